This design comes from an exercise in tuning for small area, a short achievable clock period and few clock cycles on the open sky130 flow, not from production work.
Only simulation tests tie the RTL to the original design; equivalence was not proved.
Order is by start time. A run may have started before the one above it ended, and the first run may already hold edits.
The series may have gaps, and a smaller design here may also do less where the tests do not look.
No activity file was given, so power comes from the tool's default toggle rates.

==> design/flow/design.v <==
module alu (a, b, ctrl, y, zero);
  input [31:0] a, b;
  input [2:0] ctrl;
  output [31:0] y;
  output zero;
  assign y =  (ctrl == 3'b000) ? (a & b) :
              (ctrl == 3'b001) ? (a | b) : 
              (ctrl == 3'b010) ? (a + b) :
              (ctrl == 3'b110) ? (a - b) : ((a < b) ? 32'd1: 32'd0);
  assign zero = (y == 32'd0) ? 1'b1 : 1'b0;
endmodule
module mux2to1_32b (i0, i1, sel, y);
  input [31:0] i0, i1;
  input sel;
  output [31:0] y;
  assign y = (sel==1'b1) ? i1 : i0;
endmodule
module mux4to1_32b (i0, i1, i2, i3, sel, y);
  input [31:0] i0, i1, i2, i3;
  input [1:0] sel;
  output [31:0] y;
  assign y = (sel==2'd0) ? i0 :
            (sel == 2'd1) ? i1 :
            (sel == 2'd2) ? i2 : i3;
endmodule
module mux4to1_5b (i0, i1, i2, i3, sel, y);
  input [4:0] i0, i1, i2, i3;
  input [1:0] sel;
  output [4:0] y;
  assign y = (sel==2'd0) ? i0 :
            (sel == 2'd1) ? i1 :
            (sel == 2'd2) ? i2 : i3;
endmodule
module reg_32b (d_in, sclr, ld, clk, d_out);
  input [31:0] d_in;
  input sclr, ld, clk;
  output [31:0] d_out;
  reg [31:0] d_out;
  always @(posedge clk)
  begin
    if (sclr==1'b1)
      d_out <= 32'd0;
    else if (ld)
      d_out <= d_in;
  end
endmodule
module reg_file (wr_data, rd_reg1, rd_reg2, wr_reg, reg_write, rst, clk, rd_data1, rd_data2);
  input [31:0] wr_data;
  input [4:0] rd_reg1, rd_reg2, wr_reg;
  input reg_write, rst, clk;
  output [31:0] rd_data1, rd_data2;
  reg [31:0] register_file [0:31];
  integer i;
  assign rd_data1 = (rd_reg1 == 5'b0) ? 32'd0 : register_file[rd_reg1];
  assign rd_data2 = (rd_reg2 == 5'b0) ? 32'd0 : register_file[rd_reg2];
  always @(posedge clk)
    if (rst == 1'b1)
      for (i=0; i<32 ; i=i+1 )
        register_file[i] <= 32'd0;
    else if (reg_write == 1'b1)
      if(wr_reg != 5'd0)
        register_file[wr_reg] <= wr_data;
endmodule
module shl2 (d_in, d_out);
  input [31:0] d_in;
  output [31:0] d_out;
  assign d_out = d_in << 2;
endmodule
module sign_ext (d_in, d_out);
  input [15:0] d_in;
  output [31:0] d_out;
  assign d_out = {{16{d_in[15]}}, d_in};
endmodule
module datapath( clk, rst, pc_write, pc_write_con, IorD, 
                mem_read_data, ir_write, reg_dst, reg_wr_dst, reg_write,
                alu_src_A, alu_src_B, alu_op, pc_src, zero, mem_adr, mem_write_data, instruction
                );
    input clk, rst, pc_write, pc_write_con, IorD, ir_write, reg_write, alu_src_A;
    input [1:0] pc_src;
    input [1:0] reg_dst;
    input [1:0] alu_src_B;
    input [1:0] reg_wr_dst;
    input [2:0] alu_op;
    input [31:0] mem_read_data;
    output [31:0] mem_adr;
    output [31:0] mem_write_data;
    output [31:0] instruction;
    output zero;
    wire pc_load;
    wire [31:0] pc_out;
    wire [31:0] IR_out;      
    wire [31:0] MDR_out;     
    wire [31:0] regAlu_out;
    wire [31:0] read_data1;
    wire [31:0] read_data2;
    wire[31:0] SE_out;
    wire [31:0] S1_out;
    wire [31:0] S2_out;
    wire [31:0] alu_out;
    wire[31:0] reg_d1_out;
    wire[31:0] reg_d2_out;
    wire [31:0] mux1_out;
    wire [31:0] mux3_out;
    wire [31:0] mux4_out;
    wire [31:0] mux5_out;
    wire [31:0] mux6_out;
    wire [4:0] mux2_out;
    reg_32b PC(mux6_out, rst, pc_load, clk, pc_out);  
    mux2to1_32b mux1(pc_out, regAlu_out, IorD, mux1_out);
    reg_32b IR(mem_read_data, rst, ir_write, clk, IR_out);
    reg_32b MDR(mem_read_data, rst, 1'b1, clk, MDR_out);
    mux4to1_5b mux2(IR_out[20:16], IR_out[15:11], 5'd31, 5'd0, reg_dst, mux2_out);
    mux4to1_32b mux3(regAlu_out, MDR_out, pc_out, 32'd0, reg_wr_dst, mux3_out);
    reg_file RF(mux3_out, IR_out[25:21], IR_out[20:16], mux2_out, reg_write, rst, clk, read_data1, read_data2);
    sign_ext SE(IR_out[15:0], SE_out);
    shl2 S1(SE_out, S1_out);
    reg_32b regD1(read_data1, rst, 1'b1, clk, reg_d1_out);
    reg_32b regD2(read_data2, rst, 1'b1, clk, reg_d2_out);
    mux2to1_32b mux4(pc_out, reg_d1_out, alu_src_A, mux4_out);
    mux4to1_32b mux5(reg_d2_out, 32'd4, SE_out, S1_out, alu_src_B, mux5_out);
    alu ALU(mux4_out, mux5_out, alu_op, alu_out, zero);      
    shl2 S2({6'd0, IR_out[25:0]}, S2_out);
    reg_32b regAlu(alu_out, rst, 1'b1, clk, regAlu_out);
    mux4to1_32b mux6(alu_out, {pc_out[31:28], S2_out[27:0]}, regAlu_out, read_data1, pc_src, mux6_out);
    assign pc_load = pc_write | (pc_write_con & zero);
    assign mem_adr = mux1_out;
    assign mem_write_data = reg_d2_out;
    assign instruction = IR_out;
endmodule
module mc_controller(clk,rst,opcode,func,alu_op,reg_dst,reg_wdst,reg_write,ir_write,l_or_d,alusrcA,alusrcB,pc_src,pc_write,pc_write_cond,mem_read,mem_write);
  input clk,rst;
  input[5:0] opcode,func;
  output reg[1:0] reg_dst,reg_wdst;
  output reg reg_write,ir_write,l_or_d,alusrcA;
  output reg [1:0] alusrcB;
  output reg [2:0] alu_op;
  output reg [1:0] pc_src;
  output reg pc_write,pc_write_cond;
  output reg mem_read,mem_write;
  reg [3:0] ps,ns;
  always @(posedge clk) begin
    if (rst)
      ps <= 4'd0;
    else
      ps <= ns;
  end
  always @(ps or func or opcode) begin
    ns = ps;
    case(ps)
      4'd0: ns = 4'd1;
      4'd1: case(opcode)
             6'b001010: ns = 4'd13;	 
             6'b001001: ns = 4'd12;	 
             6'b000010: ns = 4'd9;	 
             6'b000011: ns = 4'd10;	 
             6'b000110: ns = 4'd11; 	 
             6'b000000: ns = 4'd6;	 
             6'b100011: ns = 4'd2;	 
             6'b101011: ns = 4'd2;	 
             6'b000100: ns = 4'd8;	 
           endcase
      4'd2: case(opcode)
             6'b100011: ns = 4'd3;	 
             6'b101011: ns = 4'd5;	 
           endcase
      4'd3:  ns = 4'd4;
      4'd4:  ns = 4'd0;
      4'd5:  ns = 4'd0;
      4'd6:  ns = 4'd7;
      4'd7:  ns = 4'd0;
      4'd8:  ns = 4'd0;
      4'd9:  ns = 4'd0;
      4'd10: ns = 4'd0;
      4'd11: ns = 4'd0;
      4'd12: ns = 4'd14;
      4'd13: ns = 4'd14;
      4'd14: ns = 4'd0;
    endcase
  end
  always @(ps) begin
    {reg_dst,reg_wdst,reg_write,ir_write,l_or_d,alusrcA,alusrcB,pc_src,pc_write,pc_write_cond,mem_read,mem_write} = '0;
    case(ps)
      4'd0:  {mem_read,ir_write,alusrcB,pc_write,pc_src} = {1'b1,1'b1,2'b01,1'b1,2'b00};
      4'd1:  {alusrcB} = {2'b11};
      4'd2:  {alusrcA,alusrcB} = {1'b1,2'b10};
      4'd3:  {mem_read,l_or_d} = {1'b1,1'b1};
      4'd4:  {reg_dst,reg_write,reg_wdst} = {2'b00,1'b1,2'b01};
      4'd5:  {mem_write,l_or_d} = {1'b1,1'b1};
      4'd6:  {alusrcA,alusrcB} = {1'b1,2'b00};
      4'd7:  {reg_dst,reg_write,reg_wdst} = {2'b01,1'b1,2'b00};
      4'd8:  {alusrcA,alusrcB,pc_write_cond,pc_src} = {1'b1,2'b00,1'b1,2'b10};
      4'd9:  {pc_write,pc_src} = {1'b1,2'b01};
      4'd10: {reg_dst,reg_wdst,reg_write,pc_write,pc_src} = {2'b10,2'b10,1'b1,1'b1,2'b01};
      4'd11: {pc_write,pc_src} = {1'b1,2'b11};
      4'd12: {alusrcA,alusrcB} = {1'b1,2'b10};
      4'd13: {alusrcA,alusrcB} = {1'b1,2'b10};
      4'd14: {reg_dst,reg_write,reg_wdst} = {2'b00,1'b1,2'b00};
    endcase         
  end
  always @(ps or func) begin
    case(ps)
      4'd0: alu_op = 3'b010;
      4'd1: alu_op = 3'b010;
      4'd2: alu_op = 3'b010;
      4'd6: case(func)
             6'b100000: alu_op = 3'b010;
             6'b100011: alu_op = 3'b110;
             6'b100100: alu_op = 3'b000;
             6'b100101: alu_op = 3'b001;
             6'b101010: alu_op = 3'b111;
             default:   alu_op = 3'b000;
           endcase
      4'd8:  alu_op = 3'b110;
      4'd12: alu_op = 3'b010;
      4'd13: alu_op = 3'b111;
      default: alu_op = 3'b000;
    endcase
  end
endmodule
module mips_multicycle(clk, rst, mem_read_data, mem_adr, mem_write_data, mem_read, mem_write);
  input clk, rst;
  input [31:0] mem_read_data;
  output [31:0] mem_adr;
  output [31:0] mem_write_data;
  output mem_read, mem_write;
  wire pc_write, pc_write_con, IorD, ir_write, reg_write, alu_src_A, zero;
  wire [1:0] pc_src, alu_src_B, reg_wr_dst, reg_dst;
  wire [2:0] alu_op;
  wire [31:0] instruction;
  datapath dp(clk, rst, pc_write, pc_write_con, IorD,
              mem_read_data, ir_write, reg_dst, reg_wr_dst, reg_write,
              alu_src_A, alu_src_B, alu_op, pc_src,
              zero, mem_adr, mem_write_data, instruction);
  mc_controller controller(clk, rst, instruction[31:26], instruction[5:0],
                           alu_op, reg_dst, reg_wr_dst, reg_write, ir_write, IorD,
                           alu_src_A, alu_src_B, pc_src, pc_write, pc_write_con,
                           mem_read, mem_write);
endmodule
==> design/flow/run.sh <==
#!/bin/bash
# synth_recipe.tcl (not shown) runs the flow's synth.tcl, then flattens the netlist and writes it again
# the make line also repeats each setting of config.mk as NAME=value (left out here)
make -C /OpenROAD-flow-scripts/flow DESIGN_CONFIG=/design/flow/config.mk WORK_HOME=/design/flow/orfs CLKGATE_MAP_FILE= SYNTH_SCRIPT=/design/flow/synth_recipe.tcl finish
==> design/flow/config.mk <==
export PLATFORM = sky130hd
export DESIGN_NAME = mips_multicycle
export DESIGN_NICKNAME = mips_multicycle
export VERILOG_FILES = /design/flow/design.v
export SDC_FILE = /design/flow/constraint.sdc
export NUM_CORES = 4
export LEC_CHECK = 0
export CAP_MARGIN = 20
export CORE_MARGIN = 2
export CORE_UTILIZATION = 45
export PLACE_DENSITY = 0.6
export SLEW_MARGIN = 20
==> design/flow/constraint.sdc <==
create_clock -name core_clock -period 6.5 [get_ports {clk}]
set_input_delay 1.3000 -clock core_clock [delete_from_list [all_inputs] [get_ports {clk}]]
set_output_delay 1.3000 -clock core_clock [all_outputs]
set_load 0.01 [all_outputs]
==> out/results.ini, run 1 <==
[floorplanning]
core_sq_um=147000
floorplan.io_pins=100
initial_core_utilization_pct=45.2
core.rowCount=141
floorplan_die_area_sq_um=151000
dieHeight_microns=388
die-width_microns=388

[worst_hold_path]
holdCritStartpoint=dp.PC.d_out[23]$_SDFFE_PP0P_
hold_depth=2
path_class_of_the_lowest_slack_min_delay_path=flop to flop

[sta]
worst_slew_margin_rel_pct=19.5
timing_hold_violations_final=0
final.setup_skew_ps=27.7
achievable-frequency_mhz=165
report.final.setup_viol=0
fin_tns_setup_ps=0
post-route-period-util_pct=93.0
worstMarginPinSlew_ps=1200
unrepaired_setup_endpoints_after_global_routing=false
period_needed_ps=6040
timing_max_transition_violations_final=0

[grt]
global_route.usage.total_pct=33.2
first_global_vias=46718
grt-ovfl-total=0
grt_start_max_net_pins=115
first_pass_grt_wire_length_microns=353000
number_of_antenna_violations_at_the_first_check_in_global_routing=8

[clocking]
clkSlewWorstSetupHoldPaths_ps=60
root_buffer=clkbuf_16
clk_path_buf_depth=3
number_of_setup_buffers_added_after_cts=0
cts_resized=0
cts_tree=yes
clock-sinks=1240
hold_buffers=0
tritoncts.num_buffers=134
clock_insertion_delay_worst_skew_ps=800
ctsHtreeMaxLevel=4

[route]
drtAntennaViolNets=0
detail_route.first_pass.iterations=6
first_iter_violations=6393
avgViaCountPerCell=6.54
dr_total_vias=47768
drt-wirelength-per-cell_microns=34.4
drcViolationCount=0
wirelength_microns=251000

[worst_setup_path]
ordered_list_of_cells_on_the_worst_path=buf_4, mux2_2, a22o_1, ha_1, nor3_2, nand3_1, a211oi_2, nor3_1, o21a_1, xnor2_1, a21oi_1, nor4bb_1, nand4_1, or4_1, o21ai_4, a211oi_1
timing.reg2reg.worst_path_depth=16
crit_type=flop to flop
worst_path_max_delay_cell=or4_1
cp_num_buf_inv=1
timing.critical_path.fanout_max=13
worst_path_largest_cell_delay_ps=760
logic_depth_of_the_worst_path_buffers_included=16
timing.critical_path.from=dp.mux5.sel[0]$_SDFF_PP0_
critPathRequiredTime_ps=7120
cp_arrival_ps=6670
critical_register_to_register_path_startpoint=dp.mux5.sel[0]$_SDFF_PP0_
timing.critical_path.max_delay_family=simple AND/OR/NAND/NOR gates
worst_setup_path_end_kind=flop
critical_path_startpoint_category=flop

[synth]
synth.lib_cells_used.distinct=88
synth_seq_cells=1240
synth_top_cells_by_count=nor2_1 (1288), edfxtp_1 (1024), mux4_2 (570)
synth_warnings=3
synth_most_common_cell=nor2_1
post-synth-top-area-cell=edfxtp_1
postSynth.topFlopCell=edfxtp_1
netlist_instances=5314
synth_edf_count=1024
asyncSetResetFlopFracSynth_pct=0
post_synth_instance_area_sq_um=66500
share_of_the_synthesized_area_in_the_top_cell_type_pct=46.2
synth_seq_area_share_pct=52.7
avgSynthCellArea_sq_um=12.5
synth.area.top_cells=edfxtp_1 (46%), mux4_2 (19%), nor2_1 (7.3%), dfxtp_1 (6.5%), mux2i_1 (3.4%)

[power]
power.density_nw_per_um2=391
highest_ir_drop_seen_on_vdd_mv=0.318
p_leak_nw=25.2

[placement]
numPortBuffers=99
post-dp-hpwl_microns=163000
finalWeightedCongestion=1.01

[layout]
fin_nets=5397
finalCoreUtilization_pct=50.7
multiInputGateArea_sq_um=29700
syn2layout_area_growth_pct=12.2
final.fill_count=12573
final_layout_size_suffix_gt1_share_pct=21.4
seq_area_sq_um=35100

[flow_run]
max_cap_viol_count=0

[run_status]
outcome=timing/DRC/antenna clean

area by class of cell:
class | instances | share of cell area (%)
timing repair buffer | 275 | 3.59
clock buffer | 194 | 5.11
tap | 1930 | 3.24
sequential | 1240 | 47.1
clock inverter | 50 | 0.577
inverter | 122 | 0.619
multi-input combinational | 3487 | 39.8
antenna | 2 | 0.00671
final timing paths:
path / endpoint / slack, ps
worst min-delay path: dp.PC.d_out[23]$_SDFFE_PP0P_ / 500
worst max-delay path: dp.PC.d_out[21]$_SDFFE_PP0P_ / 460
worst min register to register: dp.PC.d_out[23]$_SDFFE_PP0P_ / 500
worst max register to register: dp.PC.d_out[21]$_SDFFE_PP0P_ / 460
routing by layer:
layer | wire length, microns | vias to the layer above | track usage, %
li1 | - | 19689 | -
met1 | 92700 | 24314 | 43.9
met2 | 113000 | 3126 | 50.2
met3 | 29100 | 637 | 7.74
met4 | 17100 | 2 | 19.4
met5 | 13 | - | 0
registers in the layout (all words and copies together) (netlist names), 2 cells and up, named ones only:
signal,count
controller.ps,4
dp.IR.d_out,32
dp.MDR.d_out,32
dp.PC.d_out,32
dp.RF.register_file,1024
dp.mux3.sel,2
dp.mux5.sel,2
dp.mux6.sel,2
dp.regAlu.d_out,32
dp.regD1.d_out,32
dp.regD2.d_out,32
through the flow:
stage,setup WS (ps),cells,power (W),hold WS [ps],cell area (sq um)
global route,232,7298,0.0300,535,74600
floorplan,1600,5345,0.0168,461,66600
CTS,668,7296,0.0289,498,74500
global placement,735,7045,0.0213,485,70100
detailed placement,713,7052,0.0214,490,70300
finish,456,7300,0.0292,499,74600
kinds of logic (layout without fill, tap and decap cells):
kind of cell | count (synthesis) | count (layout) | share of synthesized area, %
multiplexers | 864 | 864 | 23.8
AO/OA/AOI/OAI | 604 | 604 | 6.11
AND/OR/NAND/NOR | 1859 | 1859 | 11.5
XOR/XNOR | 25 | 25 | 0.329
buffers and inverters | 618 | 641 | 3.56
other | 1 | 34 | 0.00564
adder cells (fa/ha/maj) | 103 | 103 | 1.96
flip-flops | 1240 | 1240 | 52.7
worst reg2reg max path: stages (launching register included):
cell and delay, ps:
dfxtp_1 660, buf_4 280, mux2_2 340, a22o_1 200, ha_1 460, nor3_2 430
nand3_1 240, a211oi_2 380, nor3_1 230, o21a_1 230, xnor2_1 120, a21oi_1 250
nor4bb_1 490, nand4_1 320, or4_1 760, o21ai_4 350, a211oi_1 130
cell usage in the layout, fill, tap and decap left out, types with 61 or more instances in the layout:
cell and count:
nand2_2 61, ha_1 101, clkbuf_16 140, inv_1 119
buf_4 152, nand2_1 233, mux2_2 68, dfxtp_1 202
a21oi_1 136, edfxtp_1 1024, o21ai_0 88, nor2_1 1285
clkdlybuf4s50_1 98, mux2i_1 226, mux4_2 570
where the power goes:
part	internal [W]	switching [W]
registers	0.00917	0.000850
clock network	0.00426	0.00332
logic	0.00423	0.00734
total	0.0177	0.0115
Testbench counts, summed over its fixed seeds: cycles 95,322.
==> run 2: changes to the inputs <==
==> design/flow/design.v (replaced) <==
module mips_multicycle(clk, rst, mem_read_data, mem_adr, mem_write_data, mem_read, mem_write);
  input clk, rst;
  input [31:0] mem_read_data;
  output [31:0] mem_adr;
  output [31:0] mem_write_data;
  output mem_read, mem_write;
  reg  [31:0] pc;
  reg         e_valid;
  reg         e_alu;       
  reg         e_lw, e_sw, e_beq, e_jr;
  reg         e_use_imm;
  reg         e_sub;       
  reg         e_and, e_or, e_slt;
  reg  [4:0]  e_rd, e_rs, e_rt;    
  reg  [15:0] e_imm;
  reg  [31:0] a, b;
  reg         m_valid, m_lw;
  reg  [4:0]  m_rd;
  reg  [31:0] m_adr, m_wd;
  reg  [31:0] rf [1:31];
  reg  [31:1] rf_ok;       
  wire [31:0] ok = {rf_ok, 1'b0};
  wire [31:0] y = e_use_imm ? {{16{e_imm[15]}}, e_imm} : b;
  wire [31:0] yx = e_sub ? ~y : y;
  wire [32:0] sum = {1'b0, a} + {1'b0, yx} + {32'd0, e_sub};
  wire [31:0] alu_res = e_and ? (a & y) :
                        e_or  ? (a | y) :
                        e_slt ? {31'd0, ~sum[32]} : sum[31:0];
  wire        e_go    = e_valid & ~m_valid;
  wire        taken   = e_go & ((e_beq & (a == b)) | e_jr);
  wire [31:0] btarget = {pc[31:2] + {{14{e_imm[15]}}, e_imm}, 2'b00};
  wire [4:0]  e_wa    = (e_go & e_alu) ? e_rd : 5'd0;
  wire [31:0] ins   = mem_read_data;
  wire [5:0]  op    = ins[31:26];
  wire [4:0]  f_rs  = ins[25:21];
  wire [4:0]  f_rt  = ins[20:16];
  wire        f_r   = (op == 6'b000000);
  wire        f_addi= (op == 6'b001001);
  wire        f_slti= (op == 6'b001010);
  wire        f_lw  = (op == 6'b100011);
  wire        f_sw  = (op == 6'b101011);
  wire        f_beq = (op == 6'b000100);
  wire        f_j   = (op == 6'b000010);
  wire        f_jal = (op == 6'b000011);
  wire        f_jr  = (op == 6'b000110);
  wire [5:0]  fn    = ins[5:0];
  wire [31:0] pc4   = pc + 32'd4;
  wire [31:0] rs_rf = ok[f_rs] ? rf[f_rs] : 32'd0;
  wire [31:0] rt_rf = ok[f_rt] ? rf[f_rt] : 32'd0;
  wire [31:0] rs_v  = (e_wa != 5'd0 && e_wa == f_rs) ? alu_res : rs_rf;
  wire [31:0] rt_v  = (e_wa != 5'd0 && e_wa == f_rt) ? alu_res : rt_rf;
  wire [4:0]  w_a = m_valid ? (m_lw ? m_rd : 5'd0) : e_wa;
  wire [31:0] w_d = m_valid ? mem_read_data : alu_res;
  integer i;
  always @(posedge clk) begin
    for (i = 1; i < 32; i = i + 1)
      if (w_a == i) rf[i] <= w_d;
    if (rst) rf_ok <= 31'd0;
    else if (w_a != 5'd0) rf_ok[w_a] <= 1'b1;
  end
  always @(posedge clk) begin
    if (rst) begin
      pc      <= 32'd0;
      e_valid <= 1'b0;
      m_valid <= 1'b0;
    end else if (m_valid) begin
      m_valid <= 1'b0;
      if (m_lw && m_rd != 5'd0 && m_rd == e_rs) a <= mem_read_data;
      if (m_lw && m_rd != 5'd0 && m_rd == e_rt) b <= mem_read_data;
    end else begin
      m_valid <= e_valid & (e_lw | e_sw);
      m_lw    <= e_lw;
      m_rd    <= e_rd;
      m_adr   <= sum[31:0];
      m_wd    <= b;
      if (taken) pc <= e_jr ? a : btarget;
      else if (f_j | f_jal) pc <= {pc4[31:28], ins[25:0], 2'b00};
      else pc <= pc4;
      e_valid   <= ~taken;
      e_alu     <= f_r | f_addi | f_slti | f_jal;
      e_lw      <= f_lw;
      e_sw      <= f_sw;
      e_beq     <= f_beq;
      e_jr      <= f_jr;
      e_use_imm <= f_addi | f_slti | f_lw | f_sw;
      e_sub     <= (f_r & (fn == 6'b100011 || fn == 6'b101010)) | f_slti;
      e_and     <= f_r & ~(fn == 6'b100000 || fn == 6'b100011 || fn == 6'b100101 || fn == 6'b101010);
      e_or      <= f_r & (fn == 6'b100101);
      e_slt     <= (f_r & (fn == 6'b101010)) | f_slti;
      e_rd      <= f_r ? ins[15:11] : f_jal ? 5'd31 : (f_addi | f_slti | f_lw) ? f_rt : 5'd0;
      e_rs      <= (f_j | f_jal) ? 5'd0 : f_rs;
      e_rt      <= (f_r | f_beq | f_sw) ? f_rt : 5'd0;
      e_imm     <= ins[15:0];
      a         <= f_jal ? 32'd0 : rs_v;
      b         <= f_jal ? pc4 : rt_v;
    end
  end
  assign mem_adr        = m_valid ? m_adr : pc;
  assign mem_write_data = m_wd;
  assign mem_write      = m_valid & ~m_lw;
  assign mem_read       = ~mem_write;
endmodule
==> run 2 against run 1 <==
Effect of this change: sequential share of layout area is 5.5 points higher; via count up 12%; core utilization grew 2.0 points; still clean.
==> out/results.ini, run 2 <==
[grt]
global_route.usage.total_pct=43.3  ; +10 points
number_of_antenna_violations_at_the_first_check_in_global_routing=22  ; +14
first_global_vias=48574  ; +4.0%
first_pass_grt_wire_length_microns=404000  ; +15%
grt_start_max_net_pins=86  ; -25%
grt-ovfl-total=0  ; unchanged

[synth]
postSynth.topFlopCell=edfxtp_1
synth_seq_cells=1232  ; -0.65%
synth.lib_cells_used.distinct=101  ; +15%
synth_warnings=34  ; +31
share_of_the_synthesized_area_in_the_top_cell_type_pct=59.0  ; +13 points
post-synth-top-area-cell=edfxtp_1
netlist_instances=4898  ; -7.8%
synth.area.top_cells=edfxtp_1 (59%), a22oi_1 (11%), a21oi_1 (2.6%), nor2_1 (2.3%), nand2_1 (2.2%)
synth_edf_count=1167  ; +14%
synth_seq_area_share_pct=61.2  ; +8.5 points
synth_most_common_cell=edfxtp_1
synth_top_cells_by_count=edfxtp_1 (1167), a22oi_1 (834), nor2_1 (361)
asyncSetResetFlopFracSynth_pct=0  ; unchanged
avgSynthCellArea_sq_um=12.1  ; -3.1%
post_synth_instance_area_sq_um=59400  ; -11%

[power]
p_leak_nw=23.1  ; -8.5%
p_comb_share_pct=13.7  ; -26 points
internal-power_w=0.0144  ; -18%
highest_ir_drop_seen_on_vdd_mv=0.306  ; -3.8%
total_switching_power_w=0.00554  ; -52%
clock_power_share_pct=39.3  ; +13 points
power.share.switching_pct=27.7  ; -12 points
design_power_total_w=0.0200  ; -32%
p_seq_share_pct=47.0  ; +13 points
power.density_nw_per_um2=288  ; -26%

[clocking]
clock_insertion_delay_worst_skew_ps=830  ; +30 ps
cts_resized=0  ; unchanged
clkSlewWorstSetupHoldPaths_ps=60  ; about the same
cts_tree=yes
clk_path_buf_depth=3  ; unchanged
root_buffer=clkbuf_16
number_of_setup_buffers_added_after_cts=0  ; unchanged
tritoncts.num_buffers=134  ; unchanged
clock-sinks=1232  ; -0.65%
hold_buffers=0  ; unchanged
ctsHtreeMaxLevel=4  ; unchanged

[route]
drtAntennaViolNets=0  ; unchanged
first_iter_violations=13744  ; +110%
wirelength_microns=301000  ; +20%
dr_total_vias=53278  ; +12%
drt-wirelength-per-cell_microns=43.2  ; +25%
detail_route.first_pass.iterations=11  ; +5
avgViaCountPerCell=7.65  ; +17%
drcViolationCount=0  ; unchanged

[worst_setup_path]
timing.critical_path.max_delay_family=compound AO/OA/AOI/OAI gates
worst_r2r_setup_slack_ps=940  ; +490 ps
critical_register_to_register_path_startpoint=e_imm[15]$_DFFE_PP_
ordered_list_of_cells_on_the_worst_path=and2_1, a21oi_1, xnor2_1, ha_1, a21o_1, a21o_1, a21oi_1, nor3_1, a311oi_1, o211ai_1, nand4_1, nand2_1, o21ai_2, buf_4
worst_path_max_delay_cell=edfxtp_1
timing.critical_path.from=e_imm[15]$_DFFE_PP_
worst_setup_path_end_kind=flop
cp_num_buf_inv=1  ; unchanged
crit_type=flop to flop
critPathRequiredTime_ps=7090  ; -30 ps
critical_path_startpoint_category=flop
timing.critical_path.fanout_max=31  ; +18
cp_arrival_ps=6150  ; -520 ps
worst_path_largest_cell_delay_ps=860  ; +100 ps

[placement]
post-dp-hpwl_microns=196000  ; +20%
finalWeightedCongestion=1.06  ; +4.5%
numPortBuffers=99  ; unchanged

[floorplanning]
core_sq_um=131000  ; -11%
floorplan.io_pins=100  ; unchanged
dieHeight_microns=367  ; -5.5%
floorplan_die_area_sq_um=135000  ; -11%
die-width_microns=367  ; -5.5%
core.rowCount=133  ; -5.7%
initial_core_utilization_pct=45.2  ; +0.075 points

[layout]
layout.cells.most_common=edfxtp_1
final.fill_count=11172  ; -11%
multiInputGateArea_sq_um=22300  ; -25%
fin_nets=5200  ; -3.7%
largest_register_ffs=992  ; -3.1%
final_layout_size_suffix_gt1_share_pct=13.9  ; -7.5 points
layout_common_cells=edfxtp_1 (1167), a22oi_1 (834), nand2_1 (350)
seq_area_sq_um=36300  ; +3.5%
max_flop_register=rf
syn2layout_area_growth_pct=16.5

[worst_hold_path]
holdCritStartpoint=e_lw$_DFFE_PP_
path_class_of_the_lowest_slack_min_delay_path=flop to flop

[run_status]
outcome=timing/DRC/antenna clean

[sta]
report.final.setup_viol=0  ; unchanged
fin_tns_setup_ps=0  ; unchanged
post-route-period-util_pct=85.5  ; -7.5 points
timing_hold_violations_final=0  ; unchanged
final.setup_skew_ps=43.8  ; +16.1 ps
timing_max_transition_violations_final=0  ; unchanged
worst_slew_margin_rel_pct=12.4  ; -7.1 points
period_needed_ps=5560  ; -487 ps
worstMarginPinSlew_ps=1310  ; +107 ps
achievable-frequency_mhz=180  ; +8.8%
unrepaired_setup_endpoints_after_global_routing=false

[flow_run]
max_cap_viol_count=0  ; unchanged

[run 2: cell type report]
class                           instances  area share, %
Sequential cell                      1232           52.5
Multi-Input combinational cell       3278           32.3
Timing Repair Buffer                  390           5.23
Clock buffer                          160           5.20
Tap cell                             1755           3.17
Clock inverter                         82           1.23
Inverter                               58          0.318
Antenna cell                            9         0.0325
[run 2: final timing paths]
kind,endpoint,cells past startpoint
worst max register to register,rf[7][0]$_DFFE_PN_,14
worst min register to register,m_lw$_DFFE_PP_,0
worst max-delay path,rf[7][0]$_DFFE_PN_,14
worst min-delay path,m_lw$_DFFE_PP_,0
[run 2: worst register-to-register path: cells and delay by family, from the launching register on]
kind / cells / cell delay (ps)
xor gates and xnor gates: 1 / 190
AOI/OAI and AO/OA: 7 / 2030
buffers and inverters: 1 / 390
and+or+nand+nor: 4 / 1500
adders and majority gates: 1 / 360
DFF: 1 / 860
[run 2: cells by family (layout without fill, tap and decap cells)]
kind of cell	after synthesis	count (layout)	synth area share [%]
XOR/XNOR	161	161	2.39
buffers and inverters	388	690	2.85
AO/OA/AOI/OAI	1689	1689	20.0
adder cells (fa/ha/maj)	72	72	1.54
other	0	9	0
multiplexers	85	85	1.84
AND/OR/NAND/NOR	1271	1271	10.2
flip-flops	1232	1232	61.2
[run 2: power by group through the flow]
| stage | Clock (W) | Combinational [W] | Sequential, W |
|---|---|---|---|
| floorplan | 0 | 0.00141 | 0.00947 |
| global placement | 0 | 0.00253 | 0.00954 |
| detailed placement | 0 | 0.00255 | 0.00953 |
| CTS | 0.00783 | 0.00256 | 0.00937 |
| global route | 0.00814 | 0.00281 | 0.00938 |
| finish | 0.00785 | 0.00273 | 0.00937 |
[run 2: metrics by stage]
| stage | setup WS, ps | util (%) | cells | area [sq um] | hold WS, ps |
|---|---|---|---|---|---|
| CTS | 918 | 52.6 | 6949 | 69000 | 465 |
| floorplan | 887 | - | 4898 | 59400 | 421 |
| finish | 943 | 52.7 | 6964 | 69200 | 458 |
| global placement | 877 | 49.0 | 6700 | 64400 | 445 |
| global route | 892 | 52.7 | 6955 | 69200 | 471 |
| detailed placement | 856 | 49.2 | 6707 | 64600 | 459 |
[run 2: layer usage]
metal / GRT usage [%] / vias to the layer above / share of wire, %
li1: - / 20043 / -
met1: 53.6 / 25507 / 34
met2: 60.9 / 5957 / 40
met3: 19.4 / 1745 / 17
met4: 28.6 / 26 / 9.0
met5: 0.926 / - / 0.095
Testbench counts for the RTL of run 2, summed over its fixed seeds: cycles 34,184.
==> run 3: changes to the inputs <==
--- a/design/flow/config.mk
+++ b/design/flow/config.mk
@@ -5,8 +5,10 @@
 export SDC_FILE = /design/flow/constraint.sdc
 export NUM_CORES = 4
 export LEC_CHECK = 0
+export ABC_CLOCK_PERIOD_IN_PS = 3500
 export CAP_MARGIN = 20
 export CORE_MARGIN = 2
 export CORE_UTILIZATION = 45
 export PLACE_DENSITY = 0.6
+export SETUP_SLACK_MARGIN = 2.5
 export SLEW_MARGIN = 20
==> run 3 against run 2 <==
Effect of this change: power up 5.2%; via count up 3.9%; register-to-register slack better by 1300 ps; die area unchanged; worst hold slack better by 1.9 ps; highest routed layer unchanged.
==> out/results.ini, run 3 <==
[grt]
grt-ovfl-total=0  ; unchanged
first_pass_grt_wire_length_microns=427000  ; +5.5%
grt_start_max_net_pins=77  ; -10%
first_global_vias=49781  ; +2.5%
global_route.usage.total_pct=46.1  ; +2.8 points
number_of_antenna_violations_at_the_first_check_in_global_routing=23  ; +4.5%

[floorplanning]
floorplan_die_area_sq_um=135000  ; unchanged
die-width_microns=367  ; unchanged
dieHeight_microns=367  ; unchanged
initial_core_utilization_pct=45.2  ; unchanged
core.rowCount=133  ; unchanged
core_sq_um=131000  ; unchanged
floorplan.io_pins=100  ; unchanged

[layout]
largest_register_ffs=992  ; unchanged
max_flop_register=rf
final_layout_size_suffix_gt1_share_pct=20.1  ; +6.2 points
syn2layout_area_growth_pct=23.8
layout.cells.most_common=edfxtp_1
fin_nets=5448  ; +4.8%
layout_common_cells=edfxtp_1 (1167), a22oi_1 (833), buf_4 (388)
post_route_design_area_sq_um=73500  ; +6.3%
finalNonFillerCells=7223  ; +3.7%

[route]
drcViolationCount=0  ; unchanged
drtAntennaViolNets=0  ; unchanged
detail_route.first_pass.iterations=11  ; unchanged
dr_total_vias=55364  ; +3.9%
wirelength_microns=323000  ; +7.4%
drt-wirelength-per-cell_microns=44.8  ; +3.6%
first_iter_violations=12985  ; -5.5%
avgViaCountPerCell=7.66  ; +0.19%

[clocking]
clock_insertion_delay_worst_skew_ps=830  ; about the same
root_buffer=clkbuf_16
clkSlewWorstSetupHoldPaths_ps=60  ; about the same
clk_path_buf_depth=3  ; unchanged
ctsHtreeMaxLevel=4  ; unchanged
hold_buffers=0  ; unchanged
clock-sinks=1232  ; unchanged
cts_tree=yes
tritoncts.num_buffers=137  ; +2.2%

[sta]
achievable-frequency_mhz=235  ; +31%
timing_max_transition_violations_final=0  ; unchanged
final.setup_skew_ps=31.2  ; -12.6 ps
timing_hold_violations_final=0  ; unchanged
post-route-period-util_pct=65.4  ; -20 points
postLayoutSetupSlackWorst_ps=2250  ; +1310 ps
report.final.setup_viol=0  ; unchanged
period_needed_ps=4250  ; -1310 ps
worst_slew_margin_rel_pct=15.0  ; +2.6 points
fin_tns_setup_ps=0  ; unchanged
worstMarginPinSlew_ps=1270  ; -39.4 ps
unrepaired_setup_endpoints_after_global_routing=true

[power]
p_leak_nw=25.0  ; +8.2%
highest_ir_drop_seen_on_vdd_mv=0.299  ; -2.4%
power.density_nw_per_um2=286  ; -0.98%

[synth]
netlist_instances=4898  ; unchanged
avgSynthCellArea_sq_um=12.1  ; unchanged
synth_edf_count=1167  ; unchanged
synth_most_common_cell=edfxtp_1
synth_seq_area_share_pct=61.2  ; unchanged
share_of_the_synthesized_area_in_the_top_cell_type_pct=59.0  ; unchanged
asyncSetResetFlopFracSynth_pct=0  ; unchanged
synth.lib_cells_used.distinct=101  ; unchanged
post-synth-top-area-cell=edfxtp_1
postSynth.topFlopCell=edfxtp_1
synth_top_cells_by_count=edfxtp_1 (1167), a22oi_1 (834), nor2_1 (361)
synth_seq_cells=1232  ; unchanged
post_synth_instance_area_sq_um=59400  ; unchanged
synth_warnings=34  ; unchanged
synth.area.top_cells=edfxtp_1 (59%), a22oi_1 (11%), a21oi_1 (2.6%), nor2_1 (2.3%), nand2_1 (2.2%)

[placement]
dp_worst_setup_slack_ps=905  ; +49.3 ps
placed_cells_incl_taps=6683  ; -0.36%
finalWeightedCongestion=1.01  ; -4.5%
numPortBuffers=99  ; unchanged
placedInstanceArea_sq_um=64500  ; -0.22%
post-dp-hpwl_microns=193000  ; -1.6%

[worst_setup_path]
cp_arrival_ps=4950  ; -1200 ps
cpMostUsedCell=buf_4
critical_path_startpoint_category=flop
timing.critical_path.fanout_max=8  ; -74%
worst_setup_path_end_kind=flop
ordered_list_of_cells_on_the_worst_path=buf_12, buf_8, mux2i_4, xnor2_1, ha_1, o211ai_1, a32oi_2, buf_4, o2111ai_4, o22a_4, buf_4, buf_6, and2_4, xor2_4, nor2_1, o21ai_1, buf_4, o21ai_4, clkbuf_16
cp_num_buf_inv=7  ; +6
worst_path_largest_cell_delay_ps=420  ; -440 ps
critPathRequiredTime_ps=7200  ; +110 ps
worst_path_max_delay_cell=edfxtp_1
crit_type=flop to flop
timing.critical_path.max_delay_family=compound AO/OA/AOI/OAI gates

[flow_run]
max_cap_viol_count=0  ; unchanged

[run_status]
outcome=timing/DRC/antenna clean

[worst_hold_path]
path_class_of_the_lowest_slack_min_delay_path=flop to flop

## run 3: cell counts after synthesis
Identical to the previous run, type by type.
## run 3: per-layer routing
metal | global-route usage, % | wire length [microns]
met3 | 19.5 | 53900
met4 | 34.2 | 31900
met1 | 56.2 | 107000
met2 | 65.1 | 130000
met5 | 0.427 | 486
## run 3: final cells by class
| type | count | area [sq um] |
|---|---|---|
| fill | 10759 | 57800 |
| inverter | 58 | 234 |
| antenna | 17 | 42.5 |
| sequential | 1232 | 36400 |
| multi-input combinational | 3284 | 23500 |
| timing repair buffer | 629 | 6710 |
| clock buffer | 170 | 3660 |
| clock inverter | 78 | 865 |
| tap | 1755 | 2200 |
## run 3: final timing paths
kind	start	endpoint	depth (start not counted)	slack, ps
max	e_use_imm$_DFFE_PP_	rf[15][19]$_DFFE_PN_	19	2250
min reg2reg	e_lw$_DFFE_PP_	m_lw$_DFFE_PP_	0	460
min	e_lw$_DFFE_PP_	m_lw$_DFFE_PP_	0	460
max reg2reg	e_use_imm$_DFFE_PP_	rf[15][19]$_DFFE_PN_	19	2250
## run 3: through the flow
stage / power [W] / util, % / hold WS [ps]
finish: 0.0210 / 56.0 / 460
global route: 0.0213 / 56.0 / 471
CTS: 0.0204 / 54.6 / 463
detailed placement: 0.0121 / 49.1 / 449
global placement: 0.0121 / 49.0 / 432
floorplan: 0.0109 / - / 421
## run 3: report_power, final
part	leakage, nW	switching, W	internal (W)
Combinational	11.5	0.00227	0.00129
Sequential	11.3	0.000189	0.00919
Clock	2.21	0.00345	0.00461
## run 3: cells by family (layout without fill, tap and decap cells)
| group | Yosys count | in the layout | share of synthesized area [%] |
|---|---|---|---|
| other cells | 0 | 17 | 0 |
| xor+xnor | 161 | 161 | 2.39 |
| mux | 85 | 85 | 1.84 |
| fa+ha+maj | 72 | 72 | 1.54 |
| buf+inv | 388 | 935 | 2.85 |
| simple gates | 1271 | 1271 | 10.2 |
| compound gates | 1689 | 1695 | 20.0 |
| flops | 1232 | 1232 | 61.2 |
## run 3: worst reg2reg max path, cell delays in order (launching register included)
cell,delay [ps]
edfxtp_1,420
buf_12,170
buf_8,130
mux2i_4,180
xnor2_1,150
ha_1,410
o211ai_1,140
a32oi_2,230
buf_4,160
o2111ai_4,160
o22a_4,310
buf_4,150
buf_6,110
and2_4,160
xor2_4,180
nor2_1,110
o21ai_1,100
buf_4,190
o21ai_4,400
clkbuf_16,260
## run 3: what timing repair did
item | CTS | global route
endpoints found under the setup margin | 1112 | 854
pin swaps | 76 | 46
cloned | 9 | 26
resized for setup | 187 | 128
buffers inserted | 182 | 56
==> run 4: changes to the inputs <==
--- a/design/flow/design.v
+++ b/design/flow/design.v
@@ -14,20 +14,26 @@
   reg  [4:0]  e_rd, e_rs, e_rt;    
   reg  [15:0] e_imm;
   reg  [31:0] a, b;
+  reg         hit_a, hit_b;
+  reg  [31:0] r;
+  reg  [4:0]  w_rd;
   reg         m_valid, m_lw;
   reg  [4:0]  m_rd;
   reg  [31:0] m_adr, m_wd;
   reg  [31:0] rf [1:31];
   reg  [31:1] rf_ok;       
   wire [31:0] ok = {rf_ok, 1'b0};
-  wire [31:0] y = e_use_imm ? {{16{e_imm[15]}}, e_imm} : b;
-  wire [31:0] yx = e_sub ? ~y : y;
-  wire [32:0] sum = {1'b0, a} + {1'b0, yx} + {32'd0, e_sub};
-  wire [31:0] alu_res = e_and ? (a & y) :
-                        e_or  ? (a | y) :
+  wire [31:0] a_e = hit_a ? r : a;
+  wire [31:0] b_e = hit_b ? r : b;
+  wire [31:0] y   = e_use_imm ? {{16{e_imm[15]}}, e_imm} : b_e;
+  wire [31:0] yx  = e_sub ? ~y : y;
+  wire [33:0] sum_x = {1'b0, a_e, 1'b1} + {1'b0, yx, e_sub};
+  wire [32:0] sum = sum_x[33:1];
+  wire [31:0] alu_res = e_and ? (a_e & y) :
+                        e_or  ? (a_e | y) :
                         e_slt ? {31'd0, ~sum[32]} : sum[31:0];
   wire        e_go    = e_valid & ~m_valid;
-  wire        taken   = e_go & ((e_beq & (a == b)) | e_jr);
+  wire        taken   = e_go & ((e_beq & (a_e == b_e)) | e_jr);
   wire [31:0] btarget = {pc[31:2] + {{14{e_imm[15]}}, e_imm}, 2'b00};
   wire [4:0]  e_wa    = (e_go & e_alu) ? e_rd : 5'd0;
   wire [31:0] ins   = mem_read_data;
@@ -45,35 +51,39 @@
   wire        f_jr  = (op == 6'b000110);
   wire [5:0]  fn    = ins[5:0];
   wire [31:0] pc4   = pc + 32'd4;
-  wire [31:0] rs_rf = ok[f_rs] ? rf[f_rs] : 32'd0;
-  wire [31:0] rt_rf = ok[f_rt] ? rf[f_rt] : 32'd0;
-  wire [31:0] rs_v  = (e_wa != 5'd0 && e_wa == f_rs) ? alu_res : rs_rf;
-  wire [31:0] rt_v  = (e_wa != 5'd0 && e_wa == f_rt) ? alu_res : rt_rf;
-  wire [4:0]  w_a = m_valid ? (m_lw ? m_rd : 5'd0) : e_wa;
-  wire [31:0] w_d = m_valid ? mem_read_data : alu_res;
+  wire [31:0] rs_v = (w_rd != 5'd0 && w_rd == f_rs) ? r : ok[f_rs] ? rf[f_rs] : 32'd0;
+  wire [31:0] rt_v = (w_rd != 5'd0 && w_rd == f_rt) ? r : ok[f_rt] ? rf[f_rt] : 32'd0;
+  wire [4:0]  rf_wa = m_valid ? (m_lw ? m_rd : 5'd0) : w_rd;
+  wire [31:0] rf_wd = m_valid ? mem_read_data : r;
   integer i;
   always @(posedge clk) begin
     for (i = 1; i < 32; i = i + 1)
-      if (w_a == i) rf[i] <= w_d;
+      if (rf_wa == i) rf[i] <= rf_wd;
     if (rst) rf_ok <= 31'd0;
-    else if (w_a != 5'd0) rf_ok[w_a] <= 1'b1;
+    else if (rf_wa != 5'd0) rf_ok[rf_wa] <= 1'b1;
+  end
+  always @(posedge clk) begin
+    r     <= alu_res;
+    m_lw  <= e_lw;
+    m_rd  <= e_rd;
+    m_adr <= sum[31:0];
+    m_wd  <= b_e;
   end
   always @(posedge clk) begin
     if (rst) begin
       pc      <= 32'd0;
       e_valid <= 1'b0;
       m_valid <= 1'b0;
+      w_rd    <= 5'd0;
     end else if (m_valid) begin
       m_valid <= 1'b0;
+      w_rd    <= 5'd0;
       if (m_lw && m_rd != 5'd0 && m_rd == e_rs) a <= mem_read_data;
       if (m_lw && m_rd != 5'd0 && m_rd == e_rt) b <= mem_read_data;
     end else begin
       m_valid <= e_valid & (e_lw | e_sw);
-      m_lw    <= e_lw;
-      m_rd    <= e_rd;
-      m_adr   <= sum[31:0];
-      m_wd    <= b;
-      if (taken) pc <= e_jr ? a : btarget;
+      w_rd    <= e_wa;
+      if (taken) pc <= e_jr ? a_e : btarget;
       else if (f_j | f_jal) pc <= {pc4[31:28], ins[25:0], 2'b00};
       else pc <= pc4;
       e_valid   <= ~taken;
@@ -91,6 +101,8 @@
       e_rs      <= (f_j | f_jal) ? 5'd0 : f_rs;
       e_rt      <= (f_r | f_beq | f_sw) ? f_rt : 5'd0;
       e_imm     <= ins[15:0];
+      hit_a     <= ~(f_j | f_jal) && e_wa != 5'd0 && e_wa == f_rs;
+      hit_b     <= (f_r | f_beq | f_sw) && e_wa != 5'd0 && e_wa == f_rt;
       a         <= f_jal ? 32'd0 : rs_v;
       b         <= f_jal ? pc4 : rt_v;
     end
==> design/flow/config.mk (replaced) <==
export PLATFORM = sky130hd
export DESIGN_NAME = mips_multicycle
export DESIGN_NICKNAME = mips_multicycle
export VERILOG_FILES = /design/flow/design.v
export SDC_FILE = /design/flow/constraint.sdc
export NUM_CORES = 4
export LEC_CHECK = 0
export CAP_MARGIN = 20
export CORE_MARGIN = 2
export CORE_UTILIZATION = 40
export PLACE_DENSITY = 0.6
export SETUP_SLACK_MARGIN = 3.0
export SLEW_MARGIN = 20
==> run 4 against run 3 <==
Effect of this change: clock power decreased by 0.5%; sequential power rose by 6.2%; power grew 5.7%; first-iteration DRC count is 7.9% higher; register-to-register slack improved by 450 ps; flip-flop and latch count is 39 higher; synthesized cell count rose by 0.73%; die area up 14%; highest routed layer unchanged; non-clock buffer count rose by 179; still clean on timing, DRC and antenna; sequential share of layout area shrank 2.1 points; critical endpoint is now r[12]$_DFF_P_; critical path type unchanged.
==> out/results.ini, run 4 <==
[worst_setup_path]
cp_arrival_ps=4510  ; -440 ps
critPathRequiredTime_ps=7220  ; +20 ps
critical_register_to_register_path_startpoint=hit_b$_DFFE_PP_
timing.reg2reg.worst_path_depth=16  ; -3
critical_path.reg2reg.endpoint=r[12]$_DFF_P_
worst_setup_path_end_kind=flop
worst_r2r_setup_slack_ps=2700  ; +450 ps
timing.critical_path.fanout_max=5  ; -3
crit_type=flop to flop
critical_path_startpoint_category=flop

[floorplanning]
initial_core_utilization_pct=40.3  ; -5.0 points
dieHeight_microns=392  ; +6.8%
floorplan_die_area_sq_um=154000  ; +14%
floorplan.io_pins=100  ; unchanged
die-width_microns=392  ; +6.8%
core.rowCount=142  ; +6.8%
core_sq_um=150000  ; +14%

[sta]
fin_tns_setup_ps=0  ; unchanged
timing_hold_violations_final=0  ; unchanged
post-route-period-util_pct=58.4  ; -7.0 points
worstMarginPinSlew_ps=1200  ; -74.7 ps
report.final.setup_viol=0  ; unchanged
achievable-frequency_mhz=263  ; +12%
worst_slew_margin_rel_pct=20.0  ; +5.0 points
unrepaired_setup_endpoints_after_global_routing=true
final.setup_skew_ps=45.5  ; +14.3 ps
postLayoutSetupSlackWorst_ps=2700  ; +454 ps
period_needed_ps=3800  ; -454 ps
timing_max_transition_violations_final=0  ; unchanged

[route]
met3_wirelength_microns=55800  ; +3.5%
drtAntennaViolNets=0  ; unchanged
dr_total_vias=57453  ; +3.8%
avgViaCountPerCell=7.47  ; -2.6%
met1_length_microns=105000  ; -2.1%
wirelength_microns=322000  ; -0.46%
detail_route.first_pass.iterations=20  ; +9
top_layer_used=met5
drt-wirelength-per-cell_microns=41.8  ; -6.6%
routed_wl_met2_microns=126000  ; -2.8%
drcViolationCount=0  ; unchanged
first_iter_violations=14007  ; +7.9%

[worst_hold_path]
hold_path_end=m_rd[1]$_DFF_P_
holdCritStartpoint=e_rd[1]$_DFFE_PP_
path_class_of_the_lowest_slack_min_delay_path=flop to flop
hold_depth=0  ; unchanged

[clocking]
clock_insertion_delay_worst_skew_ps=840  ; about the same
cts_tree=yes
ctsHtreeMaxLevel=4  ; unchanged
root_buffer=clkbuf_16
clkSlewWorstSetupHoldPaths_ps=70  ; about the same
tritoncts.num_buffers=139  ; +1.5%
clock-sinks=1271  ; +3.2%
hold_buffers=0  ; unchanged
clk_path_buf_depth=3  ; unchanged

[placement]
dp_worst_setup_slack_ps=824  ; -80.8 ps
numPortBuffers=99  ; unchanged
placedInstanceArea_sq_um=66200  ; +2.8%
placed_cells_incl_taps=7002  ; +4.8%
post-dp-hpwl_microns=196000  ; +1.5%
finalWeightedCongestion=1.07  ; +5.9%

[synth]
synth_simple_gate_area_share_pct=9.58  ; -0.63 points
synth_adder_area_share_pct=1.51  ; -0.036 points
yosys.area_share.xor_xnor_pct=2.79  ; +0.40 points
synth.area.top_cells=edfxtp_1 (55%), a22oi_1 (7.1%), dfxtp_1 (5.7%), a221oi_1 (2.3%), a22o_1 (2.2%)
share_of_the_synthesized_area_in_the_top_cell_type_pct=54.7  ; -4.3 points
main_combinational_cell_family_by_area_after_synthesis=compound AO/OA/AOI/OAI gates
synth_most_common_cell=edfxtp_1
synth_seq_area_share_pct=60.4  ; -0.79 points
synth.lib_cells_used.distinct=85  ; -16%
avgSynthCellArea_sq_um=12.2  ; +0.84%
synth_seq_cells=1271  ; +3.2%
synth_top_cells_by_count=edfxtp_1 (1099), a22oi_1 (571), nor2_1 (322)
asyncSetResetFlopFracSynth_pct=0  ; unchanged
netlist_instances=4934  ; +0.73%
post_synth_instance_area_sq_um=60300  ; +1.6%
postSynth.topFlopCell=edfxtp_1
post-synth-top-area-cell=edfxtp_1
synth_compound_area_share_pct=19.8  ; -0.17 points
synth.area.mux_share_pct=3.02  ; +1.2 points
synth_warnings=34  ; unchanged
synth_edf_count=1099  ; -5.8%

[layout]
layout_common_cells=edfxtp_1 (1099), a22oi_1 (565), buf_4 (548)
syn2layout_area_growth_pct=27.7
max_flop_register=rf
fin_nets=5648  ; +3.7%
final.fill_count=12642  ; +18%
finalCoreUtilization_pct=51.4  ; -4.6 points
finalNonFillerCells=7695  ; +6.5%
layout.cells.most_common=edfxtp_1
final_layout_size_suffix_gt1_share_pct=25.8  ; +5.7 points
largest_register_ffs=992  ; unchanged
post_route_design_area_sq_um=77000  ; +4.8%

[power]
power.density_nw_per_um2=288  ; +0.94%
highest_ir_drop_seen_on_vdd_mv=0.307  ; +2.9%
p_leak_nw=26.7  ; +7.2%

[grt]
global_route.usage.total_pct=40.3  ; -5.8 points
first_global_vias=52164  ; +4.8%
number_of_antenna_violations_at_the_first_check_in_global_routing=27  ; +17%
grt_start_max_net_pins=65  ; -16%
grt-ovfl-total=0  ; unchanged
first_pass_grt_wire_length_microns=428000  ; +0.30%

[flow_run]
max_cap_viol_count=0  ; unchanged

[run_status]
outcome=timing/DRC/antenna clean

[run 4: cell count changes after synthesis, moves of 107 or more]
cell      before  now
a221oi_1      32  156
a22o_1        20  154
a22oi_1      834  571
clkbuf_1     156  266
dfxtp_1       65  172
nand2_1      350  234
[run 4: per-layer routing]
| layer | up-vias | track usage (%) |
|---|---|---|
| li1 | 21143 | - |
| met1 | 27456 | 47.3 |
| met2 | 6586 | 55.2 |
| met3 | 2228 | 20.8 |
| met4 | 40 | 30.8 |
| met5 | - | 2.74 |
[run 4: cell families after synthesis]
group | count (synthesis)
DFF | 1271
buffers and inverters | 445
adders and majority gates | 72
AOI/OAI and AO/OA | 1636
and+or+nand+nor | 1171
xor gates and xnor gates | 191
muxes | 148
[run 4: where the power goes]
group	leakage [nW]	switching, W	internal [W]	total (W)
Sequential	11.5	0.000330	0.00962	0.00995
Clock	2.18	0.00355	0.00448	0.00802
Combinational	13.1	0.00268	0.00154	0.00422
Total	26.7	0.00655	0.0156	0.0222
[run 4: how the worst max path moves through the flow]
stage / slack [ps] / startpoint / end / depth (start not counted)
2_1_floorplan: 2860 / hit_b$_DFFE_PP_ / r[26]$_DFF_P_ / 17
3_3_place_gp: 950 / mem_read_data[21] / a[21]$_DFFE_PP_ / 12
3_5_place_dp: 820 / mem_read_data[21] / a[5]$_DFFE_PP_ / 14
4_1_cts: 2740 / hit_b$_DFFE_PP_ / r[24]$_DFF_P_ / 16
5_1_grt: 2590 / hit_b$_DFFE_PP_ / r[26]$_DFF_P_ / 16
6_report: 2700 / hit_b$_DFFE_PP_ / r[12]$_DFF_P_ / 16
[run 4: cell type report]
cell class,instances,area (sq um),area share [%]
diodes,24,60.1,0.0780
clock buffers,183,3830,4.98
clock inverters,71,683,0.887
inverters,100,375,0.487
multi-input cells,3222,25000,32.5
flip-flops and latches,1271,36500,47.3
well taps,2016,2520,3.27
repair buffers,808,8060,10.5
[run 4: critical path, stage by stage (launching register included)]
cell and delay, ps:
edfxtp_1 390, buf_6 180, buf_8 140, mux2_4 340, mux2i_4 190, xnor2_1 140
ha_1 260, a21o_1 190, a31o_4 210, a221o_1 360, buf_4 160, o21a_4 220
o31ai_4 170, nand2_2 90, xor2_2 220, a21oi_2 90, a311oi_2 350
[run 4: per-stage QoR]
stage                     power [W]  hold WS (ps)
after floorplan              0.0119           343
after global placement       0.0133           425
after detailed placement     0.0134           412
after CTS                    0.0217           428
after global routing         0.0226           449
final                        0.0222           430
[run 4: timing repair]
action                     4_1_cts  5_1_grt
resized for setup              352      223
pin swaps                      136      113
setup endpoints to repair     1009      339
cloned                           9        8
setup buffers                  289      106
Testbench counts for the RTL of run 4, summed over its fixed seeds: cycles 34,184.
==> run 5: changes to the inputs <==
==> design/flow/design.v (replaced) <==
module mips_multicycle(clk, rst, mem_read_data, mem_adr, mem_write_data, mem_read, mem_write);
  input clk, rst;
  input [31:0] mem_read_data;
  output [31:0] mem_adr;
  output [31:0] mem_write_data;
  output mem_read, mem_write;
  reg  [31:0] pc;          
  reg  [31:0] adr;         
  reg         e_valid;
  reg         e_alu;       
  reg         e_lw, e_sw, e_beq, e_jr;
  reg         e_sub;       
  reg         e_and, e_or, e_slt;
  reg  [4:0]  e_rd, e_rs, e_rt;    
  reg  [15:0] e_imm;
  reg  [31:0] a, b, sd;    
  reg         hit_a, hit_b, hit_sd;
  reg  [31:0] r;
  reg  [4:0]  w_rd;
  reg         m_valid, m_lw, mw;
  reg  [4:0]  m_rd;
  reg  [31:0] m_wd;
  reg  [31:0] rf [1:31];
  reg  [31:1] rf_ok;       
  wire [31:0] ok = {rf_ok, 1'b0};
  wire [31:0] a_e = hit_a ? r : a;
  wire [31:0] y   = hit_b ? r : b;
  wire [31:0] yx  = e_sub ? ~y : y;
  wire [33:0] sum_x = {1'b0, a_e, 1'b1} + {1'b0, yx, e_sub};
  wire [32:0] sum = sum_x[33:1];
  wire [31:0] alu_res = e_and ? (a_e & y) :
                        e_or  ? (a_e | y) :
                        e_slt ? {31'd0, ~sum[32]} : sum[31:0];
  wire        e_go    = e_valid & ~m_valid;
  wire        e_mem   = e_go & (e_lw | e_sw);
  wire        taken   = e_go & ((e_beq & (a_e == y)) | e_jr);
  wire [31:0] btarget = {pc[31:2] + {{14{e_imm[15]}}, e_imm}, 2'b00};
  wire [4:0]  e_wa    = (e_go & e_alu) ? e_rd : 5'd0;
  wire [31:0] ins   = mem_read_data;
  wire [5:0]  op    = ins[31:26];
  wire [4:0]  f_rs  = ins[25:21];
  wire [4:0]  f_rt  = ins[20:16];
  wire        f_r   = (op == 6'b000000);
  wire        f_addi= (op == 6'b001001);
  wire        f_slti= (op == 6'b001010);
  wire        f_lw  = (op == 6'b100011);
  wire        f_sw  = (op == 6'b101011);
  wire        f_beq = (op == 6'b000100);
  wire        f_j   = (op == 6'b000010);
  wire        f_jal = (op == 6'b000011);
  wire        f_jr  = (op == 6'b000110);
  wire        f_imm = f_addi | f_slti | f_lw | f_sw;
  wire [5:0]  fn    = ins[5:0];
  wire [31:0] pc4   = pc + 32'd4;
  wire [31:0] pc_n  = taken ? (e_jr ? a_e : btarget) :
                      (f_j | f_jal) ? {pc4[31:28], ins[25:0], 2'b00} : pc4;
  wire [31:0] rs_v = (w_rd != 5'd0 && w_rd == f_rs) ? r : ok[f_rs] ? rf[f_rs] : 32'd0;
  wire [31:0] rt_v = (w_rd != 5'd0 && w_rd == f_rt) ? r : ok[f_rt] ? rf[f_rt] : 32'd0;
  wire [4:0]  rf_wa = m_valid ? (m_lw ? m_rd : 5'd0) : w_rd;
  wire [31:0] rf_wd = m_valid ? mem_read_data : r;
  integer i;
  always @(posedge clk) begin
    for (i = 1; i < 32; i = i + 1)
      if (rf_wa == i) rf[i] <= rf_wd;
    if (rst) rf_ok <= 31'd0;
    else if (rf_wa != 5'd0) rf_ok[rf_wa] <= 1'b1;
  end
  always @(posedge clk) begin
    r     <= alu_res;
    m_lw  <= e_lw;
    m_rd  <= e_rd;
    m_wd  <= hit_sd ? r : sd;
  end
  always @(posedge clk) begin
    if (rst) begin
      pc      <= 32'd0;
      adr     <= 32'd0;
      e_valid <= 1'b0;
      m_valid <= 1'b0;
      mw      <= 1'b0;
      w_rd    <= 5'd0;
    end else if (m_valid) begin
      m_valid <= 1'b0;
      mw      <= 1'b0;
      adr     <= pc;
      w_rd    <= 5'd0;
      if (m_lw && m_rd != 5'd0 && m_rd == e_rs) a <= mem_read_data;
      if (m_lw && m_rd != 5'd0 && m_rd == e_rt) begin
        if (e_sw) sd <= mem_read_data;
        else      b  <= mem_read_data;
      end
    end else begin
      m_valid <= e_mem;
      mw      <= e_go & e_sw;
      adr     <= e_mem ? sum[31:0] : pc_n;
      w_rd    <= e_wa;
      pc        <= pc_n;
      e_valid   <= ~taken;
      e_alu     <= f_r | f_addi | f_slti | f_jal;
      e_lw      <= f_lw;
      e_sw      <= f_sw;
      e_beq     <= f_beq;
      e_jr      <= f_jr;
      e_sub     <= (f_r & (fn == 6'b100011 || fn == 6'b101010)) | f_slti;
      e_and     <= f_r & ~(fn == 6'b100000 || fn == 6'b100011 || fn == 6'b100101 || fn == 6'b101010);
      e_or      <= f_r & (fn == 6'b100101);
      e_slt     <= (f_r & (fn == 6'b101010)) | f_slti;
      e_rd      <= f_r ? ins[15:11] : f_jal ? 5'd31 : (f_addi | f_slti | f_lw) ? f_rt : 5'd0;
      e_rs      <= (f_j | f_jal) ? 5'd0 : f_rs;
      e_rt      <= (f_r | f_beq | f_sw) ? f_rt : 5'd0;
      e_imm     <= ins[15:0];
      hit_a     <= ~(f_j | f_jal) && e_wa != 5'd0 && e_wa == f_rs;
      hit_b     <= (f_r | f_beq) && e_wa != 5'd0 && e_wa == f_rt;
      hit_sd    <= f_sw && e_wa != 5'd0 && e_wa == f_rt;
      a         <= f_jal ? 32'd0 : rs_v;
      b         <= f_jal ? pc4 : f_imm ? {{16{ins[15]}}, ins[15:0]} : rt_v;
      sd        <= rt_v;
    end
  end
  assign mem_adr        = adr;
  assign mem_write_data = m_wd;
  assign mem_write      = mw;
  assign mem_read       = ~mw;
endmodule
--- a/design/flow/config.mk
+++ b/design/flow/config.mk
@@ -9,5 +9,5 @@
 export CORE_MARGIN = 2
 export CORE_UTILIZATION = 40
 export PLACE_DENSITY = 0.6
-export SETUP_SLACK_MARGIN = 3.0
+export SETUP_SLACK_MARGIN = 3.5
 export SLEW_MARGIN = 20
==> run 5 against run 4 <==
Effect of this change: still clean on timing, DRC and antenna; non-clock buffer count grew 204; wire length grew 7.9%; critical path depth shrank 3; flip-flop and latch count grew 33; core utilization grew 3.5 points; fmax grew 3.0%; via count grew 4.6%; first-iteration DRC count shrank 1.6%; setup slack gained 110 ps; sequential share of layout area shrank 3.6 points; critical endpoint is now r[28]$_DFF_P_; largest cell class unchanged.
==> out/results.ini, run 5 <==
[run_status]
outcome=timing/DRC/antenna clean

[route]
dr_total_vias=60124  ; +4.6%
drt-wirelength-per-cell_microns=42.7  ; +2.0%
drcViolationCount=0  ; unchanged
first_iter_violations=13781  ; -1.6%
drtAntennaViolNets=0  ; unchanged
avgViaCountPerCell=7.39  ; -1.1%
detail_route.first_pass.iterations=14  ; -30%
wirelength_microns=347000  ; +7.9%

[placement]
placedInstanceArea_sq_um=68300  ; +3.1%
placed_cells_incl_taps=7192  ; +2.7%
dp_worst_setup_slack_ps=958  ; +133 ps
post-dp-hpwl_microns=195000  ; -0.75%
numPortBuffers=99  ; unchanged
finalWeightedCongestion=1.01  ; -5.0%

[sta]
post-route-period-util_pct=56.7  ; -1.7 points
timing_hold_violations_final=0  ; unchanged
fin_tns_setup_ps=0  ; unchanged
worstMarginPinSlew_ps=1190  ; -9.74 ps
unrepaired_setup_endpoints_after_global_routing=true
worst_slew_margin_rel_pct=20.8  ; +0.84 points
postLayoutSetupSlackWorst_ps=2810  ; +111 ps
timing_max_transition_violations_final=0  ; unchanged
period_needed_ps=3690  ; -111 ps
final.setup_skew_ps=50.3  ; +4.84 ps
achievable-frequency_mhz=271  ; +3.0%
report.final.setup_viol=0  ; unchanged

[synth]
post-synth-top-area-cell=edfxtp_1
postSynth.topFlopCell=edfxtp_1
avgSynthCellArea_sq_um=12.2  ; -0.17%
share_of_the_synthesized_area_in_the_top_cell_type_pct=54.3  ; -0.40 points
synth_warnings=34  ; unchanged
post_synth_instance_area_sq_um=62500  ; +3.7%
synth_seq_cells=1304  ; +2.6%
synth_seq_area_share_pct=59.8  ; -0.57 points
asyncSetResetFlopFracSynth_pct=0  ; unchanged
synth.area.top_cells=edfxtp_1 (54%), a22oi_1 (7.2%), dfxtp_1 (5.5%), ha_1 (2.7%), a22o_1 (2.1%)
synth_most_common_cell=edfxtp_1
synth.lib_cells_used.distinct=108  ; +27%
netlist_instances=5124  ; +3.9%
synth_edf_count=1131  ; +2.9%
synth_top_cells_by_count=edfxtp_1 (1131), a22oi_1 (596), nand2_1 (330)

[layout]
layout_common_cells=edfxtp_1 (1131), a22oi_1 (557), buf_4 (524)
final_layout_size_suffix_gt1_share_pct=33.5  ; +7.7 points
multiInputGateArea_sq_um=28800  ; +15%
syn2layout_area_growth_pct=36.7
largest_register_ffs=992  ; unchanged
seq_area_sq_um=37400  ; +2.7%
max_flop_register=rf
final.fill_count=12566  ; -0.60%
finalNonFillerCells=8141  ; +5.8%
fin_nets=6101  ; +8.0%
post_route_design_area_sq_um=85500  ; +11%
layout.cells.most_common=edfxtp_1

[worst_setup_path]
critical_path_startpoint_category=flop
critPathRequiredTime_ps=7200  ; -20 ps
timing.critical_path.fanout_max=7  ; +2
crit_type=flop to flop
cp_arrival_ps=4390  ; -120 ps
worst_setup_path_end_kind=flop

[grt]
global_route.usage.total_pct=41.0  ; +0.67 points
first_global_vias=54220  ; +3.9%
grt_start_max_net_pins=66  ; +1.5%
grt-ovfl-total=0  ; unchanged
first_pass_grt_wire_length_microns=449000  ; +5.0%
number_of_antenna_violations_at_the_first_check_in_global_routing=36  ; +33%

[floorplanning]
initial_core_utilization_pct=40.2  ; -0.10 points
die-width_microns=399  ; +1.8%
floorplan.io_pins=100  ; unchanged
core.rowCount=145  ; +2.1%
core_sq_um=156000  ; +3.9%
dieHeight_microns=399  ; +1.8%
floorplan_die_area_sq_um=160000  ; +3.6%

[power]
power.density_nw_per_um2=275  ; -4.7%
clock_power_share_pct=35.6  ; -0.5 points
p_seq_share_pct=43.1  ; -1.7 points
internal-power_w=0.0164  ; +4.7%
total_switching_power_w=0.00711  ; +8.6%
p_leak_nw=30.6  ; +14%
highest_ir_drop_seen_on_vdd_mv=0.286  ; -6.9%
power.share.switching_pct=30.3  ; +0.76 points
p_comb_share_pct=21.3  ; +2.3 points
design_power_total_w=0.0235  ; +5.8%

[flow_run]
max_cap_viol_count=0  ; unchanged

[clocking]
clk_path_buf_depth=3  ; unchanged
cts_tree=yes
clkSlewWorstSetupHoldPaths_ps=60  ; about the same
root_buffer=clkbuf_16
clock-sinks=1304  ; +2.6%
clock_insertion_delay_worst_skew_ps=860  ; +20 ps
tritoncts.num_buffers=144  ; +3.6%
ctsHtreeMaxLevel=4  ; unchanged

[worst_hold_path]
path_class_of_the_lowest_slack_min_delay_path=flop to flop

[run 5: worst paths after layout]
kind              slack (ps)               to  cells past startpoint            start
setup / recovery        2810    r[28]$_DFF_P_                     13  hit_a$_DFFE_PP_
hold / removal           460  m_wd[4]$_DFF_P_                      1  sd[4]$_DFFE_PP_
hold reg to reg          460  m_wd[4]$_DFF_P_                      1  sd[4]$_DFFE_PP_
setup reg to reg        2810    r[28]$_DFF_P_                     13  hit_a$_DFFE_PP_
[run 5: power by group through the flow]
stage	Sequential, W	Combinational, W	Clock (W)
2_1_floorplan	0.0102	0.00208	0
3_3_place_gp	0.0102	0.00349	0
3_5_place_dp	0.0102	0.00350	0
4_1_cts	0.0101	0.00434	0.00833
5_1_grt	0.0101	0.00516	0.00864
6_report	0.0101	0.00501	0.00837
[run 5: layout make-up]
cell class | count | share of cell area [%]
flip-flops and latches | 1304 | 43.8
multi-input cells | 3319 | 33.6
repair buffers | 1012 | 13.3
clock buffers | 187 | 4.56
well taps | 2058 | 3.01
clock inverters | 76 | 0.944
inverters | 150 | 0.683
diodes | 35 | 0.102
[run 5: kinds of logic after synthesis]
| group | Yosys count | synth area share [%] |
|---|---|---|
| AO/OA/AOI/OAI | 1671 | 19.7 |
| XOR/XNOR | 133 | 1.86 |
| adder cells (fa/ha/maj) | 136 | 2.73 |
| buffers and inverters | 508 | 3.58 |
| flip-flops | 1304 | 59.8 |
| multiplexers | 143 | 2.77 |
| AND/OR/NAND/NOR | 1229 | 9.56 |
[run 5: per-layer routing]
layer | wire (microns) | track usage, % | share of wire (%) | vias to the layer above
li1 | - | - | - | 22203
met3 | 58800 | 20.2 | 17 | 2427
met4 | 38100 | 31.2 | 11 | 42
met1 | 112000 | 47.3 | 32 | 28737
met5 | 1240 | 2.94 | 0.36 | -
met2 | 137000 | 57.8 | 40 | 6715
[run 5: per-stage QoR]
step | hold slack [ps] | utilization (%)
2_1_floorplan | 382 | -
3_3_place_gp | 458 | 43.8
3_5_place_dp | 463 | 43.9
4_1_cts | 473 | 52.0
5_1_grt | 493 | 54.9
6_report | 463 | 54.9
[run 5: timing repair]
item | 4_1_cts | 5_1_grt
hold buffers | 0 | 0
resized for setup | 780 | 512
pin swaps | 244 | 350
cloned | 23 | 12
setup endpoints to repair | 1241 | 348
endpoints found under the hold margin | 0 | 0
setup buffers | 423 | 192
[run 5: worst max-delay path, cell delays in order (launching register included)]
cell and delay, ps:
edfxtp_1 380, buf_4 250, mux2i_4 390, inv_1 160, ha_4 380, nand3_2 160, or4_4 580, nor2_2 160
o31ai_4 90, buf_6 150, a21oi_2 160, mux2i_2 300, a21oi_2 130, a211o_1 270
Testbench counts for the RTL of run 5, summed over its fixed seeds: cycles 34,184.
==> run 6: changes to the inputs <==
--- a/design/flow/design.v
+++ b/design/flow/design.v
@@ -14,7 +14,6 @@
   reg  [4:0]  e_rd, e_rs, e_rt;    
   reg  [15:0] e_imm;
   reg  [31:0] a, b, sd;    
-  reg         hit_a, hit_b, hit_sd;
   reg  [31:0] r;
   reg  [4:0]  w_rd;
   reg         m_valid, m_lw, mw;
@@ -22,12 +21,26 @@
   reg  [31:0] m_wd;
   reg  [31:0] rf [1:31];
   reg  [31:1] rf_ok;       
-  wire [31:0] ok = {rf_ok, 1'b0};
-  wire [31:0] a_e = hit_a ? r : a;
-  wire [31:0] y   = hit_b ? r : b;
+  wire [31:0] a_e = a;
+  wire [31:0] y   = b;
   wire [31:0] yx  = e_sub ? ~y : y;
-  wire [33:0] sum_x = {1'b0, a_e, 1'b1} + {1'b0, yx, e_sub};
-  wire [32:0] sum = sum_x[33:1];
+  wire [32:0] kg [0:6];
+  wire [32:0] kp [0:6];
+  assign kg[0] = {a_e & yx, e_sub};
+  assign kp[0] = {a_e ^ yx, 1'b0};
+  genvar ks, kb;
+  generate for (ks = 0; ks < 6; ks = ks + 1) begin : kst
+    for (kb = 0; kb < 33; kb = kb + 1) begin : kbt
+      if (kb >= (1 << ks)) begin : c
+        assign kg[ks+1][kb] = kg[ks][kb] | (kp[ks][kb] & kg[ks][kb - (1 << ks)]);
+        assign kp[ks+1][kb] = kp[ks][kb] & kp[ks][kb - (1 << ks)];
+      end else begin : p
+        assign kg[ks+1][kb] = kg[ks][kb];
+        assign kp[ks+1][kb] = kp[ks][kb];
+      end
+    end
+  end endgenerate
+  wire [32:0] sum = {kg[6][32], (a_e ^ yx) ^ kg[6][31:0]};    
   wire [31:0] alu_res = e_and ? (a_e & y) :
                         e_or  ? (a_e | y) :
                         e_slt ? {31'd0, ~sum[32]} : sum[31:0];
@@ -52,10 +65,24 @@
   wire        f_imm = f_addi | f_slti | f_lw | f_sw;
   wire [5:0]  fn    = ins[5:0];
   wire [31:0] pc4   = pc + 32'd4;
+  wire        hit_a = e_wa != 5'd0 && e_wa == f_rs;    
+  wire        hit_b = e_wa != 5'd0 && e_wa == f_rt;
+  reg  [31:0] rs_v, rt_v;
+  reg  [31:1] rd_ok;
+  integer k;
+  always @(*) begin
+    for (k = 1; k < 32; k = k + 1) rd_ok[k] = rf_ok[k] & (w_rd != k);
+    rs_v = r & {32{w_rd != 5'd0 && w_rd == f_rs}};
+    rt_v = r & {32{w_rd != 5'd0 && w_rd == f_rt}};
+    for (k = 1; k < 32; k = k + 1) begin
+      rs_v = rs_v | (rf[k] & {32{f_rs == k && rd_ok[k]}});
+      rt_v = rt_v | (rf[k] & {32{f_rt == k && rd_ok[k]}});
+    end
+  end
+  wire        f_jr_go = f_jr & ~hit_a;
   wire [31:0] pc_n  = taken ? (e_jr ? a_e : btarget) :
+                      f_jr_go ? rs_v :
                       (f_j | f_jal) ? {pc4[31:28], ins[25:0], 2'b00} : pc4;
-  wire [31:0] rs_v = (w_rd != 5'd0 && w_rd == f_rs) ? r : ok[f_rs] ? rf[f_rs] : 32'd0;
-  wire [31:0] rt_v = (w_rd != 5'd0 && w_rd == f_rt) ? r : ok[f_rt] ? rf[f_rt] : 32'd0;
   wire [4:0]  rf_wa = m_valid ? (m_lw ? m_rd : 5'd0) : w_rd;
   wire [31:0] rf_wd = m_valid ? mem_read_data : r;
   integer i;
@@ -69,7 +96,7 @@
     r     <= alu_res;
     m_lw  <= e_lw;
     m_rd  <= e_rd;
-    m_wd  <= hit_sd ? r : sd;
+    m_wd  <= sd;
   end
   always @(posedge clk) begin
     if (rst) begin
@@ -100,7 +127,7 @@
       e_lw      <= f_lw;
       e_sw      <= f_sw;
       e_beq     <= f_beq;
-      e_jr      <= f_jr;
+      e_jr      <= f_jr & hit_a;
       e_sub     <= (f_r & (fn == 6'b100011 || fn == 6'b101010)) | f_slti;
       e_and     <= f_r & ~(fn == 6'b100000 || fn == 6'b100011 || fn == 6'b100101 || fn == 6'b101010);
       e_or      <= f_r & (fn == 6'b100101);
@@ -109,12 +136,9 @@
       e_rs      <= (f_j | f_jal) ? 5'd0 : f_rs;
       e_rt      <= (f_r | f_beq | f_sw) ? f_rt : 5'd0;
       e_imm     <= ins[15:0];
-      hit_a     <= ~(f_j | f_jal) && e_wa != 5'd0 && e_wa == f_rs;
-      hit_b     <= (f_r | f_beq) && e_wa != 5'd0 && e_wa == f_rt;
-      hit_sd    <= f_sw && e_wa != 5'd0 && e_wa == f_rt;
-      a         <= f_jal ? 32'd0 : rs_v;
-      b         <= f_jal ? pc4 : f_imm ? {{16{ins[15]}}, ins[15:0]} : rt_v;
-      sd        <= rt_v;
+      a         <= f_jal ? 32'd0 : hit_a ? alu_res : rs_v;
+      b         <= f_jal ? pc4 : f_imm ? {{16{ins[15]}}, ins[15:0]} : hit_b ? alu_res : rt_v;
+      sd        <= hit_b ? alu_res : rt_v;
     end
   end
   assign mem_adr        = adr;
--- a/design/flow/config.mk
+++ b/design/flow/config.mk
@@ -9,5 +9,5 @@
 export CORE_MARGIN = 2
 export CORE_UTILIZATION = 40
 export PLACE_DENSITY = 0.6
-export SETUP_SLACK_MARGIN = 3.5
+export SETUP_SLACK_MARGIN = 2.6
 export SLEW_MARGIN = 20
==> run 6 against run 5 <==
Effect of this change: still clean on timing, DRC and antenna; synthesized area is 0.95% lower; non-clock buffer count is 559 lower; combinational power is 56% lower; synthesized cell count is 1.3% lower; first-iteration DRC count is 11% lower; fmax is 7.1% lower; flip-flop and latch count is 3 lower; worst hold slack worse by 120 ps; sequential share of layout area is 6.5 points higher; clock power is 1% lower; power is 14% lower; core utilization is 6.6 points lower.
==> out/results.ini, run 6 <==
[run_status]
outcome=timing/DRC/antenna clean

[power]
power.density_nw_per_um2=271  ; -1.2%
highest_ir_drop_seen_on_vdd_mv=0.258  ; -9.9%
p_leak_nw=24.8  ; -19%

[route]
drcViolationCount=0  ; unchanged
avgViaCountPerCell=7.48  ; +1.3%
drt-wirelength-per-cell_microns=42.8  ; +0.35%
detail_route.first_pass.iterations=10  ; -4
first_iter_violations=12210  ; -11%
wirelength_microns=320000  ; -7.8%
dr_total_vias=55909  ; -7.0%
drtAntennaViolNets=0  ; unchanged

[sta]
fin_tns_setup_ps=0  ; unchanged
achievable-frequency_mhz=252  ; -7.1%
timing_hold_violations_final=0  ; unchanged
finalHoldWorstSlack_ps=342  ; -121 ps
timing_max_transition_violations_final=0  ; unchanged
period_needed_ps=3970  ; +281 ps
report.final.setup_viol=0  ; unchanged
worst_slew_margin_rel_pct=20.7  ; -0.17 points
final.setup_skew_ps=37.2  ; -13.1 ps
unrepaired_setup_endpoints_after_global_routing=true
post-route-period-util_pct=61.0  ; +4.3 points
worstMarginPinSlew_ps=1190  ; +2.56 ps

[worst_setup_path]
critical_path_startpoint_category=input port
worst_path_max_delay_cell=or3b_2
cp_arrival_ps=4640  ; +250 ps
ordered_list_of_cells_on_the_worst_path=clkdlybuf4s15_2, buf_4, or3b_2, a2111oi_2, buf_12, a22o_1, a221oi_1, nand4_1, or4_1, o21ai_0, o21ai_0, buf_4
cp_num_buf_inv=4  ; +1
critPathRequiredTime_ps=7170  ; -30 ps
critical_register_to_register_path_startpoint=e_sub$_DFFE_PP_
worst_path_largest_cell_delay_ps=580  ; about the same
timing.critical_path.fanout_max=32  ; +25
timing.critical_path.max_delay_family=buffers and inverters
crit_type=input port to flop
worst_setup_path_end_kind=flop
timing.critical_path.from=mem_read_data[16]

[clocking]
root_buffer=clkbuf_16
tritoncts.num_buffers=139  ; -3.5%
clock-sinks=1301  ; -0.23%
clock_insertion_delay_worst_skew_ps=820  ; -40 ps
cts_tree=yes
clkSlewWorstSetupHoldPaths_ps=60  ; about the same
ctsHtreeMaxLevel=4  ; unchanged
clk_path_buf_depth=3  ; unchanged
hold_buffers=0  ; unchanged

[synth]
synth_top_cells_by_count=edfxtp_1 (1128), a22oi_1 (705), nand2_1 (264)
synth_warnings=2  ; -94%
synth_seq_area_share_pct=60.3  ; +0.43 points
synth_edf_count=1128  ; -0.27%
post_synth_instance_area_sq_um=62000  ; -0.95%
synth_most_common_cell=edfxtp_1
synth.area.top_cells=edfxtp_1 (55%), a22oi_1 (8.5%), dfxtp_1 (5.6%), ha_1 (2.7%), a221oi_1 (2.4%)
post-synth-top-area-cell=edfxtp_1
share_of_the_synthesized_area_in_the_top_cell_type_pct=54.7  ; +0.37 points
postSynth.topFlopCell=edfxtp_1
asyncSetResetFlopFracSynth_pct=0  ; unchanged
synth_seq_cells=1301  ; -0.23%
avgSynthCellArea_sq_um=12.3  ; +0.38%
netlist_instances=5056  ; -1.3%
synth.lib_cells_used.distinct=91  ; -16%

[placement]
placed_cells_incl_taps=7112  ; -1.1%
placedInstanceArea_sq_um=67700  ; -0.92%
numPortBuffers=99  ; unchanged
post-dp-hpwl_microns=186000  ; -4.7%
finalWeightedCongestion=1.01  ; about the same

[worst_hold_path]
path_class_of_the_lowest_slack_min_delay_path=flop to flop
holdCritStartpoint=sd[6]$_DFFE_PP_

[floorplanning]
core_sq_um=154000  ; -1.2%
floorplan_die_area_sq_um=158000  ; -0.94%
core.rowCount=144  ; -0.69%
die-width_microns=398  ; -0.47%
floorplan.io_pins=100  ; unchanged
dieHeight_microns=398  ; -0.47%
initial_core_utilization_pct=40.3  ; +0.083 points

[layout]
finalCoreUtilization_pct=48.3  ; -6.6 points
finalNonFillerCells=7476  ; -8.2%
syn2layout_area_growth_pct=20.0
layout.cells.most_common=edfxtp_1
largest_register_ffs=992  ; unchanged
post_route_design_area_sq_um=74300  ; -13%
layout_common_cells=edfxtp_1 (1128), a22oi_1 (702), buf_4 (265)
final_layout_size_suffix_gt1_share_pct=16.1  ; -17 points
max_flop_register=rf
fin_nets=5475  ; -10%

[grt]
grt-ovfl-total=0  ; unchanged
first_global_vias=51069  ; -5.8%
number_of_antenna_violations_at_the_first_check_in_global_routing=16  ; -56%
global_route.usage.total_pct=39.2  ; -1.8 points
grt_start_max_net_pins=63  ; -4.5%
first_pass_grt_wire_length_microns=428000  ; -4.7%

[flow_run]
max_cap_viol_count=0  ; unchanged

## run 6: final timing paths
check,to,slack (ps),depth (start not counted)
worst max-delay path,sd[18]$_DFFE_PP_,2530,12
worst max register to register,sd[22]$_DFFE_PP_,2580,16
worst min register to register,m_wd[6]$_DFF_P_,340,0
worst min-delay path,m_wd[6]$_DFF_P_,340,0
## run 6: cell type report
class / instances / area (sq um)
diodes: 14 / 35.0
flip-flops and latches: 1301 / 37300
clock inverters: 77 / 847
multi-input cells: 3225 / 24400
well taps: 2044 / 2560
inverters: 185 / 698
fillers: 13562 / 79500
repair buffers: 453 / 4650
clock buffers: 177 / 3800
## run 6: where the power goes
| group | total (W) | switching (W) | internal [W] |
|---|---|---|---|
| clock | 0.00825 | 0.00359 | 0.00466 |
| combinational | 0.00219 | 0.00149 | 0.000698 |
| sequential | 0.00974 | 0.000242 | 0.00949 |
## run 6: cell families after synthesis
logic type,synth area share [%]
DFF,60.3
muxes,0.380
AOI/OAI and AO/OA,22.2
and+or+nand+nor,9.14
xor gates and xnor gates,1.81
adders and majority gates,2.76
buffers and inverters,3.44
## run 6: repair_timing
action,4_1_cts,5_1_grt
resized for setup,179,100
pin swaps,30,31
buffers inserted,48,44
setup endpoints to repair,208,150
cloned,3,1
## run 6: through the flow
| step | setup slack, ps | power (W) |
|---|---|---|
| final | 2530 | 0.0202 |
| after floorplan | 2260 | 0.0109 |
| after CTS | 2570 | 0.0200 |
| after global placement | 772 | 0.0118 |
| after global routing | 2540 | 0.0206 |
| after detailed placement | 694 | 0.0118 |
## run 6: metal layers
layer	GRT usage [%]	routed length, microns	vias up
li1	-	-	21059
met1	47.0	107000	26666
met2	56.2	130000	6200
met3	17.9	52500	1968
met4	26.6	29900	16
met5	0.787	479	-
Testbench counts for the RTL of run 6, summed over its fixed seeds: cycles 33,395.
==> run 7: changes to the inputs <==
--- a/design/flow/config.mk
+++ b/design/flow/config.mk
@@ -9,5 +9,6 @@
 export CORE_MARGIN = 2
 export CORE_UTILIZATION = 40
 export PLACE_DENSITY = 0.6
-export SETUP_SLACK_MARGIN = 2.6
+export SETUP_SLACK_MARGIN = 3.5
 export SLEW_MARGIN = 20
+export TNS_END_PERCENT = 0
==> run 7 against run 6 <==
Effect of this change: cell area barely moved; fmax fell by 0.63%; wire length grew 2.3%; critical endpoint is now adr[26]$_SDFF_PP0_; core utilization about the same; worst hold slack worse by 1.5 ps; critical path depth unchanged.
==> out/results.ini, run 7 <==
[run_status]
outcome=timing/DRC/antenna clean

[route]
first_iter_violations=11903  ; -2.5%
drt-wirelength-per-cell_microns=43.8  ; +2.3%
met1_length_microns=109000  ; +1.8%
avgViaCountPerCell=7.46  ; -0.18%
routed_wl_met2_microns=134000  ; +3.1%
dr_total_vias=55845  ; -0.11%
top_layer_used=met5
wirelength_microns=328000  ; +2.3%
drcViolationCount=0  ; unchanged
drtAntennaViolNets=0  ; unchanged
detail_route.first_pass.iterations=12  ; +2
met3_wirelength_microns=51800  ; -1.3%

[floorplanning]
floorplan.io_pins=100  ; unchanged
dieHeight_microns=398  ; unchanged
initial_core_utilization_pct=40.3  ; unchanged
floorplan_die_area_sq_um=158000  ; unchanged
die-width_microns=398  ; unchanged
core_sq_um=154000  ; unchanged
core.rowCount=144  ; unchanged

[clocking]
clock_insertion_delay_worst_skew_ps=830  ; about the same
ctsHtreeMaxLevel=4  ; unchanged
cts_tree=yes
clk_path_buf_depth=3  ; unchanged
root_buffer=clkbuf_16
clock-sinks=1301  ; unchanged
hold_buffers=0  ; unchanged
clkSlewWorstSetupHoldPaths_ps=70  ; about the same
tritoncts.num_buffers=139  ; unchanged

[synth]
post-synth-top-area-cell=edfxtp_1
synth_simple_gate_area_share_pct=9.14  ; unchanged
synth_adder_area_share_pct=2.76  ; unchanged
synth.area.top_cells=edfxtp_1 (55%), a22oi_1 (8.5%), dfxtp_1 (5.6%), ha_1 (2.7%), a221oi_1 (2.4%)
synth_seq_cells=1301  ; unchanged
synth_seq_area_share_pct=60.3  ; unchanged
synth.area.mux_share_pct=0.380  ; unchanged
asyncSetResetFlopFracSynth_pct=0  ; unchanged
share_of_the_synthesized_area_in_the_top_cell_type_pct=54.7  ; unchanged
synth_compound_area_share_pct=22.2  ; unchanged
synth_most_common_cell=edfxtp_1
synth_edf_count=1128  ; unchanged
main_combinational_cell_family_by_area_after_synthesis=compound AO/OA/AOI/OAI gates
synth_warnings=2  ; unchanged
yosys.area_share.xor_xnor_pct=1.81  ; unchanged
synth_top_cells_by_count=edfxtp_1 (1128), a22oi_1 (705), nand2_1 (264)
post_synth_instance_area_sq_um=62000  ; unchanged
postSynth.topFlopCell=edfxtp_1
netlist_instances=5056  ; unchanged
synth.lib_cells_used.distinct=91  ; unchanged
avgSynthCellArea_sq_um=12.3  ; unchanged

[worst_setup_path]
cp_num_buf_inv=3  ; -1
timing.critical_path.fanout_max=32  ; unchanged
ordered_list_of_cells_on_the_worst_path=clkdlybuf4s15_2, nand3_2, a2111oi_4, buf_12, a22oi_1, nand4_1, nor3_1, a2111oi_0, buf_4, nor3_1, o21ai_1, a2bb2oi_1
cp_arrival_ps=4740  ; +100 ps
critPathRequiredTime_ps=7240  ; +70 ps
worst_path_largest_cell_delay_ps=500  ; -80 ps
cpMostUsedCell=nor3_1
worst_path_max_delay_cell=a2111oi_4
crit_type=input port to flop
critical_path_startpoint_category=input port
timing.critical_path.max_delay_family=compound AO/OA/AOI/OAI gates
worst_setup_path_end_kind=flop

[power]
design_power_total_w=0.0203  ; +0.48%
p_leak_nw=24.8  ; +0.20%
highest_ir_drop_seen_on_vdd_mv=0.282  ; +9.2%
power.density_nw_per_um2=273  ; +0.40%

[sta]
timing_hold_violations_final=0  ; unchanged
worst_slew_margin_rel_pct=18.3  ; -2.3 points
postLayoutSetupSlackWorst_ps=2510  ; -25.3 ps
unrepaired_setup_endpoints_after_global_routing=true
worstMarginPinSlew_ps=1220  ; +32.2 ps
period_needed_ps=3990  ; +25.3 ps
timing_max_transition_violations_final=0  ; unchanged
final.setup_skew_ps=40.6  ; +3.36 ps
fin_tns_setup_ps=0  ; unchanged
report.final.setup_viol=0  ; unchanged
achievable-frequency_mhz=250  ; -0.63%
post-route-period-util_pct=61.4  ; +0.39 points

[worst_hold_path]
path_class_of_the_lowest_slack_min_delay_path=flop to flop

[layout]
layout.cells.most_common=edfxtp_1
layout_common_cells=edfxtp_1 (1128), a22oi_1 (701), buf_4 (283)
final.fill_count=13479  ; -0.61%
largest_register_ffs=992  ; unchanged
syn2layout_area_growth_pct=20.1  ; about the same
final_layout_size_suffix_gt1_share_pct=15.7  ; -0.38 points
max_flop_register=rf
fin_nets=5483  ; +0.15%

[flow_run]
max_cap_viol_count=0  ; unchanged

[placement]
numPortBuffers=99  ; unchanged
finalWeightedCongestion=0.996  ; -1.9%
dp_worst_setup_slack_ps=614  ; -80.1 ps
post-dp-hpwl_microns=194000  ; +4.5%

[grt]
global_route.usage.total_pct=40.3  ; +1.1 points
number_of_antenna_violations_at_the_first_check_in_global_routing=26  ; +10
grt-ovfl-total=0  ; unchanged
grt_start_max_net_pins=58  ; -7.9%
first_global_vias=51800  ; +1.4%
first_pass_grt_wire_length_microns=437000  ; +2.0%

-- run 7: cell types whose count changed in the layout (fill, tap and decap cells not counted), sizes merged, moves of 3 or more --
cell / previous run / this run
buf: 350 / 363
bufbuf: 4 / 0
bufinv: 12 / 15
clkbuf: 183 / 175
clkdlybuf4s15: 3 / 9
diode: 14 / 10
-- run 7: cell type report --
cell class | instances | area (sq um) | share of cell area [%]
diodes | 10 | 25.0 | 0.0336
clock buffers | 175 | 3780 | 5.08
clock inverters | 80 | 931 | 1.25
inverters | 185 | 702 | 0.944
multi-input cells | 3225 | 24500 | 32.9
flip-flops and latches | 1301 | 37300 | 50.2
well taps | 2044 | 2560 | 3.44
repair buffers | 461 | 4580 | 6.16
-- run 7: worst paths after layout --
path / to / depth (start not counted) / slack [ps] / from
setup reg to reg: b[22]$_DFFE_PP_ / 15 / 2580 / e_sub$_DFFE_PP_
hold reg to reg: m_wd[8]$_DFF_P_ / 0 / 340 / sd[8]$_DFFE_PP_
hold / removal: m_wd[8]$_DFF_P_ / 0 / 340 / sd[8]$_DFFE_PP_
setup / recovery: adr[26]$_SDFF_PP0_ / 12 / 2510 / mem_read_data[23]
-- run 7: stage by stage --
step / instance area, sq um / utilization (%) / hold WS [ps] / cells
3_3_place_gp: 67900 / 44.2 / 327 / 7131
4_1_cts: 74000 / 48.1 / 341 / 7454
3_5_place_dp: 68000 / 44.2 / 329 / 7133
5_1_grt: 74400 / 48.3 / 351 / 7476
2_1_floorplan: 62300 / - / 323 / 5056
6_report: 74400 / 48.3 / 341 / 7481
-- run 7: power breakdown --
part | total, W | internal, W | switching [W]
clock network | 0.00834 | 0.00476 | 0.00357
registers | 0.00973 | 0.00949 | 0.000233
logic | 0.00221 | 0.000704 | 0.00151
-- run 7: cell families after synthesis --
group	after synthesis
AO/OA/AOI/OAI	1837
XOR/XNOR	128
adder cells (fa/ha/maj)	136
buffers and inverters	530
flip-flops	1301
multiplexers	23
AND/OR/NAND/NOR	1101
-- run 7: metal layers --
| metal | global-route usage, % | vias up |
|---|---|---|
| met5 | 1.33 | - |
| met4 | 29.2 | 34 |
| met3 | 17.4 | 1874 |
| met2 | 58.4 | 6010 |
| met1 | 47.4 | 26861 |
| li1 | - | 21066 |
-- run 7: timing repair --
item                       in CTS  in global routing
pin swaps                      40                 25
setup buffers                  66                 16
resized for setup             180                 48
setup endpoints to repair    1403               1419
==> run 8: changes to the inputs <==
--- a/design/flow/design.v
+++ b/design/flow/design.v
@@ -16,14 +16,14 @@
   reg  [31:0] a, b, sd;    
   reg  [31:0] r;
   reg  [4:0]  w_rd;
-  reg         m_valid, m_lw, mw;
-  reg  [4:0]  m_rd;
+  reg         w_ld;
+  reg         m_valid, mw;
   reg  [31:0] m_wd;
   reg  [31:0] rf [1:31];
   reg  [31:1] rf_ok;       
   wire [31:0] a_e = a;
-  wire [31:0] y   = b;
-  wire [31:0] yx  = e_sub ? ~y : y;
+  wire [31:0] y   = b;     
+  wire [31:0] yx  = b;
   wire [32:0] kg [0:6];
   wire [32:0] kp [0:6];
   assign kg[0] = {a_e & yx, e_sub};
@@ -64,38 +64,45 @@
   wire        f_jr  = (op == 6'b000110);
   wire        f_imm = f_addi | f_slti | f_lw | f_sw;
   wire [5:0]  fn    = ins[5:0];
+  wire        f_sub = (f_r & (fn == 6'b100011 || fn == 6'b101010)) | f_slti;
   wire [31:0] pc4   = pc + 32'd4;
-  wire        hit_a = e_wa != 5'd0 && e_wa == f_rs;    
-  wire        hit_b = e_wa != 5'd0 && e_wa == f_rt;
+  reg  [31:1] rs_dec, rt_dec, w_dec, e_dec;
+  integer k;
+  always @(*)
+    for (k = 1; k < 32; k = k + 1) begin
+      rs_dec[k] = (f_rs == k);
+      rt_dec[k] = (f_rt == k);
+      w_dec[k]  = (w_rd == k);
+      e_dec[k]  = (e_rd == k) & e_go & e_alu;
+    end
+  wire        hit_a = |(rs_dec & e_dec);    
+  wire        hit_b = |(rt_dec & e_dec);
   reg  [31:0] rs_v, rt_v;
-  reg  [31:1] rd_ok;
-  integer k;
+  wire [31:1] rd_ok = rf_ok & ~w_dec;
+  integer j;
   always @(*) begin
-    for (k = 1; k < 32; k = k + 1) rd_ok[k] = rf_ok[k] & (w_rd != k);
-    rs_v = r & {32{w_rd != 5'd0 && w_rd == f_rs}};
-    rt_v = r & {32{w_rd != 5'd0 && w_rd == f_rt}};
-    for (k = 1; k < 32; k = k + 1) begin
-      rs_v = rs_v | (rf[k] & {32{f_rs == k && rd_ok[k]}});
-      rt_v = rt_v | (rf[k] & {32{f_rt == k && rd_ok[k]}});
+    rs_v = r & {32{|(rs_dec & w_dec)}};
+    rt_v = r & {32{|(rt_dec & w_dec)}};
+    for (j = 1; j < 32; j = j + 1) begin
+      rs_v = rs_v | (rf[j] & {32{rs_dec[j] & rd_ok[j]}});
+      rt_v = rt_v | (rf[j] & {32{rt_dec[j] & rd_ok[j]}});
     end
   end
+  wire [31:0] b_v   = f_jal ? pc4 : f_imm ? {{16{ins[15]}}, ins[15:0]} : hit_b ? alu_res : rt_v;
   wire        f_jr_go = f_jr & ~hit_a;
   wire [31:0] pc_n  = taken ? (e_jr ? a_e : btarget) :
                       f_jr_go ? rs_v :
                       (f_j | f_jal) ? {pc4[31:28], ins[25:0], 2'b00} : pc4;
-  wire [4:0]  rf_wa = m_valid ? (m_lw ? m_rd : 5'd0) : w_rd;
-  wire [31:0] rf_wd = m_valid ? mem_read_data : r;
+  wire [31:0] rf_wd = w_ld ? mem_read_data : r;
   integer i;
   always @(posedge clk) begin
     for (i = 1; i < 32; i = i + 1)
-      if (rf_wa == i) rf[i] <= rf_wd;
+      if (w_dec[i]) rf[i] <= rf_wd;
     if (rst) rf_ok <= 31'd0;
-    else if (rf_wa != 5'd0) rf_ok[rf_wa] <= 1'b1;
+    else rf_ok <= rf_ok | w_dec;
   end
   always @(posedge clk) begin
     r     <= alu_res;
-    m_lw  <= e_lw;
-    m_rd  <= e_rd;
     m_wd  <= sd;
   end
   always @(posedge clk) begin
@@ -106,21 +113,24 @@
       m_valid <= 1'b0;
       mw      <= 1'b0;
       w_rd    <= 5'd0;
+      w_ld    <= 1'b0;
     end else if (m_valid) begin
       m_valid <= 1'b0;
       mw      <= 1'b0;
       adr     <= pc;
       w_rd    <= 5'd0;
-      if (m_lw && m_rd != 5'd0 && m_rd == e_rs) a <= mem_read_data;
-      if (m_lw && m_rd != 5'd0 && m_rd == e_rt) begin
+      w_ld    <= 1'b0;
+      if (w_ld && w_rd != 5'd0 && w_rd == e_rs) a <= mem_read_data;
+      if (w_ld && w_rd != 5'd0 && w_rd == e_rt) begin
         if (e_sw) sd <= mem_read_data;
-        else      b  <= mem_read_data;
+        else      b  <= e_sub ? ~mem_read_data : mem_read_data;
       end
     end else begin
       m_valid <= e_mem;
       mw      <= e_go & e_sw;
       adr     <= e_mem ? sum[31:0] : pc_n;
-      w_rd    <= e_wa;
+      w_rd    <= (e_go & (e_alu | e_lw)) ? e_rd : 5'd0;
+      w_ld    <= e_go & e_lw;
       pc        <= pc_n;
       e_valid   <= ~taken;
       e_alu     <= f_r | f_addi | f_slti | f_jal;
@@ -128,7 +138,7 @@
       e_sw      <= f_sw;
       e_beq     <= f_beq;
       e_jr      <= f_jr & hit_a;
-      e_sub     <= (f_r & (fn == 6'b100011 || fn == 6'b101010)) | f_slti;
+      e_sub     <= f_sub;
       e_and     <= f_r & ~(fn == 6'b100000 || fn == 6'b100011 || fn == 6'b100101 || fn == 6'b101010);
       e_or      <= f_r & (fn == 6'b100101);
       e_slt     <= (f_r & (fn == 6'b101010)) | f_slti;
@@ -137,7 +147,7 @@
       e_rt      <= (f_r | f_beq | f_sw) ? f_rt : 5'd0;
       e_imm     <= ins[15:0];
       a         <= f_jal ? 32'd0 : hit_a ? alu_res : rs_v;
-      b         <= f_jal ? pc4 : f_imm ? {{16{ins[15]}}, ins[15:0]} : hit_b ? alu_res : rt_v;
+      b         <= f_sub ? ~b_v : b_v;
       sd        <= hit_b ? alu_res : rt_v;
     end
   end
--- a/design/flow/config.mk
+++ b/design/flow/config.mk
@@ -8,7 +8,8 @@
 export CAP_MARGIN = 20
 export CORE_MARGIN = 2
 export CORE_UTILIZATION = 40
+export CTS_BUF_LIST = sky130_fd_sc_hd__clkbuf_8
+export CTS_CLUSTER_SIZE = 30
 export PLACE_DENSITY = 0.6
-export SETUP_SLACK_MARGIN = 3.5
+export SETUP_SLACK_MARGIN = 3.0
 export SLEW_MARGIN = 20
-export TNS_END_PERCENT = 0
==> run 8 against run 7 <==
Effect of this change: sequential share of layout area down 3.8 points; via count up 8.3%; register-to-register slack worse by 30 ps; sequential power up 1%; combinational power up 52%; clock power fell by 14%; critical endpoint is now b[6]$_DFFE_PP_.
==> out/results.ini, run 8 <==
[worst_setup_path]
critical_path_startpoint_category=flop
worst_r2r_setup_slack_ps=2550  ; -30 ps
crit_type=flop to flop
critical_path.reg2reg.endpoint=b[6]$_DFFE_PP_
critPathRequiredTime_ps=7230  ; about the same
timing.critical_path.from=w_rd[3]$_SDFF_PP0_
timing.reg2reg.worst_path_depth=13  ; -2
worst_setup_path_end_kind=flop
cp_arrival_ps=4690  ; -50 ps
timing.critical_path.fanout_max=5  ; -84%
critical_path.endpoint=b[6]$_DFFE_PP_
critical_register_to_register_path_startpoint=w_rd[3]$_SDFF_PP0_

[sta]
period_needed_ps=3950  ; -40.4 ps
timing_hold_violations_final=0  ; unchanged
unrepaired_setup_endpoints_after_global_routing=true
worst_slew_margin_rel_pct=15.6  ; -2.7 points
report.final.setup_viol=0  ; unchanged
final.setup_skew_ps=81.5  ; +40.9 ps
post-route-period-util_pct=60.8  ; -0.62 points
worstMarginPinSlew_ps=1260  ; +40.8 ps
fin_tns_setup_ps=0  ; unchanged
timing_max_transition_violations_final=0  ; unchanged
achievable-frequency_mhz=253  ; +1.0%

[route]
drcViolationCount=0  ; unchanged
detail_route.first_pass.iterations=13  ; +1
routed_wl_met2_microns=140000  ; +4.1%
met3_wirelength_microns=62600  ; +21%
avgViaCountPerCell=7.59  ; +1.6%
dr_total_vias=60495  ; +8.3%
drtAntennaViolNets=0  ; unchanged
top_layer_used=met5
wirelength_microns=358000  ; +9.4%
first_iter_violations=12914  ; +8.5%
drt-wirelength-per-cell_microns=44.9  ; +2.7%
met1_length_microns=114000  ; +4.9%

[grt]
first_global_vias=55218  ; +6.6%
number_of_antenna_violations_at_the_first_check_in_global_routing=22  ; -15%
grt-ovfl-total=0  ; unchanged
first_pass_grt_wire_length_microns=469000  ; +7.4%
grt_start_max_net_pins=64  ; +10%
global_route.usage.total_pct=43.1  ; +2.8 points

[floorplanning]
floorplan_die_area_sq_um=159000  ; +0.79%
die-width_microns=399  ; +0.40%
dieHeight_microns=399  ; +0.40%
core_sq_um=156000  ; +1.2%
initial_core_utilization_pct=40.1  ; -0.14 points
floorplan.io_pins=100  ; unchanged
core.rowCount=145  ; +0.69%

[clocking]
ctsHtreeMaxLevel=4  ; unchanged
clkSlewWorstSetupHoldPaths_ps=60  ; about the same
cts_tree=yes
root_buffer=clkbuf_8
clock-sinks=1296  ; -0.38%
clk_path_buf_depth=3  ; unchanged
tritoncts.num_buffers=212  ; +53%
clock_insertion_delay_worst_skew_ps=1040  ; +210 ps

[layout]
largest_register_ffs=992  ; unchanged
max_flop_register=rf
syn2layout_area_growth_pct=28.7
layout_common_cells=edfxtp_1 (1128), a22oi_1 (453), buf_4 (431)
fin_nets=5849  ; +6.7%
finalCoreUtilization_pct=51.6  ; +3.3 points
final_layout_size_suffix_gt1_share_pct=27.1  ; +11 points
layout.cells.most_common=edfxtp_1

[synth]
synth_top_cells_by_count=edfxtp_1 (1128), a22oi_1 (455), nand2_1 (268)
synth_warnings=2  ; unchanged
synth_seq_area_share_pct=59.6  ; -0.64 points
asyncSetResetFlopFracSynth_pct=0  ; unchanged
synth_seq_cells=1296  ; -0.38%
share_of_the_synthesized_area_in_the_top_cell_type_pct=54.2  ; -0.43 points
synth.area.top_cells=edfxtp_1 (54%), a22oi_1 (5.5%), dfxtp_1 (5.4%), a221oi_1 (3.4%), a22o_1 (3.3%)
synth.lib_cells_used.distinct=99  ; +8.8%
post-synth-top-area-cell=edfxtp_1
postSynth.topFlopCell=edfxtp_1
netlist_instances=5133  ; +1.5%
synth_edf_count=1128  ; unchanged
avgSynthCellArea_sq_um=12.2  ; -0.71%
synth_most_common_cell=edfxtp_1
post_synth_instance_area_sq_um=62400  ; +0.80%

[power]
internal-power_w=0.0143  ; -4.5%
p_leak_nw=27.5  ; +11%
clock_power_share_pct=35.2  ; -5.9 points
highest_ir_drop_seen_on_vdd_mv=0.253  ; -10%
p_seq_share_pct=48.4  ; +0.4 points
power.density_nw_per_um2=253  ; -7.1%
power.share.switching_pct=29.8  ; +3.6 points
total_switching_power_w=0.00607  ; +14%
p_comb_share_pct=16.4  ; +5.5 points

[worst_hold_path]
path_class_of_the_lowest_slack_min_delay_path=flop to flop

[placement]
post-dp-hpwl_microns=200000  ; +3.1%
finalWeightedCongestion=1.03  ; +3.7%
numPortBuffers=99  ; unchanged

[flow_run]
max_cap_viol_count=0  ; unchanged

[run_status]
outcome=timing/DRC/antenna clean

-- run 8: cell types whose count changed after synthesis, moves of 41 or more --
cell,before,now
a222oi_1,0,61
clkbuf_1,217,260
a22o_1,166,233
a22oi_1,705,455
a221oi_1,173,240
ha_1,135,94
-- run 8: critical path: stages, from the launching register on --
cell and delay [ps]:
dfxtp_4 390, buf_4 150, or3b_4 440, buf_6 150, o2111a_2 280, buf_12 160, buf_8 150, a22o_1 250
a221oi_2 170, nand4_1 460, a2111o_1 570, o22ai_2 130, nor2_1 80, a221o_1 310
-- run 8: how the worst min path moves through the flow --
stage                startpoint               end  slack, ps  depth (start not counted)
2_1_floorplan   sd[0]$_DFFE_PP_   m_wd[0]$_DFF_P_        320                          0
3_3_place_gp   sd[28]$_DFFE_PP_  m_wd[28]$_DFF_P_        320                          0
3_5_place_dp   sd[27]$_DFFE_PP_  m_wd[27]$_DFF_P_        330                          0
4_1_cts        sd[14]$_DFFE_PP_  m_wd[14]$_DFF_P_        340                          0
5_1_grt         sd[7]$_DFFE_PP_   m_wd[7]$_DFF_P_        340                          0
6_report       sd[14]$_DFFE_PP_  m_wd[14]$_DFF_P_        340                          0
-- run 8: cell type report --
class                           count  area (sq um)
Clock inverter                    173          1070
Timing Repair Buffer              777          8480
Tap cell                         2058          2570
Sequential cell                  1296         37300
Clock buffer                      219          3010
Antenna cell                       20          50.0
Multi-Input combinational cell   3255         27300
Inverter                          177           668
Fill cell                       13328         75300
-- run 8: stage by stage --
step	area, sq um	hold slack, ps	instances	worst slack (ps)	total power, W
floorplan	63200	323	5133	2190	0.0114
global placement	68600	325	7173	333	0.0126
detailed placement	68700	327	7174	452	0.0126
CTS	77500	339	7833	2680	0.0199
global route	80400	339	7959	2550	0.0207
finish	80400	337	7975	2550	0.0204
-- run 8: layer usage --
| metal | vias to the layer above | global-route usage (%) |
|---|---|---|
| li1 | 22227 | - |
| met1 | 28996 | 49.5 |
| met2 | 6992 | 59.3 |
| met3 | 2250 | 21.2 |
| met4 | 30 | 37.4 |
| met5 | - | 0.363 |
-- run 8: timing repair --
item | 4_1_cts | 5_1_grt
pin swaps | 154 | 176
gates resized for setup | 539 | 360
setup endpoints to repair | 285 | 160
hold buffers | 0 | 0
setup buffers | 246 | 113
gates cloned | 21 | 9
-- run 8: logic make-up after synthesis --
kind of cell	synth area share (%)
AO/OA/AOI/OAI	22.5
XOR/XNOR	1.73
adder cells (fa/ha/maj)	1.95
buffers and inverters	3.76
flip-flops	59.6
multiplexers	1.03
AND/OR/NAND/NOR	9.40
-- run 8: power by group through the flow --
| stage | clock network, W | logic, W | registers [W] |
|---|---|---|---|
| final | 0.00716 | 0.00335 | 0.00985 |
| after global routing | 0.00746 | 0.00343 | 0.00985 |
| after CTS | 0.00709 | 0.00297 | 0.00983 |
| after detailed placement | 0 | 0.00262 | 0.0100 |
| after global placement | 0 | 0.00261 | 0.0100 |
| after floorplan | 0 | 0.00143 | 0.00994 |
Testbench counts for the RTL of run 8, summed over its fixed seeds: cycles 33,395.
==> run 9: changes to the inputs <==
--- a/design/flow/design.v
+++ b/design/flow/design.v
@@ -16,14 +16,14 @@
   reg  [31:0] a, b, sd;    
   reg  [31:0] r;
   reg  [4:0]  w_rd;
-  reg         w_ld;
-  reg         m_valid, mw;
+  reg         m_valid, m_lw, mw;
+  reg  [4:0]  m_rd;
   reg  [31:0] m_wd;
   reg  [31:0] rf [1:31];
   reg  [31:1] rf_ok;       
   wire [31:0] a_e = a;
-  wire [31:0] y   = b;     
-  wire [31:0] yx  = b;
+  wire [31:0] y   = b;
+  wire [31:0] yx  = e_sub ? ~y : y;
   wire [32:0] kg [0:6];
   wire [32:0] kp [0:6];
   assign kg[0] = {a_e & yx, e_sub};
@@ -64,45 +64,39 @@
   wire        f_jr  = (op == 6'b000110);
   wire        f_imm = f_addi | f_slti | f_lw | f_sw;
   wire [5:0]  fn    = ins[5:0];
-  wire        f_sub = (f_r & (fn == 6'b100011 || fn == 6'b101010)) | f_slti;
   wire [31:0] pc4   = pc + 32'd4;
-  reg  [31:1] rs_dec, rt_dec, w_dec, e_dec;
+  wire        hit_a = e_wa != 5'd0 && e_wa == f_rs;    
+  wire        hit_b = e_wa != 5'd0 && e_wa == f_rt;
+  reg  [31:0] rs_v, rt_v;
+  reg  [31:1] rd_ok;
   integer k;
-  always @(*)
+  always @(*) begin
+    for (k = 1; k < 32; k = k + 1) rd_ok[k] = rf_ok[k] & (w_rd != k);
+    rs_v = r & {32{w_rd != 5'd0 && w_rd == f_rs}};
+    rt_v = r & {32{w_rd != 5'd0 && w_rd == f_rt}};
     for (k = 1; k < 32; k = k + 1) begin
-      rs_dec[k] = (f_rs == k);
-      rt_dec[k] = (f_rt == k);
-      w_dec[k]  = (w_rd == k);
-      e_dec[k]  = (e_rd == k) & e_go & e_alu;
-    end
-  wire        hit_a = |(rs_dec & e_dec);    
-  wire        hit_b = |(rt_dec & e_dec);
-  reg  [31:0] rs_v, rt_v;
-  wire [31:1] rd_ok = rf_ok & ~w_dec;
-  integer j;
-  always @(*) begin
-    rs_v = r & {32{|(rs_dec & w_dec)}};
-    rt_v = r & {32{|(rt_dec & w_dec)}};
-    for (j = 1; j < 32; j = j + 1) begin
-      rs_v = rs_v | (rf[j] & {32{rs_dec[j] & rd_ok[j]}});
-      rt_v = rt_v | (rf[j] & {32{rt_dec[j] & rd_ok[j]}});
+      rs_v = rs_v | (rf[k] & {32{f_rs == k && rd_ok[k]}});
+      rt_v = rt_v | (rf[k] & {32{f_rt == k && rd_ok[k]}});
     end
   end
-  wire [31:0] b_v   = f_jal ? pc4 : f_imm ? {{16{ins[15]}}, ins[15:0]} : hit_b ? alu_res : rt_v;
-  wire        f_jr_go = f_jr & ~hit_a;
+  wire        ld_hit  = e_go & e_lw & (e_rd != 5'd0) & (e_rd == f_rs);
+  wire        f_jr_go = f_jr & ~hit_a & ~ld_hit;
   wire [31:0] pc_n  = taken ? (e_jr ? a_e : btarget) :
                       f_jr_go ? rs_v :
                       (f_j | f_jal) ? {pc4[31:28], ins[25:0], 2'b00} : pc4;
-  wire [31:0] rf_wd = w_ld ? mem_read_data : r;
+  wire [4:0]  rf_wa = m_valid ? (m_lw ? m_rd : 5'd0) : w_rd;
+  wire [31:0] rf_wd = m_valid ? mem_read_data : r;
   integer i;
   always @(posedge clk) begin
     for (i = 1; i < 32; i = i + 1)
-      if (w_dec[i]) rf[i] <= rf_wd;
+      if (rf_wa == i) rf[i] <= rf_wd;
     if (rst) rf_ok <= 31'd0;
-    else rf_ok <= rf_ok | w_dec;
+    else if (rf_wa != 5'd0) rf_ok[rf_wa] <= 1'b1;
   end
   always @(posedge clk) begin
     r     <= alu_res;
+    m_lw  <= e_lw;
+    m_rd  <= e_rd;
     m_wd  <= sd;
   end
   always @(posedge clk) begin
@@ -113,32 +107,29 @@
       m_valid <= 1'b0;
       mw      <= 1'b0;
       w_rd    <= 5'd0;
-      w_ld    <= 1'b0;
     end else if (m_valid) begin
       m_valid <= 1'b0;
       mw      <= 1'b0;
       adr     <= pc;
       w_rd    <= 5'd0;
-      w_ld    <= 1'b0;
-      if (w_ld && w_rd != 5'd0 && w_rd == e_rs) a <= mem_read_data;
-      if (w_ld && w_rd != 5'd0 && w_rd == e_rt) begin
+      if (m_lw && m_rd != 5'd0 && m_rd == e_rs) a <= mem_read_data;
+      if (m_lw && m_rd != 5'd0 && m_rd == e_rt) begin
         if (e_sw) sd <= mem_read_data;
-        else      b  <= e_sub ? ~mem_read_data : mem_read_data;
+        else      b  <= mem_read_data;
       end
     end else begin
       m_valid <= e_mem;
       mw      <= e_go & e_sw;
       adr     <= e_mem ? sum[31:0] : pc_n;
-      w_rd    <= (e_go & (e_alu | e_lw)) ? e_rd : 5'd0;
-      w_ld    <= e_go & e_lw;
+      w_rd    <= e_wa;
       pc        <= pc_n;
       e_valid   <= ~taken;
       e_alu     <= f_r | f_addi | f_slti | f_jal;
       e_lw      <= f_lw;
       e_sw      <= f_sw;
       e_beq     <= f_beq;
-      e_jr      <= f_jr & hit_a;
-      e_sub     <= f_sub;
+      e_jr      <= f_jr & (hit_a | ld_hit);
+      e_sub     <= (f_r & (fn == 6'b100011 || fn == 6'b101010)) | f_slti;
       e_and     <= f_r & ~(fn == 6'b100000 || fn == 6'b100011 || fn == 6'b100101 || fn == 6'b101010);
       e_or      <= f_r & (fn == 6'b100101);
       e_slt     <= (f_r & (fn == 6'b101010)) | f_slti;
@@ -147,7 +138,7 @@
       e_rt      <= (f_r | f_beq | f_sw) ? f_rt : 5'd0;
       e_imm     <= ins[15:0];
       a         <= f_jal ? 32'd0 : hit_a ? alu_res : rs_v;
-      b         <= f_sub ? ~b_v : b_v;
+      b         <= f_jal ? pc4 : f_imm ? {{16{ins[15]}}, ins[15:0]} : hit_b ? alu_res : rt_v;
       sd        <= hit_b ? alu_res : rt_v;
     end
   end
--- a/design/flow/config.mk
+++ b/design/flow/config.mk
@@ -11,5 +11,5 @@
 export CTS_BUF_LIST = sky130_fd_sc_hd__clkbuf_8
 export CTS_CLUSTER_SIZE = 30
 export PLACE_DENSITY = 0.6
-export SETUP_SLACK_MARGIN = 3.0
+export SETUP_SLACK_MARGIN = 2.6
 export SLEW_MARGIN = 20
==> run 9 against run 8 <==
Effect of this change: still clean; clock power rose by 3.1%; wire length fell by 14%; register-to-register slack got worse by 130 ps; combinational power fell by 33%; first-iteration DRC count fell by 9.1%; global-route usage fell by 5.1 points; cell count fell by 6.3%; worst hold slack improved by 6.1 ps; setup slack got worse by 130 ps; critical path depth rose by 1; sequential share of layout area rose by 4.6 points; fmax fell by 3.1%; critical endpoint is now sd[26]$_DFFE_PP_; largest power group unchanged.
==> out/results.ini, run 9 <==
[run_status]
outcome=timing/DRC/antenna clean

[worst_setup_path]
timing.critical_path.fanout_max=6  ; +1
worst_setup_path_end_kind=flop
cp_arrival_ps=4920  ; +230 ps
worst_path_max_delay_cell=or4_4
critPathRequiredTime_ps=7340  ; +110 ps
logic_depth_of_the_worst_path_buffers_included=14  ; +1
worst_path_largest_cell_delay_ps=530  ; -40 ps
timing.critical_path.max_delay_family=simple AND/OR/NAND/NOR gates
timing.reg2reg.worst_path_depth=14  ; +1
critical_path_startpoint_category=flop
ordered_list_of_cells_on_the_worst_path=buf_6, buf_12, xor2_2, ha_4, nand2_2, or4_4, or4_4, o211a_4, a21o_4, or3_4, a32oi_4, o21ai_2, o21ai_2, buf_6
crit_type=flop to flop
cp_num_buf_inv=3  ; -1
worst_r2r_setup_slack_ps=2420  ; -130 ps

[grt]
first_global_vias=50923  ; -7.8%
top_usage_layer=met2
grt-ovfl-total=0  ; unchanged
grt_use_met3_pct=16.1  ; -5.1 points
grt_start_max_net_pins=80  ; +25%
grt_use_met2_pct=54.9  ; -4.4 points
first_pass_grt_wire_length_microns=415000  ; -12%
global_routing_usage_on_met1_pct=45.7  ; -3.8 points
number_of_antenna_violations_at_the_first_check_in_global_routing=17  ; -23%
global_route.usage.total_pct=38.1  ; -5.1 points

[synth]
netlist_instances=4962  ; -3.3%
synth.lib_cells_used.distinct=86  ; -13%
synth_top_cells_by_count=edfxtp_1 (1128), a22oi_1 (451), a221oi_1 (278)
synth_warnings=2  ; unchanged
postSynth.topFlopCell=edfxtp_1
post-synth-top-area-cell=edfxtp_1
synth.area.top_cells=edfxtp_1 (55%), dfxtp_1 (5.6%), a22oi_1 (5.5%), a221oi_1 (4.0%), a22o_1 (3.8%)
avgSynthCellArea_sq_um=12.4  ; +1.9%
asyncSetResetFlopFracSynth_pct=0  ; unchanged
synth_edf_count=1128  ; unchanged
synth_seq_area_share_pct=60.7  ; +1.1 points
share_of_the_synthesized_area_in_the_top_cell_type_pct=55.1  ; +0.81 points
synth_most_common_cell=edfxtp_1
synth_seq_cells=1301  ; +0.39%
post_synth_instance_area_sq_um=61500  ; -1.5%

[sta]
timing_hold_violations_final=0  ; unchanged
worstMarginPinSlew_ps=1190  ; -69.2 ps
final.setup_skew_ps=57.9  ; -23.6 ps
timing_max_transition_violations_final=0  ; unchanged
unrepaired_setup_endpoints_after_global_routing=true
finalHoldWorstSlack_ps=343  ; +6.10 ps
postLayoutSetupSlackWorst_ps=2420  ; -125 ps
report.final.setup_viol=0  ; unchanged
fin_tns_setup_ps=0  ; unchanged
period_needed_ps=4080  ; +125 ps
achievable-frequency_mhz=245  ; -3.1%
worst_slew_margin_rel_pct=20.2  ; +4.6 points
post-route-period-util_pct=62.7  ; +1.9 points

[flow_run]
max_cap_viol_count=0  ; unchanged

[floorplanning]
dieHeight_microns=396  ; -0.73%
initial_core_utilization_pct=40.4  ; +0.29 points
core_sq_um=152000  ; -2.2%
die-width_microns=396  ; -0.73%
core.rowCount=143  ; -1.4%
floorplan.io_pins=100  ; unchanged
floorplan_die_area_sq_um=157000  ; -1.5%

[power]
power.density_nw_per_um2=264  ; +4.4%
p_leak_nw=24.8  ; -9.8%
highest_ir_drop_seen_on_vdd_mv=0.185  ; -27%

[route]
drt-wirelength-per-cell_microns=41.4  ; -7.8%
wirelength_microns=310000  ; -14%
drtAntennaViolNets=0  ; unchanged
avgViaCountPerCell=7.39  ; -2.6%
drcViolationCount=0  ; unchanged
detail_route.first_pass.iterations=12  ; -1
first_iter_violations=11736  ; -9.1%
dr_total_vias=55230  ; -8.7%

[clocking]
clkSlewWorstSetupHoldPaths_ps=60  ; about the same
ctsHtreeMaxLevel=4  ; unchanged
clk_path_buf_depth=3  ; unchanged
tritoncts.num_buffers=207  ; -2.4%
cts_tree=yes
root_buffer=clkbuf_8
clock-sinks=1301  ; +0.39%
hold_buffers=0  ; unchanged
clock_insertion_delay_worst_skew_ps=1010  ; -30 ps

[worst_hold_path]
hold_depth=0  ; unchanged
path_class_of_the_lowest_slack_min_delay_path=flop to flop

[layout]
layout.cells.most_common=edfxtp_1
max_flop_register=rf
syn2layout_area_growth_pct=19.2
largest_register_ffs=992  ; unchanged
final.fill_count=13280  ; -0.36%
final_layout_size_suffix_gt1_share_pct=17.0  ; -10 points
fin_nets=5418  ; -7.4%
post_route_design_area_sq_um=73300  ; -8.8%
layout_common_cells=edfxtp_1 (1128), a22oi_1 (451), a221oi_1 (272)
finalCoreUtilization_pct=48.2  ; -3.5 points

[placement]
post-dp-hpwl_microns=179000  ; -11%
numPortBuffers=99  ; unchanged
finalWeightedCongestion=1.01  ; -2.4%
dp_worst_setup_slack_ps=629  ; +178 ps
placedInstanceArea_sq_um=66800  ; -2.7%

-- run 9: cell types whose count changed after synthesis, moves of 38 or more --
cell / previous run / this run
xor2_1: 50 / 93
ha_1: 94 / 135
a221oi_1: 240 / 278
nor3_1: 86 / 37
a21oi_1: 155 / 194
clkbuf_1: 260 / 209
-- run 9: power by group --
| group | switching (W) | total (W) | leakage, nW | internal (W) |
|---|---|---|---|---|
| registers | 0.000252 | 0.00976 | 11.8 | 0.00950 |
| clock network | 0.00358 | 0.00738 | 2.38 | 0.00380 |
| logic | 0.00151 | 0.00225 | 10.6 | 0.000747 |
| total | 0.00534 | 0.0194 | 24.8 | 0.0141 |
-- run 9: logic make-up (layout without fill, tap and decap cells) --
logic type | Yosys count | count (layout) | share of synthesized area [%]
AO/OA/AOI/OAI | 1778 | 1778 | 21.9
flip-flops | 1301 | 1301 | 60.7
AND/OR/NAND/NOR | 1056 | 1056 | 8.74
buffers and inverters | 517 | 979 | 3.34
XOR/XNOR | 138 | 138 | 1.96
adder cells (fa/ha/maj) | 136 | 136 | 2.78
multiplexers | 36 | 36 | 0.588
other | 0 | 22 | 0
-- run 9: path summary, 6_finish.rpt --
path / from / endpoint
worst max-delay path: e_sub$_DFFE_PP_ / sd[26]$_DFFE_PP_
worst min-delay path: sd[21]$_DFFE_PP_ / m_wd[21]$_DFF_P_
worst max register to register: e_sub$_DFFE_PP_ / sd[26]$_DFFE_PP_
worst min register to register: sd[21]$_DFFE_PP_ / m_wd[21]$_DFF_P_
-- run 9: cell type report --
class | count | area, sq um | share of cell area (%)
Antenna cell | 22 | 55.1 | 0.0751
Clock buffer | 220 | 3030 | 4.13
Clock inverter | 165 | 1210 | 1.66
Inverter | 180 | 676 | 0.922
Multi-Input combinational cell | 3144 | 24200 | 32.9
Sequential cell | 1301 | 37300 | 50.9
Tap cell | 2030 | 2540 | 3.46
Timing Repair Buffer | 414 | 4300 | 5.87
-- run 9: per-layer routing --
metal	part of all wire, %	vias to the layer above
met2	41	6003
li1	-	20826
met4	9.2	26
met5	0.19	-
met1	34	26466
met3	16	1909
-- run 9: worst reg2reg max path, delay by kind of cell (launching register included) --
family          cells  cell delay [ps]
simple gates        4             1540
compound gates      5             1050
buf+inv             3              480
flops               1              380
fa+ha+maj           1              290
xor+xnor            1              200
-- run 9: stage by stage --
step | instances | power (W)
floorplan | 4962 | 0.0109
finish | 7476 | 0.0194
global route | 7459 | 0.0198
global placement | 6969 | 0.0118
CTS | 7419 | 0.0191
detailed placement | 6970 | 0.0118
-- run 9: timing repair --
action                     in CTS  in global routing
resized for setup             188                140
pin swaps                      37                 64
cloned                          1                  1
buffers inserted               63                 34
setup endpoints to repair     448                168
Testbench counts for the RTL of run 9, summed over its fixed seeds: cycles 33,395.
==> run 10: changes to the inputs <==
--- a/design/flow/design.v
+++ b/design/flow/design.v
@@ -16,14 +16,14 @@
   reg  [31:0] a, b, sd;    
   reg  [31:0] r;
   reg  [4:0]  w_rd;
-  reg         m_valid, m_lw, mw;
-  reg  [4:0]  m_rd;
+  reg         w_ld;
+  reg         m_valid, mw;
   reg  [31:0] m_wd;
   reg  [31:0] rf [1:31];
   reg  [31:1] rf_ok;       
   wire [31:0] a_e = a;
-  wire [31:0] y   = b;
-  wire [31:0] yx  = e_sub ? ~y : y;
+  wire [31:0] y   = b;     
+  wire [31:0] yx  = b;
   wire [32:0] kg [0:6];
   wire [32:0] kp [0:6];
   assign kg[0] = {a_e & yx, e_sub};
@@ -64,39 +64,46 @@
   wire        f_jr  = (op == 6'b000110);
   wire        f_imm = f_addi | f_slti | f_lw | f_sw;
   wire [5:0]  fn    = ins[5:0];
+  wire        f_sub = (f_r & (fn == 6'b100011 || fn == 6'b101010)) | f_slti;
   wire [31:0] pc4   = pc + 32'd4;
-  wire        hit_a = e_wa != 5'd0 && e_wa == f_rs;    
-  wire        hit_b = e_wa != 5'd0 && e_wa == f_rt;
+  reg  [31:1] rs_dec, rt_dec, w_dec, e_dec;
+  integer k;
+  always @(*)
+    for (k = 1; k < 32; k = k + 1) begin
+      rs_dec[k] = (f_rs == k);
+      rt_dec[k] = (f_rt == k);
+      w_dec[k]  = (w_rd == k);
+      e_dec[k]  = (e_rd == k) & e_go & e_alu;
+    end
+  wire        hit_a = |(rs_dec & e_dec);    
+  wire        hit_b = |(rt_dec & e_dec);
   reg  [31:0] rs_v, rt_v;
-  reg  [31:1] rd_ok;
-  integer k;
+  wire [31:1] rd_ok = rf_ok & ~w_dec;
+  integer j;
   always @(*) begin
-    for (k = 1; k < 32; k = k + 1) rd_ok[k] = rf_ok[k] & (w_rd != k);
-    rs_v = r & {32{w_rd != 5'd0 && w_rd == f_rs}};
-    rt_v = r & {32{w_rd != 5'd0 && w_rd == f_rt}};
-    for (k = 1; k < 32; k = k + 1) begin
-      rs_v = rs_v | (rf[k] & {32{f_rs == k && rd_ok[k]}});
-      rt_v = rt_v | (rf[k] & {32{f_rt == k && rd_ok[k]}});
+    rs_v = r & {32{|(rs_dec & w_dec)}};
+    rt_v = r & {32{|(rt_dec & w_dec)}};
+    for (j = 1; j < 32; j = j + 1) begin
+      rs_v = rs_v | (rf[j] & {32{rs_dec[j] & rd_ok[j]}});
+      rt_v = rt_v | (rf[j] & {32{rt_dec[j] & rd_ok[j]}});
     end
   end
+  wire [31:0] b_v   = f_jal ? pc4 : f_imm ? {{16{ins[15]}}, ins[15:0]} : hit_b ? alu_res : rt_v;
   wire        ld_hit  = e_go & e_lw & (e_rd != 5'd0) & (e_rd == f_rs);
   wire        f_jr_go = f_jr & ~hit_a & ~ld_hit;
   wire [31:0] pc_n  = taken ? (e_jr ? a_e : btarget) :
                       f_jr_go ? rs_v :
                       (f_j | f_jal) ? {pc4[31:28], ins[25:0], 2'b00} : pc4;
-  wire [4:0]  rf_wa = m_valid ? (m_lw ? m_rd : 5'd0) : w_rd;
-  wire [31:0] rf_wd = m_valid ? mem_read_data : r;
+  wire [31:0] rf_wd = w_ld ? mem_read_data : r;
   integer i;
   always @(posedge clk) begin
     for (i = 1; i < 32; i = i + 1)
-      if (rf_wa == i) rf[i] <= rf_wd;
+      if (w_dec[i]) rf[i] <= rf_wd;
     if (rst) rf_ok <= 31'd0;
-    else if (rf_wa != 5'd0) rf_ok[rf_wa] <= 1'b1;
+    else rf_ok <= rf_ok | w_dec;
   end
   always @(posedge clk) begin
     r     <= alu_res;
-    m_lw  <= e_lw;
-    m_rd  <= e_rd;
     m_wd  <= sd;
   end
   always @(posedge clk) begin
@@ -107,21 +114,24 @@
       m_valid <= 1'b0;
       mw      <= 1'b0;
       w_rd    <= 5'd0;
+      w_ld    <= 1'b0;
     end else if (m_valid) begin
       m_valid <= 1'b0;
       mw      <= 1'b0;
       adr     <= pc;
       w_rd    <= 5'd0;
-      if (m_lw && m_rd != 5'd0 && m_rd == e_rs) a <= mem_read_data;
-      if (m_lw && m_rd != 5'd0 && m_rd == e_rt) begin
+      w_ld    <= 1'b0;
+      if (w_ld && w_rd != 5'd0 && w_rd == e_rs) a <= mem_read_data;
+      if (w_ld && w_rd != 5'd0 && w_rd == e_rt) begin
         if (e_sw) sd <= mem_read_data;
-        else      b  <= mem_read_data;
+        else      b  <= e_sub ? ~mem_read_data : mem_read_data;
       end
     end else begin
       m_valid <= e_mem;
       mw      <= e_go & e_sw;
       adr     <= e_mem ? sum[31:0] : pc_n;
-      w_rd    <= e_wa;
+      w_rd    <= (e_go & (e_alu | e_lw)) ? e_rd : 5'd0;
+      w_ld    <= e_go & e_lw;
       pc        <= pc_n;
       e_valid   <= ~taken;
       e_alu     <= f_r | f_addi | f_slti | f_jal;
@@ -129,7 +139,7 @@
       e_sw      <= f_sw;
       e_beq     <= f_beq;
       e_jr      <= f_jr & (hit_a | ld_hit);
-      e_sub     <= (f_r & (fn == 6'b100011 || fn == 6'b101010)) | f_slti;
+      e_sub     <= f_sub;
       e_and     <= f_r & ~(fn == 6'b100000 || fn == 6'b100011 || fn == 6'b100101 || fn == 6'b101010);
       e_or      <= f_r & (fn == 6'b100101);
       e_slt     <= (f_r & (fn == 6'b101010)) | f_slti;
@@ -138,7 +148,7 @@
       e_rt      <= (f_r | f_beq | f_sw) ? f_rt : 5'd0;
       e_imm     <= ins[15:0];
       a         <= f_jal ? 32'd0 : hit_a ? alu_res : rs_v;
-      b         <= f_jal ? pc4 : f_imm ? {{16{ins[15]}}, ins[15:0]} : hit_b ? alu_res : rt_v;
+      b         <= f_sub ? ~b_v : b_v;
       sd        <= hit_b ? alu_res : rt_v;
     end
   end
==> run 10 against run 9 <==
Effect of this change: global-route usage increased by 1.9 points; register-to-register slack got worse by 40 ps; sequential share of layout area decreased by 2.2 points; die area increased by 2.1%; clock power decreased by 4.2%; fmax decreased by 0.92%; sequential power about the same; combinational power increased by 2%; critical endpoint is now adr[10]$_SDFF_PP0_; count of clock-buffer cells in the layout increased by 10; power decreased by 1.6%; critical path depth decreased by 1; wire length increased by 9.4%.
==> out/results.ini, run 10 <==
[run_status]
outcome=timing/DRC/antenna clean

[route]
avgViaCountPerCell=7.54  ; +2.0%
drcViolationCount=0  ; unchanged
drt-wirelength-per-cell_microns=43.5  ; +5.0%
met1_length_microns=111000  ; +7.3%
first_iter_violations=14260  ; +22%
met3_wirelength_microns=56900  ; +16%
dr_total_vias=58680  ; +6.2%
top_layer_used=met5
routed_wl_met2_microns=135000  ; +5.9%
wirelength_microns=339000  ; +9.4%
detail_route.first_pass.iterations=14  ; +2
drtAntennaViolNets=0  ; unchanged

[layout]
post_route_design_area_sq_um=76500  ; +4.4%
final.fill_count=13751  ; +3.5%
fin_nets=5665  ; +4.6%
layout.cells.most_common=edfxtp_1
syn2layout_area_growth_pct=21.8
finalNonFillerCells=7786  ; +4.1%
layout_common_cells=edfxtp_1 (1128), a22oi_1 (365), buf_4 (329)
final_layout_size_suffix_gt1_share_pct=19.9  ; +2.9 points
finalCoreUtilization_pct=49.0  ; +0.89 points
largest_register_ffs=992  ; unchanged
max_flop_register=rf

[floorplanning]
core.rowCount=145  ; +1.4%
die-width_microns=400  ; +1.0%
core_sq_um=156000  ; +2.5%
floorplan_die_area_sq_um=160000  ; +2.1%
initial_core_utilization_pct=40.3  ; -0.14 points
dieHeight_microns=400  ; +1.0%
floorplan.io_pins=100  ; unchanged

[sta]
achievable-frequency_mhz=243  ; -0.92%
postLayoutSetupSlackWorst_ps=2380  ; -38.1 ps
timing_hold_violations_final=0  ; unchanged
report.final.setup_viol=0  ; unchanged
worst_slew_margin_rel_pct=16.2  ; -4.0 points
timing_max_transition_violations_final=0  ; unchanged
post-route-period-util_pct=63.3  ; +0.59 points
period_needed_ps=4120  ; +38.1 ps
worstMarginPinSlew_ps=1260  ; +63.4 ps
final.setup_skew_ps=89.8  ; +31.9 ps
fin_tns_setup_ps=0  ; unchanged
unrepaired_setup_endpoints_after_global_routing=true

[synth]
netlist_instances=5141  ; +3.6%
avgSynthCellArea_sq_um=12.2  ; -1.4%
synth_seq_cells=1296  ; -0.38%
post-synth-top-area-cell=edfxtp_1
post_synth_instance_area_sq_um=62800  ; +2.1%
synth_warnings=2  ; unchanged
synth.lib_cells_used.distinct=94  ; +9.3%
synth_top_cells_by_count=edfxtp_1 (1128), a22oi_1 (366), nand2_1 (280)
share_of_the_synthesized_area_in_the_top_cell_type_pct=53.9  ; -1.1 points
asyncSetResetFlopFracSynth_pct=0  ; unchanged
synth_edf_count=1128  ; unchanged
synth.area.top_cells=edfxtp_1 (54%), dfxtp_1 (5.4%), a22oi_1 (4.4%), a221oi_1 (3.6%), a22o_1 (3.4%)
postSynth.topFlopCell=edfxtp_1
synth_most_common_cell=edfxtp_1
synth_seq_area_share_pct=59.3  ; -1.4 points

[placement]
placedInstanceArea_sq_um=68600  ; +2.7%
numPortBuffers=99  ; unchanged
placed_cells_incl_taps=7133  ; +2.3%
dp_worst_setup_slack_ps=451  ; -179 ps
finalWeightedCongestion=1.07  ; +5.7%
post-dp-hpwl_microns=192000  ; +7.5%

[worst_setup_path]
cp_arrival_ps=4940  ; +20 ps
timing.reg2reg.worst_path_depth=13  ; -1
worst_setup_path_end_kind=flop
timing.critical_path.fanout_max=7  ; +1
critPathRequiredTime_ps=7320  ; -20 ps
critical_register_to_register_path_startpoint=w_rd[1]$_SDFF_PP0_
crit_type=flop to flop
critical_path.reg2reg.endpoint=adr[10]$_SDFF_PP0_
critical_path_startpoint_category=flop
worst_r2r_setup_slack_ps=2380  ; -40 ps

[grt]
grt-ovfl-total=0  ; unchanged
first_global_vias=53479  ; +5.0%
first_pass_grt_wire_length_microns=445000  ; +7.2%
grt_start_max_net_pins=62  ; -23%
number_of_antenna_violations_at_the_first_check_in_global_routing=14  ; -3
global_route.usage.total_pct=40.0  ; +1.9 points

[clocking]
cts_tree=yes
hold_buffers=0  ; unchanged
clkSlewWorstSetupHoldPaths_ps=60  ; about the same
ctsHtreeMaxLevel=4  ; unchanged
clock-sinks=1296  ; -0.38%
root_buffer=clkbuf_8
tritoncts.num_buffers=209  ; +0.97%
clk_path_buf_depth=3  ; unchanged
clock_insertion_delay_worst_skew_ps=1010  ; about the same

[power]
p_comb_share_pct=12.0  ; +0.4 points
highest_ir_drop_seen_on_vdd_mv=0.263  ; +42%
internal-power_w=0.0137  ; -2.5%
p_seq_share_pct=51.0  ; +0.7 points
power.share.switching_pct=28.2  ; +0.71 points
clock_power_share_pct=37.0  ; -1.1 points
p_leak_nw=26.4  ; +6.2%
power.density_nw_per_um2=249  ; -5.7%
total_switching_power_w=0.00539  ; +0.96%

[worst_hold_path]
holdCritStartpoint=sd[12]$_DFFE_PP_
hold_path_end=m_wd[12]$_DFF_P_
hold_depth=0  ; unchanged
path_class_of_the_lowest_slack_min_delay_path=flop to flop

[flow_run]
max_cap_viol_count=0  ; unchanged

[run 10: cell type report]
cell class                 count  area (sq um)  area share [%]
antenna                       14          35.0          0.0458
clock buffer                 230          3170            4.14
timing repair buffer         589          6300            8.24
tap                         2058          2570            3.37
inverter                     151           572           0.747
sequential                  1296         37300            48.7
clock inverter               160           885            1.16
multi-input combinational   3288         25700            33.6
[run 10: repair_timing]
item	CTS	global route
setup endpoints to repair	165	127
buffers inserted	116	119
gates cloned	6	7
pin swaps	48	69
gates resized for setup	205	189
[run 10: cells by family (layout without fill, tap and decap cells)]
| logic type | Yosys count | in the layout | share of synthesized area, % |
|---|---|---|---|
| multiplexers | 108 | 108 | 1.83 |
| AO/OA/AOI/OAI | 1771 | 1771 | 22.0 |
| flip-flops | 1296 | 1296 | 59.3 |
| buffers and inverters | 560 | 1130 | 3.66 |
| XOR/XNOR | 132 | 132 | 1.84 |
| adder cells (fa/ha/maj) | 96 | 96 | 1.94 |
| AND/OR/NAND/NOR | 1178 | 1181 | 9.52 |
| other | 0 | 14 | 0 |
[run 10: power groups by stage]
stage / logic (W) / clock network [W] / registers (W)
final: 0.00230 / 0.00707 / 0.00973
after global routing: 0.00236 / 0.00738 / 0.00972
after CTS: 0.00210 / 0.00701 / 0.00971
after detailed placement: 0.00198 / 0 / 0.00989
after global placement: 0.00197 / 0 / 0.00989
after floorplan: 0.00114 / 0 / 0.00978
[run 10: worst max-delay path by stage]
stage	depth (start not counted)	startpoint	endpoint
after CTS	14	w_rd[2]$_SDFF_PP0_	adr[30]$_SDFF_PP0_
after floorplan	12	mem_read_data[20]	b[0]$_DFFE_PP_
after global routing	16	b[7]$_DFFE_PP_	b[24]$_DFFE_PP_
after global placement	12	mem_read_data[24]	adr[4]$_SDFF_PP0_
final	13	w_rd[1]$_SDFF_PP0_	adr[10]$_SDFF_PP0_
after detailed placement	12	mem_read_data[24]	adr[4]$_SDFF_PP0_
[run 10: worst max-delay path: stages (launching register included)]
cell and delay [ps]:
dfxtp_4 410, buf_4 150, clkbuf_16 150, and3b_4 260
a2111oi_4 110, clkbuf_16 180, buf_4 200, buf_4 190
a222oi_1 540, nand4_1 530, a211oi_1 750, o221ai_1 270
nor2_1 150, nor3_1 70
[run 10: layer usage]
layer,vias up,track usage [%]
met4,24,30.9
met3,1989,17.8
met5,-,2.80
li1,21874,-
met2,6589,56.3
met1,28204,47.3
[run 10: metrics by stage]
step | power [W] | hold WS (ps)
floorplan | 0.0109 | 323
global placement | 0.0119 | 325
detailed placement | 0.0119 | 327
CTS | 0.0188 | 341
global route | 0.0195 | 346
finish | 0.0191 | 340
Testbench counts for the RTL of run 10, summed over its fixed seeds: cycles 33,395.
==> run 11: changes to the inputs <==
==> design/flow/flow/run.sh (new file) <==
#!/bin/bash
# Layout: the standard flow (standard synthesis and ORFS steps unchanged), with two
# placement/sizing options: the port buffers are sky130_fd_sc_hd__buf_4 instead of the
# delay cell buffer_ports picks by default, and the sizer may change a cell's footprint.
# make's full output goes to make.log in this folder; ORFS keeps its per-step logs in orfs/logs.
set -euo pipefail
bash standard.sh MATCH_CELL_FOOTPRINT=0 "BUFFER_PORTS_ARGS=-buffer_cell sky130_fd_sc_hd__buf_4" finish > make.log 2>&1
==> design/flow/standard.sh (new file) <==
#!/bin/bash
# synth_recipe.tcl (not shown) runs the flow's synth.tcl, then flattens the netlist and writes it again
# the make line also repeats each setting of config.mk as NAME=value (left out here)
make -C /OpenROAD-flow-scripts/flow DESIGN_CONFIG=/design/flow/config.mk WORK_HOME=/design/flow/orfs CLKGATE_MAP_FILE= SYNTH_SCRIPT=/design/flow/synth_recipe.tcl "${@:-finish}"
removed: design/flow/run.sh
==> run 11 against run 10 <==
Effect of this change: flip-flop and latch count unchanged; power down 0.57%; count of clock-buffer cells in the layout down 12; wire length down 3.0%; sequential power about the same; register-to-register slack better by 120 ps; combinational power down 6%; clock skew down 36 ps; clock power about the same; die area unchanged; worst hold slack better by 7.0 ps; setup slack better by 56 ps.
==> out/results.ini, run 11 <==
[flow_run]
max_cap_viol_count=0  ; unchanged

[route]
dr_total_vias=57523  ; -2.0%
drtAntennaViolNets=0  ; unchanged
drcViolationCount=0  ; unchanged
detail_route.first_pass.iterations=14  ; unchanged
wirelength_microns=329000  ; -3.0%
first_iter_violations=12552  ; -12%
drt-wirelength-per-cell_microns=43.1  ; -1.0%
met3_wirelength_microns=54900  ; -3.5%
avgViaCountPerCell=7.54  ; about the same
top_layer_used=met5
routed_wl_met2_microns=133000  ; -1.6%
met1_length_microns=109000  ; -1.8%

[clocking]
tritoncts.num_buffers=210  ; +0.48%
clkSlewWorstSetupHoldPaths_ps=70  ; about the same
ctsHtreeMaxLevel=4  ; unchanged
clock_insertion_delay_worst_skew_ps=970  ; -40 ps
cts_tree=yes
clk_path_buf_depth=3  ; unchanged
root_buffer=clkbuf_8
clock-sinks=1296  ; unchanged

[worst_setup_path]
crit_type=input port to flop
worst_path_max_delay_cell=a2111oi_4
worst_path_largest_cell_delay_ps=820  ; +70 ps
cp_arrival_ps=4860  ; -80 ps
worst_setup_path_end_kind=flop
critical_path_startpoint_category=input port
timing.critical_path.max_delay_family=compound AO/OA/AOI/OAI gates
timing.critical_path.fanout_max=16  ; +9
cpMostUsedCell=buf_4
ordered_list_of_cells_on_the_worst_path=buf_4, or2_4, buf_4, a2111oi_4, clkbuf_16, buf_4, a22o_1, a221oi_2, nand4_1, a211o_1, a41oi_1, o21ai_1, nor2_1, a221oi_2
timing.reg2reg.worst_path_depth=12  ; -1
cp_num_buf_inv=4  ; -1
worst_r2r_setup_slack_ps=2500  ; +120 ps
critical_register_to_register_path_startpoint=w_rd[0]$_SDFF_PP0_
critPathRequiredTime_ps=7300  ; -20 ps
critical_path.reg2reg.endpoint=adr[18]$_SDFF_PP0_

[worst_hold_path]
holdCritStartpoint=sd[29]$_DFFE_PP_
path_class_of_the_lowest_slack_min_delay_path=flop to flop
hold_depth=0  ; unchanged
hold_path_end=m_wd[29]$_DFF_P_

[floorplanning]
initial_core_utilization_pct=40.3  ; unchanged
die-width_microns=400  ; unchanged
floorplan.io_pins=100  ; unchanged
core.rowCount=145  ; unchanged
dieHeight_microns=400  ; unchanged
floorplan_die_area_sq_um=160000  ; unchanged
core_sq_um=156000  ; unchanged

[synth]
postSynth.topFlopCell=edfxtp_1
synth_seq_cells=1296  ; unchanged
post_synth_instance_area_sq_um=62800  ; unchanged
netlist_instances=5141  ; unchanged
asyncSetResetFlopFracSynth_pct=0  ; unchanged
synth.area.top_cells=edfxtp_1 (54%), dfxtp_1 (5.4%), a22oi_1 (4.4%), a221oi_1 (3.6%), a22o_1 (3.4%)
post-synth-top-area-cell=edfxtp_1
synth_most_common_cell=edfxtp_1
synth_edf_count=1128  ; unchanged
synth_seq_area_share_pct=59.3  ; unchanged
synth_warnings=2  ; unchanged
share_of_the_synthesized_area_in_the_top_cell_type_pct=53.9  ; unchanged
synth.lib_cells_used.distinct=94  ; unchanged
avgSynthCellArea_sq_um=12.2  ; unchanged
synth_top_cells_by_count=edfxtp_1 (1128), a22oi_1 (366), nand2_1 (280)

[layout]
fin_nets=5511  ; -2.7%
layout.cells.most_common=edfxtp_1
max_flop_register=rf
final_layout_size_suffix_gt1_share_pct=18.9  ; -1.0 points
syn2layout_area_growth_pct=18.0
largest_register_ffs=992  ; unchanged
layout_common_cells=edfxtp_1 (1128), a22oi_1 (366), buf_4 (332)

[sta]
postLayoutSetupSlackWorst_ps=2440  ; +55.6 ps
finalHoldWorstSlack_ps=347  ; +7.02 ps
timing_max_transition_violations_final=0  ; unchanged
worstMarginPinSlew_ps=1260  ; +4.89 ps
period_needed_ps=4060  ; -55.6 ps
unrepaired_setup_endpoints_after_global_routing=true
post-route-period-util_pct=62.5  ; -0.86 points
worst_slew_margin_rel_pct=15.9  ; -0.33 points
report.final.setup_viol=0  ; unchanged
fin_tns_setup_ps=0  ; unchanged
achievable-frequency_mhz=246  ; +1.4%
final.setup_skew_ps=54.2  ; -35.6 ps
timing_hold_violations_final=0  ; unchanged

[placement]
finalWeightedCongestion=0.984  ; -7.7%
dp_worst_setup_slack_ps=966  ; +516 ps
post-dp-hpwl_microns=190000  ; -0.95%
numPortBuffers=99  ; unchanged

[grt]
grt_start_max_net_pins=76  ; +23%
first_global_vias=52707  ; -1.4%
first_pass_grt_wire_length_microns=438000  ; -1.5%
grt-ovfl-total=0  ; unchanged
global_route.usage.total_pct=39.3  ; -0.69 points
number_of_antenna_violations_at_the_first_check_in_global_routing=18  ; +4

[run_status]
outcome=timing/DRC/antenna clean

[power]
power.density_nw_per_um2=256  ; +2.6%
p_leak_nw=25.4  ; -3.6%
highest_ir_drop_seen_on_vdd_mv=0.216  ; -18%

-- run 11: kinds of logic after synthesis --
family | count (synthesis) | synth area share (%)
fa+ha+maj | 96 | 1.94
mux | 108 | 1.83
flops | 1296 | 59.3
compound gates | 1771 | 22.0
buf+inv | 560 | 3.66
simple gates | 1178 | 9.52
xor+xnor | 132 | 1.84
-- run 11: worst reg2reg max path: stages, from the launching register on --
cell,delay (ps)
dfxtp_4,380
buf_12,170
buf_4,140
nor3b_2,140
buf_4,280
a2111oi_4,230
buf_4,280
a222oi_1,1080
nand3_1,410
nand3_1,160
o211ai_1,180
a22oi_1,260
a211oi_1,130
-- run 11: cell type report --
cell class                      instances  area [sq um]
Timing Repair inverter                  1          5.00
Sequential cell                      1296         37300
Inverter                              151           571
Clock inverter                        168          1030
Clock buffer                          218          3000
Tap cell                             2058          2570
Timing Repair Buffer                  433          4260
Multi-Input combinational cell       3288         25400
Antenna cell                           19          47.5
Fill cell                           13927         81900
-- run 11: worst max-delay path by stage --
stage,end,cells after the start,slack [ps],from
6_report,b[26]$_DFFE_PP_,14,2440,mem_read_data[20]
5_1_grt,b[26]$_DFFE_PP_,14,2540,mem_read_data[20]
4_1_cts,adr[21]$_SDFF_PP0_,11,2600,mem_read_data[22]
3_5_place_dp,b[22]$_DFFE_PP_,12,970,mem_read_data[20]
3_3_place_gp,b[22]$_DFFE_PP_,11,1040,mem_read_data[16]
2_1_floorplan,b[0]$_DFFE_PP_,12,2380,mem_read_data[20]
-- run 11: per-stage QoR --
stage / utilization (%) / cells / instance area [sq um] / power (W)
after global routing: 47.5 / 7617 / 74100 / 0.0194
after global placement: 43.5 / 7094 / 67900 / 0.0118
after CTS: 46.8 / 7546 / 73000 / 0.0188
final: 47.5 / 7632 / 74100 / 0.0190
after floorplan: - / 5141 / 63400 / 0.0109
after detailed placement: 43.6 / 7100 / 68000 / 0.0118
-- run 11: per-layer routing --
| metal | GRT usage (%) | vias up |
|---|---|---|
| li1 | - | 21576 |
| met1 | 46.7 | 27810 |
| met2 | 55.6 | 6259 |
| met3 | 18.4 | 1852 |
| met4 | 27.7 | 26 |
| met5 | 2.74 | - |
-- run 11: what timing repair did --
action	4_1_cts	5_1_grt
setup buffers	57	61
hold buffers	0	0
setup endpoints to repair	177	108
gates resized for setup	116	114
gates cloned	3	2
pin swaps	24	42
-- run 11: power breakdown --
| part | leakage [nW] | switching, W | total [W] | internal (W) |
|---|---|---|---|---|
| Clock | 2.25 | 0.00357 | 0.00709 | 0.00352 |
| Combinational | 11.4 | 0.00154 | 0.00217 | 0.000634 |
| Sequential | 11.8 | 0.000216 | 0.00972 | 0.00950 |
| Total | 25.4 | 0.00532 | 0.0190 | 0.0137 |
==> run 12: changes to the inputs <==
==> design/flow/design.v: back to that of run 9 <==
==> run 12 against run 11 <==
Effect of this change: clock skew fell by 4.5 ps; core utilization fell by 0.17 points; clock power is 3.8% higher; fmax about the same; critical path depth shrank 4; global-route usage shrank 0.43 points; synthesized area fell by 2.1%; sequential share of layout area rose by 1.6 points; count of clock-buffer cells in the layout is 9 higher; wire length decreased by 4.1%; register-to-register slack worse by 60 ps.
==> out/results.ini, run 12 <==
[route]
wirelength_microns=315000  ; -4.1%
drt-wirelength-per-cell_microns=42.5  ; -1.3%
drtAntennaViolNets=0  ; unchanged
drcViolationCount=0  ; unchanged
first_iter_violations=12184  ; -2.9%
dr_total_vias=55084  ; -4.2%
detail_route.first_pass.iterations=14  ; unchanged
avgViaCountPerCell=7.42  ; -1.5%

[grt]
global_routing_usage_on_met1_pct=46.3  ; -0.34 points
global_route.usage.total_pct=38.8  ; -0.43 points
top_usage_layer=met2
grt_use_met2_pct=55.9  ; +0.30 points
grt-ovfl-total=0  ; unchanged
number_of_antenna_violations_at_the_first_check_in_global_routing=13  ; -5
first_pass_grt_wire_length_microns=421000  ; -3.9%
grt_start_max_net_pins=61  ; -20%
first_global_vias=51053  ; -3.1%
grt_use_met3_pct=17.6  ; -0.85 points

[floorplanning]
core_sq_um=152000  ; -2.4%
floorplan.io_pins=100  ; unchanged
core.rowCount=143  ; -1.4%
dieHeight_microns=396  ; -1.0%
die-width_microns=396  ; -1.0%
initial_core_utilization_pct=40.4  ; +0.14 points
floorplan_die_area_sq_um=157000  ; -2.1%

[clocking]
hold_buffers=0  ; unchanged
clock-sinks=1301  ; +0.39%
clkSlewWorstSetupHoldPaths_ps=60  ; about the same
ctsHtreeMaxLevel=4  ; unchanged
root_buffer=clkbuf_8
clock_insertion_delay_worst_skew_ps=1000  ; +30 ps
clk_path_buf_depth=3  ; unchanged
cts_tree=yes
tritoncts.num_buffers=209  ; -0.48%

[flow_run]
max_cap_viol_count=0  ; unchanged

[synth]
asyncSetResetFlopFracSynth_pct=0  ; unchanged
synth_seq_area_share_pct=60.7  ; +1.4 points
post_synth_instance_area_sq_um=61500  ; -2.1%
share_of_the_synthesized_area_in_the_top_cell_type_pct=55.1  ; +1.1 points
synth_most_common_cell=edfxtp_1
synth_seq_cells=1301  ; +0.39%
synth.lib_cells_used.distinct=86  ; -8.5%
post-synth-top-area-cell=edfxtp_1
avgSynthCellArea_sq_um=12.4  ; +1.5%
synth_top_cells_by_count=edfxtp_1 (1128), a22oi_1 (451), a221oi_1 (278)
netlist_instances=4962  ; -3.5%
synth_warnings=2  ; unchanged
synth.area.top_cells=edfxtp_1 (55%), dfxtp_1 (5.6%), a22oi_1 (5.5%), a221oi_1 (4.0%), a22o_1 (3.8%)
synth_edf_count=1128  ; unchanged
postSynth.topFlopCell=edfxtp_1

[sta]
unrepaired_setup_endpoints_after_global_routing=true
achievable-frequency_mhz=246  ; about the same
timing_max_transition_violations_final=0  ; unchanged
fin_tns_setup_ps=0  ; unchanged
report.final.setup_viol=0  ; unchanged
worstMarginPinSlew_ps=1260  ; +1.80 ps
post-route-period-util_pct=62.4  ; about the same
finalHoldWorstSlack_ps=340  ; -7.31 ps
period_needed_ps=4060  ; -1.61 ps
timing_hold_violations_final=0  ; unchanged
final.setup_skew_ps=49.8  ; -4.48 ps
worst_slew_margin_rel_pct=15.5  ; -0.32 points

[worst_setup_path]
critPathRequiredTime_ps=7340  ; +40 ps
critical_path.reg2reg.endpoint=adr[0]$_SDFF_PP0_
crit_type=flop to flop
worst_setup_path_end_kind=flop
cp_arrival_ps=4900  ; +40 ps
worst_r2r_setup_slack_ps=2440  ; -60 ps
critical_register_to_register_path_startpoint=w_rd[3]$_SDFF_PN0_
timing.critical_path.fanout_max=21  ; +5
critical_path_startpoint_category=flop
timing.reg2reg.worst_path_depth=10  ; -2

[worst_hold_path]
holdCritStartpoint=sd[29]$_DFFE_PP_
hold_path_end=m_wd[29]$_DFF_P_
hold_depth=0  ; unchanged
path_class_of_the_lowest_slack_min_delay_path=flop to flop

[layout]
max_flop_register=rf
largest_register_ffs=992  ; unchanged
fin_nets=5368  ; -2.6%
layout.cells.most_common=edfxtp_1
layout_common_cells=edfxtp_1 (1128), a22oi_1 (451), buf_4 (286)
final.fill_count=13520  ; -2.9%
multiInputGateArea_sq_um=23600  ; -7.0%
seq_area_sq_um=37400  ; +0.28%
syn2layout_area_growth_pct=17.1
final_layout_size_suffix_gt1_share_pct=16.7  ; -2.2 points

[placement]
numPortBuffers=99  ; unchanged
finalWeightedCongestion=0.984  ; about the same
post-dp-hpwl_microns=184000  ; -3.3%

[power]
highest_ir_drop_seen_on_vdd_mv=0.214  ; -1.1%
power.density_nw_per_um2=267  ; +4.2%
p_leak_nw=24.6  ; -3.2%

[run_status]
outcome=timing/DRC/antenna clean

-- run 12: kinds of logic after synthesis --
| group | Yosys count | synth area share (%) |
|---|---|---|
| simple gates | 1056 | 8.74 |
| compound gates | 1778 | 21.9 |
| mux | 36 | 0.588 |
| xor+xnor | 138 | 1.96 |
| buf+inv | 517 | 3.34 |
| flops | 1301 | 60.7 |
| fa+ha+maj | 136 | 2.78 |
-- run 12: cell type report --
| class | instances | area share (%) |
|---|---|---|
| Sequential cell | 1301 | 51.8 |
| Multi-Input combinational cell | 3144 | 32.8 |
| Timing Repair Buffer | 362 | 5.03 |
| Clock buffer | 227 | 4.33 |
| Inverter | 180 | 0.937 |
| Tap cell | 2030 | 3.52 |
| Clock inverter | 161 | 1.54 |
| Antenna cell | 15 | 0.0521 |
-- run 12: how the worst max path moves through the flow --
stage	slack [ps]	endpoint	depth (start not counted)	start
2_1_floorplan	2590	b[11]$_DFFE_PP_	11	mem_read_data[18]
3_3_place_gp	1570	adr[31]$_SDFF_PP0_	11	mem_read_data[21]
3_5_place_dp	1580	adr[31]$_SDFF_PP0_	11	mem_read_data[21]
4_1_cts	2390	sd[25]$_DFFE_PP_	13	e_sub$_DFFE_PP_
5_1_grt	2450	b[30]$_DFFE_PP_	15	e_sub$_DFFE_PP_
6_report	2440	adr[0]$_SDFF_PP0_	10	w_rd[3]$_SDFF_PN0_
-- run 12: timing repair --
item / 4_1_cts / 5_1_grt
pin swaps: 24 / 20
resized for setup: 101 / 78
gates cloned: 2 / 0
setup endpoints to repair: 327 / 140
buffers inserted: 37 / 21
-- run 12: metrics by stage --
step	worst slack [ps]	power [W]	utilization, %	area, sq um	std cells
2_1_floorplan	2590	0.0109	-	61500	4962
3_3_place_gp	1570	0.0117	43.6	66500	6953
3_5_place_dp	1580	0.0118	43.7	66600	6956
4_1_cts	2390	0.0191	47.0	71500	7383
5_1_grt	2450	0.0197	47.3	72000	7408
6_report	2440	0.0192	47.3	72100	7420
-- run 12: metal layers --
metal	vias to the layer above	routed length, microns
met5	-	376
met4	20	27900
met3	1748	51000
met2	5978	130000
met1	26609	106000
li1	20729	-
-- run 12: where the power goes --
group,total (W),internal (W),leakage (nW),switching [W]
logic,0.00211,0.000654,10.4,0.00145
registers,0.00975,0.00950,11.8,0.000250
clock network,0.00736,0.00379,2.39,0.00356
-- run 12: critical path, stage by stage (launching register included) --
cell and delay [ps]:
dfxtp_2 590, and3b_2 510, a2111oi_4 130, buf_4 370
a22o_1 330, a221oi_1 250, nand4_1 140, or3_1 600
a222oi_1 560, o211ai_1 230, and2_1 210
Testbench counts for the RTL of run 12, summed over its fixed seeds: cycles 33,395.

==> what the ideal ports hide <==
Ports are ideal in the flow. The routed layouts listed here were re-timed in OpenROAD.
Step 1 sets driving cells, clkbuf_16 on the clock port and buf_2 on the other inputs (assumed; they add their load-dependent delay and slew).
Step 2 also shifts input and output timing later by t, the mid clock arrival at the registers, as if the neighbouring blocks saw the same clock.
a / b / c = ideal / step 1 / step 2; a / b = the first two.
run	t (ns)	setup slack, ns	hold WS [ns]	worst setup path after step 2
run 1	0.873	0.456 / 0.456 / 0.456	0.499 / 0.499 / 0.499	register to register
run 2	0.879	0.943 / 0.943 / 0.328	0.458 / 0.458 / 0.458	input to register
run 3	0.893	2.249 / 2.249 / 1.590	0.460 / 0.460 / 0.460	input to register
run 4	0.901	2.703 / 2.703 / 2.026	0.430 / 0.430 / 0.430	input to register
run 5	0.923	2.813 / 2.806 / 1.883	0.463 / 0.463 / 0.463	input to register
run 6	0.895	2.532 / 2.579 / 1.707	0.342 / 0.342 / 0.342	input to register
run 7	0.899	2.507 / 2.574 / 1.676	0.341 / 0.341 / 0.341	input to register
run 8	1.083	2.547 / 2.547 / 1.588	0.337 / 0.337 / 0.337	input to register
run 9	1.068	2.422 / 2.422 / 1.555	0.343 / 0.343 / 0.343	input to register
run 10	1.046	2.384 / 2.384 / 1.428	0.340 / 0.340 / 0.340	input to register
run 11	1.028	2.439 / 2.493 / 1.465	0.347 / 0.347 / 0.347	input to register
run 12	1.046	2.441 / 2.441 / 1.473	0.340 / 0.340 / 0.340	input to register
After both steps setup and hold are still met in every run listed. For run 11, which loses most, drivers alone change the setup slack by +0.054 ns; drivers and shift together by -0.974 ns.
